This design comes from an exercise in tuning for small area on the open sky130 flow, not from production work.
RTL that was checked went through simulation tests only; none was proved equivalent to the original.
Order is by start time. A run may have started before the one above it ended, and the first run may already hold edits.
The series may have gaps, and a smaller design here may also do less where the tests do not look.
No functional check of the RTL was part of runs 3 to 5.
The flow treats the clock pin as an ideal source, which a real chip does not have.
No activity file was given, so power comes from the tool's default toggle rates.

===== flow/constraint.sdc =====
create_clock -name core_clock -period 12.0 [get_ports {CLOCK_50}]
set_input_delay 2.4000 -clock core_clock [delete_from_list [all_inputs] [get_ports {CLOCK_50}]]
set_output_delay 2.4000 -clock core_clock [all_outputs]
set_load 0.01 [all_outputs]

===== flow/config.mk =====
export PLATFORM = sky130hd
export DESIGN_NAME = multi_clock_top
export DESIGN_NICKNAME = multi_clock_top
export VERILOG_FILES = /design/flow/design.v
export SDC_FILE = /design/flow/constraint.sdc
export NUM_CORES = 4
export LEC_CHECK = 0
export CAP_MARGIN = 20
export CORE_MARGIN = 2
export CORE_UTILIZATION = 40
export SLEW_MARGIN = 20

===== flow/run.sh =====
#!/bin/bash
# synth_recipe.tcl (not shown) runs the flow's synth.tcl, then flattens the netlist and writes it again
# the make line also repeats each setting of config.mk as NAME=value (left out here)
make -C /OpenROAD-flow-scripts/flow DESIGN_CONFIG=/design/flow/config.mk WORK_HOME=/design/flow/orfs CLKGATE_MAP_FILE= SYNTH_SCRIPT=/design/flow/synth_recipe.tcl finish

===== flow/design.v =====
module multi_clock_top #(
    parameter REAL_CLK = 40,         
    parameter DEBOUNCE = 16,         
    parameter HOUR = 5,
    parameter MINUTE = 3,
    parameter SECOND = 21
)(
    input CLOCK_50,
    input [3: 0] KEY,
    input [17: 0] SW,
    output [3: 0] LEDG,
    output [6: 0] HEX0,
    output [6: 0] HEX2,
    output [6: 0] HEX3,
    output [6: 0] HEX4,
    output [6: 0] HEX5,
    output [6: 0] HEX6,
    output [6: 0] HEX7,
    output [6: 0] HEX1
);
    function [4: 0] s_inc(input [4: 0] x);
        begin
            s_inc[0] = ~((x[2] & x[4]) | (x[0]));
            s_inc[1] = (x[0] & ~x[1]) | (~x[0] & x[1]);
            s_inc[2] = (x[0] & x[1] & ~x[2]) | (~x[1] & x[2] & ~x[4]) | (~x[0] & x[1] & x[2]);
            s_inc[3] = (~x[2] & x[3]) | (~x[0] & x[3]) | (x[0] & x[1] & x[2] & ~x[3]) | (~x[1] & x[3]);
            s_inc[4] = (x[0] & x[1] & x[2] & x[3]) | (~x[2] & x[4]);
        end
    endfunction
    function [1: 0] m_inc(input [1: 0] x);
        begin
            m_inc[0] = ~((x[0]) | (x[1]));
            m_inc[1] = (x[0]);
        end
    endfunction
    function [2: 0] h_inc(input [2: 0] x);
        begin
            h_inc[0] = ~((x[0]) | (x[2]));
            h_inc[1] = (~x[0] & x[1]) | (x[0] & ~x[1]);
            h_inc[2] = (x[0] & x[1]);
        end
    endfunction
    function [5: 0] d_inc(input [5: 0] x);
        begin
            d_inc[0] = (~x[0]);
            d_inc[1] = (~x[0] & x[1]) | (x[0] & ~x[1]);
            d_inc[2] = (~x[0] & x[2]) | (~x[1] & x[2]) | (x[0] & x[1] & ~x[2]);
            d_inc[3] = (~x[1] & x[3]) | (~x[0] & x[3]) | (~x[2] & x[3]) | (x[0] & x[1] & x[2] & ~x[3] & ~x[5]);
            d_inc[4] = (x[0] & x[1] & x[2] & x[3] & ~x[4]) | (~x[3] & x[4]) | (~x[1] & x[4]) | (~x[2] & x[4]) | (~x[0] & x[4]);
            d_inc[5] = (~x[2] & x[5]) | (~x[1] & x[5]) | (~x[0] & x[5]) | (x[0] & x[1] & x[2] & x[3] & x[4]);
        end
    endfunction
    function [4: 0] s_step(input [5: 0] x);
        begin
            s_step[0] = ~((~x[1] & ~x[2] & ~x[3] & ~x[4] & ~x[5]) | (x[0]) | (x[2] & x[4] & x[5]));
            s_step[1] = ~((~x[1] & ~x[2] & ~x[3] & ~x[4] & ~x[5]) | (x[0] & ~x[1] & ~x[5]) | (~x[0] & x[1] & ~x[5]) | (x[0] & x[1] & x[5]) | (~x[0] & ~x[1] & x[5]));
            s_step[2] = (x[0] & ~x[1] & x[2]) | (~x[0] & x[2] & ~x[4] & x[5]) | (~x[0] & ~x[1] & ~x[2] & ~x[5]) | (x[1] & x[2] & ~x[5]) | (x[0] & x[1] & ~x[2] & x[5]);
            s_step[3] = (x[0] & x[3] & ~x[5]) | (~x[0] & x[1] & x[3]) | (x[0] & x[1] & x[2] & ~x[3] & x[5]) | (~x[1] & x[2] & x[3]) | (~x[2] & x[3] & x[5]) | (~x[0] & ~x[1] & ~x[2] & x[4] & ~x[5]);
            s_step[4] = (x[2] & x[4] & ~x[5]) | (x[0] & x[4]) | (~x[2] & x[4] & x[5]) | (~x[0] & ~x[1] & ~x[2] & ~x[3] & ~x[4] & ~x[5]) | (x[1] & x[4]) | (x[0] & x[1] & x[2] & x[3] & x[5]);
        end
    endfunction
    function [1: 0] m_step(input [2: 0] x);
        begin
            m_step[0] = (~x[0] & ~x[1] & x[2]) | (x[1] & ~x[2]);
            m_step[1] = (x[0] & x[2]) | (~x[0] & ~x[1] & ~x[2]);
        end
    endfunction
    function [2: 0] h_step(input [3: 0] x);
        begin
            h_step[0] = ~((~x[1] & ~x[2] & ~x[3]) | (x[0]) | (x[2] & x[3]));
            h_step[1] = (x[0] & x[1] & ~x[3]) | (x[2] & ~x[3]) | (~x[0] & x[1] & x[3]) | (x[0] & ~x[1] & x[3]);
            h_step[2] = (x[0] & x[1] & x[3]) | (~x[0] & ~x[1] & ~x[2] & ~x[3]);
        end
    endfunction
    function [6: 0] seg_su(input [4: 0] x);
        begin
            seg_su[0] = ~((x[0] & x[2]) | (x[4]) | (~x[0] & ~x[2]) | (x[1] & ~x[3]) | (~x[1] & x[3]));
            seg_su[1] = (x[0] & x[1] & x[2] & x[3]) | (x[0] & ~x[1] & x[2] & ~x[3]) | (~x[0] & x[1] & x[2] & ~x[3]) | (~x[0] & ~x[1] & ~x[2] & x[4]);
            seg_su[2] = ~((~x[2] & x[3]) | (x[4]) | (~x[1] & ~x[3]) | (x[1] & x[2]) | (x[0]));
            seg_su[3] = ~((~x[0] & ~x[2]) | (~x[1] & x[3]) | (x[1] & ~x[2] & ~x[3]) | (x[2] & x[4]) | (x[0] & ~x[1] & x[2]) | (~x[0] & x[1] & ~x[3]) | (x[0] & x[2] & x[3]));
            seg_su[4] = (~x[1] & x[2] & ~x[3] & ~x[4]) | (x[0]) | (x[1] & x[2] & x[3]);
            seg_su[5] = (x[0] & x[1] & ~x[2] & ~x[4]) | (~x[1] & x[2] & x[3]) | (x[1] & ~x[2] & ~x[3] & ~x[4]) | (x[0] & x[1] & ~x[3] & ~x[4]) | (x[0] & ~x[1] & ~x[2] & ~x[3]);
            seg_su[6] = (~x[1] & ~x[2] & ~x[3] & ~x[4]) | (x[2] & x[4]) | (x[0] & ~x[1] & x[4]) | (x[0] & x[1] & x[2] & ~x[3]) | (x[1] & ~x[2] & x[3]);
        end
    endfunction
    function [6: 0] seg_st(input [4: 0] x);
        begin
            seg_st[0] = (x[1] & x[3]) | (x[2] & x[3]) | (~x[2] & x[4]);
            seg_st[1] = 1'b0;
            seg_st[2] = (x[2] & x[4]);
            seg_st[3] = (x[1] & x[3]) | (x[2] & x[3]) | (~x[2] & x[4]);
            seg_st[4] = (x[1] & x[3]) | (x[2] & x[3]) | (~x[2] & x[4]);
            seg_st[5] = (x[1] & x[3]) | (x[4]) | (x[2] & x[3]);
            seg_st[6] = ~((x[2] & x[4]));
        end
    endfunction
    function [6: 0] seg_m(input [1: 0] x);
        begin
            seg_m[0] = (x[0]);
            seg_m[1] = 1'b0;
            seg_m[2] = (x[1]);
            seg_m[3] = (x[0]);
            seg_m[4] = (x[0]);
            seg_m[5] = (x[0]) | (x[1]);
            seg_m[6] = (~x[1]);
        end
    endfunction
    function [6: 0] seg_h(input [2: 0] x);
        begin
            seg_h[0] = (x[0] & ~x[1]) | (x[2]);
            seg_h[1] = 1'b0;
            seg_h[2] = (~x[0] & x[1]);
            seg_h[3] = (x[0] & ~x[1]) | (x[2]);
            seg_h[4] = (x[0]) | (x[2]);
            seg_h[5] = (x[0]) | (x[1]);
            seg_h[6] = ~((x[1]) | (x[2]));
        end
    endfunction
    function [6: 0] seg_mode(input [3: 0] x);
        begin
            seg_mode[0] = ~((x[3]) | (x[0] & ~x[1]) | (~x[0] & x[1]) | (~x[2]));
            seg_mode[1] = (~x[0] & ~x[1] & x[3]);
            seg_mode[2] = (x[0] & ~x[1] & ~x[3]);
            seg_mode[3] = (~x[0] & ~x[1] & x[2] & ~x[3]) | (x[0] & x[1] & ~x[3]) | (x[0] & ~x[1] & x[3]);
            seg_mode[4] = ~((~x[0] & x[2] & x[3]) | (~x[2] & ~x[3]) | (x[0] & ~x[1] & ~x[3]));
            seg_mode[5] = (x[0] & ~x[1]) | (~x[0] & x[2] & ~x[3]);
            seg_mode[6] = ~((~x[0] & x[3]) | (x[0] & ~x[3]) | (x[1]));
        end
    endfunction
    wire top_rst = SW[17];
    reg [5: 0] div;
    wire tick = div[5] & div[2] & div[1] & div[0];
    always @(posedge CLOCK_50) begin
        if (top_rst || tick) div <= 6'd0;
        else div <= d_inc(div);
    end
    reg [1: 0] dq [0: 3];
    reg [3: 0] dc [0: 3];
    wire [3: 0] p;   
    genvar gi;
    generate
        for (gi = 0; gi < 4; gi = gi + 1) begin: gen_db
            wire tap = KEY[gi];
            wire [1: 0] q = dq[gi];
            wire [3: 0] c = dc[gi];
            assign p[gi] = (q == 2'd2) & ~tap;
            always @(posedge CLOCK_50) begin
                if (top_rst) begin
                    dq[gi] <= 2'd1;
                    dc[gi] <= 4'd0;
                end
                else begin
                    case (q)
                        2'd1: dq[gi] <= (tap | (c != 4'd0)) ? 2'd1 : 2'd0;
                        2'd0: dq[gi] <= (~tap & (c == 4'd15)) ? 2'd2 : 2'd0;
                        2'd3: dq[gi] <= tap ? 2'd1 : 2'd3;
                        2'd2: dq[gi] <= tap ? 2'd0 : 2'd3;
                    endcase
                    dc[gi] <= (q == 2'd0 && !tap) ? dc[gi] + 1'b1 : (q == 2'd3 && tap) ? 4'd1 : 4'd0;
                end
            end
        end
    endgenerate
    reg [1: 0] grp, sub;
    wire in_ts = (grp == 2'd1);
    wire in_al = (grp == 2'd3);
    always @(posedge CLOCK_50) begin
        if (top_rst) begin
            grp <= 2'd0;
            sub <= 2'd0;
        end
        else if (p[0]) begin
            grp <= grp + 1'b1;
            sub <= 2'd0;
        end
        else if (p[1] && grp[0]) begin
            sub <= (sub == 2'd3) ? 2'd1 : sub + 1'b1;
        end
    end
    assign HEX1 = seg_mode({grp, sub});
    wire fl_h = (sub == 2'd1);
    wire fl_m = (sub == 2'd2);
    wire fl_s = (sub == 2'd3);
    reg [4: 0] d_s;
    reg [1: 0] d_m;
    reg [2: 0] d_h;
    wire [4: 0] n_s = s_step({p[2], d_s});
    wire [1: 0] n_m = m_step({p[2], d_m});
    wire [2: 0] n_h = h_step({p[2], d_h});
    wire adj = p[2] | p[3];
    reg [4: 0] ts_s, ck_s;
    reg [1: 0] ts_m, ck_m;
    reg [2: 0] ts_h, ck_h;
    reg modified;
    always @(posedge CLOCK_50) begin
        if (top_rst) begin
            ts_h <= 3'd2;
            ts_m <= 2'd0;
            ts_s <= 5'd0;
            modified <= 1'b0;
        end
        else if (grp == 2'd0 && p[0]) begin
            ts_h <= ck_h;
            ts_m <= ck_m;
            ts_s <= ck_s;
            modified <= 1'b0;
        end
        else if (in_ts && p[0]) begin
            modified <= 1'b0;
        end
        else if (in_ts && sub != 2'd0 && adj) begin
            modified <= 1'b1;
            if (fl_s) ts_s <= n_s;
            if (fl_m) ts_m <= n_m;
            if (fl_h) ts_h <= n_h;
        end
    end
    wire ck_en = SW[2] & tick;
    wire ck_s_w = ck_s[4] & ck_s[2];     
    wire ck_m_w = ck_m[1];               
    always @(posedge CLOCK_50) begin
        if (top_rst || SW[16]) begin
            ck_h <= 3'd2;
            ck_m <= 2'd0;
            ck_s <= 5'd0;
        end
        else if (modified) begin
            ck_h <= ts_h;
            ck_m <= ts_m;
            ck_s <= ts_s;
        end
        else if (ck_en) begin
            ck_s <= s_inc(ck_s);
            if (ck_s_w) begin
                ck_m <= m_inc(ck_m);
                if (ck_m_w) ck_h <= h_inc(ck_h);
            end
        end
    end
    reg [4: 0] al_s;
    reg [1: 0] al_m;
    reg [2: 0] al_h;
    reg alarming;
    always @(posedge CLOCK_50) begin
        if (top_rst || SW[15]) begin
            al_h <= 3'd2;
            al_m <= 2'd0;
            al_s <= 5'd0;
            alarming <= 1'b0;
        end
        else begin
            if (SW[1]) begin
                if ({ck_h, ck_m, ck_s} == {al_h, al_m, al_s}) alarming <= 1'b1;
                else if (SW[3]) alarming <= 1'b0;
            end
            else alarming <= 1'b0;
            if (in_al && adj) begin
                if (fl_s) al_s <= n_s;
                if (fl_m) al_m <= n_m;
                if (fl_h) al_h <= n_h;
            end
        end
    end
    reg [5: 0] sdiv;
    reg [4: 0] sw_s;
    reg [1: 0] sw_m;
    reg [2: 0] sw_h;
    wire stick = SW[0] & sdiv[5] & sdiv[2] & sdiv[1] & sdiv[0];
    always @(posedge CLOCK_50) begin
        if (top_rst || SW[14]) begin
            sdiv <= 6'd0;
            sw_h <= 3'd0;
            sw_m <= 2'd0;
            sw_s <= 5'd0;
        end
        else begin
            if (SW[0]) sdiv <= stick ? 6'd0 : d_inc(sdiv);
            if (stick) begin
                sw_s <= s_inc(sw_s);
                if (sw_s[4] & sw_s[2]) begin
                    sw_m <= m_inc(sw_m);
                    if (sw_m[1]) sw_h <= h_inc(sw_h);
                end
            end
        end
    end
    reg [2: 0] den;  
    always @(posedge CLOCK_50) begin
        if (top_rst) den <= 3'b111;
        else if (tick) begin
            den[0] <= (fl_s | alarming) ? ~den[0] : 1'b1;
            den[1] <= (fl_m | alarming) ? ~den[1] : 1'b1;
            den[2] <= (fl_h | alarming) ? ~den[2] : 1'b1;
        end
    end
    always @(*) begin
        case (grp)
            2'd0: {d_h, d_m, d_s} = {ck_h, ck_m, ck_s};
            2'd1: {d_h, d_m, d_s} = {ts_h, ts_m, ts_s};
            2'd2: {d_h, d_m, d_s} = {sw_h, sw_m, sw_s};
            default: {d_h, d_m, d_s} = {al_h, al_m, al_s};
        endcase
    end
    assign HEX2 = seg_su(d_s) | {7{~den[0]}};
    assign HEX3 = seg_st(d_s) | {7{~den[0]}};
    assign HEX4 = seg_m(d_m) | {7{~den[1]}};
    assign HEX5 = {1'b1, {6{~den[1]}}};
    assign HEX6 = seg_h(d_h) | {7{~den[2]}};
    assign HEX7 = {1'b1, {6{~den[2]}}};
    assign HEX0 = SW[1] ? 7'b0100011 : 7'b1111111;
    assign LEDG = {2'b00, SW[0], modified};
endmodule

==> results of run 1 <==
[power breakdown]
group          internal [mW]  switching, mW
registers              0.285        0.00289
logic                0.00957         0.0119
clock network          0.193          0.109
[routing by layer]
layer  vias to the layer above  share of wire  global-route usage
met5                         -              0                   0
met4                         0         0.0090              0.0384
met3                         8          0.031              0.0479
met2                        61           0.49               0.301
met1                      2104           0.47               0.234
li1                       2263              -                   -
[logic make-up (layout without fill, tap and decap cells)]
group           Yosys count  after routing
buf+inv                 109            129
mux                      29             29
flops                    85             85
compound gates          144            144
xor+xnor                 23             23
other cells               2              7
simple gates            219            219
fa+ha+maj                26             26
[how the worst max path moves through the flow]
| stage | cells after the start | start | to |
|---|---|---|---|
| after floorplan | 2 | SW[1] | HEX0[3] |
| after global placement | 2 | SW[0] | LEDG[1] |
| after detailed placement | 2 | SW[0] | LEDG[1] |
| after CTS | 2 | SW[0] | LEDG[1] |
| after global routing | 2 | SW[0] | LEDG[1] |
| final | 2 | SW[0] | LEDG[1] |
[Yosys cell counts, types with 5 or more instances]
cell type / instances / area (um2)
o21ai_1: 6 / 30.0
buf_4: 32 / 240
inv_1: 44 / 165
nor4_1: 6 / 37.5
o21ai_0: 26 / 130
and3_1: 9 / 56.3
nor2_1: 65 / 244
a222oi_1: 10 / 100
a31oi_1: 10 / 62.6
nand2b_1: 8 / 50.1
clkbuf_1: 20 / 75.1
and2_1: 6 / 37.5
xnor2_1: 16 / 140
a22oi_1: 7 / 52.6
nand4_1: 5 / 31.3
ha_1: 26 / 325
nor3_1: 27 / 135
o211ai_1: 7 / 52.6
xor2_1: 7 / 61.3
mux2i_1: 18 / 180
a41oi_1: 7 / 61.3
buf_2: 9 / 45.0
mux2_2: 9 / 101
nand2_1: 39 / 146
dfxtp_1: 85 / 1700
a21oi_1: 44 / 220
nand3_1: 29 / 145
[cells in the final DEF, fill, tap and decap left out, drive strengths merged, types with 10 or more instances in the layout]
cell type and n:
inv 44, mux2 10, nand2 39, dfxtp 85, nor2 65, nor3 27, o21ai 32, mux2i 19
clkbuf 12, a222oi 10, a31oi 10, a21oi 44, nand3 29, clkdlybuf4s50 65, xnor2 16, ha 26
[state kept, by name, summed over array words and instances, names as in the netlist, 2 cells and up]
name / count
sw_m: 2
sub: 2
ck_s: 5
sw_s: 5
sw_h: 3
al_m: 2
ts_s: 5
al_s: 5
ck_h: 3
ck_m: 2
dq: 8
dc: 16
grp: 2
ts_m: 2
div: 6
al_h: 3
sdiv: 6
den: 3
ts_h: 3
[stage by stage]
stage	total power [mW]	std cells	hold slack, ns
after floorplan	0.308	642	0.413
after global placement	0.315	818	0.428
after detailed placement	0.316	818	0.434
after CTS	0.619	834	0.442
after global routing	0.635	834	0.481
final	0.612	834	0.443
[area by class of cell]
class | count | area share
well taps | 172 | 0.0359
inverters | 44 | 0.0276
multi-input cells | 448 | 0.485
clock buffers | 12 | 0.0428
clock inverters | 4 | 0.0117
repair buffers | 69 | 0.114
flip-flops and latches | 85 | 0.284
==> out/metrics.yaml, run 1 <==
max_freq_mhz: 166
finalWirelength_um: 11800
die_area_um2: 13700
outcome: "no timing/DRC/antenna violations"
vdd_drop_max_mv: 0.0704
critical_path.max_stage_delay_ns: 0.62
min_period_over_period: 0.501
fin_setup_tns_ns: 0
arrival_ns: 3.62
synthSimpleGateAreaFrac: 0.214
numCtsBuffers: 9
drc: 0
multi_input_area_um2: 2900
leakagePower_nw: 2.21
post-place-ws_ns: 5.98
crit_path_top_delay_cell: "clkdlybuf4s50_1"
cts_tree: "yes"
final_area_um2: 5990
drive_above_1_share: 0.0619
synthToLayoutAreaGrowth_pct: 16.9
power-per-cell-area_nw_per_um2: 102
dr.pass1.iters: 7
syn_area_um2: 5130
yosys.cell_types.count: 62
slew-limit-headroom: 0.452
rows: 41
worstMarginPinSlew_ns: 0.821
cap_violations: 0
gr-usage-all-layers: 0.180
worstPathMaxFanout: 8
synth_top_family_by_area: "simple AND/OR/NAND/NOR gates"
core_area_um2: 12600
synthArstFlopShare: 0
gr-total-overflow: 0
synth_mux_area_frac: 0.0598
r2r-start: "grp[0]"
cts_sinks: 85
critical_path.most_common_cell: "clkdlybuf4s50_1"
cts_htree_levels: 3
worstReg2RegEnd: "al_s[0]"
clk_path_buf_depth: 2
cp-start-kind: "primary input"
dpl.hpwl_um: 8700
hold_path.startpoint: "div[0]"
seq_area_frac_synth: 0.332
synth-seq-cells: 85
drt-vias-per-instance: 5.32
die_y_um: 117
cp.required_ns: 9.60
place_area_um2: 5670
fin_skew_ns: 0.00521
grt_pass1_vias: 4015
whs_path_depth: 1
ctsResizeCount: 0
avgRoutedWirePerCell_um: 14.2
ios: 83
synth_warnings: 3
start_util: 0.408
globalplace.congestion: 0.832
reg2reg_slack_ns: 9.23
postCtsHoldBufs: 0
grt_antenna_before_repair: 0
cts-root-buf: "clkbuf_16"
crit_family: "buffers and inverters"
synth_xor_area_frac: 0.0393
period_needed_ns: 6.02
synthCells: 637
drt_iter0_markers: 274
rsz0062_at_grt: "false"
regArea_um2: 1700
grt_max_degree: 47
grt_pass1_wl_um: 19600
post-route-util: 0.477
cts.clk_slew.worst_paths_ns: 0.06
ys.flop_type: "dfxtp_1"
setup_ws_ns: 5.98
hold_viol: 0
fin_nets: 706
nFillCells: 1227
synth_compound_area_frac: 0.185
synth_fa_ha_area_frac: 0.0634
crit_type: "primary input to output pin"
path_cells: "clkdlybuf4s50_1, clkdlybuf4s50_1"
clk_latency_ns: 0.34
crit_buf_inv: 2
synth_edf_count: 0
setup_viol: 0
r2r_cells: 8
die_x_um: 117
hold_path_class: "register to register"
io_buffers: 65
post-cts-setup-buffers: 0
holdPathEnd: "div[0]"
syn_avg_cell_area_um2: 8.05
cp-end-kind: "output pin"
n_antenna_cell: 0
postRouteAntennaNets: 0
slew_violations: 0
vias: 4436
==> inputs of run 2 (changes only) <==
--- a/flow/config.mk
+++ b/flow/config.mk
@@ -10,2 +10,5 @@
 export CORE_UTILIZATION = 40
+export CTS_BUF_LIST = sky130_fd_sc_hd__clkbuf_8
+export CTS_CLUSTER_DIAMETER = 100
+export CTS_CLUSTER_SIZE = 30
 export SLEW_MARGIN = 20
==> run 2 against run 1 <==
Against the previous run:
- combinational power is essentially flat
- clock power decreased by 24%
- cell count did not move
- power down 12%
- sequential share of layout area increased by 0.49 points
- setup slack about the same
- critical endpoint unchanged
- largest power group is now registers
- highest routed layer unchanged
==> out/metrics.yaml, run 2 <==
regMostFlops: "dc"  # unchanged
min_period_over_period: 0.501  # about the same
power.switching_mw: 0.117  # was 0.124 mW
drt_iter0_markers: 257  # was 274
switching_share: 0.217  # was 0.203
grt_antenna_before_repair: 0  # unchanged
ctsResizeCount: 0  # unchanged
grt-busiest-layer: "met2"  # unchanged
drc: 0  # unchanged
regArea_um2: 1700  # unchanged
crit_type: "primary input to output pin"  # unchanged
yosys-top-cells-area: "dfxtp_1 (33%), ha_1 (6.3%), nor2_1 (4.8%)"  # unchanged
p_comb_frac: 0.040  # was 0.035
synth_commonest_cells: "dfxtp_1 (85), nor2_1 (65), a21oi_1 (44), inv_1 (44), nand2_1 (39)"  # unchanged
gr-total-overflow: 0  # unchanged
drive_above_1_share: 0.0619  # unchanged
globalplace.congestion: 0.832  # unchanged
arrival_ns: 3.62  # about the same
hold_viol: 0  # unchanged
cp.required_ns: 9.60  # about the same
yosys.cell_types.count: 62  # unchanged
critical_path.most_common_cell: "clkdlybuf4s50_1"  # unchanged
synth-seq-cells: 85  # unchanged
leakagePower_nw: 2.16  # was 2.21 nW
layout_common_cells: "dfxtp_1 (85), nor2_1 (65), clkdlybuf4s50_1 (65), inv_1 (45), a21oi_1 (44)"  # was dfxtp_1 (85), nor2_1 (65), clkdlybuf4s50_1 (65), inv_1 (44), a21oi_1 (44)
grt_pass1_wl_um: 19700  # was 19,600 um
slew_violations: 0  # unchanged
hold_path_class: "register to register"  # unchanged
fin_setup_tns_ns: 0  # unchanged
cts.clk_slew.worst_paths_ns: 0.08  # was 0.06 ns
post-place-ws_ns: 5.98  # unchanged
vdd_drop_max_mv: 0.0831  # was 0.0704 mV
crit_family: "buffers and inverters"  # unchanged
avgRoutedWirePerCell_um: 14.2  # about the same
post-cts-setup-buffers: 0  # unchanged
setup_ws_ns: 5.98  # about the same
nFillCells: 1249  # was 1,227
grt_pass1_vias: 4015  # unchanged
ios: 83  # unchanged
numCtsBuffers: 9  # unchanged
die_area_um2: 13700  # unchanged
syn_area_um2: 5130  # unchanged
outcome: "no timing/DRC/antenna violations"  # unchanged
reg.largest.list: "dc (16), dq (8)"  # unchanged
io_buffers: 65  # unchanged
worstMarginPinSlew_ns: 0.816  # was 0.821 ns
period_needed_ns: 6.02  # about the same
reg2reg_slack_ns: 9.21  # was 9.23 ns
synth_top_area_frac: 0.332  # unchanged
drt-vias-per-instance: 5.32  # about the same
p_int_mw: 0.421  # was 0.488 mW
yosysMostFrequentCell: "dfxtp_1"  # unchanged
largest_reg_flops: 16  # unchanged
seq_area_frac_synth: 0.332  # unchanged
rows: 41  # unchanged
critical_path.max_stage_delay_ns: 0.62  # about the same
post-route-util: 0.469  # was 0.477
slew-limit-headroom: 0.456  # was 0.452
clk_latency_ns: 0.38  # was 0.34 ns
worstPathMaxFanout: 8  # unchanged
cts_tree: "yes"  # unchanged
cp-start-kind: "primary input"  # unchanged
crit_buf_inv: 2  # unchanged
clock_power_share: 0.426  # was 0.494
dr.pass1.iters: 6  # was 7
synth_warnings: 3  # unchanged
finalWirelength_um: 11900  # was 11,800 um
dpl.hpwl_um: 8700  # unchanged
core_area_um2: 12600  # unchanged
die_x_um: 117  # unchanged
multi_input_area_um2: 2900  # unchanged
postCtsHoldBufs: 0  # unchanged
met3_usage: 0.0499  # was 0.0479
synthArstFlopShare: 0  # unchanged
layout_commonest_cell: "dfxtp_1"  # unchanged
p_seq_frac: 0.535  # was 0.471
crit_path_top_delay_cell: "clkdlybuf4s50_1"  # unchanged
synth_edf_count: 0  # unchanged
clk_path_buf_depth: 2  # unchanged
n_antenna_cell: 0  # unchanged
rsz0062_at_grt: "false"  # unchanged
path_cells: "clkdlybuf4s50_1, clkdlybuf4s50_1"  # unchanged
gr-usage-met1: 0.233  # was 0.234
max_freq_mhz: 166  # about the same
fin_skew_ns: 0.0106  # was 0.00521 ns
die_y_um: 117  # unchanged
cts-root-buf: "clkbuf_8"  # was clkbuf_16
postRouteAntennaNets: 0  # unchanged
ys.flop_type: "dfxtp_1"  # unchanged
grt_max_degree: 47  # unchanged
fin_nets: 706  # unchanged
gr-usage-all-layers: 0.180  # about the same
grt_util_met2: 0.302  # was 0.301
cts_htree_levels: 3  # unchanged
setup_viol: 0  # unchanged
syn_avg_cell_area_um2: 8.05  # unchanged
start_util: 0.408  # unchanged
power-per-cell-area_nw_per_um2: 91.3  # was 102 nW/um2
cap_violations: 0  # unchanged
cp-end-kind: "output pin"  # unchanged
synthCells: 637  # unchanged
hold_ws_ns: 0.446  # was 0.443 ns
cts_sinks: 85  # unchanged
synthToLayoutAreaGrowth_pct: 14.9  # was 16.9%
synth_area_leader_cell: "dfxtp_1"  # unchanged
vias: 4437  # was 4,436
==> run 2: cell counts after synthesis <==
Identical to the previous run, type by type.
==> run 2: final timing paths <==
| path | cells after the start | endpoint | start |
|---|---|---|---|
| worst min-delay path | 1 | div[0] | div[0] |
| worst max register to register | 8 | al_s[0] | grp[0] |
| worst max-delay path | 2 | LEDG[1] | SW[0] |
| worst min register to register | 1 | div[0] | div[0] |
==> run 2: cell type report <==
class | count | share of cell area
Multi-Input combinational cell | 448 | 0.493
Sequential cell | 85 | 0.289
Timing Repair Buffer | 69 | 0.116
Tap cell | 172 | 0.0365
Inverter | 44 | 0.0280
Clock buffer | 11 | 0.0257
Clock inverter | 5 | 0.0125
==> run 2: stage by stage <==
step / instance area (um2) / power (mW) / cells
after floorplan: 5150 / 0.308 / 642
after detailed placement: 5670 / 0.316 / 818
after global routing: 5890 / 0.561 / 834
after CTS: 5890 / 0.545 / 834
after global placement: 5670 / 0.315 / 818
final: 5890 / 0.538 / 834
==> run 2: layer usage <==
metal,share of wire,vias to the layer above,wire [um]
met5,0,-,0
met4,0.0078,0,93
met3,0.032,8,375
met2,0.49,55,5830
met1,0.47,2111,5560
li1,-,2263,-
==> run 2: power groups by stage <==
stage                     Sequential (mW)  Clock, mW  Combinational (mW)
after global routing                0.288      0.248              0.0241
after CTS                           0.287      0.236              0.0215
after floorplan                     0.293          0              0.0150
after global placement              0.294          0              0.0210
after detailed placement            0.294          0              0.0214
final                               0.288      0.229              0.0213
==> run 2: cells by family after synthesis <==
group                      count (synthesis)  synth area share
AOI/OAI and AO/OA                        144             0.185
xor gates and xnor gates                  23            0.0393
adders and majority gates                 26            0.0634
buffers and inverters                    109             0.105
DFF                                       85             0.332
muxes                                     29            0.0598
other                                      2           0.00146
and+or+nand+nor                          219             0.214
==> inputs of run 3 (changes only) <==
--- a/flow/design.v
+++ b/flow/design.v
@@ -42,12 +42,2 @@
     endfunction
-    function [5: 0] d_inc(input [5: 0] x);
-        begin
-            d_inc[0] = (~x[0]);
-            d_inc[1] = (~x[0] & x[1]) | (x[0] & ~x[1]);
-            d_inc[2] = (~x[0] & x[2]) | (~x[1] & x[2]) | (x[0] & x[1] & ~x[2]);
-            d_inc[3] = (~x[1] & x[3]) | (~x[0] & x[3]) | (~x[2] & x[3]) | (x[0] & x[1] & x[2] & ~x[3] & ~x[5]);
-            d_inc[4] = (x[0] & x[1] & x[2] & x[3] & ~x[4]) | (~x[3] & x[4]) | (~x[1] & x[4]) | (~x[2] & x[4]) | (~x[0] & x[4]);
-            d_inc[5] = (~x[2] & x[5]) | (~x[1] & x[5]) | (~x[0] & x[5]) | (x[0] & x[1] & x[2] & x[3] & x[4]);
-        end
-    endfunction
     function [4: 0] s_step(input [5: 0] x);
@@ -129,11 +119,41 @@
     endfunction
+    function [0: 0] db_f(input [4: 0] x);
+        begin
+            db_f[0] = (x[3] & x[4]) | (x[1] & x[4]) | (x[0] & x[2]) | (~x[1] & ~x[3] & ~x[4]);
+        end
+    endfunction
+    function [0: 0] db_isf(input [4: 0] x);
+        begin
+            db_isf[0] = ~((~x[0] & ~x[1] & ~x[2] & ~x[3]) | (x[2] & x[3] & x[4]));
+        end
+    endfunction
+    function [0: 0] db_ish(input [4: 0] x);
+        begin
+            db_ish[0] = (x[2] & x[3] & x[4]);
+        end
+    endfunction
+    function [0: 0] db_ist(input [4: 0] x);
+        begin
+            db_ist[0] = (x[0] & x[1] & x[2] & ~x[4]);
+        end
+    endfunction
+    function [0: 0] div_f(input [5: 0] x);
+        begin
+            div_f[0] = ~((~x[1] & ~x[2] & x[4] & ~x[5]) | (x[1] & x[3] & x[4]) | (x[0] & x[1] & x[3] & ~x[5]) | (~x[1] & ~x[4] & x[5]) | (x[1] & ~x[3] & x[5]));
+        end
+    endfunction
+    function [0: 0] div_t(input [5: 0] x);
+        begin
+            div_t[0] = ~((x[0]) | (x[4]) | (x[2]) | (x[1]));
+        end
+    endfunction
+    localparam [5: 0] DIV_S0 = 6'd17;
     wire top_rst = SW[17];
     reg [5: 0] div;
-    wire tick = div[5] & div[2] & div[1] & div[0];
+    wire tick = div_t(div);
     always @(posedge CLOCK_50) begin
-        if (top_rst || tick) div <= 6'd0;
-        else div <= d_inc(div);
+        if (top_rst) div <= DIV_S0;
+        else div <= {div[4: 0], div_f(div)};
     end
-    reg [1: 0] dq [0: 3];
-    reg [3: 0] dc [0: 3];
+    reg [4: 0] db [0: 3];
     wire [3: 0] p;   
@@ -143,19 +163,8 @@
             wire tap = KEY[gi];
-            wire [1: 0] q = dq[gi];
-            wire [3: 0] c = dc[gi];
-            assign p[gi] = (q == 2'd2) & ~tap;
+            wire [4: 0] s = db[gi];
+            assign p[gi] = db_ist(s) & ~tap;
             always @(posedge CLOCK_50) begin
-                if (top_rst) begin
-                    dq[gi] <= 2'd1;
-                    dc[gi] <= 4'd0;
-                end
-                else begin
-                    case (q)
-                        2'd1: dq[gi] <= (tap | (c != 4'd0)) ? 2'd1 : 2'd0;
-                        2'd0: dq[gi] <= (~tap & (c == 4'd15)) ? 2'd2 : 2'd0;
-                        2'd3: dq[gi] <= tap ? 2'd1 : 2'd3;
-                        2'd2: dq[gi] <= tap ? 2'd0 : 2'd3;
-                    endcase
-                    dc[gi] <= (q == 2'd0 && !tap) ? dc[gi] + 1'b1 : (q == 2'd3 && tap) ? 4'd1 : 4'd0;
-                end
+                if (top_rst) db[gi] <= 5'b00000;
+                else if (tap) db[gi] <= {db_ish(s), 3'b000, db_isf(s)};
+                else db[gi] <= {s[3: 0], db_f(s)};
             end
@@ -267,6 +276,6 @@
     reg [2: 0] sw_h;
-    wire stick = SW[0] & sdiv[5] & sdiv[2] & sdiv[1] & sdiv[0];
+    wire stick = SW[0] & div_t(sdiv);
     always @(posedge CLOCK_50) begin
         if (top_rst || SW[14]) begin
-            sdiv <= 6'd0;
+            sdiv <= DIV_S0;
             sw_h <= 3'd0;
@@ -276,3 +285,3 @@
         else begin
-            if (SW[0]) sdiv <= stick ? 6'd0 : d_inc(sdiv);
+            if (SW[0]) sdiv <= {sdiv[4: 0], div_f(sdiv)};
             if (stick) begin
==> flow/flow/run.sh (new file) <==
#!/bin/bash
# Own layout flow: the standard ORFS flow (standard.sh) with
#  - the port buffers made of the smallest buffer cell,
#  - clock tree synthesis without dummy loads, from one large clock buffer type,
#  - no full/half adder cell extraction in synthesis (registers unchanged).
# Each make step writes its own log under orfs/logs; make's output goes to standard.log.
set -euo pipefail
export BUFFER_PORTS_ARGS="-buffer_cell sky130_fd_sc_hd__buf_1"
export CTS_ARGS="-sink_clustering_enable -repair_clock_nets -dont_use_dummy_load -buf_list sky130_fd_sc_hd__clkbuf_16 -sink_clustering_size 100 -sink_clustering_max_diameter 500"
export ADDER_MAP_FILE=""
bash standard.sh > standard.log 2>&1
==> flow/standard.sh (new file) <==
#!/bin/bash
# synth_recipe.tcl (not shown) runs the flow's synth.tcl, then flattens the netlist and writes it again
# the make line also repeats each setting of config.mk as NAME=value (left out here)
make -C /OpenROAD-flow-scripts/flow DESIGN_CONFIG=/design/flow/config.mk WORK_HOME=/design/flow/orfs CLKGATE_MAP_FILE= SYNTH_SCRIPT=/design/flow/synth_recipe.tcl "${@:-finish}"
--- a/flow/config.mk
+++ b/flow/config.mk
@@ -10,5 +10,2 @@
 export CORE_UTILIZATION = 40
-export CTS_BUF_LIST = sky130_fd_sc_hd__clkbuf_8
-export CTS_CLUSTER_DIAMETER = 100
-export CTS_CLUSTER_SIZE = 30
 export SLEW_MARGIN = 20
removed: flow/run.sh
==> run 3 against run 2 <==
Against the previous run:
- sequential power decreased by 3%
- critical path type unchanged
- combinational power increased by 15%
- setup slack improved by 0.68 ns
- highest routed layer unchanged
==> out/metrics.yaml, run 3 <==
arrival_ns: 2.93  # was 3.62 ns
path_cells: "buf_1, buf_1"  # was clkdlybuf4s50_1, clkdlybuf4s50_1
layout_common_cells: "dfxtp_1 (81), buf_1 (65), nor2_1 (58), nand2_1 (42), o21ai_0 (35)"  # was dfxtp_1 (85), nor2_1 (65), clkdlybuf4s50_1 (65), inv_1 (45), a21oi_1 (44)
min_period_over_period: 0.444  # was 0.501
postCtsHoldBufs: 0  # unchanged
start_util: 0.406  # was 0.408
vias: 4173  # was 4,437
cts_sinks: 81  # was 85
yosys.cell_types.count: 67  # was 62
core_area_um2: 11900  # was 12,600 um2
synthCells: 575  # was 637
drive_above_1_share: 0.0688  # was 0.0619
outcome: "no timing/DRC/antenna violations"  # unchanged
grt_pass1_wl_um: 19400  # was 19,700 um
synth_fa_ha_area_frac: 0.00208  # was 0.0634
ios: 83  # unchanged
synth_top_family_by_area: "simple AND/OR/NAND/NOR gates"  # unchanged
reg.largest.list: "db (20), div (6), sdiv (6)"  # was dc (16), dq (8)
postRouteAntennaNets: 0  # unchanged
crit_buf_inv: 2  # unchanged
hold_path_class: "register to register"  # unchanged
globalplace.congestion: 0.852  # was 0.832
fin_nets: 621  # was 706
cp-start-kind: "primary input"  # unchanged
syn_area_um2: 4810  # was 5130 um2
rows: 40  # was 41
seq_area_frac_synth: 0.337  # was 0.332
drt_iter0_markers: 299  # was 257
max_freq_mhz: 188  # was 166 MHz
avgRoutedWirePerCell_um: 15.9  # was 14.2 um
final_area_um2: 5140  # was 5890 um2
slew_violations: 0  # unchanged
grt_pass1_vias: 3840  # was 4,015
yosysMostFrequentCell: "dfxtp_1"  # unchanged
slew-limit-headroom: 0.535  # was 0.456
syn_avg_cell_area_um2: 8.37  # was 8.05 um2
reg2reg_slack_ns: 9.50  # was 9.21 ns
grt_antenna_before_repair: 0  # unchanged
synth_commonest_cells: "dfxtp_1 (81), nor2_1 (59), nand2_1 (42), o21ai_0 (35), buf_4 (31)"  # was dfxtp_1 (85), nor2_1 (65), a21oi_1 (44), inv_1 (44), nand2_1 (39)
synth_area_leader_cell: "dfxtp_1"  # unchanged
vdd_drop_max_mv: 0.0485  # was 0.0831 mV
crit_family: "buffers and inverters"  # unchanged
synth_edf_count: 0  # unchanged
drt-vias-per-instance: 5.62  # was 5.32
grt_max_degree: 32  # was 47
synthSimpleGateAreaFrac: 0.233  # was 0.214
gr-usage-all-layers: 0.189  # was 0.180
crit_type: "primary input to output pin"  # unchanged
cp-end-kind: "output pin"  # unchanged
cts-root-buf: "clkbuf_16"  # was clkbuf_8
die_y_um: 114  # was 117 um
ys.flop_type: "dfxtp_1"  # unchanged
synth-seq-cells: 81  # was 85
finalWirelength_um: 11800  # was 11,900 um
crit_path_top_delay_cell: "buf_1"  # was clkdlybuf4s50_1
rsz0062_at_grt: "false"  # unchanged
synth_warnings: 2  # was 3
post-cts-setup-buffers: 0  # unchanged
cts_tree: "yes"  # unchanged
numCtsBuffers: 9  # unchanged
fin_skew_ns: 0.00798  # was 0.0106 ns
setup_viol: 0  # unchanged
dpl.hpwl_um: 8600  # was 8700 um
synthArstFlopShare: 0  # unchanged
synth_mux_area_frac: 0.0959  # was 0.0598
yosys-top-cells-area: "dfxtp_1 (34%), buf_4 (4.8%), mux4_2 (4.7%)"  # was dfxtp_1 (33%), ha_1 (6.3%), nor2_1 (4.8%)
cp.required_ns: 9.60  # about the same
power-per-cell-area_nw_per_um2: 103  # was 91.3 nW/um2
dr.pass1.iters: 4  # was 6
synthToLayoutAreaGrowth_pct: 6.86  # was 14.9%
critical_path.most_common_cell: "buf_1"  # was clkdlybuf4s50_1
layout_commonest_cell: "dfxtp_1"  # unchanged
critical_path.max_stage_delay_ns: 0.33  # was 0.62 ns
die_x_um: 114  # was 117 um
ctsResizeCount: 0  # unchanged
worstPathMaxFanout: 8  # unchanged
place_area_um2: 4910  # was 5670 um2
leakagePower_nw: 1.91  # was 2.16 nW
power_mw: 0.531  # was 0.538 mW
n_antenna_cell: 0  # unchanged
regMostFlops: "db"  # was dc
cap_violations: 0  # unchanged
die_area_um2: 12900  # was 13,700 um2
cts.clk_slew.worst_paths_ns: 0.05  # was 0.08 ns
cts_htree_levels: 3  # unchanged
io_buffers: 65  # unchanged
fin_setup_tns_ns: 0  # unchanged
largest_reg_flops: 20  # was 16
synth_top_area_frac: 0.337  # was 0.332
hold_viol: 0  # unchanged
nFillCells: 1189  # was 1,249
synth_compound_area_frac: 0.186  # was 0.185
synth_xor_area_frac: 0.0473  # was 0.0393
period_needed_ns: 5.33  # was 6.02 ns
worstMarginPinSlew_ns: 0.697  # was 0.816 ns
clk_path_buf_depth: 2  # unchanged
gr-total-overflow: 0  # unchanged
drc: 0  # unchanged
clk_latency_ns: 0.34  # was 0.38 ns
-- run 3: path summary, 6_finish.rpt --
check	cells after the start	start	endpoint
worst max-delay path	2	SW[0]	LEDG[1]
worst min register to register	2	db[1][3]	db[1][4]
worst max register to register	6	grp[1]	ts_s[3]
worst min-delay path	2	db[1][3]	db[1][4]
-- run 3: logic make-up (layout without fill, tap and decap cells) --
kind of cell / count (synthesis) / after routing
xor gates and xnor gates: 26 / 26
other: 2 / 7
and+or+nand+nor: 215 / 215
DFF: 81 / 81
buffers and inverters: 85 / 101
adders and majority gates: 1 / 1
AOI/OAI and AO/OA: 132 / 132
muxes: 33 / 33
-- run 3: through the flow --
step           std cells  utilization  hold WS [ns]  worst slack (ns)
2_1_floorplan        580            -         0.433              6.92
3_3_place_gp         734        0.414         0.454              6.68
3_5_place_dp         734        0.414         0.459              6.66
4_1_cts              743        0.433         0.467              6.65
5_1_grt              743        0.434         0.498              6.62
6_report             743        0.434         0.467              6.67
-- run 3: cell type report --
type	instances	area, um2	share of cell area
multi-input combinational	414	2750	0.535
sequential	81	1620	0.315
timing repair buffer	69	274	0.0533
clock buffer	9	225	0.0438
tap	147	184	0.0358
inverter	23	86.3	0.0168
-- run 3: metal layers --
layer  up-vias  global-route usage  share of wire
li1       2055                   -              -
met1      2012               0.245           0.44
met2        93               0.316           0.50
met3        13              0.0308          0.040
met4         0              0.0756          0.017
met5         -                   0              0
-- run 3: report_power, final --
group	leakage, nW	internal, mW	total, mW	switching [mW]
sequential	0.657	0.274	0.278	0.00476
clock	0.111	0.132	0.228	0.0961
combinational	1.14	0.00879	0.0245	0.0157
==> inputs of run 4 (changes only) <==
==> flow/run.sh (new file) <==
#!/bin/bash
# synth_recipe.tcl (not shown) runs the flow's synth.tcl, then flattens the netlist and writes it again
# the make line also repeats each setting of config.mk as NAME=value (left out here)
make -C /OpenROAD-flow-scripts/flow DESIGN_CONFIG=/design/flow/config.mk WORK_HOME=/design/flow/orfs CLKGATE_MAP_FILE= SYNTH_SCRIPT=/design/flow/synth_recipe.tcl finish
removed: flow/flow/run.sh
removed: flow/standard.sh
==> run 4 against run 3 <==
Against the previous run:
- register-to-register slack got worse by 0.40 ns
- via count grew 2.1%
- sequential share of layout area is 2.9 points lower
- synthesized area grew 0.42%
==> out/metrics.yaml, run 4 <==
outcome: "no timing/DRC/antenna violations"  # unchanged
gr-total-overflow: 0  # unchanged
dp.cells: 751  # was 734
crit_path_top_delay_cell: "clkdlybuf4s50_1"  # was buf_1
synthSimpleGateAreaFrac: 0.218  # was 0.233
cts_htree_levels: 3  # unchanged
yosys-top-cells-area: "dfxtp_1 (34%), a21oi_1 (6.2%), buf_4 (4.8%)"  # was dfxtp_1 (34%), buf_4 (4.8%), mux4_2 (4.7%)
synth_area_leader_cell: "dfxtp_1"  # unchanged
post-cts-setup-buffers: 0  # unchanged
die_y_um: 114  # about the same
dr.pass1.iters: 5  # was 4
cts-root-buf: "clkbuf_16"  # unchanged
ios: 83  # unchanged
vdd_drop_max_mv: 0.0872  # was 0.0485 mV
vias: 4261  # was 4,173
synth_warnings: 2  # unchanged
worstPathMaxFanout: 10  # was 8
leakagePower_nw: 2.05  # was 1.91 nW
grt_max_degree: 43  # was 32
rows: 40  # unchanged
die_x_um: 114  # about the same
synth-seq-cells: 81  # unchanged
reg.largest.list: "db (20), div (6), sdiv (6)"  # unchanged
critical_path.max_stage_delay_ns: 0.72  # was 0.33 ns
crit_path_end: "LEDG[1]"  # unchanged
worstReg2RegEnd: "ts_s[3]"  # unchanged
io_buffers: 65  # unchanged
cap_violations: 0  # unchanged
postRouteAntennaNets: 0  # unchanged
ys.flop_type: "dfxtp_1"  # unchanged
crit_family: "buffers and inverters"  # unchanged
synth_fa_ha_area_frac: 0.0414  # was 0.00208
synthToLayoutAreaGrowth_pct: 17.2  # was 6.86%
synth_top_area_frac: 0.336  # was 0.337
arrival_ns: 3.74  # was 2.93 ns
grt_pass1_wl_um: 19300  # was 19,400 um
fin_cells: 768  # was 743
seq_area_frac_synth: 0.336  # was 0.337
cp-end-kind: "output pin"  # unchanged
setup_viol: 0  # unchanged
dpl.hpwl_um: 8340  # was 8600 um
synth_compound_area_frac: 0.225  # was 0.186
fin_nets: 655  # was 621
period_needed_ns: 6.14  # was 5.33 ns
drt_iter0_markers: 292  # was 299
die_area_um2: 13000  # was 12,900 um2
max_freq_mhz: 163  # was 188 MHz
ctsResizeCount: 0  # unchanged
crit_type: "primary input to output pin"  # unchanged
clk_latency_ns: 0.34  # about the same
syn_avg_cell_area_um2: 8.16  # was 8.37 um2
yosys.cell_types.count: 70  # was 67
grt_antenna_before_repair: 0  # unchanged
fin_setup_tns_ns: 0  # unchanged
start_util: 0.406  # about the same
yosysMostFrequentCell: "dfxtp_1"  # unchanged
crit_buf_inv: 2  # unchanged
power_mw: 0.625  # was 0.531 mW
power-per-cell-area_nw_per_um2: 110  # was 103 nW/um2
synthCells: 592  # was 575
postCtsHoldBufs: 0  # unchanged
cts.clk_slew.worst_paths_ns: 0.06  # was 0.05 ns
drt-vias-per-instance: 5.55  # was 5.62
cts_sinks: 81  # unchanged
grt_pass1_vias: 3971  # was 3,840
synth_xor_area_frac: 0.0363  # was 0.0473
cp.required_ns: 9.60  # about the same
cts_tree: "yes"  # unchanged
worstMarginPinSlew_ns: 0.757  # was 0.697 ns
clk_path_buf_depth: 2  # unchanged
layout_common_cells: "dfxtp_1 (81), clkdlybuf4s50_1 (65), a21oi_1 (60), nor2_1 (50), nand2_1 (42)"  # was dfxtp_1 (81), buf_1 (65), nor2_1 (58), nand2_1 (42), o21ai_0 (35)
drive_above_1_share: 0.0660  # was 0.0688
synth_top_family_by_area: "compound AO/OA/AOI/OAI gates"  # was simple AND/OR/NAND/NOR gates
crit_start: "SW[0]"  # unchanged
synth_edf_count: 0  # unchanged
core_area_um2: 11900  # about the same
slew-limit-headroom: 0.485  # was 0.535
hold_viol: 0  # unchanged
cp-start-kind: "primary input"  # unchanged
finalWirelength_um: 11500  # was 11,800 um
drc: 0  # unchanged
critical_path.most_common_cell: "clkdlybuf4s50_1"  # was buf_1
min_period_over_period: 0.512  # was 0.444
layout_commonest_cell: "dfxtp_1"  # unchanged
synth_commonest_cells: "dfxtp_1 (81), a21oi_1 (60), nor2_1 (50), nand2_1 (42)"  # was dfxtp_1 (81), nor2_1 (59), nand2_1 (42), o21ai_0 (35), buf_4 (31)
n_antenna_cell: 0  # unchanged
fin_skew_ns: 0.00557  # was 0.00798 ns
largest_reg_flops: 20  # unchanged
regMostFlops: "db"  # unchanged
hold_path_class: "register to register"  # unchanged
avgRoutedWirePerCell_um: 15.0  # was 15.9 um
gr-usage-all-layers: 0.182  # was 0.189
cp.depth: 2  # unchanged
synth_mux_area_frac: 0.0453  # was 0.0959
numCtsBuffers: 9  # unchanged
r2r-start: "grp[1]"  # unchanged
r2r_cells: 8  # was 6
path_cells: "clkdlybuf4s50_1, clkdlybuf4s50_1"  # was buf_1, buf_1
post-route-util: 0.476  # was 0.434
reg2reg_slack_ns: 9.10  # was 9.50 ns
globalplace.congestion: 0.800  # was 0.852
slew_violations: 0  # unchanged
synthArstFlopShare: 0  # unchanged
rsz0062_at_grt: "false"  # unchanged
syn_area_um2: 4830  # was 4810 um2
==> run 4: cell types whose count changed in the layout (fill, tap and decap cells not counted), moves of 11 or more <==
cell,delta
buf_1,-65
clkdlybuf4s50_1,+65
a21oi_1,+33
nand3_1,+19
ha_1,+16
and2_1,-13
a22oi_1,+11
==> run 4: worst min-delay path by stage <==
stage / start / cells after the start / end / slack (ns)
floorplan: div[3] / 1 / div[4] / 0.43
global placement: div[3] / 1 / div[4] / 0.45
detailed placement: ts_m[1] / 2 / ck_m[1] / 0.46
CTS: ts_m[1] / 2 / ck_m[1] / 0.47
global route: ts_m[1] / 2 / ck_m[1] / 0.51
finish: ts_m[1] / 2 / ck_m[1] / 0.48
==> run 4: kinds of logic (layout without fill, tap and decap cells) <==
| group | Yosys count | in the layout |
|---|---|---|
| DFF | 81 | 81 |
| other | 2 | 7 |
| and+or+nand+nor | 205 | 205 |
| buffers and inverters | 82 | 106 |
| muxes | 20 | 20 |
| xor gates and xnor gates | 20 | 20 |
| AOI/OAI and AO/OA | 166 | 166 |
| adders and majority gates | 16 | 16 |
==> run 4: layout make-up <==
| class | instances | area (um2) |
|---|---|---|
| flip-flops and latches | 81 | 1620 |
| inverters | 22 | 82.6 |
| well taps | 147 | 184 |
| repair buffers | 68 | 673 |
| clock inverters | 6 | 115 |
| multi-input cells | 434 | 2760 |
| fillers | 1196 | 6250 |
| clock buffers | 10 | 229 |
==> run 4: routing by layer <==
metal,share of wire,vias up,routed length (um),global-route usage
met1,0.47,1984,5460,0.253
met5,0,-,0,0
li1,-,2139,-,-
met2,0.46,129,5250,0.292
met4,0.0065,0,75,0.0382
met3,0.064,9,736,0.0399
==> run 4: stage by stage <==
stage | hold WS, ns | instance area, um2 | setup slack (ns)
after floorplan | 0.433 | 4850 | 6.92
after global placement | 0.450 | 5310 | 5.87
after detailed placement | 0.464 | 5310 | 5.85
after CTS | 0.470 | 5660 | 5.84
after global routing | 0.507 | 5670 | 5.80
final | 0.480 | 5670 | 5.86
==> run 4: where the power goes <==
group / total [mW] / internal [mW] / leakage [nW] / switching, mW
combinational: 0.0289 / 0.0141 / 1.23 / 0.0148
sequential: 0.279 / 0.273 / 0.657 / 0.00520
clock: 0.317 / 0.204 / 0.163 / 0.113
==> inputs of run 5 (changes only) <==
==> flow/flow/run.sh (new file) <==
#!/bin/bash
# Own layout flow: the standard ORFS flow (standard.sh) with
#  - the port buffers made of the smallest buffer cell,
#  - clock tree synthesis without dummy loads, each clock buffer then sized to
#    the smallest clkbuf that keeps the register clock slew low (clock_buffers.tcl),
#  - no full/half adder cell extraction in synthesis (registers unchanged).
# Each ORFS step writes its own log under orfs/logs; make's output goes to standard.log.
set -euo pipefail
here=$(cd "$(dirname "$0")" && pwd)
export BUFFER_PORTS_ARGS="-buffer_cell sky130_fd_sc_hd__buf_1"
export CTS_ARGS="-sink_clustering_enable -repair_clock_nets -dont_use_dummy_load -root_buf sky130_fd_sc_hd__clkbuf_4 -buf_list sky130_fd_sc_hd__clkbuf_4"
export POST_CTS_TCL="$here/clock_buffers.tcl"
export ADDER_MAP_FILE=""
bash standard.sh > standard.log 2>&1
==> flow/flow/clock_buffers.tcl (new file) <==
# Size each clock tree buffer to the smallest clkbuf whose loads see a slew
# of at most CLK_SLEW_TARGET (ns), then legalize the placement again.
set clk_sizes {sky130_fd_sc_hd__clkbuf_2 sky130_fd_sc_hd__clkbuf_4 sky130_fd_sc_hd__clkbuf_8 sky130_fd_sc_hd__clkbuf_16}
# loads of a buffer are registers (CLK pins) or other clock buffers
set target 0.10
set root_target 0.25
set block [ord::get_db_block]
set bufs {}
foreach inst [$block getInsts] {
  if {[string match "sky130_fd_sc_hd__clkbuf_*" [[$inst getMaster] getName]]} { lappend bufs $inst }
}
proc load_slew {inst} {
  set worst 0
  set net [[$inst findITerm X] getNet]
  foreach it [$net getITerms] {
    if {[$it isInputSignal] || [[$it getMTerm] getName] == "CLK" || [[$it getMTerm] getName] == "A"} {
      if {[$it getInst] == $inst} continue
      set pin [get_pins [[$it getInst] getName]/[[$it getMTerm] getName]]
      set s [get_property $pin slew_max]
      if {$s > $worst} { set worst $s }
    }
  }
  return $worst
}
# start every buffer at the smallest size, then grow the ones that are too slow
foreach inst $bufs { $inst swapMaster [[ord::get_db] findMaster [lindex $clk_sizes 0]] }
for {set iter 0} {$iter < 6} {incr iter} {
  estimate_parasitics -placement
  set changed 0
  foreach inst $bufs {
    set s [load_slew $inst]
    set m [[$inst getMaster] getName]
    set i [lsearch $clk_sizes $m]
    set net_in [[$inst findITerm A] getNet]
    set t [expr {[$net_in getName] == "CLOCK_50" ? $root_target : $target}]
    if {$s > $t && $i < [llength $clk_sizes] - 1} {
      $inst swapMaster [[ord::get_db] findMaster [lindex $clk_sizes [expr $i + 1]]]
      set changed 1
    }
  }
  if {!$changed} break
}
foreach inst $bufs { puts "clock buffer [$inst getName] [[$inst getMaster] getName] load slew [load_slew $inst]" }
detailed_placement
estimate_parasitics -placement
==> flow/standard.sh (new file) <==
#!/bin/bash
# synth_recipe.tcl (not shown) runs the flow's synth.tcl, then flattens the netlist and writes it again
# the make line also repeats each setting of config.mk as NAME=value (left out here)
make -C /OpenROAD-flow-scripts/flow DESIGN_CONFIG=/design/flow/config.mk WORK_HOME=/design/flow/orfs CLKGATE_MAP_FILE= SYNTH_SCRIPT=/design/flow/synth_recipe.tcl "${@:-finish}"
--- a/flow/config.mk
+++ b/flow/config.mk
@@ -9,3 +9,3 @@
 export CORE_MARGIN = 2
-export CORE_UTILIZATION = 40
+export CORE_UTILIZATION = 60
 export SLEW_MARGIN = 20
removed: flow/run.sh
==> run 5 against run 4 <==
Against the previous run:
- still clean on timing, DRC and antenna
- cell count is 9.4% lower
- via count is 3.7% lower
- synthesized area is 0.41% lower
- sequential cell count stayed put
- non-clock buffer count is 1 lower
- wire length is 5.1% lower
- largest cell class unchanged
==> out/metrics.yaml, run 5 <==
cap_violations: 0  # unchanged
nFillCells: 725  # was 1,196
switching_share: 0.241  # was 0.213
drive_above_1_share: 0.0640  # was 0.0660
grt_pass1_wl_um: 17800  # was 19,300 um
start_util: 0.620  # was 0.406
synth_edf_count: 0  # unchanged
rsz0062_at_grt: "false"  # unchanged
synth_warnings: 2  # unchanged
synthCells: 575  # was 592
layout_common_cells: "dfxtp_1 (81), buf_1 (65), nor2_1 (59), nand2_1 (42), o21ai_0 (35)"  # was dfxtp_1 (81), clkdlybuf4s50_1 (65), a21oi_1 (60), nor2_1 (50), nand2_1 (42)
clk_latency_ns: 0.42  # was 0.34 ns
drt-vias-per-instance: 5.90  # was 5.55
synth-seq-cells: 81  # unchanged
crit_type: "register to output pin"  # was primary input to output pin
postRouteAntennaNets: 0  # unchanged
io_buffers: 65  # unchanged
die_area_um2: 8750  # was 13,000 um2
cp.required_ns: 9.60  # about the same
drt_iter0_markers: 278  # was 292
gr-total-overflow: 0  # unchanged
synthArstFlopShare: 0  # unchanged
slew_violations: 0  # unchanged
leakagePower_nw: 1.85  # was 2.05 nW
yosys.cell_types.count: 67  # was 70
cp-start-kind: "register"  # was primary input
grt_max_degree: 32  # was 43
fin_nets: 619  # was 655
hold_path_class: "register to register"  # unchanged
power.switching_mw: 0.107  # was 0.133 mW
core_area_um2: 7770  # was 11,900 um2
cts_tree: "yes"  # unchanged
cts_sinks: 81  # unchanged
yosysMostFrequentCell: "dfxtp_1"  # unchanged
reg2reg_slack_ns: 9.18  # was 9.10 ns
ios: 83  # unchanged
worstMarginPinSlew_ns: 1.07  # was 0.757 ns
cp-end-kind: "output pin"  # unchanged
arrival_ns: 3.02  # was 3.74 ns
setup_viol: 0  # unchanged
seq_area_frac_synth: 0.337  # was 0.336
drc: 0  # unchanged
p_comb_frac: 0.054  # was 0.046
die_x_um: 93.6  # was 114 um
multi_input_area_um2: 2760  # about the same
synth_top_area_frac: 0.337  # was 0.336
p_seq_frac: 0.625  # was 0.446
p_int_mw: 0.338  # was 0.492 mW
regArea_um2: 1620  # unchanged
max_freq_mhz: 184  # was 163 MHz
ys.flop_type: "dfxtp_1"  # unchanged
n_antenna_cell: 0  # unchanged
hold_ws_ns: 0.472  # was 0.480 ns
clock_power_share: 0.321  # was 0.508
synthToLayoutAreaGrowth_pct: 3.02  # was 17.2%
grt_pass1_vias: 3574  # was 3,971
dr.pass1.iters: 5  # unchanged
synth_commonest_cells: "dfxtp_1 (81), nor2_1 (59), nand2_1 (42), o21ai_0 (35), buf_4 (31)"  # was dfxtp_1 (81), a21oi_1 (60), nor2_1 (50), nand2_1 (42)
rows: 32  # was 40
finalWirelength_um: 10900  # was 11,500 um
die_y_um: 93.6  # was 114 um
fin_skew_ns: 0.0252  # was 0.00557 ns
largest_reg_flops: 20  # unchanged
slew-limit-headroom: 0.283  # was 0.485
globalplace.congestion: 0.890  # was 0.800
gr-usage-all-layers: 0.255  # was 0.182
syn_avg_cell_area_um2: 8.37  # was 8.16 um2
grt_antenna_before_repair: 0  # unchanged
dpl.hpwl_um: 7910  # was 8340 um
period_needed_ns: 5.42  # was 6.14 ns
fin_setup_tns_ns: 0  # unchanged
worstPathMaxFanout: 22  # was 10
hold_viol: 0  # unchanged
power-per-cell-area_nw_per_um2: 89.8  # was 110 nW/um2
r2r_cells: 5  # was 8
synth_area_leader_cell: "dfxtp_1"  # unchanged
regMostFlops: "db"  # unchanged
whs_path_depth: 2  # unchanged
avgRoutedWirePerCell_um: 15.7  # was 15.0 um
min_period_over_period: 0.452  # was 0.512
syn_area_um2: 4810  # was 4830 um2
vdd_drop_max_mv: 0.0736  # was 0.0872 mV
outcome: "no timing/DRC/antenna violations"  # unchanged
yosys-top-cells-area: "dfxtp_1 (34%), buf_4 (4.8%), mux4_2 (4.7%)"  # was dfxtp_1 (34%), a21oi_1 (6.2%), buf_4 (4.8%)
layout_commonest_cell: "dfxtp_1"  # unchanged
vias: 4105  # was 4,261
cts.clk_slew.worst_paths_ns: 0.08  # was 0.06 ns
reg.largest.list: "db (20), div (6), sdiv (6)"  # unchanged
==> run 5: worst max-delay path, stage by stage, from the launching register on <==
cell and delay [ns]:
dfxtp_1 0.98, mux4_2 0.67, inv_1 0.13, maj3_1 0.37
o21a_1 0.19, o21ai_1 0.10, buf_1 0.15
==> run 5: metal layers <==
layer	vias up	wire, um	GRT usage
met2	108	4850	0.393
met5	-	0	0
met1	1935	5490	0.371
met4	0	107	0.0809
li1	2053	-	-
met3	9	490	0.0338
==> run 5: power groups by stage <==
stage	Clock, mW	Sequential, mW	Combinational [mW]
after floorplan	0	0.282	0.0202
after global placement	0	0.284	0.0233
after detailed placement	0	0.284	0.0238
after global routing	0.155	0.279	0.0271
final	0.143	0.278	0.0240
==> run 5: final timing paths <==
path / from / to
setup / recovery: grp[0] / HEX2[5]
hold reg to reg: db[3][3] / db[3][4]
setup reg to reg: grp[0] / ts_s[0]
hold / removal: db[3][3] / db[3][4]
==> run 5: cell type report <==
class                           count  share of cell area
Clock buffer                        9              0.0212
Tap cell                          102              0.0257
Multi-Input combinational cell    414               0.556
Inverter                           23              0.0174
Sequential cell                    81               0.327
Timing Repair Buffer               67              0.0522
==> run 5: logic make-up (layout without fill, tap and decap cells) <==
kind of cell	after synthesis	after routing	synth area share
AOI/OAI and AO/OA	132	132	0.186
muxes	33	33	0.0959
xor gates and xnor gates	26	26	0.0473
DFF	81	81	0.337
buffers and inverters	85	99	0.0970
other	2	7	0.00156
adders and majority gates	1	1	0.00208
and+or+nand+nor	215	215	0.233
==> run 5: through the flow <==
stage                     area (um2)   util  power, mW  cells  setup WS (ns)
after floorplan                 4830      -      0.303    580           6.92
after global placement          4840  0.624      0.307    687           6.68
after detailed placement        4840  0.624      0.308    687           6.68
after global routing            4960  0.638      0.461    696           6.42
final                           4960  0.638      0.445    696           6.58
==> inputs of run 6 (changes only) <==
--- a/flow/design.v
+++ b/flow/design.v
@@ -66,8 +66,8 @@
         begin
-            seg_su[0] = ~((x[0] & x[2]) | (x[4]) | (~x[0] & ~x[2]) | (x[1] & ~x[3]) | (~x[1] & x[3]));
+            seg_su[0] = ~((~x[0] & ~x[2]) | (~x[1] & x[4]) | (x[1] & ~x[3]) | (x[0] & x[2] & ~x[4]) | (~x[1] & x[3]));
             seg_su[1] = (x[0] & x[1] & x[2] & x[3]) | (x[0] & ~x[1] & x[2] & ~x[3]) | (~x[0] & x[1] & x[2] & ~x[3]) | (~x[0] & ~x[1] & ~x[2] & x[4]);
-            seg_su[2] = ~((~x[2] & x[3]) | (x[4]) | (~x[1] & ~x[3]) | (x[1] & x[2]) | (x[0]));
-            seg_su[3] = ~((~x[0] & ~x[2]) | (~x[1] & x[3]) | (x[1] & ~x[2] & ~x[3]) | (x[2] & x[4]) | (x[0] & ~x[1] & x[2]) | (~x[0] & x[1] & ~x[3]) | (x[0] & x[2] & x[3]));
+            seg_su[2] = (x[3] & x[4]) | (~x[0] & ~x[1] & x[2] & x[3]) | (~x[0] & x[1] & ~x[2] & ~x[3] & ~x[4]);
+            seg_su[3] = ~((~x[0] & ~x[2]) | (~x[1] & x[3]) | (x[1] & ~x[2] & ~x[3]) | (~x[0] & x[4]) | (x[0] & ~x[1] & x[2]) | (~x[0] & x[1] & ~x[3]) | (x[0] & x[2] & x[3] & ~x[4]));
             seg_su[4] = (~x[1] & x[2] & ~x[3] & ~x[4]) | (x[0]) | (x[1] & x[2] & x[3]);
-            seg_su[5] = (x[0] & x[1] & ~x[2] & ~x[4]) | (~x[1] & x[2] & x[3]) | (x[1] & ~x[2] & ~x[3] & ~x[4]) | (x[0] & x[1] & ~x[3] & ~x[4]) | (x[0] & ~x[1] & ~x[2] & ~x[3]);
+            seg_su[5] = (x[0] & x[1] & ~x[2] & ~x[4]) | (~x[1] & x[2] & x[3]) | (x[1] & ~x[2] & ~x[3] & ~x[4]) | (x[0] & x[1] & ~x[3] & ~x[4]) | (x[3] & x[4]) | (x[0] & ~x[1] & ~x[2] & ~x[3]);
             seg_su[6] = (~x[1] & ~x[2] & ~x[3] & ~x[4]) | (x[2] & x[4]) | (x[0] & ~x[1] & x[4]) | (x[0] & x[1] & x[2] & ~x[3]) | (x[1] & ~x[2] & x[3]);
@@ -78,3 +78,3 @@
             seg_st[0] = (x[1] & x[3]) | (x[2] & x[3]) | (~x[2] & x[4]);
-            seg_st[1] = 1'b0;
+            seg_st[1] = (x[3] & x[4]);
             seg_st[2] = (x[2] & x[4]);
@@ -83,3 +83,3 @@
             seg_st[5] = (x[1] & x[3]) | (x[4]) | (x[2] & x[3]);
-            seg_st[6] = ~((x[2] & x[4]));
+            seg_st[6] = (~x[4]) | (~x[2]) | (x[0]);
         end
@@ -89,3 +89,3 @@
             seg_m[0] = (x[0]);
-            seg_m[1] = 1'b0;
+            seg_m[1] = (x[0] & x[1]);
             seg_m[2] = (x[1]);
@@ -94,3 +94,3 @@
             seg_m[5] = (x[0]) | (x[1]);
-            seg_m[6] = (~x[1]);
+            seg_m[6] = (~x[1]) | (x[0]);
         end
@@ -100,4 +100,4 @@
             seg_h[0] = (x[0] & ~x[1]) | (x[2]);
-            seg_h[1] = 1'b0;
-            seg_h[2] = (~x[0] & x[1]);
+            seg_h[1] = (x[0] & x[2]);
+            seg_h[2] = ~((x[0] & ~x[2]) | (~x[1]));
             seg_h[3] = (x[0] & ~x[1]) | (x[2]);
@@ -105,3 +105,3 @@
             seg_h[5] = (x[0]) | (x[1]);
-            seg_h[6] = ~((x[1]) | (x[2]));
+            seg_h[6] = (~x[1] & ~x[2]) | (x[0] & x[2]);
         end
@@ -141,3 +141,3 @@
         begin
-            div_f[0] = ~((~x[1] & ~x[2] & x[4] & ~x[5]) | (x[1] & x[3] & x[4]) | (x[0] & x[1] & x[3] & ~x[5]) | (~x[1] & ~x[4] & x[5]) | (x[1] & ~x[3] & x[5]));
+            div_f[0] = ~((x[2] & x[5]) | (~x[3] & x[5]) | (~x[2] & x[3] & x[4] & ~x[5]));
         end
@@ -146,6 +146,6 @@
         begin
-            div_t[0] = ~((x[0]) | (x[4]) | (x[2]) | (x[1]));
+            div_t[0] = ~((x[0]) | (x[4]) | (~x[1]) | (x[2]));
         end
     endfunction
-    localparam [5: 0] DIV_S0 = 6'd17;
+    localparam [5: 0] DIV_S0 = 6'd4;
     wire top_rst = SW[17];
@@ -203,25 +203,2 @@
     reg modified;
-    always @(posedge CLOCK_50) begin
-        if (top_rst) begin
-            ts_h <= 3'd2;
-            ts_m <= 2'd0;
-            ts_s <= 5'd0;
-            modified <= 1'b0;
-        end
-        else if (grp == 2'd0 && p[0]) begin
-            ts_h <= ck_h;
-            ts_m <= ck_m;
-            ts_s <= ck_s;
-            modified <= 1'b0;
-        end
-        else if (in_ts && p[0]) begin
-            modified <= 1'b0;
-        end
-        else if (in_ts && sub != 2'd0 && adj) begin
-            modified <= 1'b1;
-            if (fl_s) ts_s <= n_s;
-            if (fl_m) ts_m <= n_m;
-            if (fl_h) ts_h <= n_h;
-        end
-    end
     wire ck_en = SW[2] & tick;
@@ -229,20 +206,35 @@
     wire ck_m_w = ck_m[1];               
-    always @(posedge CLOCK_50) begin
-        if (top_rst || SW[16]) begin
-            ck_h <= 3'd2;
-            ck_m <= 2'd0;
-            ck_s <= 5'd0;
-        end
-        else if (modified) begin
-            ck_h <= ts_h;
-            ck_m <= ts_m;
-            ck_s <= ts_s;
-        end
+    reg [4: 0] ckn_s;
+    reg [1: 0] ckn_m;
+    reg [2: 0] ckn_h;
+    always @(*) begin
+        {ckn_h, ckn_m, ckn_s} = {ck_h, ck_m, ck_s};
+        if (top_rst || SW[16]) {ckn_h, ckn_m, ckn_s} = {3'd2, 2'd0, 5'd0};
+        else if (modified) {ckn_h, ckn_m, ckn_s} = {ts_h, ts_m, ts_s};
         else if (ck_en) begin
-            ck_s <= s_inc(ck_s);
+            ckn_s = s_inc(ck_s);
             if (ck_s_w) begin
-                ck_m <= m_inc(ck_m);
-                if (ck_m_w) ck_h <= h_inc(ck_h);
+                ckn_m = m_inc(ck_m);
+                if (ck_m_w) ckn_h = h_inc(ck_h);
+            end
+        end
+    end
+    always @(posedge CLOCK_50) begin
+        {ck_h, ck_m, ck_s} <= {ckn_h, ckn_m, ckn_s};
+        if (top_rst) begin
+            {ts_h, ts_m, ts_s} <= {ckn_h, ckn_m, ckn_s};
+            modified <= 1'b0;
+        end
+        else if (in_ts) begin
+            if (p[0]) modified <= 1'b0;
+            else if (sub != 2'd0 && adj) begin
+                modified <= 1'b1;
+                if (fl_s) ts_s <= n_s;
+                if (fl_m) ts_m <= n_m;
+                if (fl_h) ts_h <= n_h;
             end
         end
+        else if (!(grp == 2'd0 && p[0])) begin
+            {ts_h, ts_m, ts_s} <= {ckn_h, ckn_m, ckn_s};
+        end
     end
@@ -306,13 +298,15 @@
         case (grp)
-            2'd0: {d_h, d_m, d_s} = {ck_h, ck_m, ck_s};
-            2'd1: {d_h, d_m, d_s} = {ts_h, ts_m, ts_s};
             2'd2: {d_h, d_m, d_s} = {sw_h, sw_m, sw_s};
-            default: {d_h, d_m, d_s} = {al_h, al_m, al_s};
+            2'd3: {d_h, d_m, d_s} = {al_h, al_m, al_s};
+            default: {d_h, d_m, d_s} = {ts_h, ts_m, ts_s};
         endcase
     end
-    assign HEX2 = seg_su(d_s) | {7{~den[0]}};
-    assign HEX3 = seg_st(d_s) | {7{~den[0]}};
-    assign HEX4 = seg_m(d_m) | {7{~den[1]}};
+    wire [4: 0] b_s = d_s | {5{~den[0]}};
+    wire [1: 0] b_m = d_m | {2{~den[1]}};
+    wire [2: 0] b_h = d_h | {3{~den[2]}};
+    assign HEX2 = seg_su(b_s);
+    assign HEX3 = seg_st(b_s);
+    assign HEX4 = seg_m(b_m);
     assign HEX5 = {1'b1, {6{~den[1]}}};
-    assign HEX6 = seg_h(d_h) | {7{~den[2]}};
+    assign HEX6 = seg_h(b_h);
     assign HEX7 = {1'b1, {6{~den[2]}}};
==> run 6 against run 5 <==
Against the previous run:
- register-to-register slack worse by 0.04 ns
- critical path depth unchanged
- wire length down 0.24%
- synthesized cell count rose by 0.52%
- combinational power fell by 11%
==> out/metrics.yaml, run 6 <==
syn_area_um2: 4670  # was 4810 um2
ys.flop_type: "dfxtp_1"  # unchanged
synth_commonest_cells: "dfxtp_1 (71), nor2_1 (68), nand2_1 (59), a21oi_1 (40), o21ai_0 (37)"  # was dfxtp_1 (81), nor2_1 (59), nand2_1 (42), o21ai_0 (35), buf_4 (31)
grt_pass1_wl_um: 17800  # about the same
post-place-ws_ns: 6.63  # was 6.68 ns
cts_tree: "yes"  # unchanged
min_period_over_period: 0.465  # was 0.452
path_cells: "mux2i_1, a21oi_1, nand2_1, o31a_1, o21ai_0, buf_1"  # was mux4_2, inv_1, maj3_1, o21a_1, o21ai_1, buf_1
crit_type: "register to output pin"  # unchanged
die_y_um: 92.2  # was 93.6 um
synth-seq-cells: 81  # unchanged
gr-total-overflow: 0  # unchanged
r2r_cells: 6  # was 5
dpl.hpwl_um: 8090  # was 7910 um
globalplace.congestion: 0.900  # was 0.890
die_area_um2: 8510  # was 8750 um2
drt-vias-per-instance: 5.82  # was 5.90
slew-limit-headroom: 0.355  # was 0.283
setup_ws_ns: 6.42  # was 6.58 ns
hold_viol: 0  # unchanged
rows: 32  # unchanged
reg.largest.list: "db (20), div (6), sdiv (6)"  # unchanged
cts.clk_slew.worst_paths_ns: 0.09  # was 0.08 ns
crit_start: "grp[0]"  # unchanged
gr-usage-all-layers: 0.265  # was 0.255
seq_area_frac_synth: 0.369  # was 0.337
worstReg2RegEnd: "ts_s[4]"  # was ts_s[0]
dr.pass1.iters: 5  # unchanged
grt_antenna_before_repair: 0  # unchanged
cp-end-kind: "output pin"  # unchanged
ios: 83  # unchanged
avgRoutedWirePerCell_um: 15.5  # was 15.7 um
cp.required_ns: 9.60  # about the same
outcome: "no timing/DRC/antenna violations"  # unchanged
postRouteAntennaNets: 0  # unchanged
rsz0062_at_grt: "false"  # unchanged
synthArstFlopShare: 0  # unchanged
fin_skew_ns: 0.0330  # was 0.0252 ns
place_area_um2: 4730  # was 4840 um2
finalWirelength_um: 10900  # about the same
multi_input_area_um2: 2570  # was 2760 um2
arrival_ns: 3.18  # was 3.02 ns
r2r-start: "grp[0]"  # unchanged
synthCells: 578  # was 575
worstMarginPinSlew_ns: 0.967  # was 1.07 ns
slew_violations: 0  # unchanged
worstPathMaxFanout: 21  # was 22
critical_path.max_stage_delay_ns: 0.96  # was 0.98 ns
power-per-cell-area_nw_per_um2: 91.9  # was 89.8 nW/um2
power_mw: 0.444  # was 0.445 mW
leakagePower_nw: 1.73  # was 1.85 nW
hold_path_class: "register to register"  # unchanged
grt_pass1_vias: 3704  # was 3,574
crit_path_top_delay_cell: "dfxtp_1"  # unchanged
drc: 0  # unchanged
synth_edf_count: 10  # was 0
vias: 4084  # was 4,105
n_antenna_cell: 0  # unchanged
layout_common_cells: "dfxtp_1 (71), nor2_1 (68), buf_1 (65), nand2_1 (59), a21oi_1 (40)"  # was dfxtp_1 (81), buf_1 (65), nor2_1 (59), nand2_1 (42), o21ai_0 (35)
fin_setup_tns_ns: 0  # unchanged
synth_area_leader_cell: "dfxtp_1"  # unchanged
setup_viol: 0  # unchanged
vdd_drop_max_mv: 0.0543  # was 0.0736 mV
max_freq_mhz: 179  # was 184 MHz
largest_reg_flops: 20  # unchanged
cap_violations: 0  # unchanged
clk_latency_ns: 0.46  # was 0.42 ns
period_needed_ns: 5.58  # was 5.42 ns
synth_top_area_frac: 0.304  # was 0.337
yosys-top-cells-area: "dfxtp_1 (30%), edfxtp_1 (6.4%), nor2_1 (5.5%)"  # was dfxtp_1 (34%), buf_4 (4.8%), mux4_2 (4.7%)
syn_avg_cell_area_um2: 8.08  # was 8.37 um2
crit_path_end: "HEX2[1]"  # was HEX2[5]
cts_sinks: 81  # unchanged
regArea_um2: 1720  # was 1620 um2
core_area_um2: 7650  # was 7770 um2
nFillCells: 700  # was 725
yosys.cell_types.count: 65  # was 67
cp-start-kind: "register"  # unchanged
regMostFlops: "db"  # unchanged
io_buffers: 65  # unchanged
drt_iter0_markers: 309  # was 278
final_area_um2: 4830  # was 4960 um2
fin_nets: 625  # was 619
grt_max_degree: 30  # was 32
synthToLayoutAreaGrowth_pct: 3.48  # was 3.02%
start_util: 0.611  # was 0.620
drive_above_1_share: 0.0600  # was 0.0640
die_x_um: 92.2  # was 93.6 um
reg2reg_slack_ns: 9.14  # was 9.18 ns
yosysMostFrequentCell: "dfxtp_1"  # unchanged
synth_warnings: 2  # unchanged
layout_commonest_cell: "dfxtp_1"  # unchanged
## run 6: metal layers
metal,wire length [um],GRT usage,vias to the layer above,part of all wire
met2,4970,0.427,144,0.46
met1,5060,0.351,1877,0.46
met5,0,0,-,0
met4,238,0.101,0,0.022
met3,650,0.0559,17,0.060
li1,-,-,2046,-
## run 6: cell families after synthesis
| logic type | share of synthesized area |
|---|---|
| multiplexers | 0.0624 |
| flip-flops | 0.369 |
| XOR/XNOR | 0.0412 |
| other | 0.00161 |
| AO/OA/AOI/OAI | 0.198 |
| buffers and inverters | 0.0849 |
| AND/OR/NAND/NOR | 0.243 |
## run 6: final cells by class
type	count	area share
clock buffer	9	0.0217
inverter	11	0.00854
multi-input combinational	431	0.532
sequential	81	0.356
tap	102	0.0264
timing repair buffer	68	0.0551
## run 6: worst min path at each step
stage / startpoint / endpoint / slack, ns / depth (start not counted)
detailed placement: div[1] / div[2] / 0.43 / 1
finish: div[1] / div[2] / 0.45 / 1
global route: db[2][3] / db[2][4] / 0.48 / 2
floorplan: div[1] / div[2] / 0.42 / 1
global placement: div[1] / div[2] / 0.43 / 1
## run 6: power breakdown
part | internal (mW) | switching, mW
sequential | 0.277 | 0.00348
clock | 0.0557 | 0.0862
combinational | 0.00759 | 0.0138
## run 6: worst max-delay path, delay by kind of cell (launching register included)
kind | cells | cell delay [ns]
compound gates | 3 | 1.09
buf+inv | 1 | 0.17
flops | 1 | 0.96
mux | 1 | 0.23
simple gates | 1 | 0.28
## run 6: stage by stage
| step | hold WS, ns | instances | utilization |
|---|---|---|---|
| finish | 0.452 | 702 | 0.632 |
| global route | 0.484 | 702 | 0.632 |
| detailed placement | 0.431 | 693 | 0.618 |
| global placement | 0.426 | 693 | 0.618 |
| floorplan | 0.416 | 583 | - |
==> inputs of run 7 (changes only) <==
==> flow/flow/run.sh (replaced) <==
#!/bin/bash
# Own layout flow, built on the standard ORFS flow (standard.sh):
#  1. the standard synthesis (standard.sh synth), unchanged;
#  2. its combinational logic re-mapped by ABC for area (resyn.tcl), registers
#     kept as they are; the result is proved equal to the standard netlist
#     (equiv.tcl) and used only if the proof passes;
#  3. the rest of the standard flow, with the port buffers made of the
#     smallest buffer cell, clock tree synthesis without dummy loads and each
#     clock buffer then sized to the smallest clkbuf that keeps the register
#     clock slew low (clock_buffers.tcl).
# Each tool writes its full output to a log of its own in this folder
# (and ORFS's steps also under orfs/logs).
set -euo pipefail
here=$(cd "$(dirname "$0")" && pwd)
work=$(pwd)
export BUFFER_PORTS_ARGS="-buffer_cell sky130_fd_sc_hd__buf_1"
export CTS_ARGS="-sink_clustering_enable -repair_clock_nets -dont_use_dummy_load -root_buf sky130_fd_sc_hd__clkbuf_4 -buf_list sky130_fd_sc_hd__clkbuf_4"
export POST_CTS_TCL="$here/clock_buffers.tcl"

bash standard.sh synth > synth.log 2>&1

res="$work/orfs/results/$FLOW_PLATFORM/multi_clock_top/base"
export LIB="$FLOW_HOME/platforms/$FLOW_PLATFORM/lib/sky130_fd_sc_hd__tt_025C_1v80.lib"
export TOP="$FLOW_TOP"
export IN="$res/1_2_yosys_standard.v"
export OUT="$work/resyn.v"
export OUTDIR="$work"
export ABC_SCRIPT="$here/abc_area.script"
export DONT_USE=$(grep -o 'cell ("sky130_fd_sc_hd__\(lpflow_[a-z0-9_]*\|probec\?_p_8\)")' "$LIB" | sed 's/cell ("\(.*\)")/-dont_use \1/' | tr '\n' ' ')
cp "$res/1_2_yosys.v" "$IN"
if yosys -c "$here/resyn.tcl" > resyn.log 2>&1 && yosys -c "$here/equiv.tcl" > equiv.log 2>&1; then
  cp "$OUT" "$res/1_2_yosys.v"
  rm -f "$res/1_synth.odb" "$res/1_synth.sdc"
  echo "re-mapped netlist used" > resyn_result.txt
else
  echo "re-mapping failed or not proved; standard netlist kept" > resyn_result.txt
fi

bash standard.sh > standard.log 2>&1
==> flow/flow/abc_area.script (new file) <==
strash
dch
map -a
strash
dch
map -a
strash
dch
map -a
strash
dch
map -a
strash
dch
map -a
strash
dch
map -a
topo
==> flow/flow/equiv.tcl (new file) <==
# Prove the re-mapped netlist equal to the standard one (registers paired by name).
yosys read_liberty -ignore_miss_func $::env(LIB)
yosys read_verilog $::env(IN)
yosys rename $::env(TOP) gold
yosys read_verilog $::env(OUT)
yosys rename $::env(TOP) gate
yosys flatten
yosys opt_clean
yosys async2sync
yosys equiv_make gold gate eq
yosys hierarchy -top eq
yosys equiv_simple -seq 1
yosys equiv_induct
yosys equiv_status -assert
==> flow/flow/resyn.tcl (new file) <==
# Re-map the combinational logic of the standard synthesis netlist for area.
# The registers (their instances, names and cell type) are kept as they are:
# every flip-flop cell is held as a black box while ABC maps the logic.
set lib $::env(LIB)
yosys read_liberty -ignore_miss_func $lib
yosys read_verilog $::env(IN)
yosys hierarchy -top $::env(TOP)
yosys setattr -mod -set keep_hierarchy 1 sky130_fd_sc_hd__dfxtp_1
yosys flatten
yosys opt_clean
yosys tee -o $::env(OUTDIR)/resyn_pre_stat.txt stat
yosys abc -liberty $lib -script $::env(ABC_SCRIPT) {*}$::env(DONT_USE)
yosys opt_clean -purge
yosys hilomap -singleton -hicell sky130_fd_sc_hd__conb_1 HI -locell sky130_fd_sc_hd__conb_1 LO
yosys insbuf -buf sky130_fd_sc_hd__buf_1 A X
yosys splitnets
yosys opt_clean -purge
yosys tee -o $::env(OUTDIR)/resyn_stat.txt stat -liberty $lib
yosys check -assert
yosys blackbox sky130_fd_sc_hd__dfxtp_1
yosys write_verilog -noattr -nohex -nodec $::env(OUT)
==> run 7 against run 6 <==
Against the previous run:
- sequential power about the same
- combinational power increased by 7%
- wire length decreased by 0.82%
==> out/metrics.yaml, run 7 <==
synth-seq-cells: 81  # unchanged
layout_commonest_cell: "dfxtp_1"  # unchanged
dpl.hpwl_um: 8000  # was 8090 um
slew-limit-headroom: 0.474  # was 0.355
cp.required_ns: 9.60  # about the same
cp-end-kind: "output pin"  # unchanged
rsz0062_at_grt: "false"  # unchanged
clock_power_share: 0.304  # was 0.320
syn_area_um2: 4770  # was 4670 um2
synth_top_area_frac: 0.298  # was 0.304
vdd_drop_max_mv: 0.0648  # was 0.0543 mV
hold_viol: 0  # unchanged
postRouteAntennaNets: 0  # unchanged
yosys.cell_types.count: 74  # was 65
place_area_um2: 4820  # was 4730 um2
ios: 83  # unchanged
syn_avg_cell_area_um2: 8.55  # was 8.08 um2
cts_tree: "yes"  # unchanged
cts_sinks: 81  # unchanged
drt-vias-per-instance: 5.92  # was 5.82
layout_common_cells: "dfxtp_1 (71), buf_1 (65), nor2_1 (55), nand2_1 (44), a21oi_1 (42)"  # was dfxtp_1 (71), nor2_1 (68), buf_1 (65), nand2_1 (59), a21oi_1 (40)
n_antenna_cell: 0  # unchanged
synth_area_leader_cell: "dfxtp_1"  # unchanged
leakagePower_nw: 1.94  # was 1.73 nW
critical_path.most_common_cell: "buf_1"
hold_path_class: "register to register"  # unchanged
start_util: 0.617  # was 0.611
fin_nets: 624  # was 625
crit_type: "primary input to output pin"  # was register to output pin
fin_cells: 686  # was 702
drt_iter0_markers: 251  # was 309
drive_above_1_share: 0.0651  # was 0.0600
p_comb_frac: 0.053  # was 0.048
arrival_ns: 2.95  # was 3.18 ns
path_cells: "buf_1, buf_1"  # was mux2i_1, a21oi_1, nand2_1, o31a_1, o21ai_0, buf_1
grt_pass1_vias: 3687  # was 3,704
seq_area_frac_synth: 0.361  # was 0.369
max_freq_mhz: 187  # was 179 MHz
crit_path_top_delay_cell: "buf_1"  # was dfxtp_1
clk_latency_ns: 0.43  # was 0.46 ns
drc: 0  # unchanged
synth_edf_count: 10  # unchanged
avgRoutedWirePerCell_um: 15.8  # was 15.5 um
grt_pass1_wl_um: 17700  # was 17,800 um
globalplace.congestion: 0.860  # was 0.900
slew_violations: 0  # unchanged
outcome: "no timing/DRC/antenna violations"  # unchanged
worstPathMaxFanout: 9  # was 21
cts.clk_slew.worst_paths_ns: 0.08  # was 0.09 ns
setup_ws_ns: 6.65  # was 6.42 ns
p_int_mw: 0.335  # was 0.341 mW
power-per-cell-area_nw_per_um2: 88.9  # was 91.9 nW/um2
yosys-top-cells-area: "dfxtp_1 (30%), edfxtp_1 (6.3%), buf_4 (4.7%)"  # was dfxtp_1 (30%), edfxtp_1 (6.4%), nor2_1 (5.5%)
gr-usage-all-layers: 0.257  # was 0.265
die_y_um: 93.1  # was 92.2 um
core_area_um2: 7730  # was 7650 um2
largest_reg_flops: 20  # unchanged
rows: 32  # unchanged
cp-start-kind: "primary input"  # was register
vias: 4062  # was 4,084
cap_violations: 0  # unchanged
dp.cells: 677  # was 693
regMostFlops: "db"  # unchanged
grt_max_degree: 27  # was 30
ys.flop_type: "dfxtp_1"  # unchanged
synthCells: 558  # was 578
dr.pass1.iters: 4  # was 5
synthToLayoutAreaGrowth_pct: 3.02  # was 3.48%
p_seq_frac: 0.643  # was 0.632
crit_family: "buffers and inverters"  # was compound AO/OA/AOI/OAI gates
grt_antenna_before_repair: 0  # unchanged
setup_viol: 0  # unchanged
final_area_um2: 4910  # was 4830 um2
die_x_um: 93.1  # was 92.2 um
crit_buf_inv: 2  # was 1
critical_path.max_stage_delay_ns: 0.35  # was 0.96 ns
gr-total-overflow: 0  # unchanged
synthArstFlopShare: 0  # unchanged
switching_share: 0.234  # was 0.233
fin_setup_tns_ns: 0  # unchanged
synth_commonest_cells: "dfxtp_1 (71), nor2_1 (55), nand2_1 (44), a21oi_1 (42), o21ai_0 (35)"  # was dfxtp_1 (71), nor2_1 (68), nand2_1 (59), a21oi_1 (40), o21ai_0 (37)
yosysMostFrequentCell: "dfxtp_1"  # unchanged
period_needed_ns: 5.35  # was 5.58 ns
synth_warnings: 2  # unchanged
die_area_um2: 8680  # was 8510 um2
worstMarginPinSlew_ns: 0.781  # was 0.967 ns
fin_skew_ns: 0.0320  # was 0.0330 ns
post-place-ws_ns: 6.65  # was 6.63 ns
finalWirelength_um: 10800  # was 10,900 um
reg.largest.list: "db (20), div (6), sdiv (6)"  # unchanged
power.switching_mw: 0.102  # was 0.103 mW
io_buffers: 65  # unchanged
min_period_over_period: 0.446  # was 0.465
## run 7: per-stage QoR
| stage | util | hold slack (ns) | power (mW) |
|---|---|---|---|
| after detailed placement | 0.624 | 0.419 | 0.310 |
| final | 0.636 | 0.440 | 0.437 |
| after floorplan | - | 0.405 | 0.306 |
| after global routing | 0.636 | 0.464 | 0.453 |
| after global placement | 0.624 | 0.410 | 0.309 |
## run 7: layout make-up
cell class,instances,area [um2]
inverter,16,60.1
multi-input combinational,410,2640
fill,711,2820
clock buffer,9,92.6
timing repair buffer,68,267
tap,102,128
sequential,81,1720
## run 7: power groups by stage
stage	Clock (mW)	Sequential, mW	Combinational [mW]
finish	0.133	0.281	0.0230
global route	0.145	0.282	0.0259
detailed placement	0	0.287	0.0230
global placement	0	0.287	0.0224
floorplan	0	0.286	0.0198
## run 7: layer usage
metal | up-vias | wire length (um) | part of all wire | track usage
li1 | 2028 | - | - | -
met4 | 0 | 169 | 0.016 | 0.0748
met1 | 1884 | 4950 | 0.46 | 0.351
met2 | 135 | 5090 | 0.47 | 0.428
met5 | - | 0 | 0 | 0
met3 | 15 | 618 | 0.057 | 0.0330
## run 7: path summary, 6_finish.rpt
path,start,end,slack (ns),cells past startpoint
worst max-delay path,SW[0],LEDG[1],6.65,2
worst min-delay path,div[1],div[2],0.44,1
worst max register to register,grp[0],ts_s[4],9.10,8
worst min register to register,div[1],div[2],0.44,1
## run 7: cell families after synthesis
kind of cell | count (synthesis) | synth area share
mux | 14 | 0.0294
other cells | 2 | 0.00157
compound gates | 159 | 0.241
simple gates | 199 | 0.210
fa+ha+maj | 15 | 0.0394
buf+inv | 72 | 0.0884
xor+xnor | 16 | 0.0294
flops | 81 | 0.361
==> inputs of run 8 (changes only) <==
--- a/flow/flow/run.sh
+++ b/flow/flow/run.sh
@@ -28,3 +28,5 @@
 export ABC_SCRIPT="$here/abc_area.script"
-export DONT_USE=$(grep -o 'cell ("sky130_fd_sc_hd__\(lpflow_[a-z0-9_]*\|probec\?_p_8\)")' "$LIB" | sed 's/cell ("\(.*\)")/-dont_use \1/' | tr '\n' ' ')
+# the platform's don't-use cells, the multi-output adder cells (which the
+# re-mapping cannot use) and the clock and delay cells are kept out
+export DONT_USE=$(grep -o 'cell ("sky130_fd_sc_hd__\(lpflow_[a-z0-9_]*\|probec\?_p_8\|fa[a-z0-9_]*\|ha_[0-9]*\|clk[a-z0-9_]*\|dly[a-z0-9_]*\)")' "$LIB" | sed 's/cell ("\(.*\)")/-dont_use \1/' | tr '\n' ' ')
 cp "$res/1_2_yosys.v" "$IN"
--- a/flow/flow/equiv.tcl
+++ b/flow/flow/equiv.tcl
@@ -1,2 +1,8 @@
-# Prove the re-mapped netlist equal to the standard one (registers paired by name).
+# Check the re-mapped netlist on its own, then prove it equal to the standard
+# one (registers paired by name).
+yosys read_liberty -lib $::env(LIB)
+yosys read_verilog $::env(OUT)
+yosys hierarchy -top $::env(TOP)
+yosys check -assert
+yosys design -reset
 yosys read_liberty -ignore_miss_func $::env(LIB)
--- a/flow/flow/resyn.tcl
+++ b/flow/flow/resyn.tcl
@@ -18,3 +18,2 @@
 yosys tee -o $::env(OUTDIR)/resyn_stat.txt stat -liberty $lib
-yosys check -assert
 yosys blackbox sky130_fd_sc_hd__dfxtp_1
==> run 8 against run 7 <==
Against the previous run:
- still clean
- hold slack did not move
- maximum frequency is the same
- power did not move
- non-clock buffer count is the same
- sequential power about the same
- via count unchanged
- register-to-register slack about the same
- combinational power is essentially flat
- wire length unchanged
- sequential share of layout area stayed put
- synthesized area unchanged
- setup slack is the same
- critical endpoint unchanged
==> out/metrics.yaml, run 8 <==
synthSimpleGateAreaFrac: 0.210  # unchanged
seq_area_frac_synth: 0.361  # unchanged
n_antenna_cell: 0  # unchanged
clock_power_share: 0.304  # about the same
p_seq_frac: 0.643  # about the same
fin_setup_tns_ns: 0  # unchanged
leakagePower_nw: 1.94  # unchanged
ios: 83  # unchanged
post-place-ws_ns: 6.65  # unchanged
cp-end-kind: "output pin"  # unchanged
grt_antenna_before_repair: 0  # unchanged
dr.pass1.iters: 4  # unchanged
synth-seq-cells: 81  # unchanged
grt_pass1_wl_um: 17700  # unchanged
rows: 32  # unchanged
synth_mux_area_frac: 0.0294  # unchanged
critical_path.most_common_cell: "buf_1"  # unchanged
drt_iter0_markers: 251  # unchanged
crit_buf_inv: 2  # unchanged
synthToLayoutAreaGrowth_pct: 3.02  # unchanged
dp.cells: 677  # unchanged
crit_type: "primary input to output pin"  # unchanged
synth_fa_ha_area_frac: 0.0394  # unchanged
yosysMostFrequentCell: "dfxtp_1"  # unchanged
die_x_um: 93.1  # unchanged
synth_compound_area_frac: 0.241  # unchanged
globalplace.congestion: 0.860  # unchanged
postRouteAntennaNets: 0  # unchanged
yosys-top-cells-area: "dfxtp_1 (30%), edfxtp_1 (6.3%), buf_4 (4.7%)"  # unchanged
cap_violations: 0  # unchanged
hold_path_class: "register to register"  # unchanged
cts_tree: "yes"  # unchanged
drt-vias-per-instance: 5.92  # unchanged
synth_top_family_by_area: "compound AO/OA/AOI/OAI gates"  # unchanged
cts_sinks: 81  # unchanged
cts.clk_slew.worst_paths_ns: 0.08  # about the same
cp-start-kind: "primary input"  # unchanged
cp.required_ns: 9.60  # about the same
dpl.hpwl_um: 8000  # unchanged
outcome: "no timing/DRC/antenna violations"  # unchanged
crit_path_top_delay_cell: "buf_1"  # unchanged
drc: 0  # unchanged
regMostFlops: "db"  # unchanged
hold_viol: 0  # unchanged
setup_viol: 0  # unchanged
synth_edf_count: 10  # unchanged
core_area_um2: 7730  # unchanged
io_buffers: 65  # unchanged
fin_skew_ns: 0.0320  # unchanged
min_period_over_period: 0.446  # unchanged
gr-total-overflow: 0  # unchanged
synthCells: 558  # unchanged
synthArstFlopShare: 0  # unchanged
die_area_um2: 8680  # unchanged
critical_path.max_stage_delay_ns: 0.35  # about the same
drive_above_1_share: 0.0651  # unchanged
synth_warnings: 2  # unchanged
p_int_mw: 0.335  # unchanged
gr-usage-all-layers: 0.257  # unchanged
fin_cells: 686  # unchanged
synth_commonest_cells: "dfxtp_1 (71), nor2_1 (55), nand2_1 (44), a21oi_1 (42), o21ai_0 (35)"  # unchanged
crit_family: "buffers and inverters"  # unchanged
layout_common_cells: "dfxtp_1 (71), buf_1 (65), nor2_1 (55), nand2_1 (44), a21oi_1 (42)"  # unchanged
power.switching_mw: 0.102  # unchanged
setup_ws_ns: 6.65  # unchanged
path_cells: "buf_1, buf_1"  # unchanged
yosys.cell_types.count: 74  # unchanged
layout_commonest_cell: "dfxtp_1"  # unchanged
max_freq_mhz: 187  # unchanged
switching_share: 0.234  # unchanged
finalWirelength_um: 10800  # unchanged
synth_area_leader_cell: "dfxtp_1"  # unchanged
p_comb_frac: 0.053  # about the same
syn_area_um2: 4770  # unchanged
largest_reg_flops: 20  # unchanged
grt_max_degree: 27  # unchanged
worstPathMaxFanout: 9  # unchanged
syn_avg_cell_area_um2: 8.55  # unchanged
die_y_um: 93.1  # unchanged
slew-limit-headroom: 0.474  # unchanged
reg.largest.list: "db (20), div (6), sdiv (6)"  # unchanged
ys.flop_type: "dfxtp_1"  # unchanged
nFillCells: 711  # unchanged
power-per-cell-area_nw_per_um2: 88.9  # unchanged
slew_violations: 0  # unchanged
grt_pass1_vias: 3687  # unchanged
worstMarginPinSlew_ns: 0.781  # unchanged
period_needed_ns: 5.35  # unchanged
rsz0062_at_grt: "false"  # unchanged
synth_top_area_frac: 0.298  # unchanged
vdd_drop_max_mv: 0.0648  # unchanged
synth_xor_area_frac: 0.0294  # unchanged
avgRoutedWirePerCell_um: 15.8  # unchanged
vias: 4062  # unchanged
start_util: 0.617  # unchanged
fin_nets: 624  # unchanged
arrival_ns: 2.95  # about the same
clk_latency_ns: 0.43  # about the same
place_area_um2: 4820  # unchanged
final_area_um2: 4910  # unchanged
[run 8: cell counts after synthesis]
No cell type changed its count.
[run 8: metal layers]
metal  GRT usage  part of all wire
met2       0.428              0.47
met3      0.0330             0.057
met1       0.351              0.46
met5           0                 0
met4      0.0748             0.016
[run 8: layout make-up]
| class | count | area (um2) | share of cell area |
|---|---|---|---|
| clock buffers | 9 | 92.6 | 0.0188 |
| inverters | 16 | 60.1 | 0.0122 |
| multi-input cells | 410 | 2640 | 0.538 |
| flip-flops and latches | 81 | 1720 | 0.350 |
| well taps | 102 | 128 | 0.0260 |
| repair buffers | 68 | 267 | 0.0543 |
[run 8: power groups by stage]
stage          Clock (mW)  Combinational, mW  Sequential, mW
6_report            0.133             0.0230           0.281
2_1_floorplan           0             0.0198           0.286
3_3_place_gp            0             0.0224           0.287
5_1_grt             0.145             0.0259           0.282
3_5_place_dp            0             0.0230           0.287
[run 8: worst paths after layout]
path,start,end,slack (ns),cells past startpoint
setup / recovery,SW[0],LEDG[1],6.65,2
hold / removal,div[1],div[2],0.44,1
setup reg to reg,grp[0],ts_s[4],9.10,8
hold reg to reg,div[1],div[2],0.44,1
[run 8: logic make-up (layout without fill, tap and decap cells)]
kind of cell	count (synthesis)	after routing
and+or+nand+nor	199	199
AOI/OAI and AO/OA	159	159
DFF	81	81
buffers and inverters	72	93
xor gates and xnor gates	16	16
adders and majority gates	15	15
muxes	14	14
other	2	7
[run 8: metrics by stage]
stage / hold WS (ns) / power (mW) / util
after floorplan: 0.405 / 0.306 / -
after global placement: 0.410 / 0.309 / 0.624
after detailed placement: 0.419 / 0.310 / 0.624
after global routing: 0.464 / 0.453 / 0.636
final: 0.440 / 0.437 / 0.636
==> inputs of run 9 (changes only) <==
--- a/flow/flow/resyn.tcl
+++ b/flow/flow/resyn.tcl
@@ -2,3 +2,4 @@
 # The registers (their instances, names and cell type) are kept as they are:
-# every flip-flop cell is held as a black box while ABC maps the logic.
+# every sequential cell (flip-flop or latch) is held as a black box while ABC
+# maps the logic.
 set lib $::env(LIB)
@@ -7,3 +8,4 @@
 yosys hierarchy -top $::env(TOP)
-yosys setattr -mod -set keep_hierarchy 1 sky130_fd_sc_hd__dfxtp_1
+set seq {sky130_fd_sc_hd__*df* sky130_fd_sc_hd__*dl* sky130_fd_sc_hd__lpflow_inputisolatch*}
+yosys setattr -mod -set keep_hierarchy 1 {*}$seq
 yosys flatten
@@ -18,3 +20,3 @@
 yosys tee -o $::env(OUTDIR)/resyn_stat.txt stat -liberty $lib
-yosys blackbox sky130_fd_sc_hd__dfxtp_1
+yosys blackbox {*}$seq
 yosys write_verilog -noattr -nohex -nodec $::env(OUT)
==> run 9 against run 8 <==
Against the previous run:
- sequential share of layout area rose by 3.1 points
- synthesized area down 13%
- clock power rose by 4%
- highest routed layer unchanged
==> out/metrics.yaml, run 9 <==
dr.max_layer_used: "met4"  # unchanged
n_antenna_cell: 0  # unchanged
leakagePower_nw: 1.84  # was 1.94 nW
rows: 30  # was 32
gr-usage-all-layers: 0.295  # was 0.257
synthCells: 605  # was 558
crit_family: "simple AND/OR/NAND/NOR gates"  # was buffers and inverters
largest_reg_flops: 20  # unchanged
io_buffers: 65  # unchanged
grt_max_degree: 24  # was 27
avgRoutedWirePerCell_um: 14.6  # was 15.8 um
clk_latency_ns: 0.43  # about the same
regArea_um2: 1720  # unchanged
worstPathMaxFanout: 13  # was 9
crit_type: "register to output pin"  # was primary input to output pin
slew-limit-headroom: 0.405  # was 0.474
place_area_um2: 4420  # was 4820 um2
ios: 83  # unchanged
cts.clk_slew.worst_paths_ns: 0.10  # was 0.08 ns
period_needed_ns: 5.92  # was 5.35 ns
final_area_um2: 4520  # was 4910 um2
grt_pass1_wl_um: 17600  # was 17,700 um
crit_buf_inv: 4  # was 2
reg.largest.list: "db (20), div (6), sdiv (6)"  # unchanged
max_freq_mhz: 169  # was 187 MHz
fin_skew_ns: 0.0322  # was 0.0320 ns
cp.required_ns: 9.60  # about the same
setup_viol: 0  # unchanged
grt_pass1_vias: 3854  # was 3,687
synthToLayoutAreaGrowth_pct: 9.26  # was 3.02%
fin_nets: 685  # was 624
hold_path_class: "register to register"  # unchanged
worstMarginPinSlew_ns: 0.884  # was 0.781 ns
crit_path_end: "HEX2[3]"  # was LEDG[1]
wl_met3_um: 791  # was 618 um
fin_setup_tns_ns: 0  # unchanged
dp.cells: 731  # was 677
crit_start: "grp[1]"  # was SW[0]
syn_area_um2: 4140  # was 4770 um2
hold_viol: 0  # unchanged
layout_commonest_cell: "nor2_1"  # was dfxtp_1
regMostFlops: "db"  # unchanged
cp-end-kind: "output pin"  # unchanged
multi_input_area_um2: 1940  # was 2640 um2
rsz0062_at_grt: "false"  # unchanged
drt-vias-per-instance: 5.79  # was 5.92
finalWirelength_um: 10800  # about the same
r2r_cells: 11  # was 8
drc: 0  # unchanged
postRouteAntennaNets: 0  # unchanged
vdd_drop_max_mv: 0.0630  # was 0.0648 mV
gr-total-overflow: 0  # unchanged
vias: 4286  # was 4,062
dpl.hpwl_um: 8050  # was 8000 um
reg2reg_slack_ns: 8.55  # was 9.10 ns
worstReg2RegEnd: "ts_s[4]"  # unchanged
fin_cells: 740  # was 686
synth_warnings: 2  # unchanged
critical_path.max_stage_delay_ns: 0.67  # was 0.35 ns
grt_antenna_before_repair: 0  # unchanged
nFillCells: 616  # was 711
crit_path_top_delay_cell: "nor2_1"  # was buf_1
wl_met1_um: 4790  # was 4950 um
die_y_um: 87.0  # was 93.1 um
r2r-start: "grp[1]"  # was grp[0]
cts_sinks: 81  # unchanged
post-route-util: 0.672  # was 0.636
routed-wl-met2_um: 4970  # was 5090 um
globalplace.congestion: 0.995  # was 0.860
die_area_um2: 7570  # was 8680 um2
die_x_um: 87.0  # was 93.1 um
core_area_um2: 6720  # was 7730 um2
arrival_ns: 3.52  # was 2.95 ns
syn_avg_cell_area_um2: 6.84  # was 8.55 um2
dr.pass1.iters: 5  # was 4
cap_violations: 0  # unchanged
layout_common_cells: "nor2_1 (112), inv_1 (105), dfxtp_1 (71), o21ai_0 (70)"  # was dfxtp_1 (71), buf_1 (65), nor2_1 (55), nand2_1 (44), a21oi_1 (42)
drt_iter0_markers: 323  # was 251
power-per-cell-area_nw_per_um2: 98.1  # was 88.9 nW/um2
path_cells: "inv_1, nor2_1, nand2_1, nand3_1, inv_1, nor2_1, inv_1, nor2_1, o21ai_0, nand3_1, buf_1"  # was buf_1, buf_1
cp-start-kind: "register"  # was primary input
min_period_over_period: 0.493  # was 0.446
cp.depth: 11  # was 2
slew_violations: 0  # unchanged
outcome: "no timing/DRC/antenna violations"  # unchanged
cts_tree: "yes"  # unchanged
start_util: 0.615  # was 0.617
drive_above_1_share: 0.0227  # was 0.0651
-- run 9: cell types whose count changed in the layout (fill, tap and decap cells not counted), moves of 9 or more --
cell     change
nor2_1      +57
o21ai_0     +35
xnor2_1      -9
and2_1      -17
mux2i_1     -14
ha_1        -15
nand2_1     +21
inv_1       +89
a22oi_1     +12
-- run 9: worst min path at each step --
stage,slack (ns),end,startpoint,cells after the start
after detailed placement,0.41,div[4],div[3],2
final,0.42,div[2],div[1],2
after floorplan,0.40,div[2],div[1],2
after global placement,0.41,div[4],div[3],2
after global routing,0.43,div[2],div[1],2
-- run 9: layout make-up --
cell class / instances / area share
multi-input combinational: 397 / 0.429
inverter: 105 / 0.0872
sequential: 81 / 0.381
tap: 80 / 0.0222
timing repair buffer: 68 / 0.0590
clock buffer: 9 / 0.0219
-- run 9: per-stage QoR --
stage          hold WS [ns]  worst slack [ns]  power (mW)
3_3_place_gp          0.409              6.64       0.311
6_report              0.420              6.08       0.443
2_1_floorplan         0.400              6.91       0.303
5_1_grt               0.427              5.78       0.458
3_5_place_dp          0.414              6.72       0.311
-- run 9: where the power goes --
group          leakage [nW]  switching, mW  internal [mW]
sequential            0.695        0.00270          0.278
combinational          1.09         0.0171        0.00753
clock                0.0544         0.0854         0.0525
total                  1.84          0.105          0.338
-- run 9: per-layer routing --
| metal | up-vias | global-route usage |
|---|---|---|
| met5 | - | 0 |
| li1 | 2097 | - |
| met3 | 19 | 0.0578 |
| met2 | 192 | 0.466 |
| met1 | 1978 | 0.397 |
| met4 | 0 | 0.119 |
-- run 9: tightest hold or removal path, stage by stage, from the launching register on --
cell and delay [ns]:
dfxtp_1 0.31, inv_1 0.04, nand2_1 0.06
==> inputs of run 10 (changes only) <==
--- a/flow/design.v
+++ b/flow/design.v
@@ -20,11 +20,24 @@
 );
+    function [0: 0] s_fb(input [4: 0] x);
+        begin
+            s_fb[0] = (x[1] & x[4]) | (~x[1] & ~x[3] & ~x[4]) | (x[3] & x[4]);
+        end
+    endfunction
+    function [0: 0] s_bk(input [4: 0] x);
+        begin
+            s_bk[0] = (x[0] & x[2]) | (x[0] & x[4]) | (~x[0] & ~x[2] & ~x[4]);
+        end
+    endfunction
     function [4: 0] s_inc(input [4: 0] x);
+        s_inc = {x[3: 0], s_fb(x)};
+    endfunction
+    function [4: 0] s_step(input [5: 0] x);
+        s_step = x[5] ? {x[3: 0], s_fb(x[4: 0])} : {s_bk(x[4: 0]), x[4: 1]};
+    endfunction
+    function [0: 0] s_last(input [4: 0] x);
         begin
-            s_inc[0] = ~((x[2] & x[4]) | (x[0]));
-            s_inc[1] = (x[0] & ~x[1]) | (~x[0] & x[1]);
-            s_inc[2] = (x[0] & x[1] & ~x[2]) | (~x[1] & x[2] & ~x[4]) | (~x[0] & x[1] & x[2]);
-            s_inc[3] = (~x[2] & x[3]) | (~x[0] & x[3]) | (x[0] & x[1] & x[2] & ~x[3]) | (~x[1] & x[3]);
-            s_inc[4] = (x[0] & x[1] & x[2] & x[3]) | (~x[2] & x[4]);
+            s_last[0] = ~((~x[4]) | (x[3]) | (x[2]) | (x[0]) | (x[1]));
         end
     endfunction
+    localparam [4: 0] SEC0 = 5'd0;
     function [1: 0] m_inc(input [1: 0] x);
@@ -37,16 +50,9 @@
         begin
-            h_inc[0] = ~((x[0]) | (x[2]));
-            h_inc[1] = (~x[0] & x[1]) | (x[0] & ~x[1]);
-            h_inc[2] = (x[0] & x[1]);
-        end
-    endfunction
-    function [4: 0] s_step(input [5: 0] x);
-        begin
-            s_step[0] = ~((~x[1] & ~x[2] & ~x[3] & ~x[4] & ~x[5]) | (x[0]) | (x[2] & x[4] & x[5]));
-            s_step[1] = ~((~x[1] & ~x[2] & ~x[3] & ~x[4] & ~x[5]) | (x[0] & ~x[1] & ~x[5]) | (~x[0] & x[1] & ~x[5]) | (x[0] & x[1] & x[5]) | (~x[0] & ~x[1] & x[5]));
-            s_step[2] = (x[0] & ~x[1] & x[2]) | (~x[0] & x[2] & ~x[4] & x[5]) | (~x[0] & ~x[1] & ~x[2] & ~x[5]) | (x[1] & x[2] & ~x[5]) | (x[0] & x[1] & ~x[2] & x[5]);
-            s_step[3] = (x[0] & x[3] & ~x[5]) | (~x[0] & x[1] & x[3]) | (x[0] & x[1] & x[2] & ~x[3] & x[5]) | (~x[1] & x[2] & x[3]) | (~x[2] & x[3] & x[5]) | (~x[0] & ~x[1] & ~x[2] & x[4] & ~x[5]);
-            s_step[4] = (x[2] & x[4] & ~x[5]) | (x[0] & x[4]) | (~x[2] & x[4] & x[5]) | (~x[0] & ~x[1] & ~x[2] & ~x[3] & ~x[4] & ~x[5]) | (x[1] & x[4]) | (x[0] & x[1] & x[2] & x[3] & x[5]);
+            h_inc[0] = ~((x[1]) | (x[2]));
+            h_inc[1] = (x[0]);
+            h_inc[2] = (x[1]);
         end
     endfunction
+    localparam [2: 0] HOUR0 = 3'd1;
+    localparam [2: 0] HOUR2 = 3'd6;
     function [1: 0] m_step(input [2: 0] x);
@@ -59,5 +65,5 @@
         begin
-            h_step[0] = ~((~x[1] & ~x[2] & ~x[3]) | (x[0]) | (x[2] & x[3]));
-            h_step[1] = (x[0] & x[1] & ~x[3]) | (x[2] & ~x[3]) | (~x[0] & x[1] & x[3]) | (x[0] & ~x[1] & x[3]);
-            h_step[2] = (x[0] & x[1] & x[3]) | (~x[0] & ~x[1] & ~x[2] & ~x[3]);
+            h_step[0] = (~x[1] & ~x[2] & x[3]) | (x[1] & ~x[3]);
+            h_step[1] = (x[2] & ~x[3]) | (x[0] & x[3]);
+            h_step[2] = (~x[0] & ~x[1] & ~x[3]) | (x[1] & x[3]);
         end
@@ -66,9 +72,9 @@
         begin
-            seg_su[0] = ~((~x[0] & ~x[2]) | (~x[1] & x[4]) | (x[1] & ~x[3]) | (x[0] & x[2] & ~x[4]) | (~x[1] & x[3]));
-            seg_su[1] = (x[0] & x[1] & x[2] & x[3]) | (x[0] & ~x[1] & x[2] & ~x[3]) | (~x[0] & x[1] & x[2] & ~x[3]) | (~x[0] & ~x[1] & ~x[2] & x[4]);
-            seg_su[2] = (x[3] & x[4]) | (~x[0] & ~x[1] & x[2] & x[3]) | (~x[0] & x[1] & ~x[2] & ~x[3] & ~x[4]);
-            seg_su[3] = ~((~x[0] & ~x[2]) | (~x[1] & x[3]) | (x[1] & ~x[2] & ~x[3]) | (~x[0] & x[4]) | (x[0] & ~x[1] & x[2]) | (~x[0] & x[1] & ~x[3]) | (x[0] & x[2] & x[3] & ~x[4]));
-            seg_su[4] = (~x[1] & x[2] & ~x[3] & ~x[4]) | (x[0]) | (x[1] & x[2] & x[3]);
-            seg_su[5] = (x[0] & x[1] & ~x[2] & ~x[4]) | (~x[1] & x[2] & x[3]) | (x[1] & ~x[2] & ~x[3] & ~x[4]) | (x[0] & x[1] & ~x[3] & ~x[4]) | (x[3] & x[4]) | (x[0] & ~x[1] & ~x[2] & ~x[3]);
-            seg_su[6] = (~x[1] & ~x[2] & ~x[3] & ~x[4]) | (x[2] & x[4]) | (x[0] & ~x[1] & x[4]) | (x[0] & x[1] & x[2] & ~x[3]) | (x[1] & ~x[2] & x[3]);
+            seg_su[0] = (x[2] & x[3]) | (x[0] & ~x[1] & ~x[3] & ~x[4]);
+            seg_su[1] = (x[3] & x[4]) | (x[0] & x[4]);
+            seg_su[2] = (x[0] & x[1]);
+            seg_su[3] = (x[2] & x[3]) | (x[0] & ~x[1] & ~x[3] & ~x[4]) | (~x[0] & x[1] & ~x[2] & ~x[4]);
+            seg_su[4] = (x[0] & ~x[1] & ~x[4]) | (~x[0] & x[1] & ~x[4]) | (~x[0] & x[3]) | (x[1] & x[2]);
+            seg_su[5] = (x[0] & ~x[3] & ~x[4]) | (x[1] & x[2]) | (x[1] & ~x[4]);
+            seg_su[6] = ~((~x[0] & x[2]) | (x[0] & x[1] & ~x[2]) | (~x[1] & x[3]) | (x[0] & ~x[3] & x[4]) | (~x[2] & x[3] & x[4]));
         end
@@ -77,9 +83,9 @@
         begin
-            seg_st[0] = (x[1] & x[3]) | (x[2] & x[3]) | (~x[2] & x[4]);
-            seg_st[1] = (x[3] & x[4]);
-            seg_st[2] = (x[2] & x[4]);
-            seg_st[3] = (x[1] & x[3]) | (x[2] & x[3]) | (~x[2] & x[4]);
-            seg_st[4] = (x[1] & x[3]) | (x[2] & x[3]) | (~x[2] & x[4]);
-            seg_st[5] = (x[1] & x[3]) | (x[4]) | (x[2] & x[3]);
-            seg_st[6] = (~x[4]) | (~x[2]) | (x[0]);
+            seg_st[0] = (x[0] & x[2]) | (x[2] & x[4]) | (x[1] & x[3]) | (~x[0] & ~x[2] & x[3] & ~x[4]) | (x[1] & x[4]);
+            seg_st[1] = (x[0] & x[1] & x[2]);
+            seg_st[2] = (~x[0] & ~x[1] & ~x[2] & ~x[3] & x[4]) | (x[0] & x[1] & x[2]);
+            seg_st[3] = (x[0] & x[2]) | (x[2] & x[4]) | (x[1] & x[3]) | (~x[0] & ~x[2] & x[3] & ~x[4]) | (x[1] & x[4]);
+            seg_st[4] = (x[0] & x[2]) | (x[2] & x[4]) | (x[1] & x[3]) | (~x[0] & ~x[2] & x[3] & ~x[4]) | (x[1] & x[4]);
+            seg_st[5] = (x[0] & x[2]) | (x[1] & x[3]) | (~x[0] & ~x[2] & x[3] & ~x[4]) | (~x[0] & ~x[3] & x[4]);
+            seg_st[6] = (~x[4]) | (x[3]) | (x[2]) | (x[0]) | (x[1]);
         end
@@ -99,11 +105,19 @@
         begin
-            seg_h[0] = (x[0] & ~x[1]) | (x[2]);
+            seg_h[0] = (~x[0] & ~x[2]) | (x[0] & x[1]);
             seg_h[1] = (x[0] & x[2]);
-            seg_h[2] = ~((x[0] & ~x[2]) | (~x[1]));
-            seg_h[3] = (x[0] & ~x[1]) | (x[2]);
-            seg_h[4] = (x[0]) | (x[2]);
-            seg_h[5] = (x[0]) | (x[1]);
-            seg_h[6] = (~x[1] & ~x[2]) | (x[0] & x[2]);
+            seg_h[2] = (x[1] & x[2]);
+            seg_h[3] = (~x[0] & ~x[2]) | (x[0] & x[1]);
+            seg_h[4] = (~x[0] & ~x[1]) | (x[0] & x[1]);
+            seg_h[5] = (x[1]) | (x[2]);
+            seg_h[6] = (x[0]);
         end
     endfunction
+    localparam [1: 0] G_CK = 2'd0;
+    localparam [1: 0] G_TS = 2'd1;
+    localparam [1: 0] G_SW = 2'd2;
+    localparam [1: 0] G_AL = 2'd3;
+    localparam [1: 0] S_NO = 2'd0;
+    localparam [1: 0] S_H = 2'd1;
+    localparam [1: 0] S_M = 2'd2;
+    localparam [1: 0] S_S = 2'd3;
     function [6: 0] seg_mode(input [3: 0] x);
@@ -173,15 +187,20 @@
     reg [1: 0] grp, sub;
-    wire in_ts = (grp == 2'd1);
-    wire in_al = (grp == 2'd3);
+    wire in_ts = (grp == G_TS);
+    wire in_al = (grp == G_AL);
     always @(posedge CLOCK_50) begin
         if (top_rst) begin
-            grp <= 2'd0;
-            sub <= 2'd0;
+            grp <= G_CK;
+            sub <= S_NO;
         end
         else if (p[0]) begin
-            grp <= grp + 1'b1;
-            sub <= 2'd0;
+            case (grp)
+                G_CK: grp <= G_TS;
+                G_TS: grp <= G_SW;
+                G_SW: grp <= G_AL;
+                default: grp <= G_CK;
+            endcase
+            sub <= S_NO;
         end
-        else if (p[1] && grp[0]) begin
-            sub <= (sub == 2'd3) ? 2'd1 : sub + 1'b1;
+        else if (p[1] && (in_ts || in_al)) begin
+            sub <= (sub == S_H) ? S_M : (sub == S_M) ? S_S : S_H;
         end
@@ -189,5 +208,5 @@
     assign HEX1 = seg_mode({grp, sub});
-    wire fl_h = (sub == 2'd1);
-    wire fl_m = (sub == 2'd2);
-    wire fl_s = (sub == 2'd3);
+    wire fl_h = (sub == S_H);
+    wire fl_m = (sub == S_M);
+    wire fl_s = (sub == S_S);
     reg [4: 0] d_s;
@@ -204,3 +223,3 @@
     wire ck_en = SW[2] & tick;
-    wire ck_s_w = ck_s[4] & ck_s[2];     
+    wire ck_s_w = s_last(ck_s);         
     wire ck_m_w = ck_m[1];               
@@ -211,3 +230,3 @@
         {ckn_h, ckn_m, ckn_s} = {ck_h, ck_m, ck_s};
-        if (top_rst || SW[16]) {ckn_h, ckn_m, ckn_s} = {3'd2, 2'd0, 5'd0};
+        if (top_rst || SW[16]) {ckn_h, ckn_m, ckn_s} = {HOUR2, 2'd0, SEC0};
         else if (modified) {ckn_h, ckn_m, ckn_s} = {ts_h, ts_m, ts_s};
@@ -229,3 +248,3 @@
             if (p[0]) modified <= 1'b0;
-            else if (sub != 2'd0 && adj) begin
+            else if (sub != S_NO && adj) begin
                 modified <= 1'b1;
@@ -236,3 +255,3 @@
         end
-        else if (!(grp == 2'd0 && p[0])) begin
+        else if (!(grp == G_CK && p[0])) begin
             {ts_h, ts_m, ts_s} <= {ckn_h, ckn_m, ckn_s};
@@ -246,5 +265,5 @@
         if (top_rst || SW[15]) begin
-            al_h <= 3'd2;
+            al_h <= HOUR2;
             al_m <= 2'd0;
-            al_s <= 5'd0;
+            al_s <= SEC0;
             alarming <= 1'b0;
@@ -272,5 +291,5 @@
             sdiv <= DIV_S0;
-            sw_h <= 3'd0;
+            sw_h <= HOUR0;
             sw_m <= 2'd0;
-            sw_s <= 5'd0;
+            sw_s <= SEC0;
         end
@@ -280,3 +299,3 @@
                 sw_s <= s_inc(sw_s);
-                if (sw_s[4] & sw_s[2]) begin
+                if (s_last(sw_s)) begin
                     sw_m <= m_inc(sw_m);
@@ -298,4 +317,4 @@
         case (grp)
-            2'd2: {d_h, d_m, d_s} = {sw_h, sw_m, sw_s};
-            2'd3: {d_h, d_m, d_s} = {al_h, al_m, al_s};
+            G_SW: {d_h, d_m, d_s} = {sw_h, sw_m, sw_s};
+            G_AL: {d_h, d_m, d_s} = {al_h, al_m, al_s};
             default: {d_h, d_m, d_s} = {ts_h, ts_m, ts_s};
==> run 10 against run 9 <==
Against the previous run:
- combinational power decreased by 11%
- sequential share of layout area decreased by 1.4 points
- sequential power about the same
- count of clock-buffer cells in the layout unchanged
- clock power decreased by 4%
- clock skew decreased by 0.0080 ns
- global-route usage decreased by 3.5 points
- hold slack improved by 0.022 ns
- maximum frequency increased by 5.2%
- synthesized cell count decreased by 12%
==> out/metrics.yaml, run 10 <==
synth_commonest_cells: "dfxtp_1 (71), nor2_1 (56), nand2_1 (41), a21oi_1 (38), o21ai_0 (35)"
synth_warnings: 2  # unchanged
hold_viol: 0  # unchanged
die_area_um2: 8250  # was 7570 um2
nFillCells: 688  # was 616
cts.clk_slew.worst_paths_ns: 0.09  # was 0.10 ns
syn_avg_cell_area_um2: 8.46  # was 6.84 um2
synth-seq-cells: 81
yosysMostFrequentCell: "dfxtp_1"
ys.flop_type: "dfxtp_1"
power-per-cell-area_nw_per_um2: 92.9  # was 98.1 nW/um2
crit_buf_inv: 1  # was 4
grt_max_degree: 34  # was 24
cts_tree: "yes"  # unchanged
outcome: "no timing/DRC/antenna violations"  # unchanged
gr-usage-met1: 0.355  # was 0.397
yosys-top-cells-area: "dfxtp_1 (31%), edfxtp_1 (6.6%), mux2i_1 (5.8%)"
postRouteAntennaNets: 0  # unchanged
met3_usage: 0.0593  # was 0.0578
layout_commonest_cell: "dfxtp_1"  # was nor2_1
grt_pass1_vias: 3555  # was 3,854
die_x_um: 90.9  # was 87.0 um
cp-start-kind: "register"  # unchanged
slew-limit-headroom: 0.347  # was 0.405
synthCells: 535  # was 605
crit_type: "register to output pin"  # unchanged
yosys.cell_types.count: 59
drive_above_1_share: 0.0463  # was 0.0227
synth_top_area_frac: 0.314
grt_util_met2: 0.418  # was 0.466
io_buffers: 65  # unchanged
fin_setup_tns_ns: 0  # unchanged
layout_common_cells: "dfxtp_1 (71), buf_1 (65), nor2_1 (56), nand2_1 (41), a21oi_1 (38)"  # was nor2_1 (112), inv_1 (105), dfxtp_1 (71), o21ai_0 (70)
drt_iter0_markers: 257  # was 323
ios: 83  # unchanged
worstMarginPinSlew_ns: 0.969  # was 0.884 ns
drt-vias-per-instance: 5.96  # was 5.79
crit_family: "compound AO/OA/AOI/OAI gates"  # was simple AND/OR/NAND/NOR gates
cp-end-kind: "output pin"  # unchanged
slew_violations: 0  # unchanged
globalplace.congestion: 0.875  # was 0.995
reg.largest.list: "db (20), div (6), sdiv (6)"  # unchanged
post-route-util: 0.643  # was 0.672
synth_edf_count: 10
arrival_ns: 3.22  # was 3.52 ns
rsz0062_at_grt: "false"  # unchanged
leakagePower_nw: 1.90  # was 1.84 nW
synthToLayoutAreaGrowth_pct: 3.62  # was 9.26%
gr-total-overflow: 0  # unchanged
critical_path.max_stage_delay_ns: 0.72  # was 0.67 ns
dpl.hpwl_um: 7760  # was 8050 um
multi_input_area_um2: 2450  # was 1940 um2
drc: 0  # unchanged
dr.pass1.iters: 8  # was 5
die_y_um: 90.9  # was 87.0 um
synthArstFlopShare: 0
gr-usage-all-layers: 0.260  # was 0.295
regArea_um2: 1720  # unchanged
grt_antenna_before_repair: 0  # unchanged
period_needed_ns: 5.62  # was 5.92 ns
core_area_um2: 7290  # was 6720 um2
largest_reg_flops: 20  # unchanged
vdd_drop_max_mv: 0.101  # was 0.0630 mV
max_freq_mhz: 178  # was 169 MHz
synth_area_leader_cell: "dfxtp_1"
start_util: 0.621  # was 0.615
crit_path_top_delay_cell: "ha_1"  # was nor2_1
rows: 31  # was 30
cap_violations: 0  # unchanged
grt-busiest-layer: "met2"  # unchanged
clk_latency_ns: 0.42  # was 0.43 ns
vias: 3933  # was 4,286
n_antenna_cell: 0  # unchanged
avgRoutedWirePerCell_um: 16.2  # was 14.6 um
fin_skew_ns: 0.0242  # was 0.0322 ns
cp.required_ns: 9.60  # about the same
fin_nets: 594  # was 685
cts_sinks: 81  # unchanged
regMostFlops: "db"  # unchanged
setup_viol: 0  # unchanged
hold_path_class: "register to register"  # unchanged
worstPathMaxFanout: 16  # was 13
path_cells: "ha_1, nor2_4, a21oi_1, nand3_1, o211ai_1, buf_1"  # was inv_1, nor2_1, nand2_1, nand3_1, inv_1, nor2_1, inv_1, nor2_1, o21ai_0, nand3_1, buf_1
seq_area_frac_synth: 0.380
finalWirelength_um: 10700  # was 10,800 um
min_period_over_period: 0.469  # was 0.493
syn_area_um2: 4530  # was 4140 um2
grt_pass1_wl_um: 17300  # was 17,600 um
-- run 10: cell types whose count changed in the layout (fill, tap and decap cells not counted), moves of 15 or more --
cell and change:
nand2_1 -24, and2_1 +15, mux2i_1 +26, o21ai_0 -35
inv_1 -91, nor2_1 -56
-- run 10: layout make-up --
| class | count | share of cell area |
|---|---|---|
| Clock buffer | 9 | 0.0197 |
| Inverter | 14 | 0.0112 |
| Multi-Input combinational cell | 391 | 0.522 |
| Sequential cell | 81 | 0.367 |
| Tap cell | 99 | 0.0264 |
| Timing Repair Buffer | 66 | 0.0536 |
-- run 10: stage by stage --
step	power (mW)	cells	hold WS [ns]	area, um2	worst slack (ns)
6_report	0.436	660	0.442	4690	6.38
5_1_grt	0.452	660	0.478	4690	6.14
3_5_place_dp	0.309	651	0.440	4600	6.65
3_3_place_gp	0.309	651	0.427	4600	6.65
2_1_floorplan	0.305	540	0.416	4540	6.94
-- run 10: tightest hold or removal path, stage by stage, from the launching register on --
cell,delay (ns)
dfxtp_1,0.33
nand2_1,0.06
a21oi_1,0.03
-- run 10: path summary, 6_finish.rpt --
kind                  from       end  slack, ns  cells past startpoint
setup / recovery    grp[1]   HEX3[3]       6.38                      6
hold / removal    db[2][3]  db[2][4]       0.44                      2
setup reg to reg    grp[1]   ts_s[4]       8.94                      6
hold reg to reg   db[2][3]  db[2][4]       0.44                      2
-- run 10: metal layers --
| metal | vias to the layer above | routed length (um) |
|---|---|---|
| li1 | 1935 | - |
| met1 | 1822 | 4750 |
| met2 | 163 | 5030 |
| met3 | 13 | 818 |
| met4 | 0 | 126 |
| met5 | - | 0 |
-- run 10: kinds of logic (layout without fill, tap and decap cells) --
| family | count (synthesis) | count (layout) | synth area share |
|---|---|---|---|
| adder cells (fa/ha/maj) | 8 | 8 | 0.0221 |
| other | 2 | 7 | 0.00166 |
| XOR/XNOR | 17 | 17 | 0.0329 |
| multiplexers | 27 | 27 | 0.0600 |
| AND/OR/NAND/NOR | 189 | 189 | 0.216 |
| AO/OA/AOI/OAI | 143 | 143 | 0.203 |
| buffers and inverters | 68 | 89 | 0.0829 |
| flip-flops | 81 | 81 | 0.380 |
-- run 10: power by group --
group / switching, mW / total [mW] / internal, mW
registers: 0.00412 / 0.281 / 0.277
logic: 0.0145 / 0.0220 / 0.00745
clock network: 0.0833 / 0.132 / 0.0490
total: 0.102 / 0.436 / 0.334
==> inputs of run 11 (changes only) <==
==> flow/flow/abc_area.script (replaced) <==
strash
&get -n
&deepsyn -T 20 -I 4
&put
strash
dch
map -a
strash
dch
map -a
strash
dch
map -a
topo
--- a/flow/flow/equiv.tcl
+++ b/flow/flow/equiv.tcl
@@ -13,2 +13,4 @@
 yosys flatten
+# only the ports and the register outputs are paired by name
+yosys rename -hide gold/w:_* gate/w:_*
 yosys opt_clean
--- a/flow/config.mk
+++ b/flow/config.mk
@@ -9,3 +9,3 @@
 export CORE_MARGIN = 2
-export CORE_UTILIZATION = 60
+export CORE_UTILIZATION = 70
 export SLEW_MARGIN = 20
==> run 11 against run 10 <==
Against the previous run:
- largest power group unchanged
- die area shrank 24%
- count of clock-buffer cells in the layout is the same
- hold slack lost 0.0054 ns
- critical path depth grew 7
- combinational power grew 6%
- still clean
- highest routed layer unchanged
- via count grew 0.64%
- register-to-register slack gained 0.32 ns
- critical path type unchanged
- synthesized area shrank 13%
==> out/metrics.yaml, run 11 <==
outcome: "no timing/DRC/antenna violations"  # unchanged
avgRoutedWirePerCell_um: 14.5  # was 16.2 um
arrival_ns: 3.34  # was 3.22 ns
fin_nets: 638  # was 594
final_area_um2: 4300  # was 4690 um2
period_needed_ns: 5.74  # was 5.62 ns
layout_commonest_cell: "inv_1"  # was dfxtp_1
slew_violations: 0  # unchanged
start_util: 0.719  # was 0.621
largest_reg_flops: 20  # unchanged
leakagePower_nw: 1.69  # was 1.90 nW
rows: 27  # was 31
whs_path_depth: 2  # unchanged
rsz0062_at_grt: "false"  # unchanged
setup_viol: 0  # unchanged
grt_pass1_vias: 3603  # was 3,555
die_x_um: 79.0  # was 90.9 um
drt_iter0_markers: 351  # was 257
globalplace.congestion: 1.06  # was 0.875
hold_path_class: "register to register"  # unchanged
n_antenna_cell: 0  # unchanged
vdd_drop_max_mv: 0.0904  # was 0.101 mV
syn_avg_cell_area_um2: 7.04  # was 8.46 um2
fin_skew_ns: 0.0316  # was 0.0242 ns
cts_sinks: 81  # unchanged
cap_violations: 0  # unchanged
power_mw: 0.434  # was 0.436 mW
synthCells: 559  # was 535
dpl.hpwl_um: 7560  # was 7760 um
crit_path_top_delay_cell: "dfxtp_1"  # was ha_1
worstPathMaxFanout: 16  # unchanged
gr-usage-all-layers: 0.336  # was 0.260
die_area_um2: 6240  # was 8250 um2
finalWirelength_um: 9910  # was 10,700 um
drt-vias-per-instance: 5.78  # was 5.96
max_freq_mhz: 174  # was 178 MHz
regMostFlops: "db"  # unchanged
place_area_um2: 4200  # was 4600 um2
dr.pass1.iters: 5  # was 8
gr-total-overflow: 0  # unchanged
reg.largest.list: "db (20), div (6), sdiv (6)"  # unchanged
grt_antenna_before_repair: 0  # unchanged
ios: 83  # unchanged
slew-limit-headroom: 0.325  # was 0.347
critical_path.max_stage_delay_ns: 0.75  # was 0.72 ns
worstMarginPinSlew_ns: 1.00  # was 0.969 ns
io_buffers: 65  # unchanged
r2r_cells: 10  # was 6
crit_buf_inv: 4  # was 1
crit_type: "register to output pin"  # unchanged
cp.depth: 13  # was 6
cts_tree: "yes"  # unchanged
cts.clk_slew.worst_paths_ns: 0.10  # was 0.09 ns
vias: 3958  # was 3,933
syn_area_um2: 3940  # was 4530 um2
drc: 0  # unchanged
cp-start-kind: "register"  # unchanged
cp.required_ns: 9.60  # about the same
synth_warnings: 2  # unchanged
synthToLayoutAreaGrowth_pct: 9.12  # was 3.62%
grt_max_degree: 30  # was 34
path_cells: "inv_1, nor2_1, inv_1, nor2_1, nor2_1, inv_1, nor3_1, a21oi_1, o21ai_0, o21bai_1, o21ai_0, o21ai_0, buf_1"  # was ha_1, nor2_4, a21oi_1, nand3_1, o211ai_1, buf_1
clk_latency_ns: 0.43  # was 0.42 ns
postRouteAntennaNets: 0  # unchanged
die_y_um: 79.0  # was 90.9 um
power-per-cell-area_nw_per_um2: 101  # was 92.9 nW/um2
min_period_over_period: 0.478  # was 0.469
crit_family: "compound AO/OA/AOI/OAI gates"  # unchanged
hold_viol: 0  # unchanged
cp-end-kind: "output pin"  # unchanged
core_area_um2: 5470  # was 7290 um2
grt_pass1_wl_um: 16500  # was 17,300 um
layout_common_cells: "inv_1 (106), nor2_1 (97), dfxtp_1 (71), buf_1 (65)"  # was dfxtp_1 (71), buf_1 (65), nor2_1 (56), nand2_1 (41), a21oi_1 (38)
drive_above_1_share: 0.0228  # was 0.0463
fin_setup_tns_ns: 0  # unchanged
[run 11: changes by cell type in the layout (fill, tap and decap cells not counted), moves of 15 or more]
cell	change
o22ai_1	+26
nor2_1	+41
o21ai_0	+18
inv_1	+92
mux2i_1	-26
and2_1	-15
[run 11: metal layers]
| metal | vias up | routed length [um] | share of wire | GRT usage |
|---|---|---|---|---|
| li1 | 1949 | - | - | - |
| met1 | 1791 | 4210 | 0.42 | 0.443 |
| met2 | 190 | 4650 | 0.47 | 0.549 |
| met3 | 28 | 786 | 0.079 | 0.0580 |
| met4 | 0 | 272 | 0.027 | 0.136 |
| met5 | - | 0 | 0 | 0 |
[run 11: layout make-up]
| cell class | count | area (um2) |
|---|---|---|
| clock buffer | 9 | 92.6 |
| fill | 430 | 1180 |
| inverter | 106 | 398 |
| multi-input combinational | 350 | 1730 |
| sequential | 81 | 1720 |
| tap | 72 | 90.1 |
| timing repair buffer | 67 | 259 |
[run 11: metrics by stage]
stage | std cells | hold slack (ns) | worst slack, ns | utilization
floorplan | 564 | 0.400 | 6.91 | -
global placement | 676 | 0.406 | 6.85 | 0.768
detailed placement | 676 | 0.413 | 6.84 | 0.768
global route | 685 | 0.472 | 5.89 | 0.785
finish | 685 | 0.437 | 6.26 | 0.785
[run 11: path summary, 6_finish.rpt]
| kind | start | to | slack [ns] |
|---|---|---|---|
| setup / recovery | grp[1] | HEX2[6] | 6.26 |
| hold / removal | div[3] | div[4] | 0.44 |
| hold reg to reg | div[3] | div[4] | 0.44 |
| setup reg to reg | grp[1] | ts_s[4] | 9.26 |
[run 11: power breakdown]
| group | internal, mW | total (mW) | switching (mW) |
|---|---|---|---|
| clock network | 0.0489 | 0.131 | 0.0820 |
| logic | 0.00689 | 0.0233 | 0.0164 |
| registers | 0.277 | 0.279 | 0.00193 |
| total | 0.333 | 0.434 | 0.100 |
[run 11: tightest hold or removal path: cells and delay by family (launching register included)]
family	cells	cell delay [ns]
flip-flops	1	0.32
buffers and inverters	1	0.05
AND/OR/NAND/NOR	1	0.03
==> inputs of run 12 (changes only) <==
--- a/flow/design.v
+++ b/flow/design.v
@@ -114,19 +114,19 @@
     endfunction
-    localparam [1: 0] G_CK = 2'd0;
+    localparam [1: 0] G_CK = 2'd3;
     localparam [1: 0] G_TS = 2'd1;
-    localparam [1: 0] G_SW = 2'd2;
-    localparam [1: 0] G_AL = 2'd3;
+    localparam [1: 0] G_SW = 2'd0;
+    localparam [1: 0] G_AL = 2'd2;
     localparam [1: 0] S_NO = 2'd0;
-    localparam [1: 0] S_H = 2'd1;
-    localparam [1: 0] S_M = 2'd2;
-    localparam [1: 0] S_S = 2'd3;
+    localparam [1: 0] S_H = 2'd3;
+    localparam [1: 0] S_M = 2'd1;
+    localparam [1: 0] S_S = 2'd2;
     function [6: 0] seg_mode(input [3: 0] x);
         begin
-            seg_mode[0] = ~((x[3]) | (x[0] & ~x[1]) | (~x[0] & x[1]) | (~x[2]));
-            seg_mode[1] = (~x[0] & ~x[1] & x[3]);
-            seg_mode[2] = (x[0] & ~x[1] & ~x[3]);
-            seg_mode[3] = (~x[0] & ~x[1] & x[2] & ~x[3]) | (x[0] & x[1] & ~x[3]) | (x[0] & ~x[1] & x[3]);
-            seg_mode[4] = ~((~x[0] & x[2] & x[3]) | (~x[2] & ~x[3]) | (x[0] & ~x[1] & ~x[3]));
-            seg_mode[5] = (x[0] & ~x[1]) | (~x[0] & x[2] & ~x[3]);
-            seg_mode[6] = ~((~x[0] & x[3]) | (x[0] & ~x[3]) | (x[1]));
+            seg_mode[0] = (~x[0] & x[2] & ~x[3]);
+            seg_mode[1] = ~((x[2]) | (x[0]) | (x[1]));
+            seg_mode[2] = (x[0] & x[1] & ~x[3]);
+            seg_mode[3] = (x[0] & x[1] & ~x[2]) | (~x[0] & x[2] & ~x[3]);
+            seg_mode[4] = ~((x[0] & x[1] & ~x[3]) | (~x[1] & x[3]));
+            seg_mode[5] = (~x[1] & x[2] & ~x[3]) | (x[0] & x[1]);
+            seg_mode[6] = (x[0] & x[1] & ~x[2]) | (~x[0] & ~x[1] & x[2]);
         end
--- a/flow/flow/equiv.tcl
+++ b/flow/flow/equiv.tcl
@@ -6,2 +6,4 @@
 yosys check -assert
+# only library cells: no logic left unmapped
+yosys select -assert-none {t:$*}
 yosys design -reset
==> run 12 against run 11 <==
Against the previous run:
- first-iteration DRC count up 28%
- sequential power about the same
- clock power up 4%
- wire length up 4.3%
- register-to-register slack worse by 0.23 ns
- sequential cell count unchanged
- die area about the same
==> out/metrics.yaml, run 12 <==
outcome: "no timing/DRC/antenna violations"  # unchanged
syn_area_um2: 3940  # about the same
slew-limit-headroom: 0.329  # was 0.325
max_freq_mhz: 165  # was 174 MHz
grt_pass1_wl_um: 16600  # was 16,500 um
worstMarginPinSlew_ns: 0.995  # was 1.00 ns
avgRoutedWirePerCell_um: 15.1  # was 14.5 um
drc: 0  # unchanged
power-per-cell-area_nw_per_um2: 102  # was 101 nW/um2
synthCells: 558  # was 559
io_buffers: 65  # unchanged
slew_violations: 0  # unchanged
routed-wl-met2_um: 4940  # was 4650 um
dr.pass1.iters: 6  # was 5
cap_violations: 0  # unchanged
layout_commonest_cell: "inv_1"  # unchanged
cp-end-kind: "output pin"  # unchanged
cts_sinks: 81  # unchanged
wl_met1_um: 4230  # was 4210 um
largest_reg_flops: 20  # unchanged
fin_nets: 637  # was 638
postRouteAntennaNets: 0  # unchanged
grt_antenna_before_repair: 0  # unchanged
start_util: 0.719  # about the same
multi_input_area_um2: 1720  # was 1730 um2
die_y_um: 79  # was 79.0 um
synthToLayoutAreaGrowth_pct: 9.12  # about the same
arrival_ns: 3.68  # was 3.34 ns
drive_above_1_share: 0.0261  # was 0.0228
path_cells: "nor2_1, inv_1, o21ai_0, nor3_1, nor2_1, o21ai_0, or2_2, nand2_1, buf_1"  # was inv_1, nor2_1, inv_1, nor2_1, nor2_1, inv_1, nor3_1, a21oi_1, o21ai_0, o21bai_1, o21ai_0, o21ai_0, buf_1
die_x_um: 79  # was 79.0 um
critical_path.max_stage_delay_ns: 0.79  # was 0.75 ns
hold_path_class: "register to register"  # unchanged
setup_viol: 0  # unchanged
grt_max_degree: 26  # was 30
cts_tree: "yes"  # unchanged
gr-total-overflow: 0  # unchanged
wl_met3_um: 840  # was 786 um
hold_ws_ns: 0.436  # was 0.437 ns
dr.max_layer_used: "met4"  # unchanged
fin_skew_ns: 0.0339  # was 0.0316 ns
n_antenna_cell: 0  # unchanged
ios: 83  # unchanged
grt_pass1_vias: 3688  # was 3,603
finalWirelength_um: 10300  # was 9910 um
rows: 27  # unchanged
dpl.hpwl_um: 7860  # was 7560 um
clk_latency_ns: 0.45  # was 0.43 ns
gr-usage-all-layers: 0.341  # was 0.336
drt-vias-per-instance: 5.86  # was 5.78
hold_viol: 0  # unchanged
drt_iter0_markers: 450  # was 351
crit_type: "register to output pin"  # unchanged
reg2reg_slack_ns: 9.03  # was 9.26 ns
core_area_um2: 5470  # unchanged
reg.largest.list: "db (20), div (6), sdiv (6)"  # unchanged
cp.required_ns: 9.60  # about the same
globalplace.congestion: 0.924  # was 1.06
cts.clk_slew.worst_paths_ns: 0.10  # about the same
crit_path_top_delay_cell: "o21ai_0"  # was dfxtp_1
fin_setup_tns_ns: 0  # unchanged
rsz0062_at_grt: "false"  # unchanged
nFillCells: 450  # was 430
synth_warnings: 2  # unchanged
leakagePower_nw: 1.79  # was 1.69 nW
min_period_over_period: 0.506  # was 0.478
syn_avg_cell_area_um2: 7.06  # was 7.04 um2
regArea_um2: 1720  # unchanged
layout_common_cells: "inv_1 (110), nor2_1 (80), dfxtp_1 (71), buf_1 (65), nand2_1 (63)"  # was inv_1 (106), nor2_1 (97), dfxtp_1 (71), buf_1 (65)
regMostFlops: "db"  # unchanged
vias: 4009  # was 3,958
vdd_drop_max_mv: 0.0819  # was 0.0904 mV
cp-start-kind: "register"  # unchanged
die_area_um2: 6240  # about the same
period_needed_ns: 6.08  # was 5.74 ns
worstPathMaxFanout: 16  # unchanged
==> run 12: cell types whose count changed in the layout (fill, tap and decap cells not counted), moves of 4 or more <==
cell     delta
inv_1       +4
a22oi_1     +5
nand3_1     +6
nor3_1      -4
nor2_1     -17
nand2_1    +10
==> run 12: layout make-up <==
cell class              instances  share of cell area
clock buffers                   9              0.0215
repair buffers                 67              0.0603
inverters                     110              0.0961
multi-input cells             345               0.400
well taps                      72              0.0210
flip-flops and latches         81               0.401
==> run 12: final timing paths <==
kind	from	end	cells past startpoint
max	grp[0]	HEX3[2]	9
min	div[3]	div[4]	2
max reg2reg	grp[0]	ts_s[4]	8
min reg2reg	div[3]	div[4]	2
==> run 12: per-layer routing <==
metal	track usage	vias up
li1	-	1948
met1	0.424	1821
met2	0.565	206
met3	0.0614	34
met4	0.181	0
met5	0	-
==> run 12: worst max-delay path: cells and delay by family, from the launching register on <==
family,cells,cell delay [ns]
and+or+nand+nor,5,1.32
AOI/OAI and AO/OA,2,0.97
DFF,1,0.51
buffers and inverters,2,0.45
==> run 12: metrics by stage <==
step,instances,area (um2),utilization,setup WS [ns],power (mW)
floorplan,563,3960,-,6.91,0.301
global route,684,4300,0.785,5.65,0.450
global placement,675,4200,0.768,6.54,0.307
detailed placement,675,4200,0.768,6.51,0.308
finish,684,4300,0.785,5.92,0.439
==> run 12: where the power goes <==
| group | internal [mW] | switching (mW) | leakage [nW] |
|---|---|---|---|
| logic | 0.00697 | 0.0162 | 1.04 |
| registers | 0.277 | 0.00207 | 0.691 |
| clock network | 0.0489 | 0.0874 | 0.0518 |
| total | 0.333 | 0.106 | 1.79 |
==> inputs of run 13 (changes only) <==
--- a/flow/config.mk
+++ b/flow/config.mk
@@ -9,3 +9,3 @@
 export CORE_MARGIN = 2
-export CORE_UTILIZATION = 70
+export CORE_UTILIZATION = 80
 export SLEW_MARGIN = 20
==> run 13 against run 12 <==
Against the previous run:
- count of clock-buffer cells in the layout unchanged
- core utilization rose by 12 points
- sequential power about the same
- sequential cell count is the same
- critical endpoint unchanged
- largest power group unchanged
- highest routed layer unchanged
==> out/metrics.yaml, run 13 <==
n_antenna_cell: 0  # unchanged
grt_pass1_vias: 3947  # was 3,688
syn_area_um2: 3940  # unchanged
layout_commonest_cell: "inv_1"  # unchanged
reg.largest.list: "db (20), div (6), sdiv (6)"  # unchanged
dr.pass1.iters: 6  # unchanged
rsz0062_at_grt: "false"  # unchanged
ios: 83  # unchanged
synthToLayoutAreaGrowth_pct: 9.12  # unchanged
grt_pass1_wl_um: 17900  # was 16,600 um
die_area_um2: 5500  # was 6240 um2
cp-start-kind: "register"  # unchanged
cts_tree: "yes"  # unchanged
leakagePower_nw: 1.79  # about the same
arrival_ns: 3.59  # was 3.68 ns
cap_violations: 0  # unchanged
worstPathMaxFanout: 16  # unchanged
period_needed_ns: 5.99  # was 6.08 ns
drt-vias-per-instance: 6.38  # was 5.86
globalplace.congestion: 1.03  # was 0.924
slew-limit-headroom: 0.303  # was 0.329
layout_common_cells: "inv_1 (110), nor2_1 (80), dfxtp_1 (71), buf_1 (65), nand2_1 (63)"  # unchanged
postRouteAntennaNets: 0  # unchanged
cts_sinks: 81  # unchanged
fin_nets: 637  # unchanged
hold_path_class: "register to register"  # unchanged
synthCells: 558  # unchanged
syn_avg_cell_area_um2: 7.06  # unchanged
slew_violations: 0  # unchanged
die_y_um: 74.2  # was 79 um
avgRoutedWirePerCell_um: 17.2  # was 15.1 um
core_area_um2: 4720  # was 5470 um2
hold_ws_ns: 0.432  # was 0.436 ns
crit_start: "grp[0]"  # unchanged
max_freq_mhz: 167  # was 165 MHz
drt_iter0_markers: 645  # was 450
gr-total-overflow: 0  # unchanged
vdd_drop_max_mv: 0.0794  # was 0.0819 mV
crit_type: "register to output pin"  # unchanged
dpl.hpwl_um: 8730  # was 7860 um
regMostFlops: "db"  # unchanged
setup_viol: 0  # unchanged
gr-usage-all-layers: 0.435  # was 0.341
vias: 4333  # was 4,009
die_x_um: 74.2  # was 79 um
power-per-cell-area_nw_per_um2: 103  # was 102 nW/um2
grt_max_degree: 26  # unchanged
drive_above_1_share: 0.0261  # unchanged
rows: 25  # was 27
grt_antenna_before_repair: 0  # unchanged
worstMarginPinSlew_ns: 1.03  # was 0.995 ns
hold_path.startpoint: "div[3]"  # unchanged
cp-end-kind: "output pin"  # unchanged
outcome: "no timing/DRC/antenna violations"  # unchanged
cp.required_ns: 9.60  # about the same
hold_viol: 0  # unchanged
start_util: 0.834  # was 0.719
fin_skew_ns: 0.0262  # was 0.0339 ns
min_period_over_period: 0.499  # was 0.506
synth_warnings: 2  # unchanged
largest_reg_flops: 20  # unchanged
io_buffers: 65  # unchanged
r2r-start: "grp[0]"  # unchanged
cts.clk_slew.worst_paths_ns: 0.09  # was 0.10 ns
clk_latency_ns: 0.44  # was 0.45 ns
finalWirelength_um: 11700  # was 10,300 um
drc: 0  # unchanged
fin_setup_tns_ns: 0  # unchanged
## run 13: path summary, 6_finish.rpt
| path | to | slack (ns) | cells after the start |
|---|---|---|---|
| worst max register to register | ts_s[1] | 9.05 | 7 |
| worst min register to register | div[4] | 0.43 | 2 |
| worst min-delay path | div[4] | 0.43 | 2 |
| worst max-delay path | HEX3[2] | 6.01 | 9 |
## run 13: stage by stage
| step | cells | setup WS [ns] | cell area (um2) | power, mW | util |
|---|---|---|---|---|---|
| 5_1_grt | 679 | 5.70 | 4300 | 0.451 | 0.910 |
| 2_1_floorplan | 563 | 6.91 | 3960 | 0.301 | - |
| 6_report | 679 | 6.01 | 4300 | 0.443 | 0.910 |
| 3_3_place_gp | 670 | 6.69 | 4200 | 0.307 | 0.889 |
| 3_5_place_dp | 670 | 6.61 | 4200 | 0.309 | 0.889 |
## run 13: per-layer routing
layer	vias to the layer above	track usage	routed length, um	part of all wire
li1	1944	-	-	-
met1	1909	0.471	3900	0.33
met2	402	0.756	5750	0.49
met3	78	0.111	1390	0.12
met4	0	0.279	639	0.055
met5	-	0	0	0
## run 13: critical path, stage by stage (launching register included)
cell,delay (ns)
dfxtp_1,0.51
nor2_1,0.44
inv_1,0.27
o21ai_0,0.76
nor3_1,0.22
nor2_1,0.24
o21ai_0,0.19
or2_2,0.33
nand2_1,0.06
buf_1,0.14
## run 13: area by class of cell
type	instances	area, um2
Fill cell	215	427
Clock buffer	9	98.8
Sequential cell	81	1720
Inverter	110	413
Tap cell	67	83.8
Timing Repair Buffer	67	259
Multi-Input combinational cell	345	1720
## run 13: power by group
part	switching [mW]	total [mW]	internal [mW]	leakage [nW]
Clock	0.0862	0.139	0.0524	0.0544
Sequential	0.00223	0.280	0.277	0.691
Combinational	0.0179	0.0249	0.00695	1.04
Total	0.106	0.443	0.337	1.79
==> inputs of run 14 (changes only) <==
--- a/flow/design.v
+++ b/flow/design.v
@@ -114,2 +114,4 @@
     endfunction
+    localparam [4: 0] BLANK_S = 5'd31;
+    localparam [2: 0] BLANK_H = 3'd7;
     localparam [1: 0] G_CK = 2'd3;
@@ -138,12 +140,12 @@
     endfunction
-    function [0: 0] db_isf(input [4: 0] x);
+    function [4: 0] db_tap(input [4: 0] x);
         begin
-            db_isf[0] = ~((~x[0] & ~x[1] & ~x[2] & ~x[3]) | (x[2] & x[3] & x[4]));
-        end
-    endfunction
-    function [0: 0] db_ish(input [4: 0] x);
-        begin
-            db_ish[0] = (x[2] & x[3] & x[4]);
+            db_tap[0] = ~((~x[0] & ~x[1] & ~x[2] & ~x[3]) | (x[2] & x[3] & x[4]));
+            db_tap[1] = 1'b0;
+            db_tap[2] = 1'b0;
+            db_tap[3] = 1'b0;
+            db_tap[4] = (x[2] & x[3] & x[4]);
         end
     endfunction
+    localparam [4: 0] DB_IDLE = 5'd0;
     function [0: 0] db_ist(input [4: 0] x);
@@ -180,4 +182,4 @@
             always @(posedge CLOCK_50) begin
-                if (top_rst) db[gi] <= 5'b00000;
-                else if (tap) db[gi] <= {db_ish(s), 3'b000, db_isf(s)};
+                if (top_rst) db[gi] <= DB_IDLE;
+                else if (tap) db[gi] <= db_tap(s);
                 else db[gi] <= {s[3: 0], db_f(s)};
@@ -243,3 +245,3 @@
         if (top_rst) begin
-            {ts_h, ts_m, ts_s} <= {ckn_h, ckn_m, ckn_s};
+            {ts_h, ts_m, ts_s} <= {HOUR2, 2'd0, SEC0};
             modified <= 1'b0;
@@ -322,5 +324,5 @@
     end
-    wire [4: 0] b_s = d_s | {5{~den[0]}};
+    wire [4: 0] b_s = den[0] ? d_s : BLANK_S;
     wire [1: 0] b_m = d_m | {2{~den[1]}};
-    wire [2: 0] b_h = d_h | {3{~den[2]}};
+    wire [2: 0] b_h = den[2] ? d_h : BLANK_H;
     assign HEX2 = seg_su(b_s);
--- a/flow/flow/clock_buffers.tcl
+++ b/flow/flow/clock_buffers.tcl
@@ -4,3 +4,3 @@
 # loads of a buffer are registers (CLK pins) or other clock buffers
-set target 0.10
+set target 0.095
 set root_target 0.25
--- a/flow/config.mk
+++ b/flow/config.mk
@@ -9,3 +9,3 @@
 export CORE_MARGIN = 2
-export CORE_UTILIZATION = 80
+export CORE_UTILIZATION = 70
 export SLEW_MARGIN = 20
==> run 14 against run 13 <==
Against the previous run:
- sequential share of layout area shrank 2.2 points
- cell count grew 2.8%
- still clean on timing, DRC and antenna
- register-to-register slack gained 0.14 ns
- largest power group unchanged
- wire length shrank 13%
- combinational power shrank 8%
- count of clock-buffer cells in the layout is the same
- non-clock buffer count is the same
- power shrank 3.2%
- cell area shrank 0.41%
- core utilization shrank 13 points
- largest cell class is now multi-input gates
- synthesized area shrank 0.44%
==> out/metrics.yaml, run 14 <==
max_freq_mhz: 179  # was 167 MHz
cp-end-kind: "output pin"  # unchanged
cts_sinks: 81  # unchanged
cts_tree: "yes"  # unchanged
die_area_um2: 6210  # was 5500 um2
fin_cells: 698  # was 679
cp.required_ns: 9.60  # about the same
vias: 4117  # was 4,333
crit_path_top_delay_cell: "nor2_1"  # was o21ai_0
io_buffers: 65  # unchanged
largest_reg_flops: 20  # unchanged
setup_viol: 0  # unchanged
post-route-util: 0.782  # was 0.910
die_y_um: 78.8  # was 74.2 um
slew-limit-headroom: 0.529  # was 0.303
cap_violations: 0  # unchanged
syn_area_um2: 3920  # was 3940 um2
synthToLayoutAreaGrowth_pct: 9.16  # was 9.12%
grt_pass1_wl_um: 16500  # was 17,900 um
p_seq_frac: 0.641  # was 0.631
synth_warnings: 2  # unchanged
p_comb_frac: 0.053  # was 0.056
place_area_um2: 4190  # was 4200 um2
clk_latency_ns: 0.42  # was 0.44 ns
hold_viol: 0  # unchanged
syn_avg_cell_area_um2: 6.85  # was 7.06 um2
final_area_um2: 4280  # was 4300 um2
globalplace.congestion: 0.922  # was 1.03
cts.clk_slew.worst_paths_ns: 0.10  # was 0.09 ns
leakagePower_nw: 1.70  # was 1.79 nW
ios: 83  # unchanged
reg.largest.list: "db (20), div (6), sdiv (6)"  # unchanged
slew_violations: 0  # unchanged
drt_iter0_markers: 489  # was 645
grt_antenna_before_repair: 0  # unchanged
die_x_um: 78.8  # was 74.2 um
critical_path.max_stage_delay_ns: 0.55  # was 0.76 ns
p_int_mw: 0.329  # was 0.337 mW
switching_share: 0.234  # was 0.240
postRouteAntennaNets: 0  # unchanged
vdd_drop_max_mv: 0.0762  # was 0.0794 mV
layout_common_cells: "inv_1 (115), nor2_1 (85), dfxtp_1 (81), buf_1 (65), nand2_1 (59)"  # was inv_1 (110), nor2_1 (80), dfxtp_1 (71), buf_1 (65), nand2_1 (63)
power.switching_mw: 0.101  # was 0.106 mW
cp-start-kind: "register"  # unchanged
synthCells: 572  # was 558
avgRoutedWirePerCell_um: 14.6  # was 17.2 um
layout_commonest_cell: "inv_1"  # unchanged
hold_path_class: "register to register"  # unchanged
drt-vias-per-instance: 5.90  # was 6.38
dp.cells: 689  # was 670
finalWirelength_um: 10200  # was 11,700 um
clock_power_share: 0.306  # was 0.313
post-place-ws_ns: 6.87  # was 6.61 ns
fin_nets: 651  # was 637
dpl.hpwl_um: 7860  # was 8730 um
gr-usage-all-layers: 0.337  # was 0.435
core_area_um2: 5470  # was 4720 um2
setup_ws_ns: 6.42  # was 6.01 ns
grt_pass1_vias: 3731  # was 3,947
dr.pass1.iters: 5  # was 6
fin_setup_tns_ns: 0  # unchanged
drc: 0  # unchanged
rsz0062_at_grt: "false"  # unchanged
outcome: "no timing/DRC/antenna violations"  # unchanged
rows: 27  # was 25
grt_max_degree: 34  # was 26
arrival_ns: 3.18  # was 3.59 ns
crit_type: "register to output pin"  # unchanged
gr-total-overflow: 0  # unchanged
min_period_over_period: 0.465  # was 0.499
worstMarginPinSlew_ns: 0.705  # was 1.03 ns
period_needed_ns: 5.58  # was 5.99 ns
power-per-cell-area_nw_per_um2: 100  # was 103 nW/um2
fin_skew_ns: 0.0260  # was 0.0262 ns
path_cells: "inv_1, nor2_1, inv_1, o21ai_0, nor2_1, inv_1, nor2_1, inv_1, nand2_1, nor2_1, nor3_1, a2111oi_0, buf_1"  # was nor2_1, inv_1, o21ai_0, nor3_1, nor2_1, o21ai_0, or2_2, nand2_1, buf_1
n_antenna_cell: 0  # unchanged
power_mw: 0.429  # was 0.443 mW
hold_ws_ns: 0.421  # was 0.432 ns
regMostFlops: "db"  # unchanged
drive_above_1_share: 0.0288  # was 0.0261
start_util: 0.716  # was 0.834
worstPathMaxFanout: 10  # was 16
-- run 14: path summary, 6_finish.rpt --
check	slack [ns]	cells past startpoint	endpoint	start
setup / recovery	6.42	13	HEX2[6]	grp[1]
hold / removal	0.42	2	div[4]	div[3]
setup reg to reg	9.19	13	ts_s[4]	db[2][2]
hold reg to reg	0.42	2	div[4]	div[3]
-- run 14: critical path: cells and delay by family (launching register included) --
family	cells	cell delay, ns
simple gates	6	1.05
buf+inv	5	0.72
compound gates	2	0.54
flops	1	0.45
-- run 14: per-layer routing --
metal  GRT usage  up-vias  wire (um)
met5           0        -          0
met4       0.140        0        280
met3      0.0625       32        806
met2       0.576      207       4770
met1       0.419     1889       4320
li1            -     1989          -
-- run 14: power groups by stage --
stage          Clock (mW)  Sequential, mW  Combinational [mW]
2_1_floorplan           0           0.281              0.0155
3_3_place_gp            0           0.281              0.0215
3_5_place_dp            0           0.281              0.0224
5_1_grt             0.142           0.275              0.0259
6_report            0.131           0.275              0.0229
-- run 14: final cells by class --
| type | instances | area (um2) |
|---|---|---|
| Timing Repair Buffer | 67 | 259 |
| Sequential cell | 81 | 1620 |
| Clock buffer | 9 | 92.6 |
| Inverter | 115 | 432 |
| Fill cell | 425 | 1190 |
| Tap cell | 72 | 90.1 |
| Multi-Input combinational cell | 354 | 1780 |
==> inputs of run 15 (changes only) <==
--- a/flow/flow/run.sh
+++ b/flow/flow/run.sh
@@ -18,2 +18,4 @@
 export POST_CTS_TCL="$here/clock_buffers.tcl"
+# one tie cell for each constant value, not one per constant output
+export SKIP_REPAIR_TIE_FANOUT=1
 
==> run 15 against run 14 <==
Against the previous run:
- cell count is 0.72% lower
- still clean on timing, DRC and antenna
- clock power is 11% higher
- largest power group unchanged
- synthesized cell count stayed put
- largest cell class unchanged
- core utilization stayed put
==> out/metrics.yaml, run 15 <==
die_area_um2: 6210  # unchanged
globalplace.congestion: 0.915  # was 0.922
syn_avg_cell_area_um2: 6.85  # unchanged
cap_violations: 0  # unchanged
cts_tree: "yes"  # unchanged
final_area_um2: 4280  # unchanged
arrival_ns: 3.18  # about the same
core_area_um2: 5470  # unchanged
cp-end-kind: "output pin"  # unchanged
place_area_um2: 4170  # was 4190 um2
fin_cells: 693  # was 698
power-per-cell-area_nw_per_um2: 104  # was 100 nW/um2
power_mw: 0.443  # was 0.429 mW
reg2reg_slack_ns: 9.23  # was 9.19 ns
synthToLayoutAreaGrowth_pct: 9.16  # unchanged
cp-start-kind: "register"  # unchanged
dp.cells: 684  # was 689
postRouteAntennaNets: 0  # unchanged
clk_latency_ns: 0.44  # was 0.42 ns
min_period_over_period: 0.465  # about the same
nFillCells: 435  # was 425
drt_iter0_markers: 542  # was 489
post-route-util: 0.782  # unchanged
syn_area_um2: 3920  # unchanged
switching_share: 0.235  # was 0.234
grt_pass1_wl_um: 16300  # was 16,500 um
cp.required_ns: 9.60  # about the same
p_seq_frac: 0.621  # was 0.641
layout_common_cells: "inv_1 (115), nor2_1 (85), dfxtp_1 (81), buf_1 (65), nand2_1 (59)"  # unchanged
slew-limit-headroom: 0.553  # was 0.529
whs_path_depth: 2  # unchanged
regMostFlops: "db"  # unchanged
cts.clk_slew.worst_paths_ns: 0.07  # was 0.10 ns
cts_sinks: 81  # unchanged
drive_above_1_share: 0.0290  # was 0.0288
dpl.hpwl_um: 7890  # was 7860 um
period_needed_ns: 5.58  # about the same
hold_viol: 0  # unchanged
rsz0062_at_grt: "false"  # unchanged
leakagePower_nw: 1.69  # was 1.70 nW
setup_ws_ns: 6.42  # about the same
layout_commonest_cell: "inv_1"  # unchanged
io_buffers: 65  # unchanged
rows: 27  # unchanged
avgRoutedWirePerCell_um: 14.8  # was 14.6 um
clock_power_share: 0.327  # was 0.306
gr-usage-all-layers: 0.334  # was 0.337
drc: 0  # unchanged
crit_path_top_delay_cell: "nor2_1"  # unchanged
hold_ws_ns: 0.430  # was 0.421 ns
holdPathEnd: "div[4]"  # unchanged
hold_path_class: "register to register"  # unchanged
outcome: "no timing/DRC/antenna violations"  # unchanged
fin_skew_ns: 0.0279  # was 0.0260 ns
largest_reg_flops: 20  # unchanged
worstReg2RegEnd: "ts_s[2]"  # was ts_s[4]
n_antenna_cell: 0  # unchanged
fin_nets: 646  # was 651
synth_warnings: 2  # unchanged
vias: 4133  # was 4,117
grt_antenna_before_repair: 0  # unchanged
power.switching_mw: 0.104  # was 0.101 mW
worstPathMaxFanout: 10  # unchanged
drt-vias-per-instance: 5.96  # was 5.90
path_cells: "inv_1, nor2_1, inv_1, o21ai_0, nor2_1, inv_1, nor2_1, inv_1, nand2_1, nor2_1, nor3_1, a2111oi_0, buf_1"  # unchanged
finalWirelength_um: 10200  # about the same
post-place-ws_ns: 6.83  # was 6.87 ns
reg.largest.list: "db (20), div (6), sdiv (6)"  # unchanged
slew_violations: 0  # unchanged
dr.pass1.iters: 7  # was 5
grt_pass1_vias: 3658  # was 3,731
fin_setup_tns_ns: 0  # unchanged
p_int_mw: 0.339  # was 0.329 mW
r2r-start: "db[2][2]"  # unchanged
vdd_drop_max_mv: 0.0779  # was 0.0762 mV
gr-total-overflow: 0  # unchanged
p_comb_frac: 0.052  # was 0.053
r2r_cells: 13  # unchanged
die_x_um: 78.8  # unchanged
crit_type: "register to output pin"  # unchanged
ios: 83  # unchanged
worstMarginPinSlew_ns: 0.668  # was 0.705 ns
hold_path.startpoint: "div[3]"  # unchanged
start_util: 0.716  # unchanged
critical_path.max_stage_delay_ns: 0.52  # was 0.55 ns
synthCells: 572  # unchanged
max_freq_mhz: 179  # about the same
grt_max_degree: 34  # unchanged
setup_viol: 0  # unchanged
die_y_um: 78.8  # unchanged
[run 15: worst max-delay path by stage]
stage / slack (ns) / startpoint / endpoint
after floorplan: 6.91 / SW[1] / HEX0[3]
after global placement: 6.87 / SW[1] / HEX0[4]
after detailed placement: 6.83 / SW[1] / HEX0[6]
after global routing: 6.23 / grp[1] / HEX2[6]
final: 6.42 / grp[1] / HEX2[6]
[run 15: final cells by class]
type,instances,area (um2),area share
inverter,115,432,0.101
multi-input combinational,349,1770,0.413
sequential,81,1620,0.379
tap,72,90.1,0.0211
clock buffer,9,111,0.0260
timing repair buffer,67,259,0.0605
[run 15: critical path, delay by kind of cell (launching register included)]
family | cells | cell delay, ns
simple gates | 6 | 1.01
buf+inv | 5 | 0.71
compound gates | 2 | 0.60
flops | 1 | 0.42
[run 15: power by group through the flow]
stage	clock, mW	sequential [mW]	combinational, mW
3_3_place_gp	0	0.281	0.0215
6_report	0.145	0.275	0.0231
2_1_floorplan	0	0.281	0.0155
3_5_place_dp	0	0.281	0.0225
5_1_grt	0.153	0.276	0.0261
[run 15: per-layer routing]
layer | vias to the layer above | share of wire | GRT usage
met5 | - | 0 | 0
met4 | 0 | 0.023 | 0.133
met3 | 31 | 0.096 | 0.0568
met2 | 238 | 0.47 | 0.568
met1 | 1878 | 0.41 | 0.426
li1 | 1986 | - | -
==> inputs of run 16 (changes only) <==
--- a/flow/design.v
+++ b/flow/design.v
@@ -116,19 +116,19 @@
     localparam [2: 0] BLANK_H = 3'd7;
-    localparam [1: 0] G_CK = 2'd3;
+    localparam [1: 0] G_CK = 2'd2;
     localparam [1: 0] G_TS = 2'd1;
     localparam [1: 0] G_SW = 2'd0;
-    localparam [1: 0] G_AL = 2'd2;
+    localparam [1: 0] G_AL = 2'd3;
     localparam [1: 0] S_NO = 2'd0;
     localparam [1: 0] S_H = 2'd3;
-    localparam [1: 0] S_M = 2'd1;
-    localparam [1: 0] S_S = 2'd2;
+    localparam [1: 0] S_M = 2'd2;
+    localparam [1: 0] S_S = 2'd1;
     function [6: 0] seg_mode(input [3: 0] x);
         begin
-            seg_mode[0] = (~x[0] & x[2] & ~x[3]);
-            seg_mode[1] = ~((x[2]) | (x[0]) | (x[1]));
+            seg_mode[0] = (~x[1] & x[2] & ~x[3]);
+            seg_mode[1] = ~((~x[2] & x[3]) | (x[0]) | (x[1]) | (x[2] & ~x[3]));
             seg_mode[2] = (x[0] & x[1] & ~x[3]);
-            seg_mode[3] = (x[0] & x[1] & ~x[2]) | (~x[0] & x[2] & ~x[3]);
-            seg_mode[4] = ~((x[0] & x[1] & ~x[3]) | (~x[1] & x[3]));
-            seg_mode[5] = (~x[1] & x[2] & ~x[3]) | (x[0] & x[1]);
-            seg_mode[6] = (x[0] & x[1] & ~x[2]) | (~x[0] & ~x[1] & x[2]);
+            seg_mode[3] = (~x[1] & x[2] & ~x[3]) | (x[0] & x[1] & x[3]);
+            seg_mode[4] = ~((x[0] & x[1] & ~x[3]) | (~x[0] & x[3]));
+            seg_mode[5] = (x[0] & x[1]) | (~x[0] & x[2] & ~x[3]);
+            seg_mode[6] = (~x[2] & x[3]) | (~x[0] & ~x[1] & x[2] & ~x[3]) | (x[0] & x[1] & x[3]);
         end
@@ -308,9 +308,9 @@
     end
-    reg [2: 0] den;  
+    reg [2: 0] dbl;  
     always @(posedge CLOCK_50) begin
-        if (top_rst) den <= 3'b111;
+        if (top_rst) dbl <= 3'b000;
         else if (tick) begin
-            den[0] <= (fl_s | alarming) ? ~den[0] : 1'b1;
-            den[1] <= (fl_m | alarming) ? ~den[1] : 1'b1;
-            den[2] <= (fl_h | alarming) ? ~den[2] : 1'b1;
+            dbl[0] <= (fl_s | alarming) & ~dbl[0];
+            dbl[1] <= (fl_m | alarming) & ~dbl[1];
+            dbl[2] <= (fl_h | alarming) & ~dbl[2];
         end
@@ -324,5 +324,5 @@
     end
-    wire [4: 0] b_s = den[0] ? d_s : BLANK_S;
-    wire [1: 0] b_m = d_m | {2{~den[1]}};
-    wire [2: 0] b_h = den[2] ? d_h : BLANK_H;
+    wire [4: 0] b_s = dbl[0] ? BLANK_S : d_s;
+    wire [1: 0] b_m = d_m | {2{dbl[1]}};
+    wire [2: 0] b_h = dbl[2] ? BLANK_H : d_h;
     assign HEX2 = seg_su(b_s);
@@ -330,5 +330,5 @@
     assign HEX4 = seg_m(b_m);
-    assign HEX5 = {1'b1, {6{~den[1]}}};
+    assign HEX5 = {1'b1, {6{dbl[1]}}};
     assign HEX6 = seg_h(b_h);
-    assign HEX7 = {1'b1, {6{~den[2]}}};
+    assign HEX7 = {1'b1, {6{dbl[2]}}};
     assign HEX0 = SW[1] ? 7'b0100011 : 7'b1111111;
==> run 16 against run 15 <==
Against the previous run:
- sequential power barely moved
- largest power group unchanged
- sequential share of layout area rose by 0.45 points
- setup slack got worse by 0.47 ns
- sequential cell count did not move
- wire length fell by 1.0%
- power rose by 0.24%
- global-route usage rose by 0.63 points
- count of clock-buffer cells in the layout did not move
- cell area fell by 1.2%
==> out/metrics.yaml, run 16 <==
regMostFlops: "db"  # unchanged
avgRoutedWirePerCell_um: 15.0  # was 14.8 um
largest_reg_flops: 20  # unchanged
slew_violations: 0  # unchanged
worstPathMaxFanout: 9  # was 10
outcome: "no timing/DRC/antenna violations"  # unchanged
period_needed_ns: 6.05  # was 5.58 ns
synthCells: 559  # was 572
clk_latency_ns: 0.43  # was 0.44 ns
place_area_um2: 4120  # was 4170 um2
layout_commonest_cell: "inv_1"  # unchanged
vias: 4035  # was 4,133
dr.pass1.iters: 8  # was 7
setup_viol: 0  # unchanged
switching_share: 0.237  # was 0.235
hold_path_class: "register to register"  # unchanged
power.switching_mw: 0.105  # was 0.104 mW
die_area_um2: 6160  # was 6210 um2
die_y_um: 78.5  # was 78.8 um
dpl.hpwl_um: 7770  # was 7890 um
cp-start-kind: "register"  # unchanged
gr-total-overflow: 0  # unchanged
p_comb_frac: 0.052  # about the same
fin_skew_ns: 0.0300  # was 0.0279 ns
setup_ws_ns: 5.95  # was 6.42 ns
finalWirelength_um: 10100  # was 10,200 um
rows: 27  # unchanged
cts_tree: "yes"  # unchanged
drc: 0  # unchanged
fin_setup_tns_ns: 0  # unchanged
worstMarginPinSlew_ns: 1.06  # was 0.668 ns
n_antenna_cell: 0  # unchanged
max_freq_mhz: 165  # was 179 MHz
die_x_um: 78.5  # was 78.8 um
arrival_ns: 3.65  # was 3.18 ns
min_period_over_period: 0.504  # was 0.465
layout_common_cells: "inv_1 (113), dfxtp_1 (81), nor2_1 (70), buf_1 (65), nand2_1 (55)"  # was inv_1 (115), nor2_1 (85), dfxtp_1 (81), buf_1 (65), nand2_1 (59)
ios: 83  # unchanged
cts_sinks: 81  # unchanged
start_util: 0.714  # was 0.716
p_int_mw: 0.339  # about the same
cp-end-kind: "output pin"  # unchanged
postRouteAntennaNets: 0  # unchanged
slew-limit-headroom: 0.286  # was 0.553
reg.largest.list: "db (20), div (6), sdiv (6)"  # unchanged
power-per-cell-area_nw_per_um2: 105  # was 104 nW/um2
drt_iter0_markers: 470  # was 542
crit_type: "register to output pin"  # unchanged
cp.required_ns: 9.60  # about the same
nFillCells: 419  # was 435
final_area_um2: 4230  # was 4280 um2
post-route-util: 0.778  # was 0.782
cap_violations: 0  # unchanged
synth_warnings: 2  # unchanged
leakagePower_nw: 1.67  # was 1.69 nW
vdd_drop_max_mv: 0.0843  # was 0.0779 mV
hold_viol: 0  # unchanged
globalplace.congestion: 0.926  # was 0.915
grt_pass1_vias: 3719  # was 3,658
gr-usage-all-layers: 0.341  # was 0.334
fin_nets: 630  # was 646
post-place-ws_ns: 6.60  # was 6.83 ns
dp.cells: 668  # was 684
whs_path_depth: 2  # unchanged
r2r_cells: 9  # was 13
syn_avg_cell_area_um2: 6.95  # was 6.85 um2
cts.clk_slew.worst_paths_ns: 0.09  # was 0.07 ns
synthToLayoutAreaGrowth_pct: 8.86  # was 9.16%
grt_antenna_before_repair: 0  # unchanged
grt_max_degree: 32  # was 34
clock_power_share: 0.330  # was 0.327
grt_pass1_wl_um: 16800  # was 16,300 um
rsz0062_at_grt: "false"  # unchanged
drt-vias-per-instance: 5.96  # about the same
drive_above_1_share: 0.0248  # was 0.0290
p_seq_frac: 0.619  # was 0.621
io_buffers: 65  # unchanged
core_area_um2: 5440  # was 5470 um2
fin_cells: 677  # was 693
syn_area_um2: 3880  # was 3920 um2
## run 16: cell type report
class	count	area (um2)	area share
inverter	113	424	0.100
multi-input combinational	336	1730	0.409
timing repair buffer	66	251	0.0595
sequential	81	1620	0.383
tap	72	90.1	0.0213
clock buffer	9	111	0.0263
## run 16: final timing paths
path              startpoint      end  slack, ns
setup / recovery      grp[1]  HEX2[4]       5.95
hold / removal        div[1]   div[2]       0.41
setup reg to reg      grp[1]  ts_s[3]       8.83
hold reg to reg       div[1]   div[2]       0.41
## run 16: per-layer routing
layer / up-vias / global-route usage / part of all wire
li1: 1945 / - / -
met1: 1835 / 0.441 / 0.42
met2: 216 / 0.550 / 0.45
met3: 39 / 0.0621 / 0.088
met4: 0 / 0.161 / 0.034
met5: - / 0 / 0
## run 16: worst max-delay path: stages, from the launching register on
cell and delay, ns:
dfxtp_1 0.37, inv_1 0.11, nor2_1 0.16, nor2_1 0.64, inv_1 0.30, o21ai_0 0.71
inv_1 0.24, o21ai_0 0.39, nor2_1 0.09, nand2_1 0.07, buf_1 0.15
## run 16: stage by stage
stage	hold WS, ns	total power [mW]
finish	0.405	0.444
floorplan	0.399	0.296
global route	0.442	0.458
detailed placement	0.417	0.304
global placement	0.406	0.303
## run 16: power groups by stage
stage	registers, mW	logic (mW)	clock network, mW
3_5_place_dp	0.281	0.0227	0
5_1_grt	0.275	0.0260	0.157
6_report	0.275	0.0230	0.146
3_3_place_gp	0.281	0.0219	0
2_1_floorplan	0.280	0.0158	0

[separate check: timing with driven ports]
No port has a modelled driver above. Below, the same layouts with a new extraction and two added sets of constraints.
Step 1: set_driving_cell puts a clkbuf_16 on CLOCK_50 and a buf_2 on each other input, an assumption about the parent block.
Step 2, shift: input delay + t, output delay - t, t = (earliest + latest rising clock arrival at the registers) / 2. This alone moves slack from input paths to output paths.
Three values: ideal ports, drivers, drivers and shift; two values: the first two.
run | t, ns | setup WS [ns] | worst hold slack (ns) | slew at the worst register clock pin (ns) | worst slew at a driven data input, ns
run 1 | 0.378 | 5.985 / 5.958 / 5.958 | 0.443 / 0.443 / 0.443 | 0.06 / 0.06 | 0.04
run 2 | 0.407 | 5.984 / 5.957 / 5.957 | 0.446 / 0.446 / 0.446 | 0.08 / 0.08 | 0.04
run 3 | 0.370 | 6.668 / 6.646 / 6.646 | 0.467 / 0.467 / 0.467 | 0.06 / 0.06 | 0.04
run 4 | 0.370 | 5.858 / 5.834 / 5.834 | 0.480 / 0.480 / 0.480 | 0.06 / 0.06 | 0.03
run 5 | 0.444 | 6.578 / 6.546 / 6.647 | 0.472 / 0.472 / 0.472 | 0.09 / 0.09 | 0.04
run 6 | 0.473 | 6.417 / 6.384 / 6.618 | 0.452 / 0.452 / 0.452 | 0.10 / 0.10 | 0.03
run 7 | 0.443 | 6.647 / 6.621 / 6.621 | 0.440 / 0.440 / 0.440 | 0.10 / 0.10 | 0.03
run 8 | 0.443 | 6.647 / 6.621 / 6.621 | 0.440 / 0.440 / 0.440 | 0.10 / 0.10 | 0.03
run 9 | 0.446 | 6.083 / 6.052 / 6.498 | 0.420 / 0.420 / 0.420 | 0.10 / 0.10 | 0.03
run 10 | 0.437 | 6.377 / 6.347 / 6.633 | 0.442 / 0.442 / 0.442 | 0.10 / 0.10 | 0.03
run 11 | 0.439 | 6.264 / 6.236 / 6.674 | 0.437 / 0.437 / 0.437 | 0.10 / 0.10 | 0.03
run 12 | 0.466 | 5.923 / 5.892 / 6.358 | 0.436 / 0.436 / 0.436 | 0.11 / 0.11 | 0.04
run 13 | 0.451 | 6.012 / 5.983 / 6.434 | 0.432 / 0.432 / 0.432 | 0.10 / 0.10 | 0.04
run 14 | 0.439 | 6.425 / 6.396 / 6.834 | 0.421 / 0.421 / 0.421 | 0.10 / 0.10 | 0.03
run 15 | 0.457 | 6.422 / 6.395 / 6.807 | 0.430 / 0.430 / 0.430 | 0.09 / 0.09 | 0.03
run 16 | 0.447 | 5.949 / 5.922 / 6.369 | 0.405 / 0.405 / 0.405 | 0.09 / 0.09 | 0.04
After both steps every run listed still meets setup and hold.
